Background: an optimization exercise with open tools, aiming at small area. Do not read the settings as production practice. The RTL was checked by simulation tests, not by an equivalence proof against the original design. The runs stand in the order in which they began. Some may have run side by side, so a run need not build on the results above it, and the first need not be the original design. Not every run is shown, and edits may drop behaviour that the tests do not exercise. Power and IR drop assume default switching activity.

===== flow/design.v =====
module DFF_2( clk, reset, D, Q);
	output logic Q;
	input logic clk, reset, D;
	parameter NumOfDff = 2;
	logic [ NumOfDff - 1 : 0 ] q;
	always_ff @( posedge clk ) begin
		if ( reset == 1'b1 ) begin
			q <= '0;
		end else begin
			q <= { q[ NumOfDff - 2 : 0], D };
		end
	end
	assign Q = q[ NumOfDff - 1 ];
endmodule
module button (clk, reset, inputButton, out);
	input logic clk, reset;
	input logic inputButton;
	output logic out;
	logic tempOut;
	DFF_2 d0 (.clk, .reset, .D(~inputButton), .Q(tempOut));
	enum logic [1:0]{off = 2'b00, semi= 2'b01, on = 2'b11} ps, ns;
	always_comb begin
		case (ps)
			off:
				if(tempOut)	begin											ns = semi;
				end else begin												ns = off;
				end 
			semi:
				if(tempOut)	begin											ns = semi;
				end else begin												ns = on;
				end
			on:
				begin															ns = off;
				end	
			default: ns = off;
		endcase
	end
	assign out = (ps == on);
	always_ff @(posedge clk) begin
		if (reset)				ps <= off;						
		else 		 				ps <= ns;						
	end
endmodule
module counters (clk, reset, up, topRow, HEX0);
	input logic clk, reset, up;
	input logic [15:0] topRow;
	output logic [6:0] HEX0;
	logic [3:0] ps, ns;
	parameter zero = 5'b00000, one = 5'b00001, two = 5'b00010, three = 5'b00011, four = 5'b00100, five = 5'b00101, six = 5'b00110, seven = 5'b00111, eight = 5'b01000, nine = 5'b01001,
	          ten = 5'b01010 , eleven = 5'b01011, twelve = 5'b01100, thirteen = 5'b01101, fourteen = 5'b01110, fifteen = 5'b01111,
				 sixteen = 5'b10000, seventeen = 5'b10001;
	logic increase;
	assign increase = up & (topRow != 16'b0000000000000000);  
	always_comb begin
		if ((ps == seventeen) & (increase)) begin		ns = zero;
		end
		else if ((ps == zero) & increase) begin	   ns = one;
		end
		else if ((ps == one) & increase) begin		   ns = two;
		end
		else if ((ps == two) & increase) begin		   ns = three;
		end
		else if ((ps == three) & increase) begin	ns = four;
		end
		else if ((ps == four) & increase) begin	ns = five;
		end
		else if ((ps == five) & increase) begin	ns = six;
		end
		else if ((ps == six) & increase) begin		ns = seven;
		end
		else if ((ps == seven) & increase) begin	ns = eight;
		end
		else if ((ps == eight) & increase) begin	ns = nine;
		end
	   else if ((ps == nine) & increase) begin	ns = ten;
		end
		else if ((ps == ten) & increase) begin	ns = eleven;
		end
		else if ((ps == eleven) & increase) begin	ns = twelve;
		end
		else if ((ps == twelve) & increase) begin	ns = thirteen;
		end
		else if ((ps == thirteen) & increase) begin	ns = fourteen;
		end
		else if ((ps == fourteen) & increase) begin	ns = fifteen;
		end
		else if ((ps == fifteen) & increase) begin	ns = sixteen;
		end
		else if ((ps == sixteen) & increase) begin	ns = seventeen;
		end
		else begin											ns = ps;
		end
	end
	HEXDisplay score (.state(ps), .HEX0);
   always_ff @(posedge clk) begin
    	if (reset) begin
            ps <= zero;
      end
      else begin
				ps <= ns;
      end
	end
endmodule
module HEXDisplay (state, HEX0);
	input [3:0] state;
	output logic [6:0] HEX0;
	parameter zero = 4'b0000, one = 4'b0001, two = 4'b0010, three = 4'b0011, four = 4'b0100, five = 4'b0101, six = 4'b0110, seven = 4'b0111, eight = 4'b1000, nine = 4'b1001;
	logic [6:0] off, ZERO, ONE, TWO, THREE, FOUR, FIVE, SIX, SEVEN, EIGHT, NINE;
	assign off  = 7'b1111111; 
	assign ZERO = 7'b1000000;
	assign ONE  = 7'b1111001;
	assign TWO  = 7'b0100100;
	assign THREE= 7'b0110000;
	assign FOUR = 7'b0011001;
	assign FIVE = 7'b0010010;
	assign SIX  = 7'b0000010;
	assign SEVEN= 7'b1111000;
	assign EIGHT= 7'b0000000;
	assign NINE = 7'b0010000;
	always_comb begin
		case (state)
			zero    : HEX0 = ZERO;
			one     : HEX0 = ONE;
			two     : HEX0 = TWO;
			three   : HEX0 = THREE;
			four    : HEX0 = FOUR;
			five    : HEX0 = FIVE;
			six     : HEX0 = SIX;
			seven   : HEX0 = SEVEN;
			eight   : HEX0 = EIGHT;
			nine    : HEX0 = NINE;
			default : HEX0 = off;
		endcase
	end
endmodule
module collision (clk, gA, rA, resetgame);
	input logic clk;
	input logic [15:0][15:0] gA, rA;
	output logic resetgame;
	always_ff @(posedge clk) begin
		if (((gA[0] & rA[0])  != 16'b0000000000000000) | ((gA[1] & rA[1]) != 16'b0000000000000000)  | ((gA[2] & rA[2]) != 16'b0000000000000000)
			|((gA[3] & rA[3])  != 16'b0000000000000000) | ((gA[4] & rA[4]) != 16'b0000000000000000)  | ((gA[5] & rA[5]) != 16'b0000000000000000) 
			|((gA[6] & rA[6])  != 16'b0000000000000000) | ((gA[7] & rA[7]) != 16'b0000000000000000)  | ((gA[8] & rA[8]) != 16'b0000000000000000)
			|((gA[9] & rA[9])  != 16'b0000000000000000) | ((gA[10] & rA[10]) != 16'b0000000000000000)| ((gA[11] & rA[11]) != 16'b0000000000000000)
			|((gA[12] & rA[12]) != 16'b0000000000000000)| ((gA[13] & rA[13]) != 16'b0000000000000000)| ((gA[14] & rA[14]) != 16'b0000000000000000)
			|((gA[15] & rA[15]) != 16'b0000000000000000)) begin
			resetgame <= 1'b1;
		end else begin
			resetgame <= 1'b0;
		end
	end
endmodule
module frog(clk, reset, resetField, pause, left, right, up, down , currentArray, greenArray );
	input logic clk, left, right, up, down, reset, resetField, pause;
	input logic [15:0][15:0] currentArray;
	output logic [15:0][15:0] greenArray;
	always_ff @(posedge clk) begin
    	if (reset | resetField | (up & currentArray[15] != 16'b0000000000000000)) begin
          greenArray <= {{16'b0000000000000000},
								{16'b00000000000000000},
								{16'b00000000000000000},
								{16'b00000000000000000},
								{16'b00000000000000000},
								{16'b00000000000000000},
								{16'b00000000000000000},
								{16'b00000000000000000},
								{16'b00000000000000000},
								{16'b00000000000000000},
								{16'b00000000000000000},
								{16'b00000000000000000},
								{16'b00000000000000000},
								{16'b00000000000000000},
								{16'b00000000000000000},
								{16'b00000001000000000}
								};
		end else if (down & currentArray[0] != 16'b0000000000000000) begin  
			greenArray <= currentArray;
		end else if (down) begin   
			greenArray[15] <= 16'b0000000000000000;
			greenArray[14:0] <= currentArray[15:1];
		end else if (up) begin
			greenArray[15:1] <= currentArray[14:0];
			greenArray[0] <= 16'b0000000000000000;
		end else if (right & (currentArray[0][0] == 1'b1 | currentArray[1][0] == 1'b1 | currentArray[2][0] == 1'b1 | currentArray[3][0] == 1'b1 | currentArray[4][0] == 1'b1 |
					currentArray[5][0] == 1'b1  | currentArray[6][0] == 1'b1 | currentArray[7][0] == 1'b1  |
					currentArray[8][0] == 1'b1  | currentArray[9][0] == 1'b1  | currentArray[10][0] == 1'b1 |
					currentArray[11][0] == 1'b1 | currentArray[12][0] == 1'b1 | currentArray[13][0] == 1'b1 |
					currentArray[14][0] == 1'b1 | currentArray[15][0] == 1'b1)) begin   
			greenArray[0] <= {currentArray[0][0], currentArray[0][15:1]};
			greenArray[1] <= {currentArray[1][0], currentArray[1][15:1]};
			greenArray[2] <= {currentArray[2][0], currentArray[2][15:1]};
			greenArray[3] <= {currentArray[3][0], currentArray[3][15:1]};
			greenArray[4] <= {currentArray[4][0], currentArray[4][15:1]};
			greenArray[5] <= {currentArray[5][0], currentArray[5][15:1]};
			greenArray[6] <= {currentArray[6][0], currentArray[6][15:1]};
			greenArray[7] <= {currentArray[7][0], currentArray[7][15:1]};
			greenArray[8] <= {currentArray[8][0], currentArray[8][15:1]};
			greenArray[9] <= {currentArray[9][0], currentArray[9][15:1]};
			greenArray[10] <= {currentArray[10][0], currentArray[10][15:1]};
			greenArray[11] <= {currentArray[11][0], currentArray[11][15:1]};
			greenArray[12] <= {currentArray[12][0], currentArray[12][15:1]};
			greenArray[13] <= {currentArray[13][0], currentArray[13][15:1]};
			greenArray[14] <= {currentArray[14][0], currentArray[14][15:1]};
			greenArray[15] <= {currentArray[15][0], currentArray[15][15:1]};
		end else if (right) begin   
			greenArray[0] <= {1'b0, currentArray[0][15:1]};
			greenArray[1] <= {1'b0, currentArray[1][15:1]};
			greenArray[2] <= {1'b0, currentArray[2][15:1]};
			greenArray[3] <= {1'b0, currentArray[3][15:1]};
			greenArray[4] <= {1'b0, currentArray[4][15:1]};
			greenArray[5] <= {1'b0, currentArray[5][15:1]};
			greenArray[6] <= {1'b0, currentArray[6][15:1]};
			greenArray[7] <= {1'b0, currentArray[7][15:1]};
			greenArray[8] <= {1'b0, currentArray[8][15:1]};
			greenArray[9] <= {1'b0, currentArray[9][15:1]};
			greenArray[10] <= {1'b0, currentArray[10][15:1]};
			greenArray[11] <= {1'b0, currentArray[11][15:1]};
			greenArray[12] <= {1'b0, currentArray[12][15:1]};
			greenArray[13] <= {1'b0, currentArray[13][15:1]};
			greenArray[14] <= {1'b0, currentArray[14][15:1]};
			greenArray[15] <= {1'b0, currentArray[15][15:1]};
		end else if (left & (currentArray[0][15] == 1'b1 | currentArray[1][15] == 1'b1 | currentArray[2][15] == 1'b1 | currentArray[3][15] == 1'b1 | currentArray[4][15] == 1'b1 |
					currentArray[5][15] == 1'b1 | currentArray[6][15] == 1'b1 | currentArray[7][15] == 1'b1 | currentArray[8][15] == 1'b1 | currentArray[9][15] == 1'b1 | 
					currentArray[10][15] == 1'b1| currentArray[11][15] == 1'b1| currentArray[12][15] == 1'b1| currentArray[13][15] == 1'b1| currentArray[14][15] == 1'b1| currentArray[15][15] == 1'b1)) begin  
			greenArray[0] <= {currentArray[0][14:0], currentArray[0][15]};
			greenArray[1] <= {currentArray[1][14:0], currentArray[1][15]};
			greenArray[2] <= {currentArray[2][14:0], currentArray[2][15]};
			greenArray[3] <= {currentArray[3][14:0], currentArray[3][15]};
			greenArray[4] <= {currentArray[4][14:0], currentArray[4][15]};
			greenArray[5] <= {currentArray[5][14:0], currentArray[5][15]};
			greenArray[6] <= {currentArray[6][14:0], currentArray[6][15]};
			greenArray[7] <= {currentArray[7][14:0], currentArray[7][15]};
			greenArray[8] <= {currentArray[8][14:0], currentArray[8][15]};
			greenArray[9] <= {currentArray[9][14:0], currentArray[9][15]};
			greenArray[10] <= {currentArray[10][14:0], currentArray[10][15]};
			greenArray[11] <= {currentArray[11][14:0], currentArray[11][15]};
			greenArray[12] <= {currentArray[12][14:0], currentArray[12][15]};
			greenArray[13] <= {currentArray[13][14:0], currentArray[13][15]};
			greenArray[14] <= {currentArray[14][14:0], currentArray[14][15]};
			greenArray[15] <= {currentArray[15][14:0], currentArray[15][15]};
		end else if (left) begin
			greenArray[0] <= {currentArray[0][14:0], 1'b0};
			greenArray[1] <= {currentArray[1][14:0], 1'b0};
			greenArray[2] <= {currentArray[2][14:0], 1'b0};
			greenArray[3] <= {currentArray[3][14:0], 1'b0};
			greenArray[4] <= {currentArray[4][14:0], 1'b0};
			greenArray[5] <= {currentArray[5][14:0], 1'b0};
			greenArray[6] <= {currentArray[6][14:0], 1'b0};
			greenArray[7] <= {currentArray[7][14:0], 1'b0};
			greenArray[8] <= {currentArray[8][14:0], 1'b0};
			greenArray[9] <= {currentArray[9][14:0], 1'b0};
			greenArray[10] <= {currentArray[10][14:0], 1'b0};
			greenArray[11] <= {currentArray[11][14:0], 1'b0};
			greenArray[12] <= {currentArray[12][14:0], 1'b0};
			greenArray[13] <= {currentArray[13][14:0], 1'b0};
			greenArray[14] <= {currentArray[14][14:0], 1'b0};
			greenArray[15] <= {currentArray[15][14:0], 1'b0};
		end else if (pause) begin
			greenArray <= currentArray;
		end else begin
			greenArray <= currentArray;
		end
	end
endmodule
module enable1 (clk, reset, enable);
	input clk, reset;
	output reg enable;
	reg [13:0] num;
	always @(posedge clk)
		if (reset) begin
			enable <= 1'b0;
			num <= 0;
		end
		else if (num == 14'b00000000000000) begin
			enable <= 1'b1;
			num <= 14'b00000000000001;
		end
		else begin
			enable <= 1'b0;
			num <= num + 14'b00000000000001;
		end
endmodule
module enable2 (clk, reset, enable);
	input clk, reset;
	output reg enable;
	reg [12:0] num;
	always @(posedge clk)
		if (reset) begin
			enable <= 1'b0;
			num <= 0;
		end
		else if (num == 13'b0000000000000) begin
			enable <= 1'b1;
			num <= 13'b0000000000001;
		end
		else begin
			enable <= 1'b0;
			num <= num + 13'b0000000000001;
		end
endmodule
module enable3 (clk, reset, enable);
	input clk, reset;
	output reg enable;
	reg [11:0] num;
	always @(posedge clk)
		if (reset) begin
			enable <= 1'b0;
			num <= 0;
		end
		else if (num == 12'b000000000000) begin
			enable <= 1'b1;
			num <= 12'b000000000001;
		end
		else begin
			enable <= 1'b0;
			num <= num + 12'b000000000001;
		end
endmodule
module enable4 (clk, reset, enable);
	input clk, reset;
	output reg enable;
	reg [10:0] num;
	always @(posedge clk)
		if (reset) begin
			enable <= 1'b0;
			num <= 0;
		end
		else if (num == 11'b00000000000) begin
			enable <= 1'b1;
			num <= 11'b00000000001;
		end
		else begin
			enable <= 1'b0;
			num <= num + 11'b00000000001;
		end
endmodule
module cars (clk, reset, resetField, pause, currentArray, redArray, level);
	input logic clk, reset, resetField, pause;
	input logic [15:0][15:0] currentArray;
	output logic [15:0][15:0] redArray;
	input logic [3:0] level;
	logic enable, level1, level2, level3, level4;
   always_comb begin
		if (level == 4'b0010) begin
			enable = level2;
		end else if (level == 4'b0100) begin
			enable = level3;
		end else if (level == 4'b1000) begin
			enable = level4;
		end else begin
			enable = level1;
		end
	end
	enable1 lev1(.clk(clk), .reset(reset), .enable(level1));
	enable2 lev2(.clk(clk), .reset(reset), .enable(level2));
	enable3 lev3(.clk(clk), .reset(reset), .enable(level3));
	enable4 lev4(.clk(clk), .reset(reset), .enable(level4));
	always_ff @(posedge clk) begin
		if (reset || resetField) begin
			redArray <= {  {16'b1001100101100110},
								{16'b1001000001001100},
								{16'b0101100110001101},
								{16'b1010000100100100},
								{16'b1010001100101100},
								{16'b1011000110101100},
								{16'b1010001100101000},
								{16'b1011001100101101},
								{16'b1010101000101100},
								{16'b1011101100100100},
								{16'b1011000100101100},
								{16'b1011001100111100},
								{16'b0010011001101110},
								{16'b1011001100101000},
								{16'b1010101100101100},
								{16'b0000000000000000}
							  };
		end else if (pause) begin
			redArray <= currentArray;
		end else if (enable == 1'b1) begin 
			redArray[0] <= {currentArray[0][14:0], currentArray[0][15]};
			redArray[1] <= {currentArray[1][14:0], currentArray[2][15]};
			redArray[2] <= {currentArray[2][14:0], currentArray[3][15]};
			redArray[3] <= {currentArray[3][14:0], currentArray[6][15]};
			redArray[4] <= {currentArray[4][14:0], currentArray[8][15]};
			redArray[5] <= {currentArray[5][14:0], currentArray[10][15]};
			redArray[6] <= {currentArray[6][14:0], currentArray[12][15]};
			redArray[7] <= {currentArray[7][14:0], currentArray[13][15]};
			redArray[8] <= {currentArray[8][14:0], currentArray[14][15]};
			redArray[9] <= {currentArray[9][14:0], currentArray[15][15]};
			redArray[10] <= {currentArray[10][14:0], currentArray[13][15]};
			redArray[11] <= {currentArray[11][14:0], currentArray[11][15]};
			redArray[12] <= {currentArray[12][14:0], currentArray[9][15]};
			redArray[13] <= {currentArray[13][14:0], currentArray[7][15]};
			redArray[14] <= {currentArray[14][14:0], currentArray[4][15]};
			redArray[15] <= {currentArray[15][14:0], currentArray[1][15]};
		end else begin
			redArray <= currentArray;
		end
	end
endmodule
module LEDDriver #(parameter FREQDIV = 0) (GPIO_1, RedPixels, GrnPixels, EnableCount, CLK, RST);
    output logic [35:0] GPIO_1;
    input logic [15:0][15:0] RedPixels ;
    input logic [15:0][15:0] GrnPixels ;
    input logic EnableCount, CLK, RST;
    reg [(FREQDIV + 3):0] Counter;
    logic [3:0] RowSelect;
    assign RowSelect = Counter[(FREQDIV + 3):FREQDIV];
    always_ff @(posedge CLK)
    begin
        if(RST) Counter <= 'b0;
        else if(EnableCount) Counter <= Counter + 1'b1;
    end
    assign GPIO_1[35:32] = RowSelect;
    assign GPIO_1[31:16] = { GrnPixels[RowSelect][0], GrnPixels[RowSelect][1], GrnPixels[RowSelect][2], GrnPixels[RowSelect][3], GrnPixels[RowSelect][4], GrnPixels[RowSelect][5], GrnPixels[RowSelect][6], GrnPixels[RowSelect][7], GrnPixels[RowSelect][8], GrnPixels[RowSelect][9], GrnPixels[RowSelect][10], GrnPixels[RowSelect][11], GrnPixels[RowSelect][12], GrnPixels[RowSelect][13], GrnPixels[RowSelect][14], GrnPixels[RowSelect][15] };
    assign GPIO_1[15:0] = { RedPixels[RowSelect][0], RedPixels[RowSelect][1], RedPixels[RowSelect][2], RedPixels[RowSelect][3], RedPixels[RowSelect][4], RedPixels[RowSelect][5], RedPixels[RowSelect][6], RedPixels[RowSelect][7], RedPixels[RowSelect][8], RedPixels[RowSelect][9], RedPixels[RowSelect][10], RedPixels[RowSelect][11], RedPixels[RowSelect][12], RedPixels[RowSelect][13], RedPixels[RowSelect][14], RedPixels[RowSelect][15] };
endmodule
module DE1_SoC (CLOCK_50, GPIO_1, HEX0, KEY, SW);
	input logic				CLOCK_50;  
	output logic [6:0] HEX0;
	input logic [3:0] KEY;
	input logic [9:0] SW;
	output logic	[35:0] GPIO_1;
	logic clk;
	assign clk = CLOCK_50;
	logic [15:0][15:0] greenArray, redArray;
	logic L, R, up, down;
	logic resetGame;
	logic level1, level2, level3, level4, pause, reset, k1, k2, k3, k4;
	assign level1 = SW[3];
	assign level2 = SW[4];
	assign level3 = SW[5];
	assign level4 = SW[6];
	assign pause = SW[0];
	assign reset = SW[9];
	always_comb begin
		if (!SW[1]) begin
			k1 = KEY[1];
			k2 = KEY[3];
			k3 = KEY[2];
			k4 = KEY[0];
		end else begin
			k1 = KEY[3];
			k2 = KEY[2];
			k3 = KEY[1];
			k4 = KEY[0];
		end
	end
	button butLeft(.clk(clk), .reset, .inputButton(k1), .out(L));
	button butUp(.clk(clk), .reset, .inputButton(k2), .out(up));
	button butDown(.clk(clk), .reset, .inputButton(k3), .out(down));
	button butRight(.clk(clk), .reset, .inputButton(k4), .out(R));
	counters score(.clk(clk), .reset(reset), .up(up), .topRow(greenArray[15]), .HEX0);
	collision c(.clk(clk), .gA(greenArray), .rA(redArray), .resetgame(resetGame));
	frog f(.clk(clk), .reset(reset), .resetField(resetGame), .pause(pause), .left(L), .right(R), .up(up), .down(down) , .currentArray(greenArray), .greenArray);
	cars car(.clk(clk), .reset(reset), .resetField(resetGame), .pause(pause), .currentArray(redArray), .redArray, .level({level4, level3, level2, level1}));
	LEDDriver test (.GPIO_1, .RedPixels(redArray), .GrnPixels(greenArray), .EnableCount(1'b1), .CLK(clk), .RST(reset | resetGame));
endmodule

===== flow/run.sh =====
#!/bin/bash
# synth_recipe.tcl (not shown) runs the flow's synth.tcl, then flattens the netlist and writes it again
# the make line also repeats each setting of config.mk as NAME=value (left out here)
make -C /OpenROAD-flow-scripts/flow DESIGN_CONFIG=/design/flow/config.mk WORK_HOME=/design/flow/orfs CLKGATE_MAP_FILE= SYNTH_SCRIPT=/design/flow/synth_recipe.tcl finish

===== flow/constraint.sdc =====
create_clock -name core_clock -period 10.0 [get_ports {CLOCK_50}]
set_input_delay 2.0000 -clock core_clock [delete_from_list [all_inputs] [get_ports {CLOCK_50}]]
set_output_delay 2.0000 -clock core_clock [all_outputs]
set_load 0.01 [all_outputs]

===== flow/config.mk =====
export PLATFORM = sky130hd
export DESIGN_NAME = DE1_SoC
export DESIGN_NICKNAME = DE1_SoC
export VERILOG_FILES = /design/flow/design.v
export SDC_FILE = /design/flow/constraint.sdc
export NUM_CORES = 4
export LEC_CHECK = 0
export CAP_MARGIN = 20
export CORE_MARGIN = 2
export CORE_UTILIZATION = 40
export SLEW_MARGIN = 20

==> metrics list, run 1 <==
- Result of the run: no timing/DRC/antenna violations
* Standard-cell row count: 103
* HPWL after DPL: 89600 µm
- Buffers inserted to repair hold after CTS numbered 0.
- Final number of hold-violating endpoints: 0
- Finish-stage setup viols: 0
- Global route total overflow: 0
* Number of warnings reported in the yosys synthesis log: 13
- Slowest library cell on the worst path: sky130_fd_sc_hd__buf_4
* Actual transition at the worst max-transition pin: 1.23 ns
- Prior to clock tree synthesis, the placed netlist has a worst setup slack of 4.53 ns.
- TritonCTS built the clock tree.
- Wire per inst: 27.8 µm
- Crit path kind: reg2out
- During placement, the flow inserted port buffers numbering 54.
* Logic depth of the worst path, buffers included: 4
- In this run the mean area of a mapped cell was 7.87 µm².
- Before antenna repair, the detailed router went through 6 iterations.
- Clock-pin slew was measured on the worst setup and hold paths at 0.06 ns.
- Global routing used 32.7% of the available tracks.
- Setup repair after global routing left no endpoint under its margin.
- In this run the tightest slew margin relative to its limit is 18.3%.
- Buffers inserted during clock tree synthesis total 68.
- F_max: 169 MHz
- Ordered cell list for the critical path: buf_4, mux4_2, mux4_2, clkdlybuf4s50_1
- The number of nets handed over by synthesis was 4098.
* Resized Gates After CTS: 0
* Critical path required time: 8.00 ns
* Global-route track usage on met2: 47.0%
* GPL Wtd Cong: 1.01
- Max-cap violations in this run came to 0.
* Main area contributors after synthesis: sky130_fd_sc_hd__dfxtp_1, sky130_fd_sc_hd__nand2_1, sky130_fd_sc_hd__mux4_2
- Of all flip-flops after synthesis, the portion carrying an async set or reset was 0%.
- Crit path buf inv count: 2
- In this run the most used layer during global routing was met2.
* Final wirelength: 138000 µm
- Number of storage elements in the synthesis netlist: 584
* Final worst path period need: 5.93 ns
- H-tree depth: 3
- Number of buffers added for setup after CTS: 0
- For this run, global-route usage on met1 was measured as 45.4%.
- Setup ws final: 4.07 ns
- The min-delay analysis places its worst path in the category reg2reg.
- In the synthesized netlist the dominant register cell turns out to be sky130_fd_sc_hd__dfxtp_1.
* Total core area: 0.0791 mm²
* Root Buffer: sky130_fd_sc_hd__clkbuf_16
- The synthesized design contains 0 enable-type register cells.
* Clock latency on the worst-skew pair: 0.63 ns
- The number of global-route vias before repair came to 28640.
- DRC violations left: 0
- Register-to-register path setup slack: 5.80 ns
- Crit path capture type: primary output
- Cells on worst reg2reg path: 7
- Hold path cells: 1
- Power spread over the standard cell area amounts to 181 mW/mm².
- Clock tree buffer depth: 3
- Share of the synthesized area in the top cell type: 36.5%
- Crit path DAT: 3.93 ns
* Most frequent standard cell in the layout excluding fill and tap cells: sky130_fd_sc_hd__nand2_1
* Maximum vdd ir drop: 0.122 mV
* Portion of the post-synthesis area used by sequential elements: 36.5%
- In this run, the number of DRC markers left after iteration 0 of detailed routing was 5914.
* Cell seen most often among critical-path stages: sky130_fd_sc_hd__mux4_2
- The post-route netlist has 8.57% of its cells at a drive strength greater than 1.
* Critical path's top delay family: buffers and inverters
- The initial antenna violation count is 9.
- Die Width: 287 µm
* Final Net Count: 3891
- The die is 287 µm tall.
* Netlist area before placement: 0.0320 mm²
- Final ANT Viol Nets: 0
- After detailed routing, the number of vias per cell comes to 6.58.
* Worst clock skew on the final layout: 0.0232 ns
* Area leader, netlist: sky130_fd_sc_hd__dfxtp_1
- The floorplan step defined a die boundary enclosing 0.0823 mm².
- Summed over all cells, the static leakage comes to 0.0118 µW.
- For this run, the slowest stage of the critical path takes 0.77 ns.
- Clock tree synthesis found a total of 584 sinks.
- Initial cell density of the core: 40.5%
- For this run, global-route usage on met3 was measured as 8.44%.
* Boundary pin count: 58
- Crit path launch type: register
- Max Fanout on Critical Path: 44
- Maximum number of pins on one net before global-route repair: 249
* Final Slew Violations: 0
- Number of library cell types mapped by synthesis: 52
- Most frequent cells in the layout: sky130_fd_sc_hd__nand2_1, sky130_fd_sc_hd__a21oi_1, sky130_fd_sc_hd__dfxtp_1
* Via count: 32671
- Summed over all failing endpoints, the final setup total negative slack is 0 ns.
- Synthesized instance count: 4069
* Synthesis-to-finish area growth: 9.37%
- Share of the clock period used by the worst path: 59.3%
* Global-route wire length before repair: 202000 µm
- Fill cell count: 7899
## Yosys cell counts, types with 42 or more instances
master and count:
sky130_fd_sc_hd__nand2_1 1048, sky130_fd_sc_hd__a21oi_1 632, sky130_fd_sc_hd__dfxtp_1 584, sky130_fd_sc_hd__nor2_1 288, sky130_fd_sc_hd__clkbuf_1 228, sky130_fd_sc_hd__a311oi_1 199
sky130_fd_sc_hd__o21ai_0 170, sky130_fd_sc_hd__nand3_1 164, sky130_fd_sc_hd__mux4_2 160, sky130_fd_sc_hd__buf_2 93, sky130_fd_sc_hd__a221oi_1 91, sky130_fd_sc_hd__a22o_1 77
sky130_fd_sc_hd__o21ai_1 42
## cell families (layout without fill, tap and decap cells)
family | after synthesis | count (layout) | share of synthesized area [%]
AND/OR/NAND/NOR | 1616 | 1616 | 20.6
flip-flops | 584 | 584 | 36.5
buffers and inverters | 393 | 235 | 5.47
other | 0 | 7 | 0
multiplexers | 160 | 160 | 11.3
AO/OA/AOI/OAI | 1258 | 1258 | 24.5
XOR/XNOR | 44 | 44 | 1.20
adder cells (fa/ha/maj) | 14 | 14 | 0.547
## final cells by class
cell class              count  area [µm²]  area share [%]
diodes                      7        17.5          0.0500
clock buffers              99        2040            5.83
clock inverters            20         282           0.804
inverters                  17        63.8           0.182
multi-input cells        3092       18700            53.3
flip-flops and latches    584       11700            33.4
well taps                1050        1310            3.75
repair buffers             99         931            2.66
## sequential cells by signal, indices dropped and copies added, names as in the netlist, 4 cells and up
register	count
car.lev1.num	14
car.lev2.num	13
car.lev3.num	12
car.lev4.num	11
car.redArray	249
f.greenArray	256
score.ps	4
test.Counter	4
## through the flow
stage | utilization (%) | instances | total power [µW] | cell area, µm² | hold WS, ns
after detailed placement | 41.2 | 4841 | 3680 | 32600 | 0.411
final | 44.3 | 4968 | 6340 | 35000 | 0.418
after floorplan | - | 4069 | 3320 | 32000 | 0.402
after global placement | 41.2 | 4841 | 3670 | 32600 | 0.408
after CTS | 44.2 | 4960 | 6300 | 35000 | 0.420
after global routing | 44.2 | 4962 | 6500 | 35000 | 0.430
## power by group
part           switching, µW  internal (µW)
Sequential               232           2430
Combinational            611            386
Clock                   1080           1590
Total                   1920           4410
## path summary, 6_finish.rpt
path               startpoint           endpoint
min reg2reg     butUp.d0.q[1]        butUp.ps[1]
max reg2reg  f.greenArray[10]  f.greenArray[247]
min             butUp.d0.q[1]        butUp.ps[1]
max           test.Counter[0]         GPIO_1[18]
## metal layers
metal  up-vias  routed length, µm
met3       385              17900
met2      2236              58900
met4        10               7500
met1     15662              53800
li1      14378                  -
met5         -                104
==> inputs of run 2 (changes only) <==
==> flow/design.v (replaced) <==
module DFF_2 (clk, reset, D, Q);
	output logic Q;
	input logic clk, reset, D;
	logic [1:0] q;
	always_ff @(posedge clk) begin
		if (reset) q <= 2'b00;
		else       q <= {q[0], D};
	end
	assign Q = q[1];
endmodule
module button (clk, reset, inputButton, out);
	input logic clk, reset;
	input logic inputButton;
	output logic out;
	logic tempOut;
	DFF_2 d0 (.clk, .reset, .D(~inputButton), .Q(tempOut));
	logic [1:0] ps;
	always_ff @(posedge clk) begin
		if (reset) ps <= 2'b00;
		else begin
			ps[0] <= ~ps[1] & (tempOut | ps[0]);
			ps[1] <= ps[0] & ~ps[1] & ~tempOut;
		end
	end
	assign out = ps[1];
endmodule
module counters (clk, reset, increase, HEX0);
	input logic clk, reset, increase;
	output logic [6:0] HEX0;
	logic [3:0] ps;
	always_ff @(posedge clk) begin
		if (reset)         ps <= 4'd0;
		else if (increase) ps <= ps + 4'd1;
	end
	always_comb begin
		case (ps)
			4'd0:    HEX0 = 7'b1000000;
			4'd1:    HEX0 = 7'b1111001;
			4'd2:    HEX0 = 7'b0100100;
			4'd3:    HEX0 = 7'b0110000;
			4'd4:    HEX0 = 7'b0011001;
			4'd5:    HEX0 = 7'b0010010;
			4'd6:    HEX0 = 7'b0000010;
			4'd7:    HEX0 = 7'b1111000;
			4'd8:    HEX0 = 7'b0000000;
			4'd9:    HEX0 = 7'b0010000;
			default: HEX0 = 7'b1111111;
		endcase
	end
endmodule
module collision (clk, hit, resetgame);
	input logic clk, hit;
	output logic resetgame;
	always_ff @(posedge clk) resetgame <= hit;
endmodule
module frog (clk, reset, resetField, left, right, up, down, fr, fc);
	input logic clk, reset, resetField, left, right, up, down;
	output logic [3:0] fr, fc;
	always_ff @(posedge clk) begin
		if (reset | resetField | (up & (fr == 4'd15))) begin
			fr <= 4'd0;
			fc <= 4'd9;
		end else if (down) begin
			if (fr != 4'd0) fr <= fr - 4'd1;
		end else if (up) begin
			fr <= fr + 4'd1;
		end else if (right) begin
			fc <= fc - 4'd1;
		end else if (left) begin
			fc <= fc + 4'd1;
		end
	end
endmodule
module speedEnable (clk, reset, level, enable);
	input logic clk, reset;
	input logic [3:0] level;
	output logic enable;
	logic [13:0] num;
	always_ff @(posedge clk) begin
		if (reset) num <= '0;
		else       num <= num + 14'd1;
	end
	logic e4, e3, e2, e1;
	assign e4 = (num[10:0] == 11'd1);
	assign e3 = e4 & ~num[11];
	assign e2 = e3 & ~num[12];
	assign e1 = e2 & ~num[13];
	always_comb begin
		if (level == 4'b0010)      enable = e2;
		else if (level == 4'b0100) enable = e3;
		else if (level == 4'b1000) enable = e4;
		else                       enable = e1;
	end
endmodule
module car_tables (row, q, i, j);
  input  logic [3:0] row;
  input  logic [5:0] q;
  output logic [3:0] i, j;
  always_comb begin
    i = 4'd0;
    case ({row, q})
      10'd0: i = 4'd0;
      10'd1: i = 4'd0;
      10'd2: i = 4'd0;
      10'd3: i = 4'd0;
      10'd4: i = 4'd0;
      10'd5: i = 4'd0;
      10'd6: i = 4'd0;
      10'd7: i = 4'd0;
      10'd8: i = 4'd0;
      10'd9: i = 4'd0;
      10'd10: i = 4'd0;
      10'd11: i = 4'd0;
      10'd12: i = 4'd0;
      10'd13: i = 4'd0;
      10'd14: i = 4'd0;
      10'd15: i = 4'd0;
      10'd16: i = 4'd0;
      10'd17: i = 4'd0;
      10'd18: i = 4'd0;
      10'd19: i = 4'd0;
      10'd20: i = 4'd0;
      10'd21: i = 4'd0;
      10'd22: i = 4'd0;
      10'd23: i = 4'd0;
      10'd24: i = 4'd0;
      10'd25: i = 4'd0;
      10'd26: i = 4'd0;
      10'd27: i = 4'd0;
      10'd28: i = 4'd0;
      10'd29: i = 4'd0;
      10'd30: i = 4'd0;
      10'd31: i = 4'd0;
      10'd32: i = 4'd0;
      10'd33: i = 4'd0;
      10'd34: i = 4'd0;
      10'd35: i = 4'd0;
      10'd36: i = 4'd0;
      10'd37: i = 4'd0;
      10'd38: i = 4'd0;
      10'd39: i = 4'd0;
      10'd40: i = 4'd0;
      10'd41: i = 4'd0;
      10'd42: i = 4'd0;
      10'd43: i = 4'd0;
      10'd44: i = 4'd0;
      10'd45: i = 4'd0;
      10'd46: i = 4'd0;
      10'd47: i = 4'd0;
      10'd48: i = 4'd0;
      10'd49: i = 4'd0;
      10'd50: i = 4'd0;
      10'd51: i = 4'd0;
      10'd52: i = 4'd0;
      10'd53: i = 4'd0;
      10'd54: i = 4'd0;
      10'd55: i = 4'd0;
      10'd56: i = 4'd0;
      10'd57: i = 4'd0;
      10'd58: i = 4'd0;
      10'd59: i = 4'd0;
      10'd60: i = 4'd0;
      10'd61: i = 4'd0;
      10'd62: i = 4'd0;
      10'd63: i = 4'd0;
      10'd64: i = 4'd1;
      10'd65: i = 4'd2;
      10'd66: i = 4'd3;
      10'd67: i = 4'd6;
      10'd68: i = 4'd12;
      10'd69: i = 4'd9;
      10'd70: i = 4'd15;
      10'd71: i = 4'd1;
      10'd72: i = 4'd2;
      10'd73: i = 4'd3;
      10'd74: i = 4'd6;
      10'd75: i = 4'd12;
      10'd76: i = 4'd9;
      10'd77: i = 4'd15;
      10'd78: i = 4'd1;
      10'd79: i = 4'd2;
      10'd80: i = 4'd3;
      10'd81: i = 4'd6;
      10'd82: i = 4'd12;
      10'd83: i = 4'd9;
      10'd84: i = 4'd15;
      10'd85: i = 4'd1;
      10'd86: i = 4'd2;
      10'd87: i = 4'd3;
      10'd88: i = 4'd6;
      10'd89: i = 4'd12;
      10'd90: i = 4'd9;
      10'd91: i = 4'd15;
      10'd92: i = 4'd1;
      10'd93: i = 4'd2;
      10'd94: i = 4'd3;
      10'd95: i = 4'd6;
      10'd96: i = 4'd12;
      10'd97: i = 4'd9;
      10'd98: i = 4'd15;
      10'd99: i = 4'd1;
      10'd100: i = 4'd2;
      10'd101: i = 4'd3;
      10'd102: i = 4'd6;
      10'd103: i = 4'd12;
      10'd104: i = 4'd9;
      10'd105: i = 4'd15;
      10'd106: i = 4'd1;
      10'd107: i = 4'd2;
      10'd108: i = 4'd3;
      10'd109: i = 4'd6;
      10'd110: i = 4'd12;
      10'd111: i = 4'd9;
      10'd112: i = 4'd15;
      10'd113: i = 4'd1;
      10'd114: i = 4'd2;
      10'd115: i = 4'd3;
      10'd116: i = 4'd6;
      10'd117: i = 4'd12;
      10'd118: i = 4'd9;
      10'd119: i = 4'd15;
      10'd120: i = 4'd1;
      10'd121: i = 4'd2;
      10'd122: i = 4'd3;
      10'd123: i = 4'd6;
      10'd124: i = 4'd12;
      10'd125: i = 4'd9;
      10'd126: i = 4'd15;
      10'd127: i = 4'd1;
      10'd128: i = 4'd2;
      10'd129: i = 4'd3;
      10'd130: i = 4'd6;
      10'd131: i = 4'd12;
      10'd132: i = 4'd9;
      10'd133: i = 4'd15;
      10'd134: i = 4'd1;
      10'd135: i = 4'd2;
      10'd136: i = 4'd3;
      10'd137: i = 4'd6;
      10'd138: i = 4'd12;
      10'd139: i = 4'd9;
      10'd140: i = 4'd15;
      10'd141: i = 4'd1;
      10'd142: i = 4'd2;
      10'd143: i = 4'd3;
      10'd144: i = 4'd6;
      10'd145: i = 4'd12;
      10'd146: i = 4'd9;
      10'd147: i = 4'd15;
      10'd148: i = 4'd1;
      10'd149: i = 4'd2;
      10'd150: i = 4'd3;
      10'd151: i = 4'd6;
      10'd152: i = 4'd12;
      10'd153: i = 4'd9;
      10'd154: i = 4'd15;
      10'd155: i = 4'd1;
      10'd156: i = 4'd2;
      10'd157: i = 4'd3;
      10'd158: i = 4'd6;
      10'd159: i = 4'd12;
      10'd160: i = 4'd9;
      10'd161: i = 4'd15;
      10'd162: i = 4'd1;
      10'd163: i = 4'd2;
      10'd164: i = 4'd3;
      10'd165: i = 4'd6;
      10'd166: i = 4'd12;
      10'd167: i = 4'd9;
      10'd168: i = 4'd15;
      10'd169: i = 4'd1;
      10'd170: i = 4'd2;
      10'd171: i = 4'd3;
      10'd172: i = 4'd6;
      10'd173: i = 4'd12;
      10'd174: i = 4'd9;
      10'd175: i = 4'd15;
      10'd176: i = 4'd1;
      10'd177: i = 4'd2;
      10'd178: i = 4'd3;
      10'd179: i = 4'd6;
      10'd180: i = 4'd12;
      10'd181: i = 4'd9;
      10'd182: i = 4'd15;
      10'd183: i = 4'd1;
      10'd184: i = 4'd2;
      10'd185: i = 4'd3;
      10'd186: i = 4'd6;
      10'd187: i = 4'd12;
      10'd188: i = 4'd9;
      10'd189: i = 4'd15;
      10'd190: i = 4'd1;
      10'd191: i = 4'd2;
      10'd192: i = 4'd3;
      10'd193: i = 4'd6;
      10'd194: i = 4'd12;
      10'd195: i = 4'd9;
      10'd196: i = 4'd15;
      10'd197: i = 4'd1;
      10'd198: i = 4'd2;
      10'd199: i = 4'd3;
      10'd200: i = 4'd6;
      10'd201: i = 4'd12;
      10'd202: i = 4'd9;
      10'd203: i = 4'd15;
      10'd204: i = 4'd1;
      10'd205: i = 4'd2;
      10'd206: i = 4'd3;
      10'd207: i = 4'd6;
      10'd208: i = 4'd12;
      10'd209: i = 4'd9;
      10'd210: i = 4'd15;
      10'd211: i = 4'd1;
      10'd212: i = 4'd2;
      10'd213: i = 4'd3;
      10'd214: i = 4'd6;
      10'd215: i = 4'd12;
      10'd216: i = 4'd9;
      10'd217: i = 4'd15;
      10'd218: i = 4'd1;
      10'd219: i = 4'd2;
      10'd220: i = 4'd3;
      10'd221: i = 4'd6;
      10'd222: i = 4'd12;
      10'd223: i = 4'd9;
      10'd224: i = 4'd15;
      10'd225: i = 4'd1;
      10'd226: i = 4'd2;
      10'd227: i = 4'd3;
      10'd228: i = 4'd6;
      10'd229: i = 4'd12;
      10'd230: i = 4'd9;
      10'd231: i = 4'd15;
      10'd232: i = 4'd1;
      10'd233: i = 4'd2;
      10'd234: i = 4'd3;
      10'd235: i = 4'd6;
      10'd236: i = 4'd12;
      10'd237: i = 4'd9;
      10'd238: i = 4'd15;
      10'd239: i = 4'd1;
      10'd240: i = 4'd2;
      10'd241: i = 4'd3;
      10'd242: i = 4'd6;
      10'd243: i = 4'd12;
      10'd244: i = 4'd9;
      10'd245: i = 4'd15;
      10'd246: i = 4'd1;
      10'd247: i = 4'd2;
      10'd248: i = 4'd3;
      10'd249: i = 4'd6;
      10'd250: i = 4'd12;
      10'd251: i = 4'd9;
      10'd252: i = 4'd15;
      10'd253: i = 4'd1;
      10'd254: i = 4'd2;
      10'd255: i = 4'd3;
      10'd256: i = 4'd4;
      10'd257: i = 4'd8;
      10'd258: i = 4'd14;
      10'd259: i = 4'd4;
      10'd260: i = 4'd8;
      10'd261: i = 4'd14;
      10'd262: i = 4'd4;
      10'd263: i = 4'd8;
      10'd264: i = 4'd14;
      10'd265: i = 4'd4;
      10'd266: i = 4'd8;
      10'd267: i = 4'd14;
      10'd268: i = 4'd4;
      10'd269: i = 4'd8;
      10'd270: i = 4'd14;
      10'd271: i = 4'd4;
      10'd272: i = 4'd8;
      10'd273: i = 4'd14;
      10'd274: i = 4'd4;
      10'd275: i = 4'd8;
      10'd276: i = 4'd14;
      10'd277: i = 4'd4;
      10'd278: i = 4'd8;
      10'd279: i = 4'd14;
      10'd280: i = 4'd4;
      10'd281: i = 4'd8;
      10'd282: i = 4'd14;
      10'd283: i = 4'd4;
      10'd284: i = 4'd8;
      10'd285: i = 4'd14;
      10'd286: i = 4'd4;
      10'd287: i = 4'd8;
      10'd288: i = 4'd14;
      10'd289: i = 4'd4;
      10'd290: i = 4'd8;
      10'd291: i = 4'd14;
      10'd292: i = 4'd4;
      10'd293: i = 4'd8;
      10'd294: i = 4'd14;
      10'd295: i = 4'd4;
      10'd296: i = 4'd8;
      10'd297: i = 4'd14;
      10'd298: i = 4'd4;
      10'd299: i = 4'd8;
      10'd300: i = 4'd14;
      10'd301: i = 4'd4;
      10'd302: i = 4'd8;
      10'd303: i = 4'd14;
      10'd304: i = 4'd4;
      10'd305: i = 4'd8;
      10'd306: i = 4'd14;
      10'd307: i = 4'd4;
      10'd308: i = 4'd8;
      10'd309: i = 4'd14;
      10'd310: i = 4'd4;
      10'd311: i = 4'd8;
      10'd312: i = 4'd14;
      10'd313: i = 4'd4;
      10'd314: i = 4'd8;
      10'd315: i = 4'd14;
      10'd316: i = 4'd4;
      10'd317: i = 4'd8;
      10'd318: i = 4'd14;
      10'd319: i = 4'd4;
      10'd320: i = 4'd5;
      10'd321: i = 4'd10;
      10'd322: i = 4'd13;
      10'd323: i = 4'd7;
      10'd324: i = 4'd13;
      10'd325: i = 4'd7;
      10'd326: i = 4'd13;
      10'd327: i = 4'd7;
      10'd328: i = 4'd13;
      10'd329: i = 4'd7;
      10'd330: i = 4'd13;
      10'd331: i = 4'd7;
      10'd332: i = 4'd13;
      10'd333: i = 4'd7;
      10'd334: i = 4'd13;
      10'd335: i = 4'd7;
      10'd336: i = 4'd13;
      10'd337: i = 4'd7;
      10'd338: i = 4'd13;
      10'd339: i = 4'd7;
      10'd340: i = 4'd13;
      10'd341: i = 4'd7;
      10'd342: i = 4'd13;
      10'd343: i = 4'd7;
      10'd344: i = 4'd13;
      10'd345: i = 4'd7;
      10'd346: i = 4'd13;
      10'd347: i = 4'd7;
      10'd348: i = 4'd13;
      10'd349: i = 4'd7;
      10'd350: i = 4'd13;
      10'd351: i = 4'd7;
      10'd352: i = 4'd13;
      10'd353: i = 4'd7;
      10'd354: i = 4'd13;
      10'd355: i = 4'd7;
      10'd356: i = 4'd13;
      10'd357: i = 4'd7;
      10'd358: i = 4'd13;
      10'd359: i = 4'd7;
      10'd360: i = 4'd13;
      10'd361: i = 4'd7;
      10'd362: i = 4'd13;
      10'd363: i = 4'd7;
      10'd364: i = 4'd13;
      10'd365: i = 4'd7;
      10'd366: i = 4'd13;
      10'd367: i = 4'd7;
      10'd368: i = 4'd13;
      10'd369: i = 4'd7;
      10'd370: i = 4'd13;
      10'd371: i = 4'd7;
      10'd372: i = 4'd13;
      10'd373: i = 4'd7;
      10'd374: i = 4'd13;
      10'd375: i = 4'd7;
      10'd376: i = 4'd13;
      10'd377: i = 4'd7;
      10'd378: i = 4'd13;
      10'd379: i = 4'd7;
      10'd380: i = 4'd13;
      10'd381: i = 4'd7;
      10'd382: i = 4'd13;
      10'd383: i = 4'd7;
      10'd384: i = 4'd6;
      10'd385: i = 4'd12;
      10'd386: i = 4'd9;
      10'd387: i = 4'd15;
      10'd388: i = 4'd1;
      10'd389: i = 4'd2;
      10'd390: i = 4'd3;
      10'd391: i = 4'd6;
      10'd392: i = 4'd12;
      10'd393: i = 4'd9;
      10'd394: i = 4'd15;
      10'd395: i = 4'd1;
      10'd396: i = 4'd2;
      10'd397: i = 4'd3;
      10'd398: i = 4'd6;
      10'd399: i = 4'd12;
      10'd400: i = 4'd9;
      10'd401: i = 4'd15;
      10'd402: i = 4'd1;
      10'd403: i = 4'd2;
      10'd404: i = 4'd3;
      10'd405: i = 4'd6;
      10'd406: i = 4'd12;
      10'd407: i = 4'd9;
      10'd408: i = 4'd15;
      10'd409: i = 4'd1;
      10'd410: i = 4'd2;
      10'd411: i = 4'd3;
      10'd412: i = 4'd6;
      10'd413: i = 4'd12;
      10'd414: i = 4'd9;
      10'd415: i = 4'd15;
      10'd416: i = 4'd1;
      10'd417: i = 4'd2;
      10'd418: i = 4'd3;
      10'd419: i = 4'd6;
      10'd420: i = 4'd12;
      10'd421: i = 4'd9;
      10'd422: i = 4'd15;
      10'd423: i = 4'd1;
      10'd424: i = 4'd2;
      10'd425: i = 4'd3;
      10'd426: i = 4'd6;
      10'd427: i = 4'd12;
      10'd428: i = 4'd9;
      10'd429: i = 4'd15;
      10'd430: i = 4'd1;
      10'd431: i = 4'd2;
      10'd432: i = 4'd3;
      10'd433: i = 4'd6;
      10'd434: i = 4'd12;
      10'd435: i = 4'd9;
      10'd436: i = 4'd15;
      10'd437: i = 4'd1;
      10'd438: i = 4'd2;
      10'd439: i = 4'd3;
      10'd440: i = 4'd6;
      10'd441: i = 4'd12;
      10'd442: i = 4'd9;
      10'd443: i = 4'd15;
      10'd444: i = 4'd1;
      10'd445: i = 4'd2;
      10'd446: i = 4'd3;
      10'd447: i = 4'd6;
      10'd448: i = 4'd7;
      10'd449: i = 4'd13;
      10'd450: i = 4'd7;
      10'd451: i = 4'd13;
      10'd452: i = 4'd7;
      10'd453: i = 4'd13;
      10'd454: i = 4'd7;
      10'd455: i = 4'd13;
      10'd456: i = 4'd7;
      10'd457: i = 4'd13;
      10'd458: i = 4'd7;
      10'd459: i = 4'd13;
      10'd460: i = 4'd7;
      10'd461: i = 4'd13;
      10'd462: i = 4'd7;
      10'd463: i = 4'd13;
      10'd464: i = 4'd7;
      10'd465: i = 4'd13;
      10'd466: i = 4'd7;
      10'd467: i = 4'd13;
      10'd468: i = 4'd7;
      10'd469: i = 4'd13;
      10'd470: i = 4'd7;
      10'd471: i = 4'd13;
      10'd472: i = 4'd7;
      10'd473: i = 4'd13;
      10'd474: i = 4'd7;
      10'd475: i = 4'd13;
      10'd476: i = 4'd7;
      10'd477: i = 4'd13;
      10'd478: i = 4'd7;
      10'd479: i = 4'd13;
      10'd480: i = 4'd7;
      10'd481: i = 4'd13;
      10'd482: i = 4'd7;
      10'd483: i = 4'd13;
      10'd484: i = 4'd7;
      10'd485: i = 4'd13;
      10'd486: i = 4'd7;
      10'd487: i = 4'd13;
      10'd488: i = 4'd7;
      10'd489: i = 4'd13;
      10'd490: i = 4'd7;
      10'd491: i = 4'd13;
      10'd492: i = 4'd7;
      10'd493: i = 4'd13;
      10'd494: i = 4'd7;
      10'd495: i = 4'd13;
      10'd496: i = 4'd7;
      10'd497: i = 4'd13;
      10'd498: i = 4'd7;
      10'd499: i = 4'd13;
      10'd500: i = 4'd7;
      10'd501: i = 4'd13;
      10'd502: i = 4'd7;
      10'd503: i = 4'd13;
      10'd504: i = 4'd7;
      10'd505: i = 4'd13;
      10'd506: i = 4'd7;
      10'd507: i = 4'd13;
      10'd508: i = 4'd7;
      10'd509: i = 4'd13;
      10'd510: i = 4'd7;
      10'd511: i = 4'd13;
      10'd512: i = 4'd8;
      10'd513: i = 4'd14;
      10'd514: i = 4'd4;
      10'd515: i = 4'd8;
      10'd516: i = 4'd14;
      10'd517: i = 4'd4;
      10'd518: i = 4'd8;
      10'd519: i = 4'd14;
      10'd520: i = 4'd4;
      10'd521: i = 4'd8;
      10'd522: i = 4'd14;
      10'd523: i = 4'd4;
      10'd524: i = 4'd8;
      10'd525: i = 4'd14;
      10'd526: i = 4'd4;
      10'd527: i = 4'd8;
      10'd528: i = 4'd14;
      10'd529: i = 4'd4;
      10'd530: i = 4'd8;
      10'd531: i = 4'd14;
      10'd532: i = 4'd4;
      10'd533: i = 4'd8;
      10'd534: i = 4'd14;
      10'd535: i = 4'd4;
      10'd536: i = 4'd8;
      10'd537: i = 4'd14;
      10'd538: i = 4'd4;
      10'd539: i = 4'd8;
      10'd540: i = 4'd14;
      10'd541: i = 4'd4;
      10'd542: i = 4'd8;
      10'd543: i = 4'd14;
      10'd544: i = 4'd4;
      10'd545: i = 4'd8;
      10'd546: i = 4'd14;
      10'd547: i = 4'd4;
      10'd548: i = 4'd8;
      10'd549: i = 4'd14;
      10'd550: i = 4'd4;
      10'd551: i = 4'd8;
      10'd552: i = 4'd14;
      10'd553: i = 4'd4;
      10'd554: i = 4'd8;
      10'd555: i = 4'd14;
      10'd556: i = 4'd4;
      10'd557: i = 4'd8;
      10'd558: i = 4'd14;
      10'd559: i = 4'd4;
      10'd560: i = 4'd8;
      10'd561: i = 4'd14;
      10'd562: i = 4'd4;
      10'd563: i = 4'd8;
      10'd564: i = 4'd14;
      10'd565: i = 4'd4;
      10'd566: i = 4'd8;
      10'd567: i = 4'd14;
      10'd568: i = 4'd4;
      10'd569: i = 4'd8;
      10'd570: i = 4'd14;
      10'd571: i = 4'd4;
      10'd572: i = 4'd8;
      10'd573: i = 4'd14;
      10'd574: i = 4'd4;
      10'd575: i = 4'd8;
      10'd576: i = 4'd9;
      10'd577: i = 4'd15;
      10'd578: i = 4'd1;
      10'd579: i = 4'd2;
      10'd580: i = 4'd3;
      10'd581: i = 4'd6;
      10'd582: i = 4'd12;
      10'd583: i = 4'd9;
      10'd584: i = 4'd15;
      10'd585: i = 4'd1;
      10'd586: i = 4'd2;
      10'd587: i = 4'd3;
      10'd588: i = 4'd6;
      10'd589: i = 4'd12;
      10'd590: i = 4'd9;
      10'd591: i = 4'd15;
      10'd592: i = 4'd1;
      10'd593: i = 4'd2;
      10'd594: i = 4'd3;
      10'd595: i = 4'd6;
      10'd596: i = 4'd12;
      10'd597: i = 4'd9;
      10'd598: i = 4'd15;
      10'd599: i = 4'd1;
      10'd600: i = 4'd2;
      10'd601: i = 4'd3;
      10'd602: i = 4'd6;
      10'd603: i = 4'd12;
      10'd604: i = 4'd9;
      10'd605: i = 4'd15;
      10'd606: i = 4'd1;
      10'd607: i = 4'd2;
      10'd608: i = 4'd3;
      10'd609: i = 4'd6;
      10'd610: i = 4'd12;
      10'd611: i = 4'd9;
      10'd612: i = 4'd15;
      10'd613: i = 4'd1;
      10'd614: i = 4'd2;
      10'd615: i = 4'd3;
      10'd616: i = 4'd6;
      10'd617: i = 4'd12;
      10'd618: i = 4'd9;
      10'd619: i = 4'd15;
      10'd620: i = 4'd1;
      10'd621: i = 4'd2;
      10'd622: i = 4'd3;
      10'd623: i = 4'd6;
      10'd624: i = 4'd12;
      10'd625: i = 4'd9;
      10'd626: i = 4'd15;
      10'd627: i = 4'd1;
      10'd628: i = 4'd2;
      10'd629: i = 4'd3;
      10'd630: i = 4'd6;
      10'd631: i = 4'd12;
      10'd632: i = 4'd9;
      10'd633: i = 4'd15;
      10'd634: i = 4'd1;
      10'd635: i = 4'd2;
      10'd636: i = 4'd3;
      10'd637: i = 4'd6;
      10'd638: i = 4'd12;
      10'd639: i = 4'd9;
      10'd640: i = 4'd10;
      10'd641: i = 4'd13;
      10'd642: i = 4'd7;
      10'd643: i = 4'd13;
      10'd644: i = 4'd7;
      10'd645: i = 4'd13;
      10'd646: i = 4'd7;
      10'd647: i = 4'd13;
      10'd648: i = 4'd7;
      10'd649: i = 4'd13;
      10'd650: i = 4'd7;
      10'd651: i = 4'd13;
      10'd652: i = 4'd7;
      10'd653: i = 4'd13;
      10'd654: i = 4'd7;
      10'd655: i = 4'd13;
      10'd656: i = 4'd7;
      10'd657: i = 4'd13;
      10'd658: i = 4'd7;
      10'd659: i = 4'd13;
      10'd660: i = 4'd7;
      10'd661: i = 4'd13;
      10'd662: i = 4'd7;
      10'd663: i = 4'd13;
      10'd664: i = 4'd7;
      10'd665: i = 4'd13;
      10'd666: i = 4'd7;
      10'd667: i = 4'd13;
      10'd668: i = 4'd7;
      10'd669: i = 4'd13;
      10'd670: i = 4'd7;
      10'd671: i = 4'd13;
      10'd672: i = 4'd7;
      10'd673: i = 4'd13;
      10'd674: i = 4'd7;
      10'd675: i = 4'd13;
      10'd676: i = 4'd7;
      10'd677: i = 4'd13;
      10'd678: i = 4'd7;
      10'd679: i = 4'd13;
      10'd680: i = 4'd7;
      10'd681: i = 4'd13;
      10'd682: i = 4'd7;
      10'd683: i = 4'd13;
      10'd684: i = 4'd7;
      10'd685: i = 4'd13;
      10'd686: i = 4'd7;
      10'd687: i = 4'd13;
      10'd688: i = 4'd7;
      10'd689: i = 4'd13;
      10'd690: i = 4'd7;
      10'd691: i = 4'd13;
      10'd692: i = 4'd7;
      10'd693: i = 4'd13;
      10'd694: i = 4'd7;
      10'd695: i = 4'd13;
      10'd696: i = 4'd7;
      10'd697: i = 4'd13;
      10'd698: i = 4'd7;
      10'd699: i = 4'd13;
      10'd700: i = 4'd7;
      10'd701: i = 4'd13;
      10'd702: i = 4'd7;
      10'd703: i = 4'd13;
      10'd704: i = 4'd11;
      10'd705: i = 4'd11;
      10'd706: i = 4'd11;
      10'd707: i = 4'd11;
      10'd708: i = 4'd11;
      10'd709: i = 4'd11;
      10'd710: i = 4'd11;
      10'd711: i = 4'd11;
      10'd712: i = 4'd11;
      10'd713: i = 4'd11;
      10'd714: i = 4'd11;
      10'd715: i = 4'd11;
      10'd716: i = 4'd11;
      10'd717: i = 4'd11;
      10'd718: i = 4'd11;
      10'd719: i = 4'd11;
      10'd720: i = 4'd11;
      10'd721: i = 4'd11;
      10'd722: i = 4'd11;
      10'd723: i = 4'd11;
      10'd724: i = 4'd11;
      10'd725: i = 4'd11;
      10'd726: i = 4'd11;
      10'd727: i = 4'd11;
      10'd728: i = 4'd11;
      10'd729: i = 4'd11;
      10'd730: i = 4'd11;
      10'd731: i = 4'd11;
      10'd732: i = 4'd11;
      10'd733: i = 4'd11;
      10'd734: i = 4'd11;
      10'd735: i = 4'd11;
      10'd736: i = 4'd11;
      10'd737: i = 4'd11;
      10'd738: i = 4'd11;
      10'd739: i = 4'd11;
      10'd740: i = 4'd11;
      10'd741: i = 4'd11;
      10'd742: i = 4'd11;
      10'd743: i = 4'd11;
      10'd744: i = 4'd11;
      10'd745: i = 4'd11;
      10'd746: i = 4'd11;
      10'd747: i = 4'd11;
      10'd748: i = 4'd11;
      10'd749: i = 4'd11;
      10'd750: i = 4'd11;
      10'd751: i = 4'd11;
      10'd752: i = 4'd11;
      10'd753: i = 4'd11;
      10'd754: i = 4'd11;
      10'd755: i = 4'd11;
      10'd756: i = 4'd11;
      10'd757: i = 4'd11;
      10'd758: i = 4'd11;
      10'd759: i = 4'd11;
      10'd760: i = 4'd11;
      10'd761: i = 4'd11;
      10'd762: i = 4'd11;
      10'd763: i = 4'd11;
      10'd764: i = 4'd11;
      10'd765: i = 4'd11;
      10'd766: i = 4'd11;
      10'd767: i = 4'd11;
      10'd768: i = 4'd12;
      10'd769: i = 4'd9;
      10'd770: i = 4'd15;
      10'd771: i = 4'd1;
      10'd772: i = 4'd2;
      10'd773: i = 4'd3;
      10'd774: i = 4'd6;
      10'd775: i = 4'd12;
      10'd776: i = 4'd9;
      10'd777: i = 4'd15;
      10'd778: i = 4'd1;
      10'd779: i = 4'd2;
      10'd780: i = 4'd3;
      10'd781: i = 4'd6;
      10'd782: i = 4'd12;
      10'd783: i = 4'd9;
      10'd784: i = 4'd15;
      10'd785: i = 4'd1;
      10'd786: i = 4'd2;
      10'd787: i = 4'd3;
      10'd788: i = 4'd6;
      10'd789: i = 4'd12;
      10'd790: i = 4'd9;
      10'd791: i = 4'd15;
      10'd792: i = 4'd1;
      10'd793: i = 4'd2;
      10'd794: i = 4'd3;
      10'd795: i = 4'd6;
      10'd796: i = 4'd12;
      10'd797: i = 4'd9;
      10'd798: i = 4'd15;
      10'd799: i = 4'd1;
      10'd800: i = 4'd2;
      10'd801: i = 4'd3;
      10'd802: i = 4'd6;
      10'd803: i = 4'd12;
      10'd804: i = 4'd9;
      10'd805: i = 4'd15;
      10'd806: i = 4'd1;
      10'd807: i = 4'd2;
      10'd808: i = 4'd3;
      10'd809: i = 4'd6;
      10'd810: i = 4'd12;
      10'd811: i = 4'd9;
      10'd812: i = 4'd15;
      10'd813: i = 4'd1;
      10'd814: i = 4'd2;
      10'd815: i = 4'd3;
      10'd816: i = 4'd6;
      10'd817: i = 4'd12;
      10'd818: i = 4'd9;
      10'd819: i = 4'd15;
      10'd820: i = 4'd1;
      10'd821: i = 4'd2;
      10'd822: i = 4'd3;
      10'd823: i = 4'd6;
      10'd824: i = 4'd12;
      10'd825: i = 4'd9;
      10'd826: i = 4'd15;
      10'd827: i = 4'd1;
      10'd828: i = 4'd2;
      10'd829: i = 4'd3;
      10'd830: i = 4'd6;
      10'd831: i = 4'd12;
      10'd832: i = 4'd13;
      10'd833: i = 4'd7;
      10'd834: i = 4'd13;
      10'd835: i = 4'd7;
      10'd836: i = 4'd13;
      10'd837: i = 4'd7;
      10'd838: i = 4'd13;
      10'd839: i = 4'd7;
      10'd840: i = 4'd13;
      10'd841: i = 4'd7;
      10'd842: i = 4'd13;
      10'd843: i = 4'd7;
      10'd844: i = 4'd13;
      10'd845: i = 4'd7;
      10'd846: i = 4'd13;
      10'd847: i = 4'd7;
      10'd848: i = 4'd13;
      10'd849: i = 4'd7;
      10'd850: i = 4'd13;
      10'd851: i = 4'd7;
      10'd852: i = 4'd13;
      10'd853: i = 4'd7;
      10'd854: i = 4'd13;
      10'd855: i = 4'd7;
      10'd856: i = 4'd13;
      10'd857: i = 4'd7;
      10'd858: i = 4'd13;
      10'd859: i = 4'd7;
      10'd860: i = 4'd13;
      10'd861: i = 4'd7;
      10'd862: i = 4'd13;
      10'd863: i = 4'd7;
      10'd864: i = 4'd13;
      10'd865: i = 4'd7;
      10'd866: i = 4'd13;
      10'd867: i = 4'd7;
      10'd868: i = 4'd13;
      10'd869: i = 4'd7;
      10'd870: i = 4'd13;
      10'd871: i = 4'd7;
      10'd872: i = 4'd13;
      10'd873: i = 4'd7;
      10'd874: i = 4'd13;
      10'd875: i = 4'd7;
      10'd876: i = 4'd13;
      10'd877: i = 4'd7;
      10'd878: i = 4'd13;
      10'd879: i = 4'd7;
      10'd880: i = 4'd13;
      10'd881: i = 4'd7;
      10'd882: i = 4'd13;
      10'd883: i = 4'd7;
      10'd884: i = 4'd13;
      10'd885: i = 4'd7;
      10'd886: i = 4'd13;
      10'd887: i = 4'd7;
      10'd888: i = 4'd13;
      10'd889: i = 4'd7;
      10'd890: i = 4'd13;
      10'd891: i = 4'd7;
      10'd892: i = 4'd13;
      10'd893: i = 4'd7;
      10'd894: i = 4'd13;
      10'd895: i = 4'd7;
      10'd896: i = 4'd14;
      10'd897: i = 4'd4;
      10'd898: i = 4'd8;
      10'd899: i = 4'd14;
      10'd900: i = 4'd4;
      10'd901: i = 4'd8;
      10'd902: i = 4'd14;
      10'd903: i = 4'd4;
      10'd904: i = 4'd8;
      10'd905: i = 4'd14;
      10'd906: i = 4'd4;
      10'd907: i = 4'd8;
      10'd908: i = 4'd14;
      10'd909: i = 4'd4;
      10'd910: i = 4'd8;
      10'd911: i = 4'd14;
      10'd912: i = 4'd4;
      10'd913: i = 4'd8;
      10'd914: i = 4'd14;
      10'd915: i = 4'd4;
      10'd916: i = 4'd8;
      10'd917: i = 4'd14;
      10'd918: i = 4'd4;
      10'd919: i = 4'd8;
      10'd920: i = 4'd14;
      10'd921: i = 4'd4;
      10'd922: i = 4'd8;
      10'd923: i = 4'd14;
      10'd924: i = 4'd4;
      10'd925: i = 4'd8;
      10'd926: i = 4'd14;
      10'd927: i = 4'd4;
      10'd928: i = 4'd8;
      10'd929: i = 4'd14;
      10'd930: i = 4'd4;
      10'd931: i = 4'd8;
      10'd932: i = 4'd14;
      10'd933: i = 4'd4;
      10'd934: i = 4'd8;
      10'd935: i = 4'd14;
      10'd936: i = 4'd4;
      10'd937: i = 4'd8;
      10'd938: i = 4'd14;
      10'd939: i = 4'd4;
      10'd940: i = 4'd8;
      10'd941: i = 4'd14;
      10'd942: i = 4'd4;
      10'd943: i = 4'd8;
      10'd944: i = 4'd14;
      10'd945: i = 4'd4;
      10'd946: i = 4'd8;
      10'd947: i = 4'd14;
      10'd948: i = 4'd4;
      10'd949: i = 4'd8;
      10'd950: i = 4'd14;
      10'd951: i = 4'd4;
      10'd952: i = 4'd8;
      10'd953: i = 4'd14;
      10'd954: i = 4'd4;
      10'd955: i = 4'd8;
      10'd956: i = 4'd14;
      10'd957: i = 4'd4;
      10'd958: i = 4'd8;
      10'd959: i = 4'd14;
      10'd960: i = 4'd15;
      10'd961: i = 4'd1;
      10'd962: i = 4'd2;
      10'd963: i = 4'd3;
      10'd964: i = 4'd6;
      10'd965: i = 4'd12;
      10'd966: i = 4'd9;
      10'd967: i = 4'd15;
      10'd968: i = 4'd1;
      10'd969: i = 4'd2;
      10'd970: i = 4'd3;
      10'd971: i = 4'd6;
      10'd972: i = 4'd12;
      10'd973: i = 4'd9;
      10'd974: i = 4'd15;
      10'd975: i = 4'd1;
      10'd976: i = 4'd2;
      10'd977: i = 4'd3;
      10'd978: i = 4'd6;
      10'd979: i = 4'd12;
      10'd980: i = 4'd9;
      10'd981: i = 4'd15;
      10'd982: i = 4'd1;
      10'd983: i = 4'd2;
      10'd984: i = 4'd3;
      10'd985: i = 4'd6;
      10'd986: i = 4'd12;
      10'd987: i = 4'd9;
      10'd988: i = 4'd15;
      10'd989: i = 4'd1;
      10'd990: i = 4'd2;
      10'd991: i = 4'd3;
      10'd992: i = 4'd6;
      10'd993: i = 4'd12;
      10'd994: i = 4'd9;
      10'd995: i = 4'd15;
      10'd996: i = 4'd1;
      10'd997: i = 4'd2;
      10'd998: i = 4'd3;
      10'd999: i = 4'd6;
      10'd1000: i = 4'd12;
      10'd1001: i = 4'd9;
      10'd1002: i = 4'd15;
      10'd1003: i = 4'd1;
      10'd1004: i = 4'd2;
      10'd1005: i = 4'd3;
      10'd1006: i = 4'd6;
      10'd1007: i = 4'd12;
      10'd1008: i = 4'd9;
      10'd1009: i = 4'd15;
      10'd1010: i = 4'd1;
      10'd1011: i = 4'd2;
      10'd1012: i = 4'd3;
      10'd1013: i = 4'd6;
      10'd1014: i = 4'd12;
      10'd1015: i = 4'd9;
      10'd1016: i = 4'd15;
      10'd1017: i = 4'd1;
      10'd1018: i = 4'd2;
      10'd1019: i = 4'd3;
      10'd1020: i = 4'd6;
      10'd1021: i = 4'd12;
      10'd1022: i = 4'd9;
      10'd1023: i = 4'd15;
    endcase
  end
  always_comb begin
    j = 4'd0;
    case (i)
      4'd0: j = 4'd0;
      4'd1: j = 4'd2;
      4'd2: j = 4'd3;
      4'd3: j = 4'd6;
      4'd4: j = 4'd8;
      4'd5: j = 4'd10;
      4'd6: j = 4'd12;
      4'd7: j = 4'd13;
      4'd8: j = 4'd14;
      4'd9: j = 4'd15;
      4'd10: j = 4'd13;
      4'd11: j = 4'd11;
      4'd12: j = 4'd9;
      4'd13: j = 4'd7;
      4'd14: j = 4'd4;
      4'd15: j = 4'd1;
    endcase
  end
endmodule
module car_init (i, pat);
  input logic [3:0] i;
  output logic [15:0] pat;
  always_comb begin
    pat = 16'd0;
    case (i)
      4'd0: pat = 16'b0000000000000000;
      4'd1: pat = 16'b1010101100101100;
      4'd2: pat = 16'b1011001100101000;
      4'd3: pat = 16'b0010011001101110;
      4'd4: pat = 16'b1011001100111100;
      4'd5: pat = 16'b1011000100101100;
      4'd6: pat = 16'b1011101100100100;
      4'd7: pat = 16'b1010101000101100;
      4'd8: pat = 16'b1011001100101101;
      4'd9: pat = 16'b1010001100101000;
      4'd10: pat = 16'b1011000110101100;
      4'd11: pat = 16'b1010001100101100;
      4'd12: pat = 16'b1010000100100100;
      4'd13: pat = 16'b0101100110001101;
      4'd14: pat = 16'b1001000001001100;
      4'd15: pat = 16'b1001100101100110;
    endcase
  end
endmodule
module cars (clk, reset, resetField, pause, level, row, redRow, fr, fc, hit);
	input logic clk, reset, resetField, pause;
	input logic [3:0] level;
	input logic [3:0] row, fr, fc;
	output logic [15:0] redRow;
	output logic hit;
	logic enable;
	speedEnable sp(.clk, .reset, .level, .enable);
	logic [3:0] s;
	logic [5:0] q;
	always_ff @(posedge clk) begin
		if (reset || resetField) begin
			s <= 4'd0;
			q <= 6'd0;
		end else if (!pause && enable) begin
			s <= s + 4'd1;
			if (s == 4'd15) q <= (q == 6'd43) ? 6'd2 : q + 6'd1;
		end
	end
	logic [3:0] di, dj;
	logic [15:0] dpi, dpj;
	car_tables dt(.row, .q, .i(di), .j(dj));
	car_init dti(.i(di), .pat(dpi));
	car_init dtj(.i(dj), .pat(dpj));
	logic [31:0] sh;
	assign sh = {dpi, dpj} << s;
	assign redRow = sh[31:16];
	logic [3:0] ci, cj, d;
	logic [15:0] cp;
	car_tables ct(.row(fr), .q, .i(ci), .j(cj));
	assign d = fc - s;
	car_init cti(.i((fc < s) ? cj : ci), .pat(cp));
	assign hit = cp[d];
endmodule
module LEDDriver (CLK, RST, RowSelect);
	input logic CLK, RST;
	output logic [3:0] RowSelect;
	always_ff @(posedge CLK) begin
		if (RST) RowSelect <= 4'd0;
		else     RowSelect <= RowSelect + 4'd1;
	end
endmodule
module DE1_SoC (CLOCK_50, GPIO_1, HEX0, KEY, SW);
	input logic				CLOCK_50;  
	output logic [6:0] HEX0;
	input logic [3:0] KEY;
	input logic [9:0] SW;
	output logic	[35:0] GPIO_1;
	logic clk;
	assign clk = CLOCK_50;
	logic reset, pause;
	assign reset = SW[9];
	assign pause = SW[0];
	logic k1, k2, k3, k4;
	always_comb begin
		if (!SW[1]) begin
			k1 = KEY[1];
			k2 = KEY[3];
			k3 = KEY[2];
			k4 = KEY[0];
		end else begin
			k1 = KEY[3];
			k2 = KEY[2];
			k3 = KEY[1];
			k4 = KEY[0];
		end
	end
	logic L, R, up, down;
	button butLeft(.clk, .reset, .inputButton(k1), .out(L));
	button butUp(.clk, .reset, .inputButton(k2), .out(up));
	button butDown(.clk, .reset, .inputButton(k3), .out(down));
	button butRight(.clk, .reset, .inputButton(k4), .out(R));
	logic resetGame;
	logic [3:0] fr, fc;
	frog f(.clk, .reset, .resetField(resetGame), .left(L), .right(R), .up, .down, .fr, .fc);
	counters score(.clk, .reset, .increase(up & (fr == 4'd15)), .HEX0);
	logic [3:0] row;
	LEDDriver scan(.CLK(clk), .RST(reset | resetGame), .RowSelect(row));
	logic [15:0] redRow;
	logic hit;
	cars car(.clk, .reset, .resetField(resetGame), .pause, .level(SW[6:3]),
	         .row, .redRow, .fr, .fc, .hit);
	collision c(.clk, .hit, .resetgame(resetGame));
	assign GPIO_1[35:32] = row;
	genvar k;
	generate
		for (k = 0; k < 16; k++) begin : px
			assign GPIO_1[31-k] = (row == fr) && (fc == k);
			assign GPIO_1[15-k] = redRow[k];
		end
	endgenerate
endmodule
--- a/flow/config.mk
+++ b/flow/config.mk
@@ -6,4 +6,5 @@
 export NUM_CORES = 4
 export LEC_CHECK = 0
+export ABC_AREA = 1
 export CAP_MARGIN = 20
 export CORE_MARGIN = 2
==> run 2 against run 1 <==
Wire length decreased by 81%. First-iteration DRC count decreased by 83%. Sequential cell count decreased by 520. Largest cell class unchanged. Combinational power about the same. Highest routed layer is now met4. Core utilization increased by 1.3 points. Power decreased by 74%. Sequential share of layout area decreased by 20 points. Critical path depth increased by 24. Critical path type unchanged. Via count decreased by 70%. Cell area decreased by 74%. Cell count decreased by 64%. Still clean on timing, DRC and antenna.
==> metrics list, run 2 <==
- Sequential cells burn 17.3% of the power.
- The run finished with no timing, DRC or antenna violations.
- At the end of the flow, the number of nets in the layout was 1560.
* Clk slew on worst S/H paths: 0.06 ns
- Combinational cell fraction of total power: 61.2%
- Resized Gates After CTS: 0
* Slowest library cell on the worst path: sky130_fd_sc_hd__dfxtp_1
* Overall die area: 0.0219 mm²
- The path class of the tightest hold or removal check is reg2reg.
- Of the total power, the share spent switching nets is 47.4%.
- Fraction of registers with async set/reset: 0%
- Share of the synthesized area in the top cell type: 20.2%
* Area leader, netlist: sky130_fd_sc_hd__nand3_1
- The startpoint identified for the worst hold timing path is butUp.d0.q[0].
- Initial antenna violation count: 0
* GPL Wtd Cong: 0.940
- HPWL after DPL: 19900 µm
- Fill cell count: 2253
* Primary FF master, synth: sky130_fd_sc_hd__dfxtp_1
- The area growth from synthesis to layout is 11.5%.
* Die Width: 148 µm
- Measured in cells, the most critical reg-to-reg path has a length of 29.
- For this configuration, the core starts out at a cell density of 40.8%.
- Crit path launch type: register
* Global-route wire length before repair: 42500 µm
- The routed design has 25900 µm of wire.
- The routed design could run at a clock period as short as 8.09 ns.
- Clock sink count: 64
- Across all layers, the routed design uses 9684 vias.
* Crit path kind: reg2out
* Crit path DAT: 6.09 ns
- By area, the combinational part of the netlist is dominated by simple AND/OR/NAND/NOR gates.
- Maximum number of pins on one net before global-route repair: 36
* Max Fanout on Critical Path: 14
* H-tree depth: 3
- Summing the areas of all fa, ha and maj instances in the mapped netlist gives 8.63% of the synthesized area.
- The longest clock path from root to sink contains 2 buffers.
- The final count of hold timing violations is 0.
* Standard-cell row count: 52
- Antenna fix cells: 0
* Worst flop-to-flop path endpoint: c.resetgame
* Internal portion of total power: 881 µW
- Summing the areas of all compound-gate instances in the mapped netlist gives 10.4% of the synthesized area.
- Counting flops per register, the top entry is car.sp.num.
- Number of library cell types mapped by synthesis: 48
- Global-route usage over all layers: 23.3%
- Crit path buf inv count: 6
- After clock tree synthesis, the flow added hold-fix buffers numbering 0.
- Number of warnings reported in the yosys synthesis log: 11
- TritonCTS Buffers: 9
* Number of storage elements in the synthesis netlist: 64
- After Yosys synthesis, XOR and XNOR cells account for 1.37% of the synthesized area.
- Setup repair after global routing left no endpoint under its margin.
- TritonCTS clock tree: done
- The synthesized netlist occupies a cell area of 0.00829 mm².
- By count the netlist is led by sky130_fd_sc_hd__nand2_1, sky130_fd_sc_hd__nand3_1, sky130_fd_sc_hd__inv_1, sky130_fd_sc_hd__nor2_1, sky130_fd_sc_hd__dfxtp_1.
- Measured against its own limit, the worst slew margin works out to 33.6%.
* Detailed-router iteration count before antenna repair: 6
- In the routed layout, each cell is associated on average with a via count of 5.49.
* Number of synthesized flops with an enable pin: 0
- Portion of netlist area occupied by mux cells: 0.241%
- Synthesized-area fraction occupied by and/or/nand/nor cells: 53.4%
- The largest single stage delay on the critical path is 0.79 ns.
- For this run, design rule violations remaining after detail routing come to 0.
* Share of the clock period used by the worst path: 80.9%
- The max-slew violation count came to 0.
- During placement, the flow inserted port buffers numbering 54.
* Wire per inst: 14.7 µm
* F_max: 124 MHz
- Worst clock skew on the final layout: 0.00618 ns
- Adding up every negative setup slack in the final design gives 0 ns.
* Power density of the placed cells: 181 mW/mm²
- Synthesis produced 1480 cells.
- Clock network power share: 21.5%
- Summed over all nets, the switching power comes to 795 µW.
- Ratio of cells with drive above 1 in the final layout: 4.89%
- Actual transition at the worst max-transition pin: 0.995 ns
- Hold path cells: 2
- Among cell families on the critical path, the largest total delay comes from simple AND/OR/NAND/NOR gates.
- Portion of the post-synthesis area used by sequential elements: 15.5%
* Root Buffer: sky130_fd_sc_hd__clkbuf_16
- The number of global-route vias before repair is 8602.
- Initial detailed-routing violation count: 1013
* Area taken by multi-input logic gates: 0.00614 mm²
- The floorplan step set the die height to 148 µm.
- Post-CTS timing repair inserted 0 buffers for setup.
- The register with the most flip-flops in the layout has 14 of them.
- In this run the remaining antenna-violating nets after routing total 0.
- Leakage: 0.00428 µW
- For the worst-skew pair, the clock arrives at the later sink with an insertion delay of 0.33 ns.
- Maximum vdd ir drop: 0.111 mV
- The sequential cells in the finished layout cover a total of 0.00128 mm².
* Most frequent standard cell in the layout excluding fill and tap cells: sky130_fd_sc_hd__nand2_1
* Maximum capacitance violations: 0
* Crit path capture type: primary output
- Syn_nets: 1551
- The total area inside the core boundary comes to 0.0203 mm².
- Register-to-register path setup slack: 4.92 ns
- Global route total overflow: 0
* Library cell with the highest instance count after synthesis: sky130_fd_sc_hd__nand2_1
* Main area contributors after synthesis: sky130_fd_sc_hd__nand3_1, sky130_fd_sc_hd__nand2_1, sky130_fd_sc_hd__dfxtp_1
- The worst register-to-register path begins at car.q[0].
- In this run the count of I/O pins placed on the die edge is 58.
- Average cell area after synthesis: 5.60 µm²
* Most frequent cells in the layout: sky130_fd_sc_hd__nand2_1, sky130_fd_sc_hd__nand3_1, sky130_fd_sc_hd__inv_1
* Capture endpoint of the worst hold path: butUp.d0.q[1]
* Final Hold Slack: 0.399 ns
* Cell seen most often among critical-path stages: sky130_fd_sc_hd__nand2_1
* Critical path required time: 8.00 ns
- Finish-stage setup viols: 0
## run 2: cell types whose count changed in the layout (fill, tap and decap cells not counted), moves of 90 or more
cell and change:
sky130_fd_sc_hd__a21oi_1 -583, sky130_fd_sc_hd__nand2_1 -607, sky130_fd_sc_hd__dfxtp_1 -516, sky130_fd_sc_hd__inv_1 +117
sky130_fd_sc_hd__nand3_1 +170, sky130_fd_sc_hd__a221oi_1 -90, sky130_fd_sc_hd__nor2_1 -168, sky130_fd_sc_hd__a311oi_1 -199
sky130_fd_sc_hd__mux4_2 -160, sky130_fd_sc_hd__o21ai_0 -113
## run 2: final cells by class
class | instances | area share (%)
sequential | 64 | 13.9
inverter | 146 | 5.98
clock buffer | 9 | 2.44
clock inverter | 7 | 1.30
tap | 270 | 3.65
timing repair buffer | 61 | 6.41
multi-input combinational | 1207 | 66.4
## run 2: stage by stage
step	power (µW)	cells	utilization (%)	cell area, µm²	setup WS (ns)
final	1680	1764	45.5	9250	1.91
after global routing	1830	1764	45.5	9250	1.45
after CTS	1680	1764	45.5	9250	2.05
after detailed placement	1310	1748	43.8	8900	2.41
after global placement	1310	1748	43.8	8900	2.37
after floorplan	1010	1480	-	8290	4.17
## run 2: kinds of logic after synthesis
| family | count (synthesis) |
|---|---|
| simple gates | 984 |
| xor+xnor | 13 |
| fa+ha+maj | 56 |
| flops | 64 |
| compound gates | 152 |
| mux | 2 |
| buf+inv | 209 |
## run 2: worst max path at each step
stage | cells past startpoint | slack (ns) | from | endpoint
after floorplan | 28 | 4.17 | car.q[0] | GPIO_1[11]
after global placement | 30 | 2.37 | car.q[0] | GPIO_1[13]
after detailed placement | 30 | 2.41 | car.q[0] | GPIO_1[15]
after CTS | 27 | 2.05 | car.q[0] | GPIO_1[10]
after global routing | 29 | 1.45 | car.q[0] | GPIO_1[15]
final | 28 | 1.91 | car.q[0] | GPIO_1[13]
## run 2: power groups by stage
stage / Combinational [µW] / Sequential, µW / Clock [µW]
after detailed placement: 1010 / 295 / 0
final: 1030 / 291 / 360
after global placement: 1010 / 296 / 0
after global routing: 1150 / 293 / 378
after floorplan: 731 / 282 / 0
after CTS: 1020 / 290 / 367
## run 2: routing by layer
layer	global-route usage, %	wire length, µm	up-vias
li1	-	-	4937
met3	3.46	1900	26
met2	36.0	11300	364
met5	0	0	-
met1	33.9	12300	4357
met4	5.71	419	0
## run 2: worst reg2reg max path: cells and delay by family, from the launching register on
| kind | cells | cell delay [ns] |
|---|---|---|
| and+or+nand+nor | 21 | 2.35 |
| adders and majority gates | 3 | 0.90 |
| DFF | 1 | 0.79 |
| buffers and inverters | 3 | 0.74 |
| AOI/OAI and AO/OA | 2 | 0.19 |
==> inputs of run 3 (changes only) <==
==> flow/design.v (replaced) <==
module DFF_2 (clk, reset, D, Q);
	output logic Q;
	input logic clk, reset, D;
	logic [1:0] q;
	always_ff @(posedge clk) begin
		if (reset) q <= 2'b00;
		else       q <= {q[0], D};
	end
	assign Q = q[1];
endmodule
module button (clk, reset, inputButton, out);
	input logic clk, reset;
	input logic inputButton;
	output logic out;
	logic tempOut;
	DFF_2 d0 (.clk, .reset, .D(~inputButton), .Q(tempOut));
	logic [1:0] ps;
	always_ff @(posedge clk) begin
		if (reset) ps <= 2'b00;
		else begin
			ps[0] <= ~ps[1] & (tempOut | ps[0]);
			ps[1] <= ps[0] & ~ps[1] & ~tempOut;
		end
	end
	assign out = ps[1];
endmodule
module counters (clk, reset, increase, HEX0);
	input logic clk, reset, increase;
	output logic [6:0] HEX0;
	logic [3:0] ps;
	always_ff @(posedge clk) begin
		if (reset)         ps <= 4'd0;
		else if (increase) ps <= ps + 4'd1;
	end
	always_comb begin
		case (ps)
			4'd0:    HEX0 = 7'b1000000;
			4'd1:    HEX0 = 7'b1111001;
			4'd2:    HEX0 = 7'b0100100;
			4'd3:    HEX0 = 7'b0110000;
			4'd4:    HEX0 = 7'b0011001;
			4'd5:    HEX0 = 7'b0010010;
			4'd6:    HEX0 = 7'b0000010;
			4'd7:    HEX0 = 7'b1111000;
			4'd8:    HEX0 = 7'b0000000;
			4'd9:    HEX0 = 7'b0010000;
			default: HEX0 = 7'b1111111;
		endcase
	end
endmodule
module collision (clk, hit, resetgame);
	input logic clk, hit;
	output logic resetgame;
	always_ff @(posedge clk) resetgame <= hit;
endmodule
module frog (clk, reset, resetField, left, right, up, down, fr, fc);
	input logic clk, reset, resetField, left, right, up, down;
	output logic [3:0] fr, fc;
	always_ff @(posedge clk) begin
		if (reset | resetField | (up & (fr == 4'd15))) begin
			fr <= 4'd0;
			fc <= 4'd9;
		end else if (down) begin
			if (fr != 4'd0) fr <= fr - 4'd1;
		end else if (up) begin
			fr <= fr + 4'd1;
		end else if (right) begin
			fc <= fc - 4'd1;
		end else if (left) begin
			fc <= fc + 4'd1;
		end
	end
endmodule
module speedEnable (clk, reset, level, enable);
	input logic clk, reset;
	input logic [3:0] level;
	output logic enable;
	logic [13:0] num;
	always_ff @(posedge clk) begin
		if (reset) num <= '0;
		else       num <= num + 14'd1;
	end
	logic e4, e3, e2, e1;
	assign e4 = (num[10:0] == 11'd1);
	assign e3 = e4 & ~num[11];
	assign e2 = e3 & ~num[12];
	assign e1 = e2 & ~num[13];
	always_comb begin
		if (level == 4'b0010)      enable = e2;
		else if (level == 4'b0100) enable = e3;
		else if (level == 4'b1000) enable = e4;
		else                       enable = e1;
	end
endmodule
module cars (clk, reset, resetField, pause, level, row, redRow, fr, fc, hit);
	input logic clk, reset, resetField, pause;
	input logic [3:0] level;
	input logic [3:0] row, fr, fc;
	output logic [15:0] redRow;
	output logic hit;
	logic enable;
	speedEnable sp(.clk, .reset, .level, .enable);
	logic [3:0] s;
	logic [2:0] q7;
	logic [1:0] q3;
	logic q2, t0, t1;
	always_ff @(posedge clk) begin
		if (reset || resetField) begin
			s <= 4'd0; q7 <= 3'd0; q3 <= 2'd0; q2 <= 1'b0; t0 <= 1'b1; t1 <= 1'b0;
		end else if (!pause && enable) begin
			s <= s + 4'd1;
			if (s == 4'd15) begin
				q7 <= (q7 >= 3'd6) ? 3'd0 : q7 + 3'd1;
				q3 <= (q3 >= 2'd2) ? 2'd0 : q3 + 2'd1;
				q2 <= ~q2;
				t0 <= 1'b0;
				t1 <= t0;
			end
		end
	end
	function automatic logic [15:0] pat7(input logic [2:0] a);
		case (a)
			3'd0: pat7 = 16'b1010101100101100;
			3'd1: pat7 = 16'b1011001100101000;
			3'd2: pat7 = 16'b0010011001101110;
			3'd3: pat7 = 16'b1011101100100100;
			3'd4: pat7 = 16'b1010000100100100;
			3'd5: pat7 = 16'b1010001100101000;
			3'd6: pat7 = 16'b1001100101100110;
			default: pat7 = 16'b1010101100101100;
		endcase
	endfunction
	function automatic logic [15:0] pat3(input logic [1:0] a);
		case (a)
			2'd0: pat3 = 16'b1011001100111100;
			2'd1: pat3 = 16'b1011001100101101;
			2'd2: pat3 = 16'b1001000001001100;
			default: pat3 = 16'b1011001100111100;
		endcase
	endfunction
	function automatic logic [15:0] pat2(input logic a);
		pat2 = a ? 16'b0101100110001101 : 16'b1010101000101100;
	endfunction
	function automatic logic [2:0] place7(input logic [3:0] r);
		case (r)
			4'd1: place7 = 3'd0;
			4'd2: place7 = 3'd1;
			4'd3: place7 = 3'd2;
			4'd6: place7 = 3'd3;
			4'd9: place7 = 3'd5;
			4'd12: place7 = 3'd4;
			4'd15: place7 = 3'd6;
			default: place7 = 3'd0;
		endcase
	endfunction
	function automatic logic [1:0] place3(input logic [3:0] r);
		case (r)
			4'd4: place3 = 2'd0;
			4'd8: place3 = 2'd1;
			4'd14: place3 = 2'd2;
			default: place3 = 2'd0;
		endcase
	endfunction
	function automatic logic place2(input logic [3:0] r);
		place2 = (r == 4'd13) || (r == 4'd5);
	endfunction
	function automatic logic [2:0] add7(input logic [2:0] a, input logic [2:0] b);
		logic [3:0] t;
		t = a + b;
		add7 = (t >= 4'd7) ? 3'(t - 4'd7) : t[2:0];
	endfunction
	function automatic logic [1:0] add3(input logic [1:0] a, input logic [1:0] b);
		logic [2:0] t;
		t = a + b;
		add3 = (t >= 3'd3) ? 2'(t - 3'd3) : t[1:0];
	endfunction
	function automatic logic is7(input logic [3:0] r);
		is7 = (r == 4'd1) || (r == 4'd2) || (r == 4'd3) || (r == 4'd6) || (r == 4'd12) || (r == 4'd9) || (r == 4'd15);
	endfunction
	function automatic logic is3(input logic [3:0] r);
		is3 = (r == 4'd4) || (r == 4'd8) || (r == 4'd14);
	endfunction
	function automatic logic is2(input logic [3:0] r);
		is2 = (r == 4'd5) || (r == 4'd7) || (r == 4'd10) || (r == 4'd13);
	endfunction
	logic [15:0] hi, z7, z3, z2, z;
	logic [2:0] a7; logic [1:0] a3; logic a2;
	assign a7 = add7(place7(row), q7);
	assign a3 = add3(place3(row), q3);
	assign a2 = place2(row) ^ q2;
	genvar k;
	generate
		for (k = 0; k < 16; k++) begin : th
			assign hi[k] = ({1'b0, s} + 5'(k)) >= 5'd16;
		end
	endgenerate
	assign z7 = (hi & pat7(add7(a7, 3'd1))) | (~hi & pat7(a7));
	assign z3 = (hi & pat3(add3(a3, 2'd1))) | (~hi & pat3(a3));
	assign z2 = (hi & pat2(~a2)) | (~hi & pat2(a2));
	always_comb begin
		if (((row == 4'd10) && t0) || ((row == 4'd5) && t1))
			z = (hi & 16'b0101100110001101) | (~hi & 16'b1011000110101100);
		else if ((row == 4'd5) && t0)
			z = (hi & 16'b1011000110101100) | (~hi & 16'b1011000100101100);
		else if (is7(row)) z = z7;
		else if (is3(row)) z = z3;
		else if (is2(row)) z = z2;
		else if (row == 4'd11) z = 16'b1010001100101100;
		else z = 16'd0;
	end
	logic [31:0] zz;
	assign zz = {z, z} << s;
	assign redRow = zz[31:16];
	logic [3:0] d; logic b;
	assign d = fc - s;
	assign b = fc < s;
	logic [2:0] f7; logic [1:0] f3; logic f2;
	assign f7 = add7(place7(fr), q7 + {2'b00, b});
	assign f3 = add3(place3(fr), q3 + {1'b0, b});
	assign f2 = place2(fr) ^ q2 ^ b;
	logic [15:0] zf;
	always_comb begin
		if (((fr == 4'd10) && t0) || ((fr == 4'd5) && t1))
			zf = b ? 16'b0101100110001101 : 16'b1011000110101100;
		else if ((fr == 4'd5) && t0)
			zf = b ? 16'b1011000110101100 : 16'b1011000100101100;
		else if (is7(fr)) zf = pat7(f7);
		else if (is3(fr)) zf = pat3(f3);
		else if (is2(fr)) zf = pat2(f2);
		else if (fr == 4'd11) zf = 16'b1010001100101100;
		else zf = 16'd0;
	end
	assign hit = zf[d];
endmodule
module LEDDriver (CLK, RST, RowSelect);
	input logic CLK, RST;
	output logic [3:0] RowSelect;
	always_ff @(posedge CLK) begin
		if (RST) RowSelect <= 4'd0;
		else     RowSelect <= RowSelect + 4'd1;
	end
endmodule
module DE1_SoC (CLOCK_50, GPIO_1, HEX0, KEY, SW);
	input logic				CLOCK_50;  
	output logic [6:0] HEX0;
	input logic [3:0] KEY;
	input logic [9:0] SW;
	output logic	[35:0] GPIO_1;
	logic clk;
	assign clk = CLOCK_50;
	logic reset, pause;
	assign reset = SW[9];
	assign pause = SW[0];
	logic k1, k2, k3, k4;
	always_comb begin
		if (!SW[1]) begin
			k1 = KEY[1];
			k2 = KEY[3];
			k3 = KEY[2];
			k4 = KEY[0];
		end else begin
			k1 = KEY[3];
			k2 = KEY[2];
			k3 = KEY[1];
			k4 = KEY[0];
		end
	end
	logic L, R, up, down;
	button butLeft(.clk, .reset, .inputButton(k1), .out(L));
	button butUp(.clk, .reset, .inputButton(k2), .out(up));
	button butDown(.clk, .reset, .inputButton(k3), .out(down));
	button butRight(.clk, .reset, .inputButton(k4), .out(R));
	logic resetGame;
	logic [3:0] fr, fc;
	frog f(.clk, .reset, .resetField(resetGame), .left(L), .right(R), .up, .down, .fr, .fc);
	counters score(.clk, .reset, .increase(up & (fr == 4'd15)), .HEX0);
	logic [3:0] row;
	LEDDriver scan(.CLK(clk), .RST(reset | resetGame), .RowSelect(row));
	logic [15:0] redRow;
	logic hit;
	cars car(.clk, .reset, .resetField(resetGame), .pause, .level(SW[6:3]),
	         .row, .redRow, .fr, .fc, .hit);
	collision c(.clk, .hit, .resetgame(resetGame));
	assign GPIO_1[35:32] = row;
	genvar k;
	generate
		for (k = 0; k < 16; k++) begin : px
			assign GPIO_1[31-k] = (row == fr) && (fc == k);
			assign GPIO_1[15-k] = redRow[k];
		end
	endgenerate
endmodule
==> run 3 against run 2 <==
Clock skew is 0.0011 ns lower. Fmax is 14% higher. Power is 29% lower. Register-to-register slack worse by 0.60 ns. Worst setup slack better by 0.97 ns. First-iteration DRC count is 60% lower. Non-clock buffer count is 4 lower. Via count is 32% lower. Sequential power is 1% higher. Cell count is 29% lower. Die area is 22% lower. Highest routed layer unchanged.
==> metrics list, run 3 <==
* Number of library cell types mapped by synthesis: 55
- Syn_nets: 1070
- Wire per inst: 13.0 µm
- Global routing consumed, on the met2 layer, 34.1% of the routing resources.
* Fin cells: 1261
- In this run, synthesis inferred 0 flip-flops with an integrated enable.
- The register with the most flip-flops in the layout has 14 of them.
* Crit path launch type: register
- Across the run, the number of max-cap violations was 0.
* Number of storage elements in the synthesis netlist: 66
- By area, the combinational part of the netlist is dominated by simple AND/OR/NAND/NOR gates.
* Switching fraction of total power: 39.4%
* Synthesized-area fraction occupied by and/or/nand/nor cells: 38.7%
- For this run, design rule violations remaining after detail routing come to 0.
- Counting flops per register, the top entry is car.sp.num.
- CTS placed an instance of sky130_fd_sc_hd__clkbuf_16 at the clock tree root.
* Overall die area: 0.0171 mm²
- By instance count, the leading cell after synthesis is sky130_fd_sc_hd__nand2_1.
- Internal portion of total power: 720 µW
* Synthesis-to-finish area growth: 16.1%
- Summed over all layers, the global routing overflow is 0.
* Initial detailed-routing violation count: 408
- The die is 131 µm tall.
- Average cell area after synthesis: 6.45 µm²
- For this design the static power due to leakage is 0.00334 µW.
- Critical path required time: 8.00 ns
- Summed over all instances, the cell type with the most area after synthesis is sky130_fd_sc_hd__dfxtp_1.
- Counting I/O delays and the setup requirement, the final critical path takes 7.12 ns.
* Final design area excluding fillers: 0.00746 mm²
* Placed cell count: 1245
* Parity-gate share of the synthesized area counting xor and xnor cells: 3.00%
* Per-cell via count in the routed design: 5.19
- At the pin with the least slew margin, the transition time is 0.889 ns.
- Resized Gates After CTS: 0
- Global-route usage over all layers: 19.9%
* Maximum vdd ir drop: 0.112 mV
* Portion of netlist area occupied by mux cells: 0.467%
* Standard-cell row count: 46
- In this run the count of I/O pins placed on the die edge is 58.
- Ratio of cells with drive above 1 in the final layout: 9.09%
- Clock sink count: 66
* Number of warnings reported in the yosys synthesis log: 9
- Worst Hold Class: reg2reg
* Total core area: 0.0158 mm²
* Via count: 6548
* Register-to-register path setup slack: 4.32 ns
- The library cell used most frequently in the layout, excluding fill and tap cells, is sky130_fd_sc_hd__nand2_1.
- The number of global-route vias before repair came to 5981.
* TritonCTS Buffers: 9
- Post-CTS Hold Buffers: 0
* GPL Wtd Cong: 0.922
* Most utilized layer in the global route result: met2
* Worst flop-to-flop path endpoint: c.resetgame
- Area taken by multi-input logic gates: 0.00448 mm²
- After clock tree synthesis, the setup repair step added 0 buffers.
- Portion of total power attributed to sequential cells: 24.8%
* TritonCTS clock tree: done
- Power after layout: 1190 µW
- The clock network is responsible for 28.5% of the overall power.
* Final ANT Viol Nets: 0
- Worst clock skew on the final layout: 0.00512 ns
- Fill cell count: 1707
- The final count of hold timing violations came to 0.
- F_max: 141 MHz
- After Yosys synthesis, full adders, half adders and majority gates account for 12.1% of the synthesized area.
- Unrepaired setup endpoints after global routing: no
- Hold path cells: 2
- Dividing total power by cell area gives a power density of 159 mW/mm².
- Clock tree buffer depth: 2
- In this run the most critical hold path is launched from butLeft.d0.q[0].
- In this run the cell area measured after placement is 0.00713 mm².
- Maximum number of pins on one net before global-route repair: 27
- Clk slew on worst S/H paths: 0.05 ns
- Global-route wire length before repair: 27800 µm
- Final Net Count: 1114
* Share of the synthesized area in the top cell type: 20.6%
* Switching pwr: 469 µW
* Initial antenna violation count: 0
* Compound-cell area share of the yosys netlist: 15.4%
* Register Area: 0.00132 mm²
- For this run, the register share of the synthesized area comes to 20.6%.
* Netlist area before placement: 0.00642 mm²
* Finish-stage setup viols: 0
- Met1 Track Usage GR: 25.8%
- Utilization after layout: 47.3%
- In the layout the commonest cells are sky130_fd_sc_hd__nand2_1, sky130_fd_sc_hd__nand3_1, sky130_fd_sc_hd__inv_1.
* Max Fanout on Critical Path: 7
- The later pin in the worst-skew pair is clocked with a latency of 0.33 ns.
* Final wirelength: 16400 µm
* Primary FF master, synth: sky130_fd_sc_hd__dfxtp_1
- In the finished design, the share of the clock period the worst path needs comes to 71.2%.
- HPWL after DPL: 13000 µm
- For this run, the detailed router's first-pass iteration total came to 6.
- The worst register-to-register path has a depth of 22.
- Result of the run: no timing/DRC/antenna violations
- The max-slew violation count is 0.
* Crit path capture type: primary output
* Met3 Usage GRT: 2.40%
- In the synthesized netlist, the cells that appear most often are sky130_fd_sc_hd__nand2_1, sky130_fd_sc_hd__nand3_1, sky130_fd_sc_hd__inv_1, sky130_fd_sc_hd__nor2_1, sky130_fd_sc_hd__dfxtp_1.
- In this run the critical register-to-register path is launched from car.s[2].
- H-tree depth: 3
- Yosys attributes the largest share of cell area to sky130_fd_sc_hd__dfxtp_1, sky130_fd_sc_hd__ha_1, sky130_fd_sc_hd__nand2_1.
- After synthesis, the share of flip-flops with an asynchronous set or reset is 0%.
- Die Width: 131 µm
* Combinational cell fraction of total power: 46.7%
* Crit path DAT: 5.12 ns
- 0 antenna diodes ended up in the layout.
- Crit path kind: reg2out
- Sum of negative setup slack: 0 ns
* Initial cell density of the core: 40.7%
- Capture endpoint of the worst hold path: butLeft.d0.q[1]
- Synthesis produced 996 cells.
- Port buffering added 54 buffers.
- Worst rel slew slack: 40.7%
[run 3: cell count changes after synthesis, sizes merged, moves of 4 or more]
cell / delta
nor3: +4
a21boi: -4
nand2: -255
clkbuf: -17
xor2: +8
nand4: -14
nand3: -197
buf: -22
inv: -12
[run 3: kinds of logic after synthesis]
| kind of cell | count (synthesis) |
|---|---|
| AND/OR/NAND/NOR | 524 |
| XOR/XNOR | 22 |
| buffers and inverters | 157 |
| multiplexers | 3 |
| flip-flops | 66 |
| AO/OA/AOI/OAI | 165 |
| adder cells (fa/ha/maj) | 59 |
[run 3: critical path, cell delays in order, from the launching register on]
cell and delay, ns:
sky130_fd_sc_hd__dfxtp_1 0.47, sky130_fd_sc_hd__inv_1 0.10, sky130_fd_sc_hd__ha_1 0.25, sky130_fd_sc_hd__inv_1 0.13, sky130_fd_sc_hd__o21ai_2 0.07, sky130_fd_sc_hd__ha_1 0.23, sky130_fd_sc_hd__fa_1 0.52, sky130_fd_sc_hd__ha_1 0.24
sky130_fd_sc_hd__nand3_2 0.14, sky130_fd_sc_hd__nand2_2 0.12, sky130_fd_sc_hd__nand2_2 0.07, sky130_fd_sc_hd__nand2_4 0.11, sky130_fd_sc_hd__ha_1 0.31, sky130_fd_sc_hd__inv_1 0.12, sky130_fd_sc_hd__nor2_1 0.15, sky130_fd_sc_hd__nand3_1 0.08
sky130_fd_sc_hd__nand2_1 0.11, sky130_fd_sc_hd__nand2_2 0.10, sky130_fd_sc_hd__nand2_1 0.10, sky130_fd_sc_hd__o21ai_1 0.07, sky130_fd_sc_hd__nand2_1 0.06, sky130_fd_sc_hd__nand2_1 0.09, sky130_fd_sc_hd__nand3_1 0.11, sky130_fd_sc_hd__nand3_1 0.12
sky130_fd_sc_hd__nand3_1 0.17, sky130_fd_sc_hd__nand3_1 0.10, sky130_fd_sc_hd__nand2_1 0.11, sky130_fd_sc_hd__clkdlybuf4s50_1 0.54
[run 3: routing by layer]
metal  up-vias  routed length [µm]
li1       3414                   -
met5         -                   0
met4         0                 454
met2       137                7710
met1      2960                7660
met3        37                 534
[run 3: cell type report]
class                      count  share of cell area [%]
timing repair buffer          57                    7.55
sequential                    66                    17.7
inverter                     133                    6.72
clock inverter                 6                    1.21
tap                          216                    3.62
multi-input combinational    773                    60.0
clock buffer                  10                    3.20
[run 3: worst max path at each step]
stage / start / end / slack (ns) / cells past startpoint
5_1_grt: scan.RowSelect[0] / GPIO_1[13] / 2.47 / 27
3_5_place_dp: scan.RowSelect[0] / GPIO_1[10] / 3.21 / 27
3_3_place_gp: scan.RowSelect[0] / GPIO_1[9] / 3.23 / 27
2_1_floorplan: scan.RowSelect[0] / GPIO_1[11] / 4.29 / 26
6_report: scan.RowSelect[0] / GPIO_1[9] / 2.88 / 27
4_1_cts: scan.RowSelect[0] / GPIO_1[13] / 2.85 / 27
[run 3: power groups by stage]
stage | Combinational [µW] | Clock, µW | Sequential [µW]
5_1_grt | 624 | 358 | 297
6_report | 555 | 338 | 295
3_5_place_dp | 555 | 0 | 301
2_1_floorplan | 388 | 0 | 292
3_3_place_gp | 554 | 0 | 300
4_1_cts | 557 | 345 | 295
[run 3: stage by stage]
stage	hold WS [ns]	worst slack, ns
4_1_cts	0.400	2.85
6_report	0.399	2.88
3_3_place_gp	0.390	3.23
3_5_place_dp	0.393	3.21
5_1_grt	0.418	2.47
2_1_floorplan	0.388	4.29
==> inputs of run 4 (changes only) <==
--- a/flow/design.v
+++ b/flow/design.v
@@ -34,17 +34,15 @@
 	end
 	always_comb begin
-		case (ps)
-			4'd0:    HEX0 = 7'b1000000;
-			4'd1:    HEX0 = 7'b1111001;
-			4'd2:    HEX0 = 7'b0100100;
-			4'd3:    HEX0 = 7'b0110000;
-			4'd4:    HEX0 = 7'b0011001;
-			4'd5:    HEX0 = 7'b0010010;
-			4'd6:    HEX0 = 7'b0000010;
-			4'd7:    HEX0 = 7'b1111000;
-			4'd8:    HEX0 = 7'b0000000;
-			4'd9:    HEX0 = 7'b0010000;
-			default: HEX0 = 7'b1111111;
-		endcase
+		if (ps == 4'd0) HEX0 = 7'b1000000;
+		else if (ps == 4'd1) HEX0 = 7'b1111001;
+		else if (ps == 4'd2) HEX0 = 7'b0100100;
+		else if (ps == 4'd3) HEX0 = 7'b0110000;
+		else if (ps == 4'd4) HEX0 = 7'b0011001;
+		else if (ps == 4'd5) HEX0 = 7'b0010010;
+		else if (ps == 4'd6) HEX0 = 7'b0000010;
+		else if (ps == 4'd7) HEX0 = 7'b1111000;
+		else if (ps == 4'd8) HEX0 = 7'b0000000;
+		else if (ps == 4'd9) HEX0 = 7'b0010000;
+		else HEX0 = 7'b1111111;
 	end
 endmodule
==> flow/flow/run.sh (new file) <==
#!/bin/bash
# Own flow: the standard layout (standard.sh) with two changes.
#  - Synthesis is synth_recipe.tcl, but Yosys's abc runs a stronger area script
#    (flow/abc_deep.script, via flow/abc_override.tcl), and adders are left to
#    abc instead of being mapped to half/full adder cells first
#    (ADDER_MAP_FILE empty). Flip-flops are mapped before abc runs, so the
#    registers, their names and their cells are those of the standard synthesis.
#  - Every port still gets a buffer, of the smallest buffer cell.
# Each tool's full output is in the ORFS logs under orfs/logs; make's output
# is in own_flow.log.
set -euo pipefail
cd "$(dirname "$0")/.."
W=$(pwd)
export OWN_ABC_SCRIPT=$W/flow/abc_deep.script
{ echo "source $W/flow/abc_override.tcl"; cat synth_recipe.tcl; } > own_synth.tcl
sed "s#$W/synth_recipe.tcl#$W/own_synth.tcl#" standard.sh > own_standard.sh
grep -q own_synth.tcl own_standard.sh
bash own_standard.sh "ADDER_MAP_FILE=" "BUFFER_PORTS_ARGS=-buffer_cell sky130_fd_sc_hd__buf_1" finish > own_flow.log 2>&1
==> flow/flow/abc_deep.script (new file) <==
strash
&get -n
&deepsyn -T 90
&put
dch -f
map -a
topo
==> flow/flow/abc_override.tcl (new file) <==
# Run Yosys's abc with this flow's area script in place of the one ORFS picks.
# Only the combinational logic changes: the flip-flops are already mapped.
proc abc {args} {
  set i [lsearch -exact $args -script]
  if {$i >= 0} {
    lset args [expr {$i + 1}] $::env(OWN_ABC_SCRIPT)
  }
  set j [lsearch -exact $args -D]
  if {$j >= 0} {
    set args [lreplace $args $j [expr {$j + 1}]]
  }
  yosys abc {*}$args
}
==> flow/standard.sh (new file) <==
#!/bin/bash
# synth_recipe.tcl (not shown) runs the flow's synth.tcl, then flattens the netlist and writes it again
# the make line also repeats each setting of config.mk as NAME=value (left out here)
make -C /OpenROAD-flow-scripts/flow DESIGN_CONFIG=/design/flow/config.mk WORK_HOME=/design/flow/orfs CLKGATE_MAP_FILE= SYNTH_SCRIPT=/design/flow/synth_recipe.tcl "${@:-finish}"
--- a/flow/config.mk
+++ b/flow/config.mk
@@ -9,4 +9,6 @@
 export CAP_MARGIN = 20
 export CORE_MARGIN = 2
-export CORE_UTILIZATION = 40
+export CORE_UTILIZATION = 70
+export CTS_BUF_LIST = sky130_fd_sc_hd__clkbuf_4
+export CTS_CLUSTER_SIZE = 8
 export SLEW_MARGIN = 20
removed: flow/run.sh
==> run 4 against run 3 <==
First-iteration DRC count grew 24%. Via count fell by 16%. Synthesized cell count decreased by 21%. Core utilization is 32 points higher. Sequential power is about 10% lower. Critical endpoint is now GPIO_1[1]. Largest power group unchanged.
==> metrics list, run 4 <==
- Antenna fix cells: 0
- Crit path capture type: primary output
- The net count of the finished layout is 868.
- In this design, the stage delay of the slowest critical-path cell is 0.60 ns.
- I/O Buffers: 54
- The filler cells instantiated in the layout total 503.
* Initial antenna violation count: 0
- Leakage: 0.00190 µW
- H-tree depth: 3
- Parity-gate share of the synthesized area counting xor and xnor cells: 2.94%
- TritonCTS clock tree: done
* Portion of the post-synthesis area used by sequential elements: 26.5%
* Number of buffers added for setup after CTS: 0
* Final Slew Violations: 0
* Crit path DAT: 5.05 ns
- By instance count, the leading cell after synthesis is sky130_fd_sc_hd__nor2_1.
* Crit path kind: reg2out
- Entering global routing, the biggest net connects 27 pins.
- Portion of netlist area occupied by mux cells: 0.673%
- Setup slack on the worst reg-to-reg path comes out at 3.58 ns.
* Number of warnings reported in the yosys synthesis log: 9
- Leaving out fill and tap cells, the most frequent cell in the layout is sky130_fd_sc_hd__nor2_1.
- Initial detailed-routing violation count: 505
- The clock net in this run drives a total of 59 sinks.
* Sum of negative setup slack: 0 ns
- Setup repair after global routing left no endpoint under its margin.
- Final Hold Slack: 0.403 ns
- In this run, distinct cell masters in the synthesized netlist total 32.
* Main area contributors after synthesis: sky130_fd_sc_hd__dfxtp_1, sky130_fd_sc_hd__nor2_1, sky130_fd_sc_hd__nand2_1
* Final wirelength: 12500 µm
* Maximum capacitance violations: 0
- The synthesized netlist occupies a cell area of 0.00446 mm².
- Using the TritonRoute via totals, the vias-per-cell ratio works out to 5.86.
- Setup violations remaining at the end of the flow were counted as 0.
* Initial cell density of the core: 71.5%
* Placed cell count: 919
* Final number of hold-violating endpoints: 0
- car.sp.num holds more flip-flops than any other register.
- The synthesized design spends more area on one cell type than any other, namely sky130_fd_sc_hd__dfxtp_1.
- After global routing the overflow that remains totals 0.
* Average cell area after synthesis: 5.68 µm²
- The final critical path takes up 70.5% of the cycle.
- TritonCTS Buffers: 9
- The cell count after synthesis came out at 786.
- Standard-cell row count: 29
- Power spread over the standard cell area amounts to 173 mW/mm².
- Result of the run: no timing/DRC/antenna violations
* Critical path required time: 8.00 ns
- Die Width: 83.9 µm
* Root Buffer: sky130_fd_sc_hd__clkbuf_4
* Synthesized-area fraction occupied by and/or/nand/nor cells: 35.3%
- The worst setup path is launched from a register.
- Utilization after layout: 78.9%
* Dominant combinational cell family by area after synthesis: simple AND/OR/NAND/NOR gates
* Most used standard cells in the synthesized netlist: sky130_fd_sc_hd__nor2_1, sky130_fd_sc_hd__nand2_1, sky130_fd_sc_hd__clkinv_1, sky130_fd_sc_hd__o21ai_0, sky130_fd_sc_hd__dfxtp_1
- Dividing the detail-routed wire length by the instance count gives 13.4 µm.
* Final ANT Viol Nets: 0
* Number of storage elements in the synthesis netlist: 59
- Yosys mapped a number of flops with a built-in enable equal to 0.
* Worst Hold Class: reg2reg
- The final route contains 5475 vias.
* Most frequent cells in the layout: sky130_fd_sc_hd__nor2_1, sky130_fd_sc_hd__nand2_1, sky130_fd_sc_hd__clkinv_1
- Detailed-router iteration count before antenna repair: 5
- The number of global-route vias before repair is 5023.
- Final worst path period need: 7.05 ns
- Global-route wire length before repair: 21400 µm
- Boundary pin count: 58
- Clk slew on worst S/H paths: 0.12 ns
- Measured against its own limit, the worst slew margin works out to 44.2%.
* Post-CTS Hold Buffers: 0
- Primary FF master, synth: sky130_fd_sc_hd__dfxtp_1
- Syn_nets: 801
- Largest register FFs: 14
- After the flow finishes, the layout carries non-filler instances totaling 935.
- F_max: 142 MHz
* Cell seen most often among critical-path stages: sky130_fd_sc_hd__o21ai_0
- The HPWL after detailed placement is 9460 µm.
- Across the routed clock network, the largest skew measured is 0.0175 ns.
* Global-route usage over all layers: 36.5%
- GPL Wtd Cong: 0.945
- DRC violations left: 0
* Clock latency on the worst-skew pair: 0.43 ns
- The synthesized netlist devotes 0% of its cell area to adder and majority cells.
- Compound-cell area share of the yosys netlist: 24.4%
- Total core area: 0.00624 mm²
* Clock tree buffer depth: 2
- Resized Gates After CTS: 0
- Ratio of cells with drive above 1 in the final layout: 3.85%
* Synthesis-to-finish area growth: 10.3%
* Floorplan die height: 83.9 µm
* Fraction of registers with async set/reset: 0%
- Max Fanout on Critical Path: 11
- The floorplan step defined a die boundary enclosing 0.00703 mm².
- Slowest library cell on the worst path: sky130_fd_sc_hd__dfxtp_1
* Share of the synthesized area in the top cell type: 26.5%
- Actual transition at the worst max-transition pin: 0.828 ns
- VDD sags by at most 0.138 mV.
run 4: final timing paths:
path | cells after the start | end | startpoint
setup / recovery | 25 | GPIO_1[1] | scan.RowSelect[0]
hold / removal | 2 | butDown.d0.q[1] | butDown.d0.q[0]
setup reg to reg | 29 | c.resetgame | car.s[0]
hold reg to reg | 2 | butDown.d0.q[1] | butDown.d0.q[0]
run 4: per-stage QoR:
stage	worst slack, ns	power, µW	area [µm²]
2_1_floorplan	4.31	565	4460
3_3_place_gp	3.65	659	4780
3_5_place_dp	3.53	670	4780
4_1_cts	3.04	845	4920
5_1_grt	2.52	920	4920
6_report	2.95	854	4920
run 4: routing by layer:
layer	vias to the layer above	routed length [µm]	share of wire, %	global-route usage (%)
li1	2737	-	-	-
met1	2451	5170	41	43.6
met2	236	6230	50	63.8
met3	51	716	5.7	5.54
met4	0	432	3.4	17.6
met5	-	0	0	0
run 4: cell type report:
cell class | instances | area (µm²) | share of cell area, %
Tap cell | 77 | 96.3 | 1.96
Multi-Input combinational cell | 606 | 2830 | 57.5
Sequential cell | 59 | 1180 | 24.0
Timing Repair Buffer | 56 | 218 | 4.42
Inverter | 121 | 454 | 9.22
Clock inverter | 7 | 77.6 | 1.58
Clock buffer | 9 | 67.6 | 1.37
run 4: worst max-delay path: cells and delay by family (launching register included):
kind | cells | cell delay, ns
compound gates | 11 | 1.63
simple gates | 9 | 1.51
buf+inv | 5 | 0.88
flops | 1 | 0.60
run 4: cell families after synthesis:
| group | after synthesis |
|---|---|
| buffers and inverters | 121 |
| and+or+nand+nor | 389 |
| DFF | 59 |
| xor gates and xnor gates | 15 |
| muxes | 3 |
| AOI/OAI and AO/OA | 199 |
run 4: report_power, final:
part / total, µW / switching [µW] / internal [µW]
Clock: 178 / 101 / 77.0
Sequential: 265 / 18.5 / 246
Combinational: 411 / 277 / 134
==> inputs of run 5 (changes only) <==
--- a/flow/flow/run.sh
+++ b/flow/flow/run.sh
@@ -7,4 +7,5 @@
 #    registers, their names and their cells are those of the standard synthesis.
 #  - Every port still gets a buffer, of the smallest buffer cell.
+#  - The clock tree uses small clock buffers and no dummy loads.
 # Each tool's full output is in the ORFS logs under orfs/logs; make's output
 # is in own_flow.log.
@@ -16,3 +17,4 @@
 sed "s#$W/synth_recipe.tcl#$W/own_synth.tcl#" standard.sh > own_standard.sh
 grep -q own_synth.tcl own_standard.sh
-bash own_standard.sh "ADDER_MAP_FILE=" "BUFFER_PORTS_ARGS=-buffer_cell sky130_fd_sc_hd__buf_1" finish > own_flow.log 2>&1
+CTS="-sink_clustering_enable -repair_clock_nets -dont_use_dummy_load -sink_clustering_size 8 -root_buf sky130_fd_sc_hd__clkbuf_8 -buf_list {sky130_fd_sc_hd__clkbuf_4 sky130_fd_sc_hd__clkbuf_8}"
+bash own_standard.sh "ADDER_MAP_FILE=" "BUFFER_PORTS_ARGS=-buffer_cell sky130_fd_sc_hd__buf_1" "CTS_ARGS=$CTS" finish > own_flow.log 2>&1
==> flow/flow/abc_deep.script (replaced) <==
strash
&get -n
&deepsyn -T 120
&put
dch -f
amap -F 4 -A 8
--- a/flow/config.mk
+++ b/flow/config.mk
@@ -9,6 +9,4 @@
 export CAP_MARGIN = 20
 export CORE_MARGIN = 2
-export CORE_UTILIZATION = 70
-export CTS_BUF_LIST = sky130_fd_sc_hd__clkbuf_4
-export CTS_CLUSTER_SIZE = 8
+export CORE_UTILIZATION = 75
 export SLEW_MARGIN = 20
==> run 5 against run 4 <==
Worst setup slack worse by 0.46 ns. Cell area is 5.9% lower. Highest routed layer unchanged. Register-to-register slack worse by 0.08 ns. Critical path depth down 2. Largest power group unchanged. Power decreased by 13%. Sequential cell count stayed put. Largest cell class unchanged.
==> metrics list, run 5 <==
- Result of the run: no timing/DRC/antenna violations
* Maximum capacitance violations: 0
* Number of synthesized flops with an enable pin: 0
* Cells on worst reg2reg path: 26
- Once the clock tree was built, the resizer swapped 0 gates to a different size.
* Syn_nets: 667
* Fill cell count: 343
- Clock tree synthesis found a total of 59 sinks.
- Worst clock skew on the final layout: 0.0250 ns
- Critical path required time: 8.00 ns
- Static timing analysis puts the maximum clock frequency at 133 MHz.
* Final ANT Viol Nets: 0
- Share of the clock period used by the worst path: 75.1%
- STA puts the critical path data arrival time at 5.51 ns.
- After detailed routing, the average wire length per cell comes to 16.1 µm.
- Max Fanout on Critical Path: 10
* Initial detailed-routing violation count: 631
* Final Hold Slack: 0.424 ns
- The floorplan step defined a die boundary enclosing 0.00623 mm².
- Clock-pin slew was measured on the worst setup and hold paths at 0.06 ns.
- Via count: 5324
- Register ranked first by flip-flop count: car.sp.num
- The number of clock buffers added by TritonCTS is 9.
- The floorplan step set the die height to 78.9 µm.
- The longest clock path from root to sink contains 2 buffers.
* Primary FF master, synth: sky130_fd_sc_hd__dfxtp_1
* Met1 Wirelength: 4880 µm
- Sequential elements use 28.1% of the synthesized area.
- Clock latency on the worst-skew pair, taken at its later pin, is 0.35 ns.
- Utilization after layout: 84.7%
- The first global-routing pass estimated 21000 µm of wire.
* Crit path capture type: primary output
* Number of library cell types mapped by synthesis: 36
- Compared with the post-synthesis result, the final layout area differs by 10.1%.
- Detailed placement finished with a half-perimeter wire length of 8930 µm.
* Launch point of the worst hold path: butLeft.d0.q[1]
- Of all flip-flops after synthesis, the portion carrying an async set or reset was 0%.
- For this run, the post-layout net count is 733.
* Boundary pin count: 58
- Synthesized instance count: 652
* Total core area: 0.00547 mm²
* Power density of the placed cells: 160 mW/mm²
* Average cell area after synthesis: 6.46 µm²
- TritonCTS clock tree: done
- In the final layout, the share of cells above drive strength 1 is 1.40%.
- H-tree depth: 3
- The initial utilization of the core area, before any placement, comes to 76.9%.
- Global-route usage over all layers: 41.3%
- Antenna fix cells: 0
- In this run the tightest slew margin relative to its limit is 37.7%.
- The library cell used most frequently in the layout, excluding fill and tap cells, is sky130_fd_sc_hd__nor2_1.
* Finish-stage setup viols: 0
* Maximum number of pins on one net before global-route repair: 31
* Sum of negative setup slack: 0 ns
- Setup repair after global routing left no endpoint under its margin.
- The setup check on the worst reg-to-reg path leaves a slack of 3.50 ns.
- Highest layer used for signal routing: met4
* Area leader, netlist: sky130_fd_sc_hd__dfxtp_1
- The worst setup path is launched from a register.
- The max-slew violation count was 0.
- Post-CTS Hold Buffers: 0
- Die Width: 78.9 µm
- Number of buffers added for setup after CTS: 0
- Dividing the detail-routed via count by the number of cells gives 6.76.
* Share of the synthesized area in the top cell type: 28.1%
- DRC violations left: 0
- Detailed-router iteration count before antenna repair: 6
- Leakage: 0.00152 µW
- The congestion estimate from routability-driven global placement came to 1.00.
* Worst flop-to-flop path endpoint: c.resetgame
* Largest register FFs: 14
- By count the netlist is led by sky130_fd_sc_hd__nor2_1, sky130_fd_sc_hd__clkinv_1, sky130_fd_sc_hd__dfxtp_1, sky130_fd_sc_hd__a21oi_1, sky130_fd_sc_hd__o21ai_0.
* Final worst path period need: 7.51 ns
- Most frequent cells in the layout: sky130_fd_sc_hd__nor2_1, sky130_fd_sc_hd__clkinv_1, sky130_fd_sc_hd__dfxtp_1
* Initial antenna violation count: 0
- Number of warnings reported in the yosys synthesis log: 9
- Detailed route wirelength on metal3: 1270 µm
- Number of global-route vias before repair: 4663
* Standard-cell row count: 27
- The path with the worst hold slack has its endpoint at butLeft.ps[1].
* Worst reg2reg path startpoint: car.s[1]
* Netlist area before placement: 0.00421 mm²
- The path class of the tightest hold or removal check is reg2reg.
- Synthesis inferred 59 register bits.
- Global route total overflow: 0
* Met2 wire length: 5960 µm
- After synthesis, the cell types taking the most area are sky130_fd_sc_hd__dfxtp_1, sky130_fd_sc_hd__nor2_1, sky130_fd_sc_hd__clkinv_1.
- VDD sags by at most 0.118 mV.
- Hold path cells: 1
- In the post-synthesis netlist, the cell with the most instances is sky130_fd_sc_hd__nor2_1.
* Root Buffer: sky130_fd_sc_hd__clkbuf_8
* I/O Buffers: 54
- For the pin with the worst max-slew slack, the measured transition is 0.924 ns.
- The setup path with the least slack is of type reg2out.
* Final wirelength: 12700 µm
- Final number of hold-violating endpoints: 0
## run 5: power by group
part,total [µW],leakage [µW],internal (µW),switching [µW]
Clock,163,0.0000647,79.7,83.0
Sequential,258,0.000479,244,13.9
Combinational,321,0.000972,117,204
## run 5: worst max-delay path: stages, from the launching register on
cell,delay (ns)
sky130_fd_sc_hd__dfxtp_1,0.55
sky130_fd_sc_hd__clkinv_1,0.27
sky130_fd_sc_hd__o21ai_0,0.30
sky130_fd_sc_hd__a21oi_1,0.14
sky130_fd_sc_hd__nor2b_1,0.16
sky130_fd_sc_hd__o22ai_1,0.17
sky130_fd_sc_hd__clkinv_1,0.14
sky130_fd_sc_hd__o221ai_1,0.25
sky130_fd_sc_hd__nor2_1,0.08
sky130_fd_sc_hd__a21oi_1,0.35
sky130_fd_sc_hd__clkinv_1,0.28
sky130_fd_sc_hd__o21ai_0,0.26
sky130_fd_sc_hd__nor2_1,0.07
sky130_fd_sc_hd__a21oi_1,0.31
sky130_fd_sc_hd__nor2_1,0.13
sky130_fd_sc_hd__nand2_1,0.22
sky130_fd_sc_hd__clkinv_1,0.17
sky130_fd_sc_hd__o32ai_1,0.40
sky130_fd_sc_hd__o22a_1,0.21
sky130_fd_sc_hd__o22a_1,0.14
sky130_fd_sc_hd__o22ai_1,0.10
sky130_fd_sc_hd__a21oi_1,0.20
sky130_fd_sc_hd__o22ai_1,0.10
sky130_fd_sc_hd__buf_1,0.18
## run 5: logic make-up after synthesis
logic type / Yosys count / synth area share (%)
flip-flops: 59 / 28.1
buffers and inverters: 84 / 7.49
AND/OR/NAND/NOR: 270 / 28.6
AO/OA/AOI/OAI: 239 / 35.8
## run 5: worst max-delay path by stage
stage	start	cells past startpoint	end	slack (ns)
floorplan	scan.RowSelect[0]	23	GPIO_1[0]	3.95
global placement	scan.RowSelect[0]	22	GPIO_1[0]	3.17
detailed placement	scan.RowSelect[0]	24	GPIO_1[0]	3.04
CTS	scan.RowSelect[0]	22	GPIO_1[0]	2.62
global route	scan.RowSelect[0]	23	GPIO_1[3]	1.92
finish	scan.RowSelect[0]	23	GPIO_1[15]	2.49
## run 5: layer usage
layer  vias up  GRT usage, %
met2       359          69.0
met4         0          22.1
met3        80          6.59
li1       2527             -
met5         -             0
met1      2358          51.2
## run 5: area by class of cell
type | count | area [µm²] | share of cell area [%]
repair buffers | 55 | 210 | 4.54
well taps | 72 | 90.1 | 1.94
flip-flops and latches | 59 | 1180 | 25.5
clock buffers | 9 | 124 | 2.67
multi-input cells | 509 | 2710 | 58.6
inverters | 84 | 315 | 6.80
## run 5: metrics by stage
stage                     setup slack (ns)  instances  area, µm²  power (µW)
after floorplan                       3.95        652       4210         493
after global placement                3.17        779       4510         559
after detailed placement              3.04        779       4510         571
after CTS                             2.62        788       4630         729
after global routing                  1.92        788       4630         781
final                                 2.49        788       4630         742
==> inputs of run 6 (changes only) <==
--- a/flow/flow/run.sh
+++ b/flow/flow/run.sh
@@ -17,4 +17,4 @@
 sed "s#$W/synth_recipe.tcl#$W/own_synth.tcl#" standard.sh > own_standard.sh
 grep -q own_synth.tcl own_standard.sh
-CTS="-sink_clustering_enable -repair_clock_nets -dont_use_dummy_load -sink_clustering_size 8 -root_buf sky130_fd_sc_hd__clkbuf_8 -buf_list {sky130_fd_sc_hd__clkbuf_4 sky130_fd_sc_hd__clkbuf_8}"
+CTS="-sink_clustering_enable -repair_clock_nets -dont_use_dummy_load -sink_clustering_size 6 -buf_list sky130_fd_sc_hd__clkbuf_4"
 bash own_standard.sh "ADDER_MAP_FILE=" "BUFFER_PORTS_ARGS=-buffer_cell sky130_fd_sc_hd__buf_1" "CTS_ARGS=$CTS" finish > own_flow.log 2>&1
==> run 6 against run 5 <==
Sequential share of layout area is 0.31 points higher. Count of clock-buffer cells in the layout did not move. Combinational power about the same. Sequential power about the same. Core utilization fell by 1.0 points. Synthesized cell count did not move. Via count down 0.66%. Synthesized area did not move. Wire length decreased by 3.5%. Critical path type unchanged. Critical endpoint unchanged. Largest cell class unchanged. Highest routed layer unchanged.
==> metrics list, run 6 <==
* Post-CTS Hold Buffers: 0
- After clock tree synthesis, the clock-pin slew on the worst setup and hold paths is 0.10 ns.
- The critical path crosses 23 cells after its start point.
- Registers take 0.00118 mm².
- The number of cells on the worst reg-to-reg path is 26.
- The final layout contains 733 nets.
- The congestion estimate from routability-driven global placement came to 1.00.
* Global-route wire length before repair: 20100 µm
- HPWL after DPL: 8930 µm
- By area the synthesized netlist is led by sky130_fd_sc_hd__dfxtp_1, sky130_fd_sc_hd__nor2_1, sky130_fd_sc_hd__clkinv_1.
- Most used standard cells in the synthesized netlist: sky130_fd_sc_hd__nor2_1, sky130_fd_sc_hd__clkinv_1, sky130_fd_sc_hd__dfxtp_1, sky130_fd_sc_hd__a21oi_1, sky130_fd_sc_hd__o21ai_0
- Across the run, the number of max-cap violations was 0.
- Synthesis produced a netlist whose cell count is 652.
* Wire per inst: 15.5 µm
* Number of buffers added for setup after CTS: 0
* Final design area excluding fillers: 0.00458 mm²
- Final wirelength: 12200 µm
- Netlist area before placement: 0.00421 mm²
- Detailed-router iteration count before antenna repair: 6
- Die Width: 78.9 µm
* DRC violations left: 0
- Along the worst hold path, the cell count comes to 1.
- Standard-cell row count: 27
* Number of synthesized flops with an enable pin: 0
- The synthesized design contains 59 register bits.
- In this run the worst hold path is classified as reg2reg.
- Hold timing on the final database bottoms out at a slack of 0.439 ns.
* Initial detailed-routing violation count: 562
- Area leader, netlist: sky130_fd_sc_hd__dfxtp_1
* Share of the synthesized area in the top cell type: 28.1%
* Worst flop-to-flop path endpoint: c.resetgame
* Area taken by multi-input logic gates: 0.00271 mm²
- Across all register-to-register paths, the minimum setup slack is 3.53 ns.
- H-tree depth: 3
- Crit path DAT: 5.57 ns
* Power density of the placed cells: 152 mW/mm²
- Boundary pin count: 58
- The Yosys step of the flow raised 9 warnings.
- Critical path required time: 8.00 ns
* Global route total overflow: 0
* Post-placement cell area: 0.00451 mm²
* Ordered cell list for the critical path: clkinv_1, o21ai_0, a21oi_1, nor2b_1, o22ai_1, clkinv_1, o221ai_1, nor2_1, a21oi_1, clkinv_1, o21ai_0, nor2_1, a21oi_1, nor2_1, nand2_1, clkinv_1, o32ai_1, o22a_1, o22a_1, o22ai_1, a21oi_1, o22ai_1, buf_1
* Clock tree buffer depth: 2
* Most frequent cells in the layout: sky130_fd_sc_hd__nor2_1, sky130_fd_sc_hd__clkinv_1, sky130_fd_sc_hd__dfxtp_1
* Final Slew Violations: 0
- In this run the critical register-to-register path is launched from car.s[1].
- The path with the worst hold slack has its endpoint at butLeft.ps[1].
- Syn_nets: 667
- Initial cell density of the core: 76.9%
- For the final routed database, the setup TNS stands at 0 ns.
- The total area inside the core boundary comes to 0.00547 mm².
- Actual transition at the worst max-transition pin: 0.933 ns
- Input and output buffers added on the ports amount to 54.
* Final ANT Viol Nets: 0
- Fraction of registers with async set/reset: 0%
* Crit path capture type: primary output
* Leakage: 0.00149 µW
* Max incr delay on CP: 0.55 ns
- Synthesis-to-finish area growth: 8.74%
- VDD sags by at most 0.119 mV.
- The startpoint identified for the worst hold timing path is butLeft.d0.q[1].
- Counting the fill cells in the layout gives 364.
- Antenna fix cells: 0
- The initial antenna violation count came to 0.
- Buffers inserted during clock tree synthesis total 9.
- Register ranked first by flip-flop count: car.sp.num
- In the post-synthesis netlist, the cell with the most instances is sky130_fd_sc_hd__nor2_1.
- Entering global routing, the biggest net connects 31 pins.
- Worst clock skew on the final layout: 0.0379 ns
- Leaving out fill and tap cells, the most frequent cell in the layout is sky130_fd_sc_hd__nor2_1.
- For the finished layout, the period the worst path requires is 7.57 ns.
- Per-cell via count in the routed design: 6.71
- Number of library cell types mapped by synthesis: 36
- The final count of hold timing violations is 0.
- Floorplan die height: 78.9 µm
- Number of global-route vias before repair: 4581
- Critical path's top delay family: compound AO/OA/AOI/OAI gates
- The tree is rooted in a sky130_fd_sc_hd__clkbuf_4.
- Overall die area: 0.00623 mm²
* Global-route usage over all layers: 39.6%
- Ratio of cells with drive above 1 in the final layout: 1.40%
- In this run the worst path has a maximum fanout of 10.
- Share of the clock period used by the worst path: 75.7%
- Finish-stage setup viols: 0
- TritonCTS built the clock tree.
* Clock latency on the worst-skew pair: 0.41 ns
* Unrepaired setup endpoints after global routing: no
- For this design, the slowest cell found on the critical path is sky130_fd_sc_hd__dfxtp_1.
- The worst setup path is launched from a register.
* Clock sink count: 59
- Portion of the post-synthesis area used by sequential elements: 28.1%
* Worst rel slew slack: 37.2%
- In this run the mean area of a mapped cell was 6.46 µm².
- By startpoint and endpoint, the worst setup path is classified as reg2out.
* Largest register FFs: 14
* F_max: 132 MHz
- The flow ran to the end and the layout has no timing, DRC or antenna violations.
- Once the clock tree was built, the resizer swapped 0 gates to a different size.
- The final route contains 5289 vias.
- Crit path buf inv count: 5
* Primary FF master, synth: sky130_fd_sc_hd__dfxtp_1
-- run 6: where the power goes --
group	switching [µW]	leakage (µW)	total [µW]	internal, µW
clock network	78.7	0.0000414	120	41.7
registers	13.5	0.000479	257	244
logic	203	0.000972	319	117
total	295	0.00149	697	403
-- run 6: through the flow --
| stage | util, % | setup slack [ns] | instances | total power, µW |
|---|---|---|---|---|
| finish | 83.7 | 2.43 | 788 | 697 |
| global route | 83.7 | 1.88 | 788 | 736 |
| CTS | 83.7 | 2.55 | 788 | 684 |
| detailed placement | 82.4 | 3.04 | 779 | 571 |
| global placement | 82.4 | 3.17 | 779 | 559 |
| floorplan | - | 3.95 | 652 | 493 |
-- run 6: worst reg2reg max path, delay by kind of cell, from the launching register on --
family                 cells  cell delay (ns)
flip-flops                 1             0.83
AO/OA/AOI/OAI             16             3.43
buffers and inverters      2             0.83
AND/OR/NAND/NOR            8             1.33
-- run 6: logic make-up (layout without fill, tap and decap cells) --
group | Yosys count | count (layout) | synth area share [%]
AND/OR/NAND/NOR | 270 | 270 | 28.6
AO/OA/AOI/OAI | 239 | 239 | 35.8
buffers and inverters | 84 | 148 | 7.49
flip-flops | 59 | 59 | 28.1
-- run 6: area by class of cell --
type,count,share of cell area [%]
Sequential cell,59,25.8
Timing Repair Buffer,55,4.59
Inverter,84,6.89
Clock buffer,9,1.48
Tap cell,72,1.97
Multi-Input combinational cell,509,59.3
-- run 6: worst max path at each step --
stage / startpoint / to / slack, ns
after floorplan: scan.RowSelect[0] / GPIO_1[0] / 3.95
after global placement: scan.RowSelect[0] / GPIO_1[0] / 3.17
after detailed placement: scan.RowSelect[0] / GPIO_1[0] / 3.04
after CTS: scan.RowSelect[0] / GPIO_1[0] / 2.55
after global routing: scan.RowSelect[0] / GPIO_1[3] / 1.88
final: scan.RowSelect[0] / GPIO_1[15] / 2.43
-- run 6: per-layer routing --
metal  GRT usage, %  part of all wire [%]  vias to the layer above
met1           49.1                    39                     2369
met5              0                     0                        -
met4           18.4                   3.3                        0
met3           5.68                   9.1                       51
met2           68.0                    48                      342
li1               -                     -                     2527
==> inputs of run 7 (changes only) <==
--- a/flow/design.v
+++ b/flow/design.v
@@ -74,14 +74,20 @@
 	input logic [3:0] level;
 	output logic enable;
-	logic [13:0] num;
-	always_ff @(posedge clk) begin
-		if (reset) num <= '0;
-		else       num <= num + 14'd1;
+	logic [10:0] lo;    
+	logic [2:0] hi;     
+	always_ff @(posedge clk) begin
+		if (reset) begin
+			lo <= '0;
+			hi <= '0;
+		end else begin
+			lo <= {lo[9:0], lo[10] ^ lo[8] ^ (lo[9:0] == 10'd0)};
+			if (lo == 11'h400) hi <= hi + 3'd1;    
+		end
 	end
 	logic e4, e3, e2, e1;
-	assign e4 = (num[10:0] == 11'd1);
-	assign e3 = e4 & ~num[11];
-	assign e2 = e3 & ~num[12];
-	assign e1 = e2 & ~num[13];
+	assign e4 = (lo == 11'd1);                   
+	assign e3 = e4 & ~hi[0];
+	assign e2 = e3 & ~hi[1];
+	assign e1 = e2 & ~hi[2];
 	always_comb begin
 		if (level == 4'b0010)      enable = e2;
@@ -103,15 +109,15 @@
 	logic [1:0] q3;
 	logic q2, t0, t1;
+	assign t0 = (q7 == 3'd7);
+	assign t1 = (q3 == 2'd3);
 	always_ff @(posedge clk) begin
 		if (reset || resetField) begin
-			s <= 4'd0; q7 <= 3'd0; q3 <= 2'd0; q2 <= 1'b0; t0 <= 1'b1; t1 <= 1'b0;
+			s <= 4'd0; q7 <= 3'd7; q3 <= 2'd0; q2 <= 1'b0;
 		end else if (!pause && enable) begin
 			s <= s + 4'd1;
 			if (s == 4'd15) begin
-				q7 <= (q7 >= 3'd6) ? 3'd0 : q7 + 3'd1;
-				q3 <= (q3 >= 2'd2) ? 2'd0 : q3 + 2'd1;
+				q7 <= (q7 == 3'd6) ? 3'd0 : (q7 == 3'd7) ? 3'd1 : q7 + 3'd1;
+				q3 <= t0 ? 2'd3 : (q3 == 2'd3) ? 2'd2 : (q3 == 2'd2) ? 2'd0 : q3 + 2'd1;
 				q2 <= ~q2;
-				t0 <= 1'b0;
-				t1 <= t0;
 			end
 		end
@@ -173,4 +179,6 @@
 		add3 = (t >= 3'd3) ? 2'(t - 3'd3) : t[1:0];
 	endfunction
+	logic [1:0] q3e;
+	assign q3e = t1 ? 2'd1 : q3;
 	function automatic logic is7(input logic [3:0] r);
 		is7 = (r == 4'd1) || (r == 4'd2) || (r == 4'd3) || (r == 4'd6) || (r == 4'd12) || (r == 4'd9) || (r == 4'd15);
@@ -185,5 +193,5 @@
 	logic [2:0] a7; logic [1:0] a3; logic a2;
 	assign a7 = add7(place7(row), q7);
-	assign a3 = add3(place3(row), q3);
+	assign a3 = add3(place3(row), q3e);
 	assign a2 = place2(row) ^ q2;
 	genvar k;
@@ -214,6 +222,6 @@
 	assign b = fc < s;
 	logic [2:0] f7; logic [1:0] f3; logic f2;
-	assign f7 = add7(place7(fr), q7 + {2'b00, b});
-	assign f3 = add3(place3(fr), q3 + {1'b0, b});
+	assign f7 = add7(place7(fr), t0 ? {2'b00, b} : q7 + {2'b00, b});
+	assign f3 = add3(place3(fr), q3e + {1'b0, b});
 	assign f2 = place2(fr) ^ q2 ^ b;
 	logic [15:0] zf;
==> run 7 against run 6 <==
Die area is 2.2% lower. Hold slack got worse by 0.012 ns. Sequential share of layout area shrank 0.37 points. Synthesized cell count shrank 1.4%. Wire length rose by 12%. Power grew 25%. Cell count down 1.3%. Largest cell class unchanged.
==> metrics list, run 7 <==
* Result of the run: no timing/DRC/antenna violations
- The most numerous cell type found on the critical path is sky130_fd_sc_hd__nor2_1.
- H-tree depth: 3
* TritonCTS clock tree: done
* Global route total overflow: 0
- F_max: 124 MHz
* Maximum capacitance violations: 0
* TritonCTS Buffers: 9
- The floorplan step defined a core boundary enclosing 0.00520 mm².
* Initial detailed-routing violation count: 994
* Hold path cells: 1
- STA puts the critical path data arrival time at 6.08 ns.
* Clk slew on worst S/H paths: 0.08 ns
- Syn_nets: 658
* Via count: 5522
* GPL Wtd Cong: 1.04
* Actual transition at the worst max-transition pin: 0.954 ns
- No sink is reached through more buffers than the 2 on the longest clock path.
- By area the synthesized netlist is led by sky130_fd_sc_hd__dfxtp_1, sky130_fd_sc_hd__nor2_1, sky130_fd_sc_hd__clkinv_1.
* Largest register FFs: 11
* Crit path buf inv count: 6
* Overall die area: 0.00609 mm²
- Compared with the post-synthesis result, the final layout area differs by 9.06%.
* Global-route usage over all layers: 45.0%
- Unrepaired setup endpoints after global routing: no
* Leakage: 0.00152 µW
- Initial cell density of the core: 79.0%
- Most frequent cells in the layout: sky130_fd_sc_hd__nor2_1, sky130_fd_sc_hd__clkinv_1, sky130_fd_sc_hd__o21ai_0
- Share of the clock period used by the worst path: 80.8%
- During I/O placement, the number of pins put on the boundary was 58.
- Standard-cell row count: 26
- The initial antenna violation count is 0.
- The die is 78.1 µm tall.
- For this design, the sink count on the clock tree is 57.
- Crit path capture type: primary output
- Counting instances in the post-synthesis netlist gives the leading cell types as sky130_fd_sc_hd__nor2_1, sky130_fd_sc_hd__clkinv_1, sky130_fd_sc_hd__o21ai_0, sky130_fd_sc_hd__dfxtp_1, sky130_fd_sc_hd__a21oi_1.
- The register with the most flip-flops in the final layout is car.sp.lo.
* Ratio of cells with drive above 1 in the final layout: 1.55%
- Synthesized instance count: 643
* Worst rel slew slack: 36.3%
* Resized Gates After CTS: 0
- The count of buffers added on input and output ports is 54.
- STA puts the critical path data required time at 8.00 ns.
- The max-slew violation count was 0.
- Max incr delay on CP: 0.50 ns
- Fin cells: 778
- The number of global-route vias before repair came to 4929.
- The cell family contributing the most delay on the critical path is compound AO/OA/AOI/OAI gates.
* Detailed-router iteration count before antenna repair: 8
- Final ANT Viol Nets: 0
- At the later pin of the worst-skew pair, clock insertion delay measures 0.40 ns.
* Final Net Count: 725
- Yosys instantiated no cell more often than sky130_fd_sc_hd__nor2_1.
- DRC violations left: 0
* Portion of the post-synthesis area used by sequential elements: 27.7%
- The synthesized netlist contains 41 unique library cells.
- Power density of the placed cells: 194 mW/mm²
- The first global-routing pass estimated 22400 µm of wire.
- Netlist area before placement: 0.00411 mm²
* Die Width: 78.1 µm
- Per-cell via count in the routed design: 7.10
- Maximum number of pins on one net before global-route repair: 31
- Max Fanout on Critical Path: 8
- Sum of negative setup slack: 0 ns
- Area leader, netlist: sky130_fd_sc_hd__dfxtp_1
- Primary FF master, synth: sky130_fd_sc_hd__dfxtp_1
* Fraction of registers with async set/reset: 0%
- For the final database, setup skew stands at 0.0336 ns.
- The library cell used most frequently in the layout, excluding fill and tap cells, is sky130_fd_sc_hd__nor2_1.
* Logic depth of the worst path, buffers included: 27
* Placed cell count: 769
* Crit path launch type: register
- Slowest library cell on the worst path: sky130_fd_sc_hd__dfxtp_1
- Cells on worst reg2reg path: 28
- Root Buffer: sky130_fd_sc_hd__clkbuf_4
* Number of storage elements in the synthesis netlist: 57
- After detailed routing, the average wire length per cell comes to 17.6 µm.
- The worst-case IR drop observed on VDD is 0.163 mV.
- Final wirelength: 13700 µm
* Utilization after layout: 86.2%
- Antenna fix cells: 0
- Final worst path period need: 8.08 ns
* Power after layout: 873 µW
- The worst setup path is of the reg2out kind.
- Setup violations remaining at the end of the flow were counted as 0.
- For this run, the number of Yosys warnings is 9.
- For this design, the CTS-stage hold fixing added 0 buffers.
- Summed over all nets, the half-perimeter wirelength after detailed placement is 9220 µm.
- In this run, synthesis inferred 0 flip-flops with an integrated enable.
- Worst Hold Class: reg2reg
* Average cell area after synthesis: 6.40 µm²
- The final count of hold timing violations was 0.
- Number of buffers added for setup after CTS: 0
- Summed over its instances, the top area cell type makes up 27.7% of the synthesized netlist area.
[run 7: changes by cell type in the layout (fill, tap and decap cells not counted), moves of 5 or more]
cell                       previous run  this run
sky130_fd_sc_hd__a211oi_1             6        12
sky130_fd_sc_hd__o21ai_0             53        64
sky130_fd_sc_hd__nor2b_1              6        16
sky130_fd_sc_hd__or2_0               10         4
sky130_fd_sc_hd__o221ai_1            10         5
sky130_fd_sc_hd__nor3_1              36        20
sky130_fd_sc_hd__o22a_1              25        15
[run 7: layout make-up]
class / count / area [µm²]
Clock buffer: 9 / 67.6
Fill cell: 317 / 718
Inverter: 86 / 323
Multi-Input combinational cell: 500 / 2650
Sequential cell: 57 / 1140
Tap cell: 70 / 87.6
Timing Repair Buffer: 56 / 218
[run 7: logic make-up (layout without fill, tap and decap cells)]
kind of cell | count (synthesis) | count (layout) | synth area share (%)
flops | 57 | 57 | 27.7
buf+inv | 86 | 151 | 7.85
simple gates | 246 | 246 | 25.4
xor+xnor | 1 | 1 | 0.213
compound gates | 253 | 253 | 38.8
[run 7: worst reg2reg max path, delay by kind of cell, from the launching register on]
kind                   cells  cell delay [ns]
AO/OA/AOI/OAI             16             3.24
buffers and inverters      4             1.48
AND/OR/NAND/NOR            7             0.99
flip-flops                 1             0.70
XOR/XNOR                   1             0.24
[run 7: through the flow]
stage,instance area (µm²),worst slack [ns],hold slack (ns)
detailed placement,4420,2.57,0.403
finish,4490,1.92,0.426
global route,4490,1.32,0.443
CTS,4490,2.10,0.426
global placement,4420,2.74,0.396
floorplan,4110,3.62,0.391
[run 7: report_power, final]
group          leakage [µW]  total, µW  internal (µW)  switching (µW)
sequential         0.000464        260            239            21.6
clock             0.0000414        118           41.7            76.2
combinational       0.00101        494            168             326
total               0.00152        873            449             424
[run 7: path summary, 6_finish.rpt]
path	start	endpoint	slack (ns)
worst min register to register	butDown.d0.q[1]	butDown.ps[1]	0.43
worst min-delay path	butDown.d0.q[1]	butDown.ps[1]	0.43
worst max register to register	car.s[1]	c.resetgame	3.25
worst max-delay path	car.q7[0]	GPIO_1[12]	1.92
[run 7: metal layers]
metal | vias to the layer above | wire length, µm | GRT usage (%)
met5 | - | 0 | 0
met4 | 0 | 771 | 22.1
met3 | 133 | 1600 | 11.6
met2 | 514 | 6340 | 76.2
met1 | 2379 | 4950 | 52.9
li1 | 2496 | - | -
==> inputs of run 8 (changes only) <==
--- a/flow/flow/run.sh
+++ b/flow/flow/run.sh
@@ -2,5 +2,6 @@
 # Own flow: the standard layout (standard.sh) with two changes.
 #  - Synthesis is synth_recipe.tcl, but Yosys's abc runs a stronger area script
-#    (flow/abc_deep.script, via flow/abc_override.tcl), and adders are left to
+#    (deepsyn from a few seeds, amap, the smallest kept; flow/abc_override.tcl),
+#    and adders are left to
 #    abc instead of being mapped to half/full adder cells first
 #    (ADDER_MAP_FILE empty). Flip-flops are mapped before abc runs, so the
@@ -13,5 +14,8 @@
 cd "$(dirname "$0")/.."
 W=$(pwd)
-export OWN_ABC_SCRIPT=$W/flow/abc_deep.script
+mkdir -p $W/own_abc
+export OWN_ABC_DIR=$W/own_abc
+export OWN_ABC_SEEDS="1 11 22 33"
+export OWN_ABC_SECONDS=60
 { echo "source $W/flow/abc_override.tcl"; cat synth_recipe.tcl; } > own_synth.tcl
 sed "s#$W/synth_recipe.tcl#$W/own_synth.tcl#" standard.sh > own_standard.sh
==> flow/flow/abc_override.tcl (replaced) <==
# Run Yosys's abc with this flow's own area script in place of the one ORFS
# picks: deepsyn from a few seeds, each mapped with amap; the smallest mapped
# netlist is kept. Only the combinational logic changes: the flip-flops are
# already mapped, so registers, their names and their cells stay as they are.
proc abc {args} {
  set i [lsearch -exact $args -script]
  if {$i >= 0} { set args [lreplace $args $i [expr {$i + 1}]] }
  set j [lsearch -exact $args -D]
  if {$j >= 0} { set args [lreplace $args $j [expr {$j + 1}]] }
  set libs {}
  foreach {k v} $args { if {$k eq "-liberty"} { lappend libs -liberty $v } }
  set dir $::env(OWN_ABC_DIR)
  yosys design -save own_preabc
  set best -1
  foreach seed $::env(OWN_ABC_SEEDS) {
    yosys design -load own_preabc
    set f [open $dir/abc_seed$seed.script w]
    puts $f "strash\n&get -n\n&deepsyn -T $::env(OWN_ABC_SECONDS) -S $seed\n&put\ndch -f\namap -F 4 -A 8"
    close $f
    yosys abc -script $dir/abc_seed$seed.script {*}$args
    yosys tee -q -o $dir/abc_seed$seed.stat stat {*}$libs
    set f [open $dir/abc_seed$seed.stat r]
    set txt [read $f]
    close $f
    regexp {Chip area for module[^:]*:\s*([0-9.]+)} $txt -> area
    puts "own abc: seed $seed area $area"
    if {$best < 0 || $area < $best} {
      set best $area
      yosys design -save own_best
    }
  }
  yosys design -load own_best
  puts "own abc: kept area $best"
}
removed: flow/flow/abc_deep.script
==> run 8 against run 7 <==
Still clean. Via count decreased by 4.6%. Combinational power increased by 37%. Register-to-register slack about the same. Sequential cell count unchanged. Core utilization increased by 0.14 points.
==> metrics list, run 8 <==
- Worst rel slew slack: 39.3%
- Setup repair after global routing left no endpoint under its margin.
- Measured in cells, the most critical reg-to-reg path has a length of 26.
- Crit path DAT: 6.02 ns
- TritonCTS clock tree: done
* Critical path required time: 8.00 ns
* Switching pwr: 533 µW
- For the pin with the worst max-slew slack, the measured transition is 0.910 ns.
* Number of library cell types mapped by synthesis: 37
- Dividing total power by cell area gives a power density of 235 mW/mm².
* Cell seen most often among critical-path stages: sky130_fd_sc_hd__nor2_1
- The biggest area contributor in the post-synthesis netlist is sky130_fd_sc_hd__dfxtp_1.
- Per-cell via count in the routed design: 6.73
- For this design the top-level I/O count stands at 58.
* TritonCTS Buffers: 9
- The setup path with the least slack is of type reg2out.
- The final count of hold timing violations is 0.
* Syn_nets: 661
- Clock latency on the worst-skew pair: 0.42 ns
- Sum of negative setup slack: 0 ns
* Leakage: 0.00146 µW
* Initial detailed-routing violation count: 712
* Endpoint of the worst setup timing path: GPIO_1[7]
- The share of total power dissipated in sequential elements is 25.0%.
- Resized Gates After CTS: 0
- After clock tree synthesis, the clock-pin slew on the worst setup and hold paths is 0.10 ns.
- F_max: 125 MHz
- Crit path capture type: primary output
* Synthesized instance count: 646
- Power after layout: 1060 µW
* Register-to-register path setup slack: 3.24 ns
* Number of synthesized flops with an enable pin: 0
* Result of the run: no timing/DRC/antenna violations
* Final Slew Violations: 0
- Share of the clock period used by the worst path: 80.2%
- After detailed routing, the number of remaining DRC violations is 0.
- Synthesis inferred 57 register bits.
- Clock network power share: 11.0%
* Worst reg2reg path startpoint: car.s[2]
* Crit path from: scan.RowSelect[3]
- Overall die area: 0.00608 mm²
* Clock tree buffer depth: 2
- The number of global-route vias before repair came to 4813.
- Maximum number of pins on one net before global-route repair: 28
- Netlist area before placement: 0.00411 mm²
- Final worst path period need: 8.02 ns
- Post-CTS Hold Buffers: 0
- Wire per inst: 15.3 µm
- Switching fraction of total power: 50.5%
* Slowest library cell on the worst path: sky130_fd_sc_hd__dfxtp_1
- Max incr delay on CP: 0.56 ns
- The first global-routing pass estimated 20500 µm of wire.
- Clock sink count: 57
- Before antenna repair, the detailed router went through 7 iterations.
- Number of buffers added for setup after CTS: 0
- In the synthesized netlist the dominant register cell turns out to be sky130_fd_sc_hd__dfxtp_1.
- Portion of the post-synthesis area used by sequential elements: 27.8%
- Final ANT Viol Nets: 0
- Counting instances, the worst hold path has a depth of 1.
- The number of antenna diodes in the final layout is 0.
- The die is 78.0 µm wide.
- On the final layout, the worst clock skew is 0.0278 ns.
* I/O Buffers: 54
* Synthesis-to-finish area growth: 9.45%
- Ranked by total cell area, the synthesized netlist is headed by sky130_fd_sc_hd__dfxtp_1, sky130_fd_sc_hd__nor2_1, sky130_fd_sc_hd__o22ai_1.
* Share of the synthesized area in the top cell type: 27.8%
* Fraction of registers with async set/reset: 0%
- CTS placed an instance of sky130_fd_sc_hd__clkbuf_4 at the clock tree root.
- Most frequent standard cell in the layout excluding fill and tap cells: sky130_fd_sc_hd__nor2_1
- Along the worst path, the maximum fanout reaches 10.
* Largest register FFs: 11
- Across every metal layer, demand over resource in global routing totals 40.9%.
* Final wirelength: 11900 µm
* Number of warnings reported in the yosys synthesis log: 9
- Worst flop-to-flop path endpoint: c.resetgame
- Total core area: 0.00520 mm²
* Standard-cell row count: 26
* HPWL after DPL: 8810 µm
- Initial cell density of the core: 78.9%
* Setup ws final: 1.98 ns
* Global route total overflow: 0
- The share of total power dissipated in combinational logic is 63.9%.
- The post-route netlist has 1.82% of its cells at a drive strength greater than 1.
* Maximum capacitance violations: 0
- The initial antenna violation count is 0.
- Average cell area after synthesis: 6.36 µm²
* Most frequent cells in the layout: sky130_fd_sc_hd__nor2_1, sky130_fd_sc_hd__clkinv_1, sky130_fd_sc_hd__o21ai_0
- In the synthesized netlist, the cells that appear most often are sky130_fd_sc_hd__nor2_1, sky130_fd_sc_hd__clkinv_1, sky130_fd_sc_hd__o21ai_0, sky130_fd_sc_hd__dfxtp_1, sky130_fd_sc_hd__o22ai_1.
- IR analysis of the VDD net gives a maximum drop of 0.185 mV.
- Via count: 5267
- Setup violations remaining at the end of the flow were counted as 0.
- At the end of routability-driven placement, the weighted congestion stood at 1.10.
- sky130_fd_sc_hd__nor2_1 is the most common cell in the netlist.
- The H-tree was split into 3 levels.
- Internal portion of total power: 523 µW
* Register ranked first by flip-flop count: car.sp.lo
- Worst Hold Class: reg2reg
- Post-Place Worst Slack: 2.66 ns
- Crit path launch type: register
* Floorplan die height: 78.0 µm
- The final layout contains 730 nets.
## run 8: cell families after synthesis
| family | count (synthesis) | synth area share [%] |
|---|---|---|
| AO/OA/AOI/OAI | 246 | 37.2 |
| buffers and inverters | 76 | 6.95 |
| flip-flops | 57 | 27.8 |
| AND/OR/NAND/NOR | 267 | 28.1 |
## run 8: worst min path at each step
stage / end / startpoint / slack [ns]
after detailed placement: butUp.ps[1] / butUp.d0.q[1] / 0.40
after global placement: butUp.ps[1] / butUp.d0.q[1] / 0.39
after global routing: butDown.ps[1] / butDown.d0.q[1] / 0.43
after floorplan: butRight.ps[1] / butRight.d0.q[1] / 0.39
final: butRight.ps[1] / butRight.d0.q[1] / 0.42
after CTS: butRight.ps[1] / butRight.d0.q[1] / 0.42
## run 8: power by group through the flow
stage | logic, µW | registers, µW | clock network [µW]
finish | 676 | 264 | 117
global route | 747 | 266 | 123
CTS | 652 | 263 | 114
detailed placement | 645 | 268 | 0
global placement | 625 | 268 | 0
floorplan | 492 | 265 | 0
## run 8: critical path, delay by kind of cell, from the launching register on
kind	cells	cell delay [ns]
buffers and inverters	5	0.87
DFF	1	0.56
AOI/OAI and AO/OA	18	3.47
and+or+nand+nor	7	0.71
## run 8: per-layer routing
layer  share of wire (%)  GRT usage, %
met2                  44          68.9
met4                 3.8          19.8
met1                  40          50.0
met5                   0             0
met3                  11          7.79
## run 8: through the flow
stage               instances  hold WS, ns  utilization [%]  cell area (µm²)
global placement          774        0.394             85.0             4430
global route              783        0.427             86.3             4490
finish                    783        0.420             86.3             4490
detailed placement        774        0.403             85.0             4430
CTS                       783        0.418             86.3             4490
floorplan                 646        0.391                -             4110
## run 8: final cells by class
class / instances / area (µm²)
timing repair buffer: 58 / 233
clock buffer: 9 / 67.6
fill: 328 / 711
multi-input combinational: 513 / 2680
tap: 70 / 87.6
inverter: 76 / 285
sequential: 57 / 1140
==> inputs of run 9 (changes only) <==
--- a/flow/design.v
+++ b/flow/design.v
@@ -219,23 +219,420 @@
 	assign redRow = zz[31:16];
 	logic [3:0] d; logic b;
-	assign d = fc - s;
-	assign b = fc < s;
+	assign {b, d} = {1'b0, fc} - {1'b0, s};
 	logic [2:0] f7; logic [1:0] f3; logic f2;
-	assign f7 = add7(place7(fr), t0 ? {2'b00, b} : q7 + {2'b00, b});
-	assign f3 = add3(place3(fr), q3e + {1'b0, b});
-	assign f2 = place2(fr) ^ q2 ^ b;
-	logic [15:0] zf;
+	assign f7 = add7(place7(fr), q7);
+	assign f3 = add3(place3(fr), q3e);
+	assign f2 = place2(fr) ^ q2;
+	function automatic logic hit7(input logic [2:0] a, input logic h, input logic [3:0] d);
+		case ({a, h, d})
+			8'd0: hit7 = 1'b0;
+			8'd1: hit7 = 1'b0;
+			8'd2: hit7 = 1'b1;
+			8'd3: hit7 = 1'b1;
+			8'd4: hit7 = 1'b0;
+			8'd5: hit7 = 1'b1;
+			8'd6: hit7 = 1'b0;
+			8'd7: hit7 = 1'b0;
+			8'd8: hit7 = 1'b1;
+			8'd9: hit7 = 1'b1;
+			8'd10: hit7 = 1'b0;
+			8'd11: hit7 = 1'b1;
+			8'd12: hit7 = 1'b0;
+			8'd13: hit7 = 1'b1;
+			8'd14: hit7 = 1'b0;
+			8'd15: hit7 = 1'b1;
+			8'd16: hit7 = 1'b0;
+			8'd17: hit7 = 1'b0;
+			8'd18: hit7 = 1'b0;
+			8'd19: hit7 = 1'b1;
+			8'd20: hit7 = 1'b0;
+			8'd21: hit7 = 1'b1;
+			8'd22: hit7 = 1'b0;
+			8'd23: hit7 = 1'b0;
+			8'd24: hit7 = 1'b1;
+			8'd25: hit7 = 1'b1;
+			8'd26: hit7 = 1'b0;
+			8'd27: hit7 = 1'b0;
+			8'd28: hit7 = 1'b1;
+			8'd29: hit7 = 1'b1;
+			8'd30: hit7 = 1'b0;
+			8'd31: hit7 = 1'b1;
+			8'd32: hit7 = 1'b0;
+			8'd33: hit7 = 1'b0;
+			8'd34: hit7 = 1'b0;
+			8'd35: hit7 = 1'b1;
+			8'd36: hit7 = 1'b0;
+			8'd37: hit7 = 1'b1;
+			8'd38: hit7 = 1'b0;
+			8'd39: hit7 = 1'b0;
+			8'd40: hit7 = 1'b1;
+			8'd41: hit7 = 1'b1;
+			8'd42: hit7 = 1'b0;
+			8'd43: hit7 = 1'b0;
+			8'd44: hit7 = 1'b1;
+			8'd45: hit7 = 1'b1;
+			8'd46: hit7 = 1'b0;
+			8'd47: hit7 = 1'b1;
+			8'd48: hit7 = 1'b0;
+			8'd49: hit7 = 1'b1;
+			8'd50: hit7 = 1'b1;
+			8'd51: hit7 = 1'b1;
+			8'd52: hit7 = 1'b0;
+			8'd53: hit7 = 1'b1;
+			8'd54: hit7 = 1'b1;
+			8'd55: hit7 = 1'b0;
+			8'd56: hit7 = 1'b0;
+			8'd57: hit7 = 1'b1;
+			8'd58: hit7 = 1'b1;
+			8'd59: hit7 = 1'b0;
+			8'd60: hit7 = 1'b0;
+			8'd61: hit7 = 1'b1;
+			8'd62: hit7 = 1'b0;
+			8'd63: hit7 = 1'b0;
+			8'd64: hit7 = 1'b0;
+			8'd65: hit7 = 1'b1;
+			8'd66: hit7 = 1'b1;
+			8'd67: hit7 = 1'b1;
+			8'd68: hit7 = 1'b0;
+			8'd69: hit7 = 1'b1;
+			8'd70: hit7 = 1'b1;
+			8'd71: hit7 = 1'b0;
+			8'd72: hit7 = 1'b0;
+			8'd73: hit7 = 1'b1;
+			8'd74: hit7 = 1'b1;
+			8'd75: hit7 = 1'b0;
+			8'd76: hit7 = 1'b0;
+			8'd77: hit7 = 1'b1;
+			8'd78: hit7 = 1'b0;
+			8'd79: hit7 = 1'b0;
+			8'd80: hit7 = 1'b0;
+			8'd81: hit7 = 1'b0;
+			8'd82: hit7 = 1'b1;
+			8'd83: hit7 = 1'b0;
+			8'd84: hit7 = 1'b0;
+			8'd85: hit7 = 1'b1;
+			8'd86: hit7 = 1'b0;
+			8'd87: hit7 = 1'b0;
+			8'd88: hit7 = 1'b1;
+			8'd89: hit7 = 1'b1;
+			8'd90: hit7 = 1'b0;
+			8'd91: hit7 = 1'b1;
+			8'd92: hit7 = 1'b1;
+			8'd93: hit7 = 1'b1;
+			8'd94: hit7 = 1'b0;
+			8'd95: hit7 = 1'b1;
+			8'd96: hit7 = 1'b0;
+			8'd97: hit7 = 1'b0;
+			8'd98: hit7 = 1'b1;
+			8'd99: hit7 = 1'b0;
+			8'd100: hit7 = 1'b0;
+			8'd101: hit7 = 1'b1;
+			8'd102: hit7 = 1'b0;
+			8'd103: hit7 = 1'b0;
+			8'd104: hit7 = 1'b1;
+			8'd105: hit7 = 1'b1;
+			8'd106: hit7 = 1'b0;
+			8'd107: hit7 = 1'b1;
+			8'd108: hit7 = 1'b1;
+			8'd109: hit7 = 1'b1;
+			8'd110: hit7 = 1'b0;
+			8'd111: hit7 = 1'b1;
+			8'd112: hit7 = 1'b0;
+			8'd113: hit7 = 1'b0;
+			8'd114: hit7 = 1'b1;
+			8'd115: hit7 = 1'b0;
+			8'd116: hit7 = 1'b0;
+			8'd117: hit7 = 1'b1;
+			8'd118: hit7 = 1'b0;
+			8'd119: hit7 = 1'b0;
+			8'd120: hit7 = 1'b1;
+			8'd121: hit7 = 1'b0;
+			8'd122: hit7 = 1'b0;
+			8'd123: hit7 = 1'b0;
+			8'd124: hit7 = 1'b0;
+			8'd125: hit7 = 1'b1;
+			8'd126: hit7 = 1'b0;
+			8'd127: hit7 = 1'b1;
+			8'd128: hit7 = 1'b0;
+			8'd129: hit7 = 1'b0;
+			8'd130: hit7 = 1'b1;
+			8'd131: hit7 = 1'b0;
+			8'd132: hit7 = 1'b0;
+			8'd133: hit7 = 1'b1;
+			8'd134: hit7 = 1'b0;
+			8'd135: hit7 = 1'b0;
+			8'd136: hit7 = 1'b1;
+			8'd137: hit7 = 1'b0;
+			8'd138: hit7 = 1'b0;
+			8'd139: hit7 = 1'b0;
+			8'd140: hit7 = 1'b0;
+			8'd141: hit7 = 1'b1;
+			8'd142: hit7 = 1'b0;
+			8'd143: hit7 = 1'b1;
+			8'd144: hit7 = 1'b0;
+			8'd145: hit7 = 1'b0;
+			8'd146: hit7 = 1'b0;
+			8'd147: hit7 = 1'b1;
+			8'd148: hit7 = 1'b0;
+			8'd149: hit7 = 1'b1;
+			8'd150: hit7 = 1'b0;
+			8'd151: hit7 = 1'b0;
+			8'd152: hit7 = 1'b1;
+			8'd153: hit7 = 1'b1;
+			8'd154: hit7 = 1'b0;
+			8'd155: hit7 = 1'b0;
+			8'd156: hit7 = 1'b0;
+			8'd157: hit7 = 1'b1;
+			8'd158: hit7 = 1'b0;
+			8'd159: hit7 = 1'b1;
+			8'd160: hit7 = 1'b0;
+			8'd161: hit7 = 1'b0;
+			8'd162: hit7 = 1'b0;
+			8'd163: hit7 = 1'b1;
+			8'd164: hit7 = 1'b0;
+			8'd165: hit7 = 1'b1;
+			8'd166: hit7 = 1'b0;
+			8'd167: hit7 = 1'b0;
+			8'd168: hit7 = 1'b1;
+			8'd169: hit7 = 1'b1;
+			8'd170: hit7 = 1'b0;
+			8'd171: hit7 = 1'b0;
+			8'd172: hit7 = 1'b0;
+			8'd173: hit7 = 1'b1;
+			8'd174: hit7 = 1'b0;
+			8'd175: hit7 = 1'b1;
+			8'd176: hit7 = 1'b0;
+			8'd177: hit7 = 1'b1;
+			8'd178: hit7 = 1'b1;
+			8'd179: hit7 = 1'b0;
+			8'd180: hit7 = 1'b0;
+			8'd181: hit7 = 1'b1;
+			8'd182: hit7 = 1'b1;
+			8'd183: hit7 = 1'b0;
+			8'd184: hit7 = 1'b1;
+			8'd185: hit7 = 1'b0;
+			8'd186: hit7 = 1'b0;
+			8'd187: hit7 = 1'b1;
+			8'd188: hit7 = 1'b1;
+			8'd189: hit7 = 1'b0;
+			8'd190: hit7 = 1'b0;
+			8'd191: hit7 = 1'b1;
+			8'd192: hit7 = 1'b0;
+			8'd193: hit7 = 1'b1;
+			8'd194: hit7 = 1'b1;
+			8'd195: hit7 = 1'b0;
+			8'd196: hit7 = 1'b0;
+			8'd197: hit7 = 1'b1;
+			8'd198: hit7 = 1'b1;
+			8'd199: hit7 = 1'b0;
+			8'd200: hit7 = 1'b1;
+			8'd201: hit7 = 1'b0;
+			8'd202: hit7 = 1'b0;
+			8'd203: hit7 = 1'b1;
+			8'd204: hit7 = 1'b1;
+			8'd205: hit7 = 1'b0;
+			8'd206: hit7 = 1'b0;
+			8'd207: hit7 = 1'b1;
+			8'd208: hit7 = 1'b0;
+			8'd209: hit7 = 1'b0;
+			8'd210: hit7 = 1'b1;
+			8'd211: hit7 = 1'b1;
+			8'd212: hit7 = 1'b0;
+			8'd213: hit7 = 1'b1;
+			8'd214: hit7 = 1'b0;
+			8'd215: hit7 = 1'b0;
+			8'd216: hit7 = 1'b1;
+			8'd217: hit7 = 1'b1;
+			8'd218: hit7 = 1'b0;
+			8'd219: hit7 = 1'b1;
+			8'd220: hit7 = 1'b0;
+			8'd221: hit7 = 1'b1;
+			8'd222: hit7 = 1'b0;
+			8'd223: hit7 = 1'b1;
+			8'd224: hit7 = 1'b0;
+			8'd225: hit7 = 1'b0;
+			8'd226: hit7 = 1'b1;
+			8'd227: hit7 = 1'b1;
+			8'd228: hit7 = 1'b0;
+			8'd229: hit7 = 1'b1;
+			8'd230: hit7 = 1'b0;
+			8'd231: hit7 = 1'b0;
+			8'd232: hit7 = 1'b1;
+			8'd233: hit7 = 1'b1;
+			8'd234: hit7 = 1'b0;
+			8'd235: hit7 = 1'b1;
+			8'd236: hit7 = 1'b0;
+			8'd237: hit7 = 1'b1;
+			8'd238: hit7 = 1'b0;
+			8'd239: hit7 = 1'b1;
+			8'd240: hit7 = 1'b0;
+			8'd241: hit7 = 1'b0;
+			8'd242: hit7 = 1'b0;
+			8'd243: hit7 = 1'b1;
+			8'd244: hit7 = 1'b0;
+			8'd245: hit7 = 1'b1;
+			8'd246: hit7 = 1'b0;
+			8'd247: hit7 = 1'b0;
+			8'd248: hit7 = 1'b1;
+			8'd249: hit7 = 1'b1;
+			8'd250: hit7 = 1'b0;
+			8'd251: hit7 = 1'b0;
+			8'd252: hit7 = 1'b1;
+			8'd253: hit7 = 1'b1;
+			8'd254: hit7 = 1'b0;
+			8'd255: hit7 = 1'b1;
+		endcase
+	endfunction
+	function automatic logic hit3(input logic [1:0] a, input logic h, input logic [3:0] d);
+		case ({a, h, d})
+			7'd0: hit3 = 1'b0;
+			7'd1: hit3 = 1'b0;
+			7'd2: hit3 = 1'b1;
+			7'd3: hit3 = 1'b1;
+			7'd4: hit3 = 1'b1;
+			7'd5: hit3 = 1'b1;
+			7'd6: hit3 = 1'b0;
+			7'd7: hit3 = 1'b0;
+			7'd8: hit3 = 1'b1;
+			7'd9: hit3 = 1'b1;
+			7'd10: hit3 = 1'b0;
+			7'd11: hit3 = 1'b0;
+			7'd12: hit3 = 1'b1;
+			7'd13: hit3 = 1'b1;
+			7'd14: hit3 = 1'b0;
+			7'd15: hit3 = 1'b1;
+			7'd16: hit3 = 1'b1;
+			7'd17: hit3 = 1'b0;
+			7'd18: hit3 = 1'b1;
+			7'd19: hit3 = 1'b1;
+			7'd20: hit3 = 1'b0;
+			7'd21: hit3 = 1'b1;
+			7'd22: hit3 = 1'b0;
+			7'd23: hit3 = 1'b0;
+			7'd24: hit3 = 1'b1;
+			7'd25: hit3 = 1'b1;
+			7'd26: hit3 = 1'b0;
+			7'd27: hit3 = 1'b0;
+			7'd28: hit3 = 1'b1;
+			7'd29: hit3 = 1'b1;
+			7'd30: hit3 = 1'b0;
+			7'd31: hit3 = 1'b1;
+			7'd32: hit3 = 1'b1;
+			7'd33: hit3 = 1'b0;
+			7'd34: hit3 = 1'b1;
+			7'd35: hit3 = 1'b1;
+			7'd36: hit3 = 1'b0;
+			7'd37: hit3 = 1'b1;
+			7'd38: hit3 = 1'b0;
+			7'd39: hit3 = 1'b0;
+			7'd40: hit3 = 1'b1;
+			7'd41: hit3 = 1'b1;
+			7'd42: hit3 = 1'b0;
+			7'd43: hit3 = 1'b0;
+			7'd44: hit3 = 1'b1;
+			7'd45: hit3 = 1'b1;
+			7'd46: hit3 = 1'b0;
+			7'd47: hit3 = 1'b1;
+			7'd48: hit3 = 1'b0;
+			7'd49: hit3 = 1'b0;
+			7'd50: hit3 = 1'b1;
+			7'd51: hit3 = 1'b1;
+			7'd52: hit3 = 1'b0;
+			7'd53: hit3 = 1'b0;
+			7'd54: hit3 = 1'b1;
+			7'd55: hit3 = 1'b0;
+			7'd56: hit3 = 1'b0;
+			7'd57: hit3 = 1'b0;
+			7'd58: hit3 = 1'b0;
+			7'd59: hit3 = 1'b0;
+			7'd60: hit3 = 1'b1;
+			7'd61: hit3 = 1'b0;
+			7'd62: hit3 = 1'b0;
+			7'd63: hit3 = 1'b1;
+			7'd64: hit3 = 1'b0;
+			7'd65: hit3 = 1'b0;
+			7'd66: hit3 = 1'b1;
+			7'd67: hit3 = 1'b1;
+			7'd68: hit3 = 1'b0;
+			7'd69: hit3 = 1'b0;
+			7'd70: hit3 = 1'b1;
+			7'd71: hit3 = 1'b0;
+			7'd72: hit3 = 1'b0;
+			7'd73: hit3 = 1'b0;
+			7'd74: hit3 = 1'b0;
+			7'd75: hit3 = 1'b0;
+			7'd76: hit3 = 1'b1;
+			7'd77: hit3 = 1'b0;
+			7'd78: hit3 = 1'b0;
+			7'd79: hit3 = 1'b1;
+			7'd80: hit3 = 1'b0;
+			7'd81: hit3 = 1'b0;
+			7'd82: hit3 = 1'b1;
+			7'd83: hit3 = 1'b1;
+			7'd84: hit3 = 1'b1;
+			7'd85: hit3 = 1'b1;
+			7'd86: hit3 = 1'b0;
+			7'd87: hit3 = 1'b0;
+			7'd88: hit3 = 1'b1;
+			7'd89: hit3 = 1'b1;
+			7'd90: hit3 = 1'b0;
+			7'd91: hit3 = 1'b0;
+			7'd92: hit3 = 1'b1;
+			7'd93: hit3 = 1'b1;
+			7'd94: hit3 = 1'b0;
+			7'd95: hit3 = 1'b1;
+			7'd96: hit3 = 1'b0;
+			7'd97: hit3 = 1'b0;
+			7'd98: hit3 = 1'b1;
+			7'd99: hit3 = 1'b1;
+			7'd100: hit3 = 1'b1;
+			7'd101: hit3 = 1'b1;
+			7'd102: hit3 = 1'b0;
+			7'd103: hit3 = 1'b0;
+			7'd104: hit3 = 1'b1;
+			7'd105: hit3 = 1'b1;
+			7'd106: hit3 = 1'b0;
+			7'd107: hit3 = 1'b0;
+			7'd108: hit3 = 1'b1;
+			7'd109: hit3 = 1'b1;
+			7'd110: hit3 = 1'b0;
+			7'd111: hit3 = 1'b1;
+			7'd112: hit3 = 1'b1;
+			7'd113: hit3 = 1'b0;
+			7'd114: hit3 = 1'b1;
+			7'd115: hit3 = 1'b1;
+			7'd116: hit3 = 1'b0;
+			7'd117: hit3 = 1'b1;
+			7'd118: hit3 = 1'b0;
+			7'd119: hit3 = 1'b0;
+			7'd120: hit3 = 1'b1;
+			7'd121: hit3 = 1'b1;
+			7'd122: hit3 = 1'b0;
+			7'd123: hit3 = 1'b0;
+			7'd124: hit3 = 1'b1;
+			7'd125: hit3 = 1'b1;
+			7'd126: hit3 = 1'b0;
+			7'd127: hit3 = 1'b1;
+		endcase
+	endfunction
+	localparam logic [15:0] INIT5 = 16'b1011000100101100;
+	localparam logic [15:0] INIT10 = 16'b1011000110101100;
+	localparam logic [15:0] INIT11 = 16'b1010001100101100;
+	localparam logic [15:0] INIT13 = 16'b0101100110001101;
+	logic [15:0] p2f;
+	assign p2f = pat2(f2 ^ b);
+	logic hf;
 	always_comb begin
 		if (((fr == 4'd10) && t0) || ((fr == 4'd5) && t1))
-			zf = b ? 16'b0101100110001101 : 16'b1011000110101100;
+			hf = b ? INIT13[d] : INIT10[d];
 		else if ((fr == 4'd5) && t0)
-			zf = b ? 16'b1011000110101100 : 16'b1011000100101100;
-		else if (is7(fr)) zf = pat7(f7);
-		else if (is3(fr)) zf = pat3(f3);
-		else if (is2(fr)) zf = pat2(f2);
-		else if (fr == 4'd11) zf = 16'b1010001100101100;
-		else zf = 16'd0;
+			hf = b ? INIT10[d] : INIT5[d];
+		else if (is7(fr)) hf = hit7(f7, b, d);
+		else if (is3(fr)) hf = hit3(f3, b, d);
+		else if (is2(fr)) hf = p2f[d];
+		else if (fr == 4'd11) hf = INIT11[d];
+		else hf = 1'b0;
 	end
-	assign hit = zf[d];
+	assign hit = hf;
 endmodule
 module LEDDriver (CLK, RST, RowSelect);
--- a/flow/config.mk
+++ b/flow/config.mk
@@ -9,4 +9,4 @@
 export CAP_MARGIN = 20
 export CORE_MARGIN = 2
-export CORE_UTILIZATION = 75
+export CORE_UTILIZATION = 85
 export SLEW_MARGIN = 20
==> run 9 against run 8 <==
The run now fails in global placement without I/O. Synthesized cell count is 0.46% lower. Synthesized area is 0.24% higher.
==> metrics list, run 9 <==
- After Yosys synthesis, XOR and XNOR cells account for 0% of the synthesized area.
- Share of synthesized cell area in full adder, half adder and majority cells: 0%
- Syn_nets: 658
- Floorplan die height: 73.6 µm
- Exit stage: global placement without I/O
- Primary FF master, synth: sky130_fd_sc_hd__dfxtp_1
- After synthesis, the mean cell area works out to 6.40 µm².
- The tool reported: "[ERROR GPL-0301] Utilization 105.042 % exceeds 100%".
* Library cell with the highest instance count after synthesis: sky130_fd_sc_hd__nor2_1
- Main area contributors after synthesis: sky130_fd_sc_hd__dfxtp_1, sky130_fd_sc_hd__nor2_1, sky130_fd_sc_hd__clkinv_1
- The synthesized netlist devotes 25.1% of its cell area to simple gates.
- The flow did not finish.
* Standard-cell row count: 25
* Initial cell density of the core: 87.7%
- Of all flip-flops after synthesis, the portion carrying an async set or reset was 0%.
- Dominant combinational cell family by area after synthesis: compound AO/OA/AOI/OAI gates
- The synthesized netlist devotes 38.9% of its cell area to compound gates.
* Number of warnings reported in the yosys synthesis log: 9
* Area leader, netlist: sky130_fd_sc_hd__dfxtp_1
* Most used standard cells in the synthesized netlist: sky130_fd_sc_hd__nor2_1, sky130_fd_sc_hd__clkinv_1, sky130_fd_sc_hd__o21ai_0, sky130_fd_sc_hd__dfxtp_1, sky130_fd_sc_hd__a21oi_1
* Number of synthesized flops with an enable pin: 0
- In this run, synthesis produced a sequential element count of 57.
* Netlist area before placement: 0.00412 mm²
- After technology mapping, the gate count stands at 643.
- Of the post-synthesis cell area, the part taken by muxes is 0%.
- The share of synthesized area in the top cell type comes to 27.7%.
- Sequential elements use 27.7% of the synthesized area.
- Die Width: 73.6 µm
- Number of library cell types mapped by synthesis: 36
## run 9: cell families after synthesis
| group | after synthesis |
|---|---|
| AO/OA/AOI/OAI | 251 |
| flip-flops | 57 |
| AND/OR/NAND/NOR | 245 |
| buffers and inverters | 90 |
==> inputs of run 10 (changes only) <==
--- a/flow/config.mk
+++ b/flow/config.mk
@@ -9,4 +9,5 @@
 export CAP_MARGIN = 20
 export CORE_MARGIN = 2
-export CORE_UTILIZATION = 85
+export CORE_UTILIZATION = 75
+export GPL_TIMING_DRIVEN = 0
 export SLEW_MARGIN = 20
==> run 10 against run 9 <==
Synthesized area is the same. Synthesized cell count is the same. The run now finishes clean.
==> metrics list, run 10 <==
- Across all layers, the routed design uses 5275 vias.
- In this run the static leakage power is 0.00147 µW.
- On the final layout, the worst clock skew is 0.0202 ns.
* Met2 wire length: 5840 µm
- Counting tap cells, the placed design contains a total of 767 instances.
- The cell sitting at the root of the clock tree is a sky130_fd_sc_hd__clkbuf_4.
* Sum of negative setup slack: 0 ns
* Maximum capacitance violations: 0
* Synthesized instance count: 643
- Setup repair after global routing left no endpoint under its margin.
* Boundary pin count: 58
* Crit path DAT: 5.81 ns
- Initial cell density of the core: 79.1%
- The register with the most flip-flops in the layout has 11 of them.
- Final Slew Violations: 0
* DRC violations left: 0
* Post-CTS Hold Buffers: 0
* Primary FF master, synth: sky130_fd_sc_hd__dfxtp_1
- Area leader, netlist: sky130_fd_sc_hd__dfxtp_1
* Area taken by multi-input logic gates: 0.00264 mm²
- CTS saw 57 sinks.
- Most frequent cells in the layout: sky130_fd_sc_hd__nor2_1, sky130_fd_sc_hd__clkinv_1, sky130_fd_sc_hd__o21ai_0
- The floorplan has 26 rows.
- The core region is 0.00520 mm².
- TritonCTS Buffers: 9
- The number of nets handed over by synthesis was 658.
* Number of storage elements in the synthesis netlist: 57
- In this run the cell area of the synthesized design comes to 0.00412 mm².
* Maximum vdd ir drop: 0.171 mV
- Worst rel slew slack: 37.6%
- Global route total overflow: 0
* F_max: 128 MHz
* Power density of the placed cells: 160 mW/mm²
* Number of synthesized flops with an enable pin: 0
- Fill cell count: 323
* Global-route usage over all layers: 41.0%
* Share of the synthesized area in the top cell type: 27.7%
- Number of library cell types mapped by synthesis: 36
* Crit path capture type: primary output
- Of the cells placed in the final design, the portion with a size suffix greater than 1 is 1.42%.
* Final Hold Slack: 0.421 ns
- Global-route wire length before repair: 20400 µm
- The placed instances occupy a cell area of 0.00441 mm².
- After detailed routing, the number of vias per cell comes to 6.80.
- TritonCTS clock tree: done
- Crit path kind: reg2out
- Dividing the final minimum period by the clock period gives 78.1%.
- Overall die area: 0.00610 mm²
- At the end of the flow, the number of nets in the layout was 723.
- Maximum number of pins on one net before global-route repair: 30
- Once the clock tree was built, the resizer swapped 0 gates to a different size.
- For this run, the number of Yosys warnings is 9.
- Wire per inst: 16.3 µm
* Final wirelength: 12600 µm
- Summing all non-filler instances in the final layout gives an area of 0.00448 mm².
- Synthesis-to-finish area growth: 8.72%
- The wire-length estimate of the detail-placed layout is 8840 µm.
- Actual transition at the worst max-transition pin: 0.935 ns
- Number of global-route vias before repair: 4633
* H-tree depth: 3
- Signal routing reaches up to met4.
- Worst reg2reg path startpoint: car.s[1]
- Prior to clock tree synthesis, the placed netlist has a worst setup slack of 2.86 ns.
- Antenna fix cells: 0
- Initial antenna violation count: 0
- Worst Hold Class: reg2reg
* Most frequent standard cell in the layout excluding fill and tap cells: sky130_fd_sc_hd__nor2_1
- The die is 78.1 µm wide.
* Register-to-register path setup slack: 3.94 ns
- In the final routing, the length of wire on met1 measures 4720 µm.
* Initial detailed-routing violation count: 874
* Final number of hold-violating endpoints: 0
- Main area contributors after synthesis: sky130_fd_sc_hd__dfxtp_1, sky130_fd_sc_hd__nor2_1, sky130_fd_sc_hd__clkinv_1
* Cells on worst reg2reg path: 22
- For this run, the number of standard cells in the final layout without fillers is 776.
* Final worst path period need: 7.81 ns
- GPL Wtd Cong: 1.05
- Clk slew on worst S/H paths: 0.09 ns
- Clock latency on the worst-skew pair, taken at its later pin, is 0.41 ns.
- Summed over all nets, wire length on met3 after detailed routing comes to 1420 µm.
- Sequential elements use 27.7% of the synthesized area.
- Input and output buffers added on the ports amount to 54.
- Before antenna repair, the detailed router went through 9 iterations.
* Fraction of registers with async set/reset: 0%
- Data on the critical path is required at its endpoint by 8.00 ns.
- Following the worst setup path forward leads to its endpoint at GPIO_1[10].
- Setup violations remaining at the end of the flow were counted as 0.
* Max Fanout on Critical Path: 8
* Library cell with the highest instance count after synthesis: sky130_fd_sc_hd__nor2_1
- Result of the run: no timing/DRC/antenna violations
* Crit path launch type: register
- Ranked by flip-flop count, first place goes to car.sp.lo.
- Register Area: 0.00114 mm²
- The most critical setup path has its startpoint at car.q7[0].
* Worst flop-to-flop path endpoint: c.resetgame
- Floorplan die height: 78.1 µm
- Clock tree buffer depth: 2
- Final ANT Viol Nets: 0
- Number of buffers added for setup after CTS: 0
* Setup ws final: 2.19 ns
- Most used standard cells in the synthesized netlist: sky130_fd_sc_hd__nor2_1, sky130_fd_sc_hd__clkinv_1, sky130_fd_sc_hd__o21ai_0, sky130_fd_sc_hd__dfxtp_1, sky130_fd_sc_hd__a21oi_1
* Average cell area after synthesis: 6.40 µm²
==> run 10: cell counts after synthesis <==
Identical to the previous run, type by type.
==> run 10: worst min-delay path by stage <==
| stage | startpoint | end | slack [ns] | depth (start not counted) |
|---|---|---|---|---|
| 6_report | butDown.d0.q[1] | butDown.ps[1] | 0.42 | 1 |
| 5_1_grt | butDown.d0.q[1] | butDown.ps[1] | 0.42 | 1 |
| 4_1_cts | butDown.d0.q[1] | butDown.ps[1] | 0.42 | 1 |
| 3_5_place_dp | butDown.d0.q[1] | butDown.ps[1] | 0.41 | 1 |
| 3_3_place_gp | butRight.d0.q[1] | butRight.ps[1] | 0.39 | 1 |
| 2_1_floorplan | butRight.d0.q[1] | butRight.ps[1] | 0.39 | 1 |
==> run 10: layout make-up <==
type | instances | area share [%]
clock buffer | 9 | 1.51
inverter | 90 | 7.55
multi-input combinational | 496 | 58.9
timing repair buffer | 54 | 4.56
tap | 70 | 1.96
sequential | 57 | 25.5
==> run 10: worst max-delay path: stages (launching register included) <==
cell	delay, ns
sky130_fd_sc_hd__dfxtp_1	0.51
sky130_fd_sc_hd__clkinv_1	0.25
sky130_fd_sc_hd__nor2_1	0.20
sky130_fd_sc_hd__a21oi_1	0.07
sky130_fd_sc_hd__o21ai_0	0.40
sky130_fd_sc_hd__clkinv_1	0.23
sky130_fd_sc_hd__a21oi_1	0.50
sky130_fd_sc_hd__nor2_1	0.14
sky130_fd_sc_hd__a21oi_1	0.31
sky130_fd_sc_hd__clkinv_1	0.15
sky130_fd_sc_hd__o21a_1	0.19
sky130_fd_sc_hd__or3_1	0.32
sky130_fd_sc_hd__o21ai_0	0.26
sky130_fd_sc_hd__clkinv_1	0.10
sky130_fd_sc_hd__o32ai_1	0.24
sky130_fd_sc_hd__nor2_1	0.08
sky130_fd_sc_hd__a21oi_1	0.19
sky130_fd_sc_hd__o22ai_1	0.15
sky130_fd_sc_hd__a31oi_1	0.23
sky130_fd_sc_hd__o22ai_1	0.12
sky130_fd_sc_hd__o22ai_1	0.23
sky130_fd_sc_hd__nor2_1	0.08
sky130_fd_sc_hd__a21oi_1	0.18
sky130_fd_sc_hd__o22ai_1	0.09
sky130_fd_sc_hd__buf_1	0.17
==> run 10: cells by family after synthesis <==
kind of cell           share of synthesized area [%]
flip-flops                                      27.7
buffers and inverters                           8.21
AND/OR/NAND/NOR                                 25.1
AO/OA/AOI/OAI                                   38.9
==> run 10: report_power, final <==
part,internal [µW],switching [µW]
Sequential,238,17.1
Combinational,121,219
Clock,41.7,78.9
Total,400,315
==> run 10: metal layers <==
| layer | GRT usage, % | vias to the layer above |
|---|---|---|
| met5 | 0 | - |
| met4 | 21.1 | 0 |
| met3 | 10.1 | 97 |
| met2 | 67.2 | 441 |
| met1 | 49.9 | 2263 |
| li1 | - | 2474 |
==> run 10: through the flow <==
step	total power (µW)	utilization (%)
final	715	86.0
after global routing	753	86.0
after CTS	697	86.0
after detailed placement	581	84.7
after global placement	571	84.7
after floorplan	502	-
==> inputs of run 11 (changes only) <==
--- a/flow/design.v
+++ b/flow/design.v
@@ -19,6 +19,6 @@
 		if (reset) ps <= 2'b00;
 		else begin
-			ps[0] <= ~ps[1] & (tempOut | ps[0]);
-			ps[1] <= ps[0] & ~ps[1] & ~tempOut;
+			ps[0] <= tempOut & ~ps[1];    
+			ps[1] <= ps[0] & ~tempOut;    
 		end
 	end
--- a/flow/flow/run.sh
+++ b/flow/flow/run.sh
@@ -1,6 +1,7 @@
 #!/bin/bash
-# Own flow: the standard layout (standard.sh) with two changes.
+# Own flow: the standard layout (standard.sh) with these changes.
 #  - Synthesis is synth_recipe.tcl, but Yosys's abc runs a stronger area script
-#    (deepsyn from a few seeds, amap, the smallest kept; flow/abc_override.tcl),
+#    (deepsyn from four seeds in parallel, amap, the smallest kept;
+#    flow/abc_override.tcl),
 #    and adders are left to
 #    abc instead of being mapped to half/full adder cells first
@@ -8,5 +9,5 @@
 #    registers, their names and their cells are those of the standard synthesis.
 #  - Every port still gets a buffer, of the smallest buffer cell.
-#  - The clock tree uses small clock buffers and no dummy loads.
+#  - The clock tree uses small clock buffers (clkbuf_4) and no dummy loads.
 # Each tool's full output is in the ORFS logs under orfs/logs; make's output
 # is in own_flow.log.
@@ -17,5 +18,5 @@
 export OWN_ABC_DIR=$W/own_abc
 export OWN_ABC_SEEDS="1 11 22 33"
-export OWN_ABC_SECONDS=60
+export OWN_ABC_SECONDS=240
 { echo "source $W/flow/abc_override.tcl"; cat synth_recipe.tcl; } > own_synth.tcl
 sed "s#$W/synth_recipe.tcl#$W/own_synth.tcl#" standard.sh > own_standard.sh
==> flow/flow/abc_override.tcl (replaced) <==
# Run Yosys's abc with this flow's own area script in place of the one ORFS
# picks: deepsyn from several seeds (one Yosys process per seed, in
# parallel), each mapped with amap; the smallest mapped netlist is kept.
# Only the combinational logic changes: the flip-flops are already mapped,
# so registers, their names and their cells stay as they are.
proc abc {args} {
  set i [lsearch -exact $args -script]
  if {$i >= 0} { set args [lreplace $args $i [expr {$i + 1}]] }
  set j [lsearch -exact $args -D]
  if {$j >= 0} { set args [lreplace $args $j [expr {$j + 1}]] }
  set libs {}
  foreach {k v} $args { if {$k eq "-liberty"} { lappend libs -liberty $v } }
  set dir $::env(OWN_ABC_DIR)
  set yosys_exe yosys
  if {[info exists ::env(YOSYS_EXE)] && $::env(YOSYS_EXE) ne ""} { set yosys_exe $::env(YOSYS_EXE) }
  yosys write_rtlil $dir/preabc.il
  set jobs {}
  foreach seed $::env(OWN_ABC_SEEDS) {
    set f [open $dir/abc_seed$seed.script w]
    puts $f "strash\n&get -n\n&deepsyn -T $::env(OWN_ABC_SECONDS) -S $seed\n&put\ndch -f\namap -F 4 -A 8"
    close $f
    set f [open $dir/seed$seed.ys w]
    puts $f "read_rtlil $dir/preabc.il"
    puts $f "abc -script $dir/abc_seed$seed.script $args"
    puts $f "write_rtlil $dir/seed$seed.il"
    puts $f "tee -o $dir/seed$seed.stat stat $libs"
    close $f
    append jobs "$yosys_exe -s $dir/seed$seed.ys > $dir/seed$seed.log 2>&1 & "
  }
  exec sh -c "$jobs wait"
  set best -1
  set bestseed {}
  foreach seed $::env(OWN_ABC_SEEDS) {
    if {[catch {
      set f [open $dir/seed$seed.stat r]
      set txt [read $f]
      close $f
    }]} { continue }
    if {![regexp {Chip area for module[^:]*:\s*([0-9.]+)} $txt -> area]} { continue }
    puts "own abc: seed $seed area $area"
    if {$best < 0 || $area < $best} {
      set best $area
      set bestseed $seed
    }
  }
  if {$bestseed eq {}} { error "own abc: no seed finished" }
  yosys design -reset
  yosys read_rtlil $dir/seed$bestseed.il
  puts "own abc: kept seed $bestseed, area $best"
}
==> run 11 against run 10 <==
Die area fell by 1.9%. Count of clock-buffer cells in the layout is the same. Critical path depth fell by 3. Largest cell class unchanged.
==> metrics list, run 11 <==
- Result of the run: no timing/DRC/antenna violations
- Synthesis-to-finish area growth: 8.87%
- The mapped netlist covers 0.00403 mm².
* Worst Hold Class: reg2reg
- Logic depth of the worst path, buffers included: 21
* Synthesized instance count: 615
- Of the total power, registers draw 40.9%.
- Setup repair after global routing left no endpoint under its margin.
- VDD sags by at most 0.114 mV.
- Of the synthesized area, sequential elements account for 28.3%.
- Yosys mapped a number of flops with a built-in enable equal to 0.
- In this run the deepest clock path goes through 2 buffers.
- The final layout contains routed wiring with a total length of 12300 µm.
- In this run the static leakage power is 0.00149 µW.
* HPWL after DPL: 9170 µm
- Number of library cell types mapped by synthesis: 39
- Adding up every negative setup slack in the final design gives 0 ns.
* Share of the synthesized area in the top cell type: 28.3%
* Post-Place Worst Slack: 2.93 ns
- Buffers placed on the I/O ports in this run total 54.
* Cells on worst reg2reg path: 16
- The critical path is of the reg2out type.
- Global routing used 41.5% of the available tracks.
* Number of buffers added for setup after CTS: 0
- Via count: 5079
- The commonest cells after synthesis are sky130_fd_sc_hd__nor2_1, sky130_fd_sc_hd__clkinv_1, sky130_fd_sc_hd__o21ai_0, sky130_fd_sc_hd__dfxtp_1, sky130_fd_sc_hd__a21oi_1.
- The max-slew violation count is 0.
- The endpoint identified for the worst register-to-register timing path is c.resetgame.
* Max incr delay on CP: 0.60 ns
- H-tree depth: 3
* Crit path capture type: primary output
* Number of warnings reported in the yosys synthesis log: 9
* Boundary pin count: 58
- Crit path buf inv count: 4
- Subtracting the final worst setup slack from the clock period gives 7.95 ns.
- Utilization after layout: 85.4%
- Global-route wire length before repair: 20500 µm
- The first TritonRoute pass finished after 6 iterations.
* Ratio of cells with drive above 1 in the final layout: 1.33%
- By area the synthesized netlist is led by sky130_fd_sc_hd__dfxtp_1, sky130_fd_sc_hd__nor2_1, sky130_fd_sc_hd__o21ai_0.
* Area leader, netlist: sky130_fd_sc_hd__dfxtp_1
* Register-to-register path setup slack: 4.91 ns
* TritonCTS clock tree: done
- Cell seen most often among critical-path stages: sky130_fd_sc_hd__nor2_1
- Cell internal power was estimated by the tool at 367 µW.
- Per-cell via count in the routed design: 6.79
* Floorplan die height: 77.3 µm
- At the later pin of the worst-skew pair, clock insertion delay measures 0.40 ns.
* Most frequent cells in the layout: sky130_fd_sc_hd__nor2_1, sky130_fd_sc_hd__clkinv_1, sky130_fd_sc_hd__o21ai_0
- Initial cell density of the core: 78.5%
- After detailed routing, the average wire length per cell comes to 16.5 µm.
- Actual transition at the worst max-transition pin: 0.985 ns
- Leaving out fill and tap cells, the most frequent cell in the layout is sky130_fd_sc_hd__nor2_1.
* GPL Wtd Cong: 0.989
- STA puts the critical path data arrival time at 5.95 ns.
- Fraction of registers with async set/reset: 0%
* Worst rel slew slack: 34.3%
* Final ANT Viol Nets: 0
- The critical path starts at scan.RowSelect[0].
- Maximum number of pins on one net before global-route repair: 28
- The register with the most flip-flops in the layout has 11 of them.
* Syn_nets: 630
* Crit path launch type: register
* TritonCTS Buffers: 9
* Initial detailed-routing violation count: 680
- Overall die area: 0.00598 mm²
- After clock tree synthesis, the clock-pin slew on the worst setup and hold paths is 0.09 ns.
- Gates resized during post-CTS repair numbered 0.
- The initial antenna violation count was 0.
* Number of global-route vias before repair: 4640
- In this run, synthesis produced a sequential element count of 57.
- In this run the core area contains 26 standard-cell rows.
- The most common cell in the synthesized netlist is sky130_fd_sc_hd__nor2_1.
- The critical path ends at GPIO_1[8].
- Traced cell by cell, the critical path runs through clkinv_1, nor2_1, nor2_1, a21boi_0, o21ai_0, nor2_1, nor3_1, clkinv_1, nor2b_1, a211oi_1, nand2_1, nor2_1, clkinv_1, a222oi_1, nor2_1, nor2_1, o21ai_0, o21ai_0, o22ai_1, o22a_1, buf_1.
- Critical path required time: 8.00 ns
* Root Buffer: sky130_fd_sc_hd__clkbuf_4
- Slowest library cell on the worst path: sky130_fd_sc_hd__a21boi_0
- Final Net Count: 695
- The die is 77.3 µm wide.
- Setup ws final: 2.05 ns
- After clock tree synthesis, the flow added hold-fix buffers numbering 0.
- Total core area: 0.00514 mm²
* Primary FF master, synth: sky130_fd_sc_hd__dfxtp_1
- Combinational logic is responsible for 40.2% of the overall power.
- Final number of hold-violating endpoints: 0
* Register ranked first by flip-flop count: car.sp.lo
- Switching fraction of total power: 38.9%
* Share of the clock period used by the worst path: 79.5%
- Per report_power, the clock group accounts for 18.9% of the total.
* Switching pwr: 234 µW
- Clock sink count: 57
- The repair_antennas step left the layout with diodes totalling 0.
* Critical path's top delay family: compound AO/OA/AOI/OAI gates
- After detailed routing, the number of remaining DRC violations is 0.
- Static timing analysis puts the maximum clock frequency at 126 MHz.
* Maximum capacitance violations: 0
- The clock arrives with 0.0241 ns of skew.
* Average cell area after synthesis: 6.56 µm²
- Worst reg2reg path startpoint: car.s[0]
- Power density of the placed cells: 137 mW/mm²
- The design draws 601 µW.
* Global route total overflow: 0
- Finish-stage setup viols: 0
- Along the worst path, the maximum fanout reaches 7.
[run 11: power groups by stage]
| stage | Sequential (µW) | Clock [µW] | Combinational (µW) |
|---|---|---|---|
| 5_1_grt | 246 | 121 | 268 |
| 6_report | 246 | 114 | 242 |
| 2_1_floorplan | 247 | 0 | 177 |
| 3_3_place_gp | 249 | 0 | 222 |
| 3_5_place_dp | 250 | 0 | 232 |
| 4_1_cts | 245 | 111 | 233 |
[run 11: layout make-up]
type | count | area (µm²)
clock buffers | 9 | 67.6
fillers | 324 | 749
inverters | 80 | 300
multi-input cells | 478 | 2590
flip-flops and latches | 57 | 1140
well taps | 70 | 87.6
repair buffers | 54 | 203
[run 11: worst min path at each step]
stage	start	end	slack, ns	depth (start not counted)
floorplan	butRight.d0.q[1]	butRight.ps[1]	0.38	1
finish	butLeft.ps[1]	butLeft.ps[0]	0.41	1
detailed placement	butRight.d0.q[1]	butRight.ps[1]	0.39	1
CTS	butRight.d0.q[1]	butRight.ps[1]	0.41	1
global route	butRight.d0.q[1]	butRight.ps[1]	0.42	1
global placement	butRight.d0.q[1]	butRight.ps[1]	0.39	1
[run 11: kinds of logic (layout without fill, tap and decap cells)]
kind of cell    Yosys count  in the layout  share of synthesized area, %
compound gates          240            240                          38.7
simple gates            237            237                          25.4
buf+inv                  80            143                          7.45
flops                    57             57                          28.3
xor+xnor                  1              1                         0.217
[run 11: layer usage]
metal  global-route usage, %  vias up  wire (µm)
met1                    48.1     2232       4660
met2                    73.8      404       5960
li1                        -     2375          -
met4                    18.4        0        439
met3                    8.00       68       1290
met5                       0        -          0
[run 11: worst reg2reg max path: stages, from the launching register on]
cell                        delay, ns
sky130_fd_sc_hd__dfxtp_1         0.87
sky130_fd_sc_hd__clkinv_1        0.74
sky130_fd_sc_hd__o22ai_1         0.34
sky130_fd_sc_hd__o21ai_0         0.17
sky130_fd_sc_hd__nor2_1          0.19
sky130_fd_sc_hd__a21oi_1         0.08
sky130_fd_sc_hd__a21oi_1         0.45
sky130_fd_sc_hd__clkinv_1        0.20
sky130_fd_sc_hd__nor2_1          0.17
sky130_fd_sc_hd__a21oi_1         0.08
sky130_fd_sc_hd__o21ai_0         0.39
sky130_fd_sc_hd__clkinv_1        0.21
sky130_fd_sc_hd__o21ai_0         0.16
sky130_fd_sc_hd__clkinv_1        0.17
sky130_fd_sc_hd__a2111oi_0       0.46
sky130_fd_sc_hd__a2111oi_0       0.13
sky130_fd_sc_hd__nor2_1          0.19
[run 11: metrics by stage]
step	instances	area, µm²	hold WS (ns)
detailed placement	739	4320	0.392
CTS	748	4390	0.408
finish	748	4390	0.410
global route	748	4390	0.420
floorplan	615	4030	0.382
global placement	739	4320	0.385
==> inputs of run 12 (changes only) <==
--- a/flow/design.v
+++ b/flow/design.v
@@ -215,7 +215,9 @@
 		else z = 16'd0;
 	end
-	logic [31:0] zz;
-	assign zz = {z, z} << s;
-	assign redRow = zz[31:16];
+	logic [15:0] r1, r2, r3;
+	assign r1 = s[3] ? {z[7:0], z[15:8]} : z;
+	assign r2 = s[2] ? {r1[11:0], r1[15:12]} : r1;
+	assign r3 = s[1] ? {r2[13:0], r2[15:14]} : r2;
+	assign redRow = s[0] ? {r3[14:0], r3[15]} : r3;
 	logic [3:0] d; logic b;
 	assign {b, d} = {1'b0, fc} - {1'b0, s};
--- a/flow/flow/run.sh
+++ b/flow/flow/run.sh
@@ -2,5 +2,5 @@
 # Own flow: the standard layout (standard.sh) with these changes.
 #  - Synthesis is synth_recipe.tcl, but Yosys's abc runs a stronger area script
-#    (deepsyn from four seeds in parallel, amap, the smallest kept;
+#    (deepsyn from eight seeds, four at a time, amap, the smallest kept;
 #    flow/abc_override.tcl),
 #    and adders are left to
@@ -17,6 +17,7 @@
 mkdir -p $W/own_abc
 export OWN_ABC_DIR=$W/own_abc
-export OWN_ABC_SEEDS="1 11 22 33"
-export OWN_ABC_SECONDS=240
+export OWN_ABC_SEEDS="1 11 22 33 44 55 66 77"
+export OWN_ABC_SECONDS=300
+export OWN_ABC_JOBS=${NUM_CORES:-4}
 { echo "source $W/flow/abc_override.tcl"; cat synth_recipe.tcl; } > own_synth.tcl
 sed "s#$W/synth_recipe.tcl#$W/own_synth.tcl#" standard.sh > own_standard.sh
--- a/flow/flow/abc_override.tcl
+++ b/flow/flow/abc_override.tcl
@@ -1,5 +1,5 @@
 # Run Yosys's abc with this flow's own area script in place of the one ORFS
-# picks: deepsyn from several seeds (one Yosys process per seed, in
-# parallel), each mapped with amap; the smallest mapped netlist is kept.
+# picks: deepsyn from several seeds (one Yosys process per seed, a few at
+# a time), each mapped with amap; the smallest mapped netlist is kept.
 # Only the combinational logic changes: the flip-flops are already mapped,
 # so registers, their names and their cells stay as they are.
@@ -15,5 +15,5 @@
   if {[info exists ::env(YOSYS_EXE)] && $::env(YOSYS_EXE) ne ""} { set yosys_exe $::env(YOSYS_EXE) }
   yosys write_rtlil $dir/preabc.il
-  set jobs {}
+  set cmds {}
   foreach seed $::env(OWN_ABC_SEEDS) {
     set f [open $dir/abc_seed$seed.script w]
@@ -26,7 +26,11 @@
     puts $f "tee -o $dir/seed$seed.stat stat $libs"
     close $f
-    append jobs "$yosys_exe -s $dir/seed$seed.ys > $dir/seed$seed.log 2>&1 & "
+    append cmds "$yosys_exe -s $dir/seed$seed.ys > $dir/seed$seed.log 2>&1\n"
   }
-  exec sh -c "$jobs wait"
+  set f [open $dir/jobs.txt w]
+  puts -nonewline $f $cmds
+  close $f
+  # as many at a time as the flow has cores
+  exec sh -c "xargs -P $::env(OWN_ABC_JOBS) -I CMD sh -c CMD < $dir/jobs.txt; true"
   set best -1
   set bestseed {}
==> run 12 against run 11 <==
Still clean on timing, DRC and antenna. Cell area shrank 2.8%. First-iteration DRC count grew 2.6%. Combinational power shrank about 20%. Die area shrank 2.9%. Critical endpoint is now GPIO_1[13]. Largest cell class unchanged.
==> metrics list, run 12 <==
* Number of global-route vias before repair: 4259
* Ratio of cells with drive above 1 in the final layout: 1.37%
* Share of the synthesized area in the top cell type: 29.2%
- Maximum number of pins on one net before global-route repair: 25
- Final number of hold-violating endpoints: 0
- STA puts the critical path data required time at 8.00 ns.
* Detailed-router iteration count before antenna repair: 6
- Synthesized instance count: 594
- The routed design could run at a clock period as short as 7.30 ns.
- The worst register-to-register path ends at c.resetgame.
- The tool flagged a number of max-cap violations equal to 0.
* Worst Hold Class: reg2reg
- Counting flops with a built-in enable in the synthesized netlist gives 0.
- The max-slew violation count is 0.
* Synthesis-to-finish area growth: 9.16%
* Crit path launch type: register
* Library cell with the highest instance count after synthesis: sky130_fd_sc_hd__nor2_1
- Finish-stage setup viols: 0
- Actual transition at the worst max-transition pin: 0.982 ns
- Post-CTS Hold Buffers: 0
* Launch point of the worst hold path: butLeft.ps[1]
* Global route total overflow: 0
- Counting the buffers created by CTS gives 9.
- Dividing the detail-routed via count by the number of cells gives 6.74.
* Max Fanout on Critical Path: 12
- The largest total area in the synthesized netlist belongs to sky130_fd_sc_hd__dfxtp_1.
- Summing all non-filler instances in the final layout gives an area of 0.00427 mm².
* Final ANT Viol Nets: 0
* Root Buffer: sky130_fd_sc_hd__clkbuf_4
- Worst clock skew on the final layout: 0.0302 ns
- Pin placement for this block handled 58 I/O pins.
- Post-placement cell area: 0.00420 mm²
- I/O Buffers: 54
- Sum of negative setup slack: 0 ns
- Sequential elements use 29.2% of the synthesized area.
- Crit path kind: reg2out
* Most frequent standard cell in the layout excluding fill and tap cells: sky130_fd_sc_hd__nor2_1
* Setup ws final: 2.70 ns
- The worst setup path is captured at a primary output.
- Summed over all nets, the half-perimeter wirelength after detailed placement is 8400 µm.
* Unrepaired setup endpoints after global routing: no
- H-tree depth: 3
* Antenna fix cells: 0
- In this run the vertical extent of the chip is 76.2 µm.
- The flow ran to the end and the layout has no timing, DRC or antenna violations.
- Number of storage elements in the synthesis netlist: 57
* Via count: 4897
* Most used standard cells in the synthesized netlist: sky130_fd_sc_hd__nor2_1, sky130_fd_sc_hd__clkinv_1, sky130_fd_sc_hd__dfxtp_1, sky130_fd_sc_hd__o21ai_0, sky130_fd_sc_hd__a21oi_1
- Capture endpoint of the worst hold path: butLeft.ps[0]
* Initial cell density of the core: 77.0%
* Post-Place Worst Slack: 3.47 ns
- The congestion estimate from routability-driven global placement came to 1.11.
- The floorplan step defined a die boundary enclosing 0.00580 mm².
- Each instance of the synthesized netlist takes up on average 6.58 µm².
- The initial antenna violation count came to 0.
- The first global-routing pass estimated 19500 µm of wire.
* Final wirelength: 11600 µm
- For this run, design rule violations remaining after detail routing come to 0.
* Number of library cell types mapped by synthesis: 41
- After detailed routing, the average wire length per cell comes to 15.9 µm.
- The worst-case IR drop observed on VDD is 0.101 mV.
- In this run the static leakage power is 0.00140 µW.
- Counting cells, the worst reg-to-reg path comes to 16.
- The longest clock path from root to sink contains 2 buffers.
- Most frequent cells in the layout: sky130_fd_sc_hd__nor2_1, sky130_fd_sc_hd__clkinv_1, sky130_fd_sc_hd__dfxtp_1
* Number of buffers added for setup after CTS: 0
- Clock-pin slew was measured on the worst setup and hold paths at 0.08 ns.
- TritonCTS built the clock tree.
- Initial detailed-routing violation count: 698
* Worst reg2reg path startpoint: car.s[0]
* Syn_nets: 609
* Crit path DAT: 5.30 ns
* Crit path from: scan.RowSelect[0]
- On the final layout, the worst hold slack is 0.421 ns.
* Largest register FFs: 11
* Global-route usage over all layers: 40.3%
* Resized Gates After CTS: 0
- The region available for standard cell placement spans 0.00507 mm².
- Final Net Count: 674
- Clock latency on the worst-skew pair: 0.40 ns
- Counting instances, the worst hold path has a depth of 1.
- Standard-cell row count: 26
- Worst rel slew slack: 34.5%
* Fraction of registers with async set/reset: 0%
- The die is 76.2 µm wide.
- Power density of the placed cells: 129 mW/mm²
* Primary FF master, synth: sky130_fd_sc_hd__dfxtp_1
- F_max: 137 MHz
- Share of the clock period used by the worst path: 73.0%
* Register-to-register path setup slack: 5.59 ns
* Netlist area before placement: 0.00391 mm²
- Register ranked first by flip-flop count: car.sp.lo
- Clock sink count: 57
- Main area contributors after synthesis: sky130_fd_sc_hd__dfxtp_1, sky130_fd_sc_hd__nor2_1, sky130_fd_sc_hd__clkinv_1
- Number of warnings reported in the yosys synthesis log: 9
run 12: cell count changes in the layout (fill, tap and decap cells not counted), sizes merged, moves of 4 or more:
cell    delta
o221ai     -6
clkinv     -7
o22ai      +4
nor2       -7
o21ai     -12
a21oi      +9
o22a      -16
o32ai      +7
run 12: through the flow:
stage | std cells | util, % | power (µW)
2_1_floorplan | 594 | - | 385
3_3_place_gp | 718 | 82.7 | 428
3_5_place_dp | 718 | 82.7 | 433
4_1_cts | 727 | 84.0 | 543
5_1_grt | 727 | 84.0 | 580
6_report | 727 | 84.0 | 551
run 12: cell type report:
cell class / count / area [µm²]
flip-flops and latches: 57 / 1140
fillers: 363 / 810
well taps: 70 / 87.6
clock buffers: 9 / 67.6
inverters: 73 / 274
repair buffers: 54 / 203
multi-input cells: 464 / 2490
run 12: where the power goes:
| part | internal (µW) | leakage, µW | switching (µW) |
|---|---|---|---|
| sequential | 233 | 0.000463 | 10.8 |
| clock | 41.7 | 0.0000414 | 71.0 |
| combinational | 68.9 | 0.000895 | 125 |
run 12: cell families after synthesis:
logic type	share of synthesized area, %
buffers and inverters	7.01
flip-flops	29.2
AO/OA/AOI/OAI	37.0
AND/OR/NAND/NOR	26.8
run 12: critical path, cell delays in order, from the launching register on:
cell and delay (ns):
sky130_fd_sc_hd__dfxtp_1 0.60, sky130_fd_sc_hd__clkinv_1 0.30, sky130_fd_sc_hd__nor2_1 0.29, sky130_fd_sc_hd__o21ai_0 0.17
sky130_fd_sc_hd__o21a_1 0.16, sky130_fd_sc_hd__nor2_1 0.18, sky130_fd_sc_hd__o22ai_1 0.15, sky130_fd_sc_hd__o21ai_0 0.45
sky130_fd_sc_hd__nor2_1 0.16, sky130_fd_sc_hd__clkinv_1 0.17, sky130_fd_sc_hd__o21ai_0 0.16, sky130_fd_sc_hd__a211oi_1 0.62
sky130_fd_sc_hd__nor2_1 0.18, sky130_fd_sc_hd__a21oi_1 0.31, sky130_fd_sc_hd__nor2_1 0.08, sky130_fd_sc_hd__a21oi_1 0.17
sky130_fd_sc_hd__o221ai_1 0.17, sky130_fd_sc_hd__o22a_1 0.28, sky130_fd_sc_hd__o22a_1 0.20, sky130_fd_sc_hd__buf_1 0.12
run 12: how the worst max path moves through the flow:
stage / endpoint / slack (ns)
final: GPIO_1[13] / 2.70
after global routing: GPIO_1[14] / 2.38
after CTS: GPIO_1[15] / 3.03
after detailed placement: GPIO_1[15] / 3.47
after global placement: GPIO_1[15] / 3.62
after floorplan: GPIO_1[13] / 4.42
run 12: routing by layer:
metal	part of all wire (%)	vias up	global-route usage (%)
met1	40	2171	51.3
met3	9.8	67	7.94
met4	3.9	0	17.5
met2	47	350	66.9
met5	0	-	0
li1	-	2309	-
==> inputs of run 13 (changes only) <==
--- a/flow/flow/run.sh
+++ b/flow/flow/run.sh
@@ -2,5 +2,5 @@
 # Own flow: the standard layout (standard.sh) with these changes.
 #  - Synthesis is synth_recipe.tcl, but Yosys's abc runs a stronger area script
-#    (deepsyn from eight seeds, four at a time, amap, the smallest kept;
+#    (deepsyn from twelve seeds, four at a time, amap, the smallest kept;
 #    flow/abc_override.tcl),
 #    and adders are left to
@@ -17,6 +17,6 @@
 mkdir -p $W/own_abc
 export OWN_ABC_DIR=$W/own_abc
-export OWN_ABC_SEEDS="1 11 22 33 44 55 66 77"
-export OWN_ABC_SECONDS=300
+export OWN_ABC_SEEDS="1 11 22 33 44 55 66 77 88 99 5 15"
+export OWN_ABC_SECONDS=360
 export OWN_ABC_JOBS=${NUM_CORES:-4}
 { echo "source $W/flow/abc_override.tcl"; cat synth_recipe.tcl; } > own_synth.tcl
==> run 13 against run 12 <==
Wire length unchanged. Global-route usage unchanged. Count of clock-buffer cells in the layout stayed put. Sequential cell count stayed put. Cell area is the same. Still clean. Critical path depth did not move. Register-to-register slack barely moved. First-iteration DRC count unchanged. Synthesized cell count is the same. Largest power group unchanged.
==> metrics list, run 13 <==
- Primary FF master, synth: sky130_fd_sc_hd__dfxtp_1
- Clock tree buffer depth: 2
* Number of synthesized flops with an enable pin: 0
- Floorplan die height: 76.2 µm
- The number of hold buffers added after CTS was 0.
- Including well taps, the total number of placed cells is 718.
- The initial antenna violation count is 0.
- Number of storage elements in the synthesis netlist: 57
- Overall die area: 0.00580 mm²
- The worst setup path is captured at a primary output.
- For this configuration, the core starts out at a cell density of 77.0%.
- Number of global-route vias before repair: 4259
- The final layout contains routed wiring with a total length of 11600 µm.
- Wire per inst: 15.9 µm
- Most frequent cells in the layout: sky130_fd_sc_hd__nor2_1, sky130_fd_sc_hd__clkinv_1, sky130_fd_sc_hd__dfxtp_1
- Dividing the final minimum period by the clock period gives 73.0%.
- Fraction of registers with async set/reset: 0%
* Register Area: 0.00114 mm²
* Via count: 4897
* Worst Hold Class: reg2reg
- Clk slew on worst S/H paths: 0.08 ns
- After synthesis, flip-flops and latches occupy 29.2% of the total area.
* TritonCTS Buffers: 9
- Boundary pin count: 58
- In this run the standard cell core region covers 0.00507 mm².
* Standard-cell row count: 26
- Ratio of cells with drive above 1 in the final layout: 1.37%
- Global-route usage over all layers: 40.3%
* Synthesized instance count: 594
* HPWL after DPL: 8400 µm
- Crit path launch type: register
- Resized Gates After CTS: 0
- Met2 wire length: 5400 µm
* H-tree depth: 3
- TritonCTS clock tree: done
- The congestion estimate from routability-driven global placement came to 1.11.
- Sum of negative setup slack: 0 ns
- Global route total overflow: 0
* Actual transition at the worst max-transition pin: 0.982 ns
- Fill cell count: 363
- For this block, wires on met1 add up to 4590 µm.
- Main area contributors after synthesis: sky130_fd_sc_hd__dfxtp_1, sky130_fd_sc_hd__nor2_1, sky130_fd_sc_hd__clkinv_1
* Syn_nets: 609
- Most frequent standard cell in the layout excluding fill and tap cells: sky130_fd_sc_hd__nor2_1
* I/O Buffers: 54
* F_max: 137 MHz
- Max Fanout on Critical Path: 12
- After detailed routing, the number of remaining DRC violations is 0.
- Worst rel slew slack: 34.5%
- Summing all multi-input logic gate instances after layout gives 0.00249 mm².
- Area leader, netlist: sky130_fd_sc_hd__dfxtp_1
- Max-cap violations in this run came to 0.
- Maximum number of pins on one net before global-route repair: 25
* Final worst path period need: 7.30 ns
* Number of buffers added for setup after CTS: 0
* Result of the run: no timing/DRC/antenna violations
* Clock sink count: 57
* Netlist area before placement: 0.00391 mm²
- The Yosys step of the flow raised 9 warnings.
* Finish-stage setup viols: 0
* Synthesis-to-finish area growth: 9.16%
- For the final database, setup skew stands at 0.0302 ns.
- Detailed route wirelength on metal3: 1140 µm
- The most common cell in the synthesized netlist is sky130_fd_sc_hd__nor2_1.
- Critical path required time: 8.00 ns
- Fin cells: 727
* Highest layer used for signal routing: met4
- The count of nets left with antenna violations once routing finished came out at 0.
- CTS placed an instance of sky130_fd_sc_hd__clkbuf_4 at the clock tree root.
- Final number of hold-violating endpoints: 0
- Power density of the placed cells: 129 mW/mm²
- In the final design database the tool counted 674 nets.
* Per-cell via count in the routed design: 6.74
- Clock latency on the worst-skew pair: 0.40 ns
- In this run the biggest area consumer among cell types represents 29.2% of the synthesized area.
- Data on the critical path arrives at its endpoint at 5.30 ns.
- Counting instances in the post-synthesis netlist gives the leading cell types as sky130_fd_sc_hd__nor2_1, sky130_fd_sc_hd__clkinv_1, sky130_fd_sc_hd__dfxtp_1, sky130_fd_sc_hd__o21ai_0, sky130_fd_sc_hd__a21oi_1.
- Die Width: 76.2 µm
- VDD sags by at most 0.101 mV.
- Initial detailed-routing violation count: 698
- The first global-routing pass estimated 19500 µm of wire.
- Unrepaired setup endpoints after global routing: no
* Largest register FFs: 11
* Antenna fix cells: 0
* Register ranked first by flip-flop count: car.sp.lo
- For this design the static power due to leakage is 0.00140 µW.
- Detailed-router iteration count before antenna repair: 6
* Crit path kind: reg2out
- After synthesis, the netlist uses 41 different library cells.
- Average cell area after synthesis: 6.58 µm²
- Final Slew Violations: 0
-- run 13: cell counts after synthesis --
Identical to the previous run, type by type.
-- run 13: final cells by class --
type,count,area share (%)
multi-input combinational,464,58.4
timing repair buffer,54,4.75
clock buffer,9,1.58
inverter,73,6.42
tap,70,2.05
sequential,57,26.8
-- run 13: final timing paths --
| check | from | to | slack (ns) | cells past startpoint |
|---|---|---|---|---|
| worst max-delay path | scan.RowSelect[0] | GPIO_1[13] | 2.70 | 19 |
| worst min-delay path | butLeft.ps[1] | butLeft.ps[0] | 0.42 | 1 |
| worst max register to register | car.s[0] | c.resetgame | 5.59 | 16 |
| worst min register to register | butLeft.ps[1] | butLeft.ps[0] | 0.42 | 1 |
-- run 13: where the power goes --
part,leakage (µW),switching (µW),internal [µW]
combinational,0.000895,125,68.9
sequential,0.000463,10.8,233
clock,0.0000414,71.0,41.7
total,0.00140,207,344
-- run 13: kinds of logic (layout without fill, tap and decap cells) --
family	count (synthesis)	in the layout	share of synthesized area, %
AOI/OAI and AO/OA	226	226	37.0
buffers and inverters	73	136	7.01
DFF	57	57	29.2
and+or+nand+nor	238	238	26.8
-- run 13: critical path, stage by stage (launching register included) --
cell and delay (ns):
sky130_fd_sc_hd__dfxtp_1 0.60, sky130_fd_sc_hd__clkinv_1 0.30, sky130_fd_sc_hd__nor2_1 0.29, sky130_fd_sc_hd__o21ai_0 0.17
sky130_fd_sc_hd__o21a_1 0.16, sky130_fd_sc_hd__nor2_1 0.18, sky130_fd_sc_hd__o22ai_1 0.15, sky130_fd_sc_hd__o21ai_0 0.45
sky130_fd_sc_hd__nor2_1 0.16, sky130_fd_sc_hd__clkinv_1 0.17, sky130_fd_sc_hd__o21ai_0 0.16, sky130_fd_sc_hd__a211oi_1 0.62
sky130_fd_sc_hd__nor2_1 0.18, sky130_fd_sc_hd__a21oi_1 0.31, sky130_fd_sc_hd__nor2_1 0.08, sky130_fd_sc_hd__a21oi_1 0.17
sky130_fd_sc_hd__o221ai_1 0.17, sky130_fd_sc_hd__o22a_1 0.28, sky130_fd_sc_hd__o22a_1 0.20, sky130_fd_sc_hd__buf_1 0.12
-- run 13: metal layers --
layer	vias to the layer above	global-route usage, %
met5	-	0
met1	2171	51.3
li1	2309	-
met4	0	17.5
met2	350	66.9
met3	67	7.94
-- run 13: stage by stage --
stage | util, % | instance area [µm²] | setup WS (ns) | total power [µW] | hold WS, ns
final | 84.0 | 4270 | 2.70 | 551 | 0.421
after global routing | 84.0 | 4270 | 2.38 | 580 | 0.443
after CTS | 84.0 | 4270 | 3.03 | 543 | 0.413
after detailed placement | 82.7 | 4200 | 3.47 | 433 | 0.408
after global placement | 82.7 | 4200 | 3.62 | 428 | 0.392
after floorplan | - | 3910 | 4.42 | 385 | 0.384

==> port drivers added, routing unchanged <==
No port has a modelled driver above. Below, the same layouts with a new extraction and two added sets of constraints. Step 1: set_driving_cell puts a clkbuf_16 on CLOCK_50 and a buf_2 on each other input, an assumption about the parent block. Step 2 moves the port delays by t, midway between the first and last clock arrival at a register: inputs arrive t later, outputs are due t later. That takes back most of the time a late clock gives input paths. Three values: ideal, step 1, step 2; two values: the first two.
run | shift t [ns] | setup slack, ns | latest minus earliest clock arrival (ns)
run 1 | 0.681 | 4.066 / 3.998 / 4.415 | 0.024 / 0.024
run 2 | 0.363 | 1.912 / 1.874 / 2.237 | 0.008 / 0.008
run 3 | 0.361 | 2.884 / 2.850 / 3.211 | 0.007 / 0.006
run 4 | 0.448 | 2.950 / 2.920 / 3.368 | 0.018 / 0.018
run 5 | 0.366 | 2.490 / 2.457 / 2.824 | 0.025 / 0.025
run 6 | 0.421 | 2.430 / 2.400 / 2.821 | 0.038 / 0.038
run 7 | 0.412 | 1.919 / 1.892 / 2.304 | 0.034 / 0.034
run 8 | 0.433 | 1.982 / 1.953 / 2.386 | 0.027 / 0.028
run 10 | 0.423 | 2.186 / 2.159 / 2.582 | 0.020 / 0.021
run 11 | 0.406 | 2.049 / 2.027 / 2.433 | 0.024 / 0.024
run 12 | 0.408 | 2.699 / 2.674 / 3.082 | 0.030 / 0.031
run 13 | 0.408 | 2.699 / 2.674 / 3.082 | 0.030 / 0.031
After both steps setup and hold are still met in every run listed.
